This is an optimization exercise on Yosys and OpenROAD, whose aim is small area, not a production implementation. At most, simulation tests tie the RTL to the original design; equivalence was not proved. Order is by start time. A run may have started before the one above it ended, and the first run may already hold edits. The series may have gaps, and a smaller design here may also do less where the tests do not look. Only the layout flow was run in runs 4, 5 and 7 to 10; the RTL was not checked for function there. No activity file was given, so power comes from the tool's default toggle rates.

==> design/flow/design.v <==
module ALU (alu_cntrl,opr1,opr2,result,z_flg);
	input [15:0] opr1,opr2;
	input [1:0] alu_cntrl;
	output reg [16:0] result;
	output z_flg;
	assign z_flg = ~(|result[15:0]);
	always@(*)
	begin
		case (alu_cntrl)
			2'b00		: result = 17'b00000000000000000;
			2'b01		: result = opr1+opr2;
			2'b10		: result = {1'b0,~(opr1 & opr2)};
			2'b11		: result = opr1 - opr2;
			default	: result = 17'b00000000000000000;
		endcase
	end
endmodule
module ALU_BR (opr1,opr2,result);
	input [15:0] opr1,opr2;
	output reg [15:0] result;
	always@(*)
	begin
		result = opr1+opr2;
	end
endmodule 
module ALU_PC (opr1,opr2,result);
	input [15:0] opr1,opr2;
	output reg [15:0] result;
	always@(*)
	begin
		result = opr1+opr2;
	end
endmodule
module alu_control (input [3:0] opcode, output reg [1:0] alu_cntrl);
	always@(*)
	begin
		case (opcode)
			4'b0001, 4'b0100, 4'b0000 : alu_cntrl = 2'b01;
			4'b0010 : alu_cntrl = 2'b10;
			default : alu_cntrl = 2'b00;
		endcase
	end
endmodule 
module controller (ir_id,regwrite_id,memtoreg_id,memread_id,memwrite_id,branch_id,aluop_id,alusrc_id,
						regdest_id, pc_regread_id, irlast_id, lhi_reg_id);
	input [15:0] ir_id;
	output reg regwrite_id,memtoreg_id,memread_id,memwrite_id,branch_id, regdest_id, pc_regread_id, lhi_reg_id;
	output reg [1:0] alusrc_id, irlast_id;
	output reg [3:0] aluop_id;
	always@(*)
	begin
		case (ir_id[15:12])
			4'b0000 : 
			begin
				regwrite_id=1'b1; memtoreg_id=1'b0; memread_id=1'b0; 
				memwrite_id=1'b0; branch_id=1'b0; aluop_id=ir_id[15:12]; alusrc_id=2'b00; 
				regdest_id=1'b0; pc_regread_id = 1'b1; irlast_id = ir_id[1:0]; lhi_reg_id = 1'b0;
			end
			4'b0001 : 
			begin
				regwrite_id=1'b1; memtoreg_id=1'b0; memread_id=1'b0; 
				memwrite_id=1'b0; branch_id=1'b0; aluop_id=ir_id[15:12]; alusrc_id=2'b10; 
				regdest_id=1'b1; pc_regread_id = 1'b1; irlast_id = ir_id[1:0]; lhi_reg_id = 1'b0;
			end
			4'b0010 : 
			begin
				regwrite_id=1'b1; memtoreg_id=1'b0; memread_id=1'b0; 
				memwrite_id=1'b0; branch_id=1'b0; aluop_id=ir_id[15:12]; alusrc_id=2'b00; 
				regdest_id=1'b0; pc_regread_id = 1'b1; irlast_id = ir_id[1:0]; lhi_reg_id = 1'b0;
			end
			4'b0011 : 
			begin
				regwrite_id=1'b1; memtoreg_id=1'b0; memread_id=1'b0; 
				memwrite_id=1'b0; branch_id=1'b0; aluop_id=ir_id[15:12]; alusrc_id=2'b00; 
				regdest_id=1'b0; pc_regread_id = 1'b1; irlast_id = ir_id[1:0]; lhi_reg_id = 1'b1;
			end
			4'b0100 : 
			begin
				regwrite_id=1'b1; memtoreg_id=1'b1; memread_id=1'b1; 
				memwrite_id=1'b0; branch_id=1'b0; aluop_id=ir_id[15:12]; alusrc_id=2'b10; 
				regdest_id=1'b1; pc_regread_id = 1'b1; irlast_id = ir_id[1:0]; lhi_reg_id = 1'b0;
			end
			default: 
			begin
				regwrite_id=1'b0; memtoreg_id=1'b0; memread_id=1'b0; 
				memwrite_id=1'b0; branch_id=1'b0; aluop_id=ir_id[15:12]; alusrc_id=2'b00; 
				regdest_id=1'b0; pc_regread_id = 1'b1; irlast_id = ir_id[1:0]; lhi_reg_id = 1'b0;
			end
		endcase
	end
endmodule 
module IF_ID_reg (clk, resetn, ir_if,npc_if,pc_if,ir_id,npc_id,pc_id);
	input clk, resetn;
	input [15:0] ir_if,npc_if,pc_if;
	output reg [15:0] ir_id,npc_id, pc_id;
	always@(posedge clk)
	begin
		if (!resetn)
		begin
			ir_id <= 0;
			npc_id <= 0;
			pc_id <= 0;
		end
		else
		begin
		ir_id <= ir_if;
		npc_id <= npc_if;
		pc_id <= pc_if;
		end
	end 
endmodule
module ID_RD_reg (clk, resetn, npc_id, reg1add_id, reg2add_id, reg3add_id, imm6_id, pc_id, imm9_id,
						npc_rd, reg1add_rd, reg2add_rd, reg3add_rd, imm6_rd, pc_rd, imm9_rd,
						regwrite_id,memtoreg_id,memread_id,memwrite_id,branch_id,aluop_id,alusrc_id,regdest_id,pc_regread_id, irlast_id, lhi_reg_id,
						regwrite_rd,memtoreg_rd,memread_rd,memwrite_rd,branch_rd,aluop_rd,alusrc_rd,regdest_rd,pc_regread_rd, irlast_rd, lhi_reg_rd);
	input clk, resetn;
	input [15:0] npc_id, pc_id;
	input [2:0] reg1add_id, reg2add_id, reg3add_id;
	input regwrite_id,memtoreg_id,memread_id,memwrite_id,branch_id,regdest_id,pc_regread_id, lhi_reg_id;
	input [1:0] alusrc_id, irlast_id;
	input [3:0] aluop_id;
	input [5:0] imm6_id;
	input [8:0] imm9_id;
	output reg [3:0] aluop_rd;
	output reg [15:0] npc_rd, pc_rd;
	output reg [2:0] reg1add_rd, reg2add_rd, reg3add_rd;
	output reg regwrite_rd,memtoreg_rd,memread_rd,memwrite_rd,branch_rd,regdest_rd,pc_regread_rd, lhi_reg_rd;
	output reg [1:0] alusrc_rd, irlast_rd;
	output reg [5:0] imm6_rd;
	output reg [8:0] imm9_rd;
	always@(posedge clk)
	begin
		if (!resetn)
		begin
			aluop_rd <= 0;
			npc_rd <= 0;
			pc_rd <= 0;
			reg1add_rd <= 0;
			reg2add_rd <= 0;
			reg3add_rd <= 0;
			regwrite_rd <= 0;
			memtoreg_rd <= 0;
			memread_rd <= 0;
			memwrite_rd <= 0;
			branch_rd <= 0;
			regdest_rd <= 0;
			pc_regread_rd <= 0;
			lhi_reg_rd <= 0;
			alusrc_rd <= 0;
			irlast_rd <= 0;
			imm6_rd <= 0;
			imm9_rd <= 0;
		end
		else
		begin
		npc_rd <= npc_id;
		pc_rd <= pc_id;
		reg1add_rd <= reg1add_id;
		reg2add_rd <= reg2add_id;
		reg3add_rd <= reg3add_id;
		imm6_rd <= imm6_id;
		imm9_rd <= imm9_id;
		regwrite_rd <= regwrite_id;
		memtoreg_rd <= memtoreg_id;
		memread_rd <= memread_id;
		memwrite_rd <= memwrite_id;
		branch_rd <= branch_id;
		aluop_rd <= aluop_id;
		alusrc_rd <= alusrc_id;
		regdest_rd <= regdest_id;
		pc_regread_rd <= pc_regread_id;
		irlast_rd <= irlast_id;
		lhi_reg_rd <= lhi_reg_id;
		end
	end 
endmodule
module RD_EX_reg (clk, resetn, npc_rd, reg1data_rd, reg2data_rd, imm6_rd, regdst_rd, pc_rd, imm9_rd,
						npc_ex, reg1data_ex, reg2data_ex, imm6_ex, regdst_ex, pc_ex, imm9_ex,
						regwrite_rd,memtoreg_rd,memread_rd,memwrite_rd,branch_rd,aluop_rd,alusrc_rd,pc_regread_rd, irlast_rd, lhi_reg_rd,
						regwrite_ex,memtoreg_ex,memread_ex,memwrite_ex,branch_ex,aluop_ex,alusrc_ex,pc_regread_ex, irlast_ex, lhi_reg_ex);
	input clk, resetn;
	input [15:0] npc_rd, pc_rd;
	input [15:0] reg1data_rd, reg2data_rd;
	input [15:0] imm6_rd;
	input [2:0] regdst_rd;
	input regwrite_rd,memtoreg_rd,memread_rd,memwrite_rd,branch_rd,pc_regread_rd, lhi_reg_rd;
	input [1:0] alusrc_rd, irlast_rd;
	input [3:0] aluop_rd;
	input [8:0] imm9_rd;
	output reg [15:0] npc_ex, pc_ex;
	output reg [15:0] reg1data_ex, reg2data_ex;
	output reg [15:0] imm6_ex;
	output reg [2:0] regdst_ex;
	output reg regwrite_ex,memtoreg_ex,memread_ex,memwrite_ex,branch_ex,pc_regread_ex, lhi_reg_ex;
	output reg [1:0] alusrc_ex, irlast_ex;
	output reg [3:0] aluop_ex;
	output reg [8:0] imm9_ex;
	always@(posedge clk)
	begin
		if (!resetn)
		begin
			npc_ex <= 0;
			pc_ex <= 0;
			reg1data_ex <= 0;
			reg2data_ex <= 0;
			imm6_ex <= 0;
			regdst_ex <= 0;
			regwrite_ex <= 0;
			memtoreg_ex <= 0;
			memread_ex <= 0;
			memwrite_ex <= 0;
			branch_ex <= 0;
			pc_regread_ex <= 0;
			lhi_reg_ex <= 0;
			alusrc_ex <= 0;
			irlast_ex <= 0;
			aluop_ex <= 0;
			imm9_ex <= 0;
		end
		else
		begin
		npc_ex <= npc_rd;
		pc_ex <= pc_rd;
		reg1data_ex <= reg1data_rd;
		reg2data_ex <= reg2data_rd;
		imm6_ex <= imm6_rd;
		regdst_ex <= regdst_rd;
		regwrite_ex <= regwrite_rd;
		memtoreg_ex <= memtoreg_rd;
		memread_ex <= memread_rd;
		memwrite_ex <= memwrite_rd;
		branch_ex <= branch_rd;
		aluop_ex <= aluop_rd;
		alusrc_ex <= alusrc_rd;
		pc_regread_ex <= pc_regread_rd;
		irlast_ex <= irlast_rd;
		lhi_reg_ex <= lhi_reg_rd;
		imm9_ex <= imm9_rd;
		end
	end 
endmodule
module EX_MEM_reg (clk, resetn, npc_ex, alu_result_ex, alu_z_ex, alu_c_ex, reg2data_ex, regdst_ex, pc_ex, imm9_0_pad_ex, 
						npc_mem, alu_result_mem, alu_z_mem, alu_c_mem, reg2data_mem, regdst_mem, pc_mem, imm9_0_pad_mem,
						regwrite_ex,memtoreg_ex,memread_ex,memwrite_ex,branch_ex,pc_regread_ex, aluop_ex, irlast_ex, lhi_reg_ex,
						regwrite_mem,memtoreg_mem,memread_mem,memwrite_mem,branch_mem,pc_regread_mem, aluop_mem, irlast_mem, lhi_reg_mem);
	input clk, resetn, alu_z_ex, alu_c_ex;
	input [15:0] npc_ex, alu_result_ex, reg2data_ex, pc_ex;
	input [2:0] regdst_ex;
	input regwrite_ex,memtoreg_ex,memread_ex,memwrite_ex,branch_ex,pc_regread_ex;	
	input [3:0] aluop_ex;
	input [1:0] irlast_ex;
	input lhi_reg_ex;
	input [15:0] imm9_0_pad_ex;
	output reg alu_z_mem, alu_c_mem;
	output reg [15:0] npc_mem, alu_result_mem, reg2data_mem, pc_mem;
	output reg [2:0] regdst_mem;
	output reg regwrite_mem,memtoreg_mem,memread_mem,memwrite_mem,branch_mem,pc_regread_mem;
	output reg [3:0] aluop_mem;
	output reg [1:0] irlast_mem;
	output reg lhi_reg_mem;
	output reg [15:0] imm9_0_pad_mem;
	always@(posedge clk)
	begin
		if (!resetn)
		begin
			alu_z_mem <= 0;
			alu_c_mem <= 0;
			npc_mem <= 0;
			alu_result_mem <= 0;
			reg2data_mem <= 0;
			pc_mem <= 0;
			regdst_mem <= 0;
			regwrite_mem <= 0;
			memtoreg_mem <= 0;
			memread_mem <= 0;
			memwrite_mem <= 0;
			branch_mem <= 0;
			pc_regread_mem <= 0;
			aluop_mem <= 0;
			irlast_mem <= 0;
			imm9_0_pad_mem <= 0;
			lhi_reg_mem <= 0;
		end
		else
		begin
		npc_mem <= npc_ex;
		pc_mem <= pc_ex;
		alu_result_mem <= alu_result_ex;
		alu_z_mem <= alu_z_ex;
		alu_c_mem <= alu_c_ex;
		reg2data_mem <= reg2data_ex;
		regdst_mem <= regdst_ex;
		imm9_0_pad_mem <= imm9_0_pad_ex;
		regwrite_mem <= regwrite_ex;
		memtoreg_mem <= memtoreg_ex;
		memread_mem <= memread_ex;
		memwrite_mem <= memwrite_ex;
		branch_mem <= branch_ex;
		pc_regread_mem <= pc_regread_ex;
		aluop_mem <= aluop_ex;
		irlast_mem <= irlast_ex;
		lhi_reg_mem <= lhi_reg_ex;
		end
	end 
endmodule
module MEM_WB_reg (clk, resetn,  alu_result_mem, memrd_data_mem, regdst_mem, pc_mem, imm9_0_pad_mem,
						alu_result_wb, memrd_data_wb, regdst_wb, pc_wb, imm9_0_pad_wb,
						regwrite_mem,memtoreg_mem, prev_cz_mem, cz_mem, aluop_mem, irlast_mem,
						regwrite_wb,memtoreg_wb, prev_cz_wb, cz_wb, aluop_wb, irlast_wb);
	input clk, resetn;
	input [15:0] memrd_data_mem, pc_mem;
	input [15:0] alu_result_mem;
	input [2:0] regdst_mem;
	input regwrite_mem,memtoreg_mem;	
	input [1:0] prev_cz_mem, cz_mem, irlast_mem;
	input [3:0] aluop_mem;
	input [15:0] imm9_0_pad_mem;
	output reg [15:0] memrd_data_wb, pc_wb;
	output reg [15:0] alu_result_wb;
	output reg [2:0] regdst_wb;
	output reg regwrite_wb,memtoreg_wb;
	output reg [1:0] prev_cz_wb, cz_wb, irlast_wb;
	output reg [3:0] aluop_wb;
	output reg [15:0] imm9_0_pad_wb;
	always@(posedge clk)
	begin
		if (!resetn)
		begin
			memrd_data_wb <= 0;
			pc_wb <= 0;
			alu_result_wb <= 0;
			regdst_wb <= 0;
			regwrite_wb <= 0;
			memtoreg_wb <= 0;
			prev_cz_wb <= 0;
			cz_wb <= 0;
			irlast_wb <= 0;
			aluop_wb <= 0;
			imm9_0_pad_wb <= 0;
		end
		else
		begin
		memrd_data_wb <= memrd_data_mem;
		alu_result_wb <= alu_result_mem;
		regdst_wb <= regdst_mem;
		pc_wb <= pc_mem;
		prev_cz_wb <= prev_cz_mem;
		cz_wb <= cz_mem;
		aluop_wb <= aluop_mem;
		imm9_0_pad_wb <= imm9_0_pad_mem;
		regwrite_wb <= regwrite_mem;
		memtoreg_wb <= memtoreg_mem;
		irlast_wb <= irlast_mem;
		end
	end 
endmodule
module reg_16bits (clk, resetn, Ld, Din, Dout);
	input clk, resetn;
	input Ld;
	input [15:0] Din;
	output reg [15:0] Dout;
	always@(posedge clk)
	begin
		if (!resetn) Dout <= 16'h0000;
		else if(Ld==1) Dout <= Din;
	end 
endmodule
module mux_8to1 (In0, In1, In2, In3, In4, In5, In6, In7, sel, out);
	input [15:0] In0, In1, In2, In3, In4, In5, In6, In7;
	input [2:0] sel;
	output reg [15:0] out;
	always@(*)
	begin
		case (sel)
			3'b000: out = In0;
			3'b001: out = In1;
			3'b010: out = In2;
			3'b011: out = In3;
			3'b100: out = In4;
			3'b101: out = In5;
			3'b110: out = In6;
			3'b111: out = In7;
			default: out = 16'h0000;
		endcase
	end 
endmodule 
module demux_1to8 (In, out0, out1, out2, out3, out4, out5, out6, out7, sel);
	input In;
	input [2:0] sel;
	output reg out0, out1, out2, out3, out4, out5, out6, out7;
	always@(*)
	begin
		out0 = 1'b0; out1 = 1'b0; out2 = 1'b0; out3 = 1'b0;
		out4 = 1'b0; out5 = 1'b0; out6 = 1'b0; out7 = 1'b0;
		case (sel)
			3'b000: out0 = In;
			3'b001: out1 = In;
			3'b010: out2 = In;
			3'b011: out3 = In;
			3'b100: out4 = In;
			3'b101: out5 = In;
			3'b110: out6 = In;
			3'b111: out7 = In;
			default: out7 = 1'b0;
		endcase 
	end 
endmodule
module reg_file (clk, resetn, regr_add1, regr_add2, regw_add3, pc_write, pc_read, pc_held, regwrite, wr_data, reg_out1, reg_out2,
						pc_regread_rd);
	input  clk,resetn,regwrite,pc_regread_rd;
	input [2:0] regr_add1, regr_add2, regw_add3;
	input [15:0] pc_write, wr_data;
	output [15:0] pc_read, pc_held, reg_out1, reg_out2;
	wire [15:0] Dout0,Dout1,Dout2,Dout3,Dout4,Dout5,Dout6,Dout7;
	wire [15:0] Cur0,Cur1,Cur2,Cur3,Cur4,Cur5,Cur6,Cur7;
	wire Ld0,Ld1,Ld2,Ld3,Ld4,Ld5,Ld6,Ld7w,Ld7;
	wire [15:0] LoadDin7;
	demux_1to8 DMUX (regwrite, Ld0, Ld1, Ld2, Ld3, Ld4, Ld5, Ld6, Ld7w, regw_add3);
	assign Ld7 = pc_regread_rd || regwrite;
	assign LoadDin7 = (Ld7w==1'b1) ? wr_data : pc_write; 
	assign Cur0 = Ld0 ? wr_data : Dout0;
	assign Cur1 = Ld1 ? wr_data : Dout1;
	assign Cur2 = Ld2 ? wr_data : Dout2;
	assign Cur3 = Ld3 ? wr_data : Dout3;
	assign Cur4 = Ld4 ? wr_data : Dout4;
	assign Cur5 = Ld5 ? wr_data : Dout5;
	assign Cur6 = Ld6 ? wr_data : Dout6;
	assign Cur7 = Ld7 ? LoadDin7 : Dout7;
	reg_16bits R0(clk, resetn, Ld0, wr_data, Dout0);
	reg_16bits R1(clk, resetn, Ld1, wr_data, Dout1);
	reg_16bits R2(clk, resetn, Ld2, wr_data, Dout2);
	reg_16bits R3(clk, resetn, Ld3, wr_data, Dout3);
	reg_16bits R4(clk, resetn, Ld4, wr_data, Dout4);
	reg_16bits R5(clk, resetn, Ld5, wr_data, Dout5);
	reg_16bits R6(clk, resetn, Ld6, wr_data, Dout6);
	reg_16bits R7(clk, resetn, Ld7, LoadDin7, Dout7);
	mux_8to1 MUX1 (Cur0, Cur1, Cur2, Cur3, Cur4, Cur5, Cur6, Cur7, regr_add1, reg_out1);
	mux_8to1 MUX2 (Cur0, Cur1, Cur2, Cur3, Cur4, Cur5, Cur6, Cur7, regr_add2, reg_out2);
	assign pc_read = Cur7;
	assign pc_held = Dout7;
endmodule
module regwrite_cntrl (irlast_wb, prev_cz_wb, aluop_wb, regwrite_wb, regwrite_wb_final);
	input [1:0] prev_cz_wb, irlast_wb;
	input [3:0] aluop_wb;
	input regwrite_wb;
	output reg regwrite_wb_final;
	always@(*)
	begin
		case (aluop_wb)
			4'b0010, 4'b0000 : 
				begin
					if ((irlast_wb == 2'b01) & (prev_cz_wb[0] == 1'b1))
						regwrite_wb_final = regwrite_wb;
					else if ((irlast_wb == 2'b10) & (prev_cz_wb[1] == 1'b1))
						regwrite_wb_final = regwrite_wb;
					else if ((irlast_wb == 2'b00))
						regwrite_wb_final = regwrite_wb;
					else
						regwrite_wb_final = 1'b0;
				end
			4'b0100, 4'b0001, 4'b0011 : regwrite_wb_final = regwrite_wb;
			default : regwrite_wb_final = 1'b0;
		endcase
	end
endmodule 
module datapath_proc (clk, resetn, imem_addr, imem_data, dmem_addr, dmem_re, dmem_rdata,
						wb_en, wb_addr, wb_data);
	input clk, resetn;
	output [15:0] imem_addr;
	input [15:0] imem_data;
	output [15:0] dmem_addr;
	output dmem_re;
	input [15:0] dmem_rdata;
	output wb_en;
	output [2:0] wb_addr;
	output [15:0] wb_data;
	wire [15:0] NPC_IF, NPC_ID, NPC_RD, NPC_EX, NPC_MEM, NPC_WB;
	wire [15:0] PC_IF, PC_ID, PC_RD, PC_EX, PC_MEM, PC_WB;
	wire [15:0] IR_IF, IR_ID;
	wire [2:0] REG1ADD_ID, REG2ADD_ID, REG3ADD_ID, REG1ADD_RD, REG2ADD_RD, REG3ADD_RD;
	wire REGWRITE_ID,MEMTOREG_ID,MEMREAD_ID,MEMWRITE_ID,BRANCH_ID,REGDEST_ID, 
			REGWRITE_RD,MEMTOREG_RD,MEMREAD_RD,MEMWRITE_RD,BRANCH_RD,REGDEST_RD;
	wire [1:0] ALUSRC_ID, ALUSRC_RD;
	wire [3:0] ALUOP_ID;
	wire [5:0] IMM6_ID, IMM6_RD, IMM6_EX;
	wire [15:0] REG1DATA_RD, REG2DATA_RD, REG1DATA_EX, REG2DATA_EX;
	wire [2:0] REGDST_RD, REGDST_EX;
	wire REGWRITE_EX,MEMTOREG_EX,MEMREAD_EX,MEMWRITE_EX,BRANCH_EX;
	wire [1:0] ALUSRC_EX;
	wire [3:0] ALUOP_RD, ALUOP_EX;
	wire ALU_Z_EX, ALU_Z_MEM, ALU_C_EX, ALU_C_MEM;
	wire [15:0] ALU_RESULT_EX, ALU_RESULT_MEM, REG2DATA_MEM;
	wire [2:0] REGDST_MEM;
	wire REGWRITE_MEM, MEMTOREG_MEM, MEMREAD_MEM, MEMWRITE_MEM, BRANCH_MEM;	
	wire [15:0] MEMRD_DATA_MEM, MEMRD_DATA_WB, ALU_RESULT_WB;
	wire [2:0] REGDST_WB;
	wire REGWRITE_WB, MEMTOREG_WB;	
	wire [15:0] REG3WR_WB;
	wire [1:0] ALU_CNTRL_EX;
	wire [15:0] OPR1, OPR2, OPR_BR_1, OPR_BR_2, RESULT_BR_NPC;
	wire [16:0] RESULT;
	wire [15:0] PC_READ, PC_WRITE, PC_HELD, NPC_HELD;
	wire [15:0] IMM6_RD_SIGN_EXT;
	wire [2:0] REG3ADD_FINAL_RD;
	wire PC_REGREAD_ID, PC_REGREAD_RD, PC_REGREAD_EX, PC_REGREAD_MEM, NPC_CNTRL_MEM;
	wire [3:0] ALUOP_MEM, ALUOP_WB;
	wire [1:0] CZ_MEM, CZ_WB, PREV_CZ_WB;
	wire REGWRITE_WB_FINAL;
	wire [1:0] IRLAST_ID, IRLAST_RD, IRLAST_EX, IRLAST_MEM, IRLAST_WB;
	wire [8:0] IMM9_ID, IMM9_RD, IMM9_EX;
	wire [15:0] IMM9_0_PAD_EX, IMM9_0_PAD_MEM, IMM9_0_PAD_ALURSLT_MEM, IMM9_0_PAD_WB; 
	wire LHI_REG_ID, LHI_REG_RD, LHI_REG_EX, LHI_REG_MEM;
	assign imem_addr = PC_READ;
	assign IR_IF = imem_data;
	assign PC_IF = PC_READ;
	ALU_PC alupc_dut(PC_READ,16'h0001,NPC_IF);
	IF_ID_reg ifid_reg(clk,resetn,IR_IF,NPC_IF,PC_IF,IR_ID,NPC_ID,PC_ID);
	ALU_PC alupc_wr(PC_HELD,16'h0001,NPC_HELD);
	assign PC_WRITE = (NPC_CNTRL_MEM != 1'b1) ? NPC_HELD : RESULT_BR_NPC;
	controller cntrl (IR_ID,REGWRITE_ID,MEMTOREG_ID,MEMREAD_ID,MEMWRITE_ID,BRANCH_ID,ALUOP_ID,ALUSRC_ID,REGDEST_ID, PC_REGREAD_ID, IRLAST_ID, LHI_REG_ID);
	assign REG1ADD_ID = IR_ID[11:9];
	assign REG2ADD_ID = IR_ID[8:6];
	assign IMM6_ID = IR_ID[5:0];
	assign REG3ADD_ID = IR_ID[5:3];
	assign IMM9_ID = IR_ID[8:0];
	ID_RD_reg idrd_reg (clk,resetn,NPC_ID,REG1ADD_ID, REG2ADD_ID, REG3ADD_ID, IMM6_ID, PC_ID, IMM9_ID,
									NPC_RD, REG1ADD_RD, REG2ADD_RD, REG3ADD_RD, IMM6_RD, PC_RD, IMM9_RD,
									REGWRITE_ID,MEMTOREG_ID,MEMREAD_ID,MEMWRITE_ID,BRANCH_ID,ALUOP_ID,ALUSRC_ID,REGDEST_ID,PC_REGREAD_ID, IRLAST_ID, LHI_REG_ID, 
									REGWRITE_RD,MEMTOREG_RD,MEMREAD_RD,MEMWRITE_RD,BRANCH_RD,ALUOP_RD,ALUSRC_RD,REGDEST_RD,PC_REGREAD_RD, IRLAST_RD, LHI_REG_RD);
	reg_file regfile(clk, resetn, REG1ADD_RD, REG2ADD_RD, REGDST_WB, PC_WRITE, PC_READ, PC_HELD, REGWRITE_WB_FINAL, 
								REG3WR_WB, REG1DATA_RD, REG2DATA_RD, PC_REGREAD_RD);
	assign IMM6_RD_SIGN_EXT = {10'b0000000000, IMM6_RD};
	assign REG3ADD_FINAL_RD = (LHI_REG_RD==1'b1) ? REG1ADD_RD : ((REGDEST_RD==1'b1) ? REG2ADD_RD : REG3ADD_RD);
	RD_EX_reg rdex_reg (clk,resetn,NPC_RD, REG1DATA_RD, REG2DATA_RD, IMM6_RD_SIGN_EXT, REG3ADD_FINAL_RD, PC_RD, IMM9_RD,
									NPC_EX, REG1DATA_EX, REG2DATA_EX, IMM6_EX, REGDST_EX, PC_EX, IMM9_EX,
									REGWRITE_RD,MEMTOREG_RD,MEMREAD_RD,MEMWRITE_RD,BRANCH_RD,ALUOP_RD,ALUSRC_RD,PC_REGREAD_RD, IRLAST_RD, LHI_REG_RD,
									REGWRITE_EX,MEMTOREG_EX,MEMREAD_EX,MEMWRITE_EX,BRANCH_EX,ALUOP_EX,ALUSRC_EX,PC_REGREAD_EX, IRLAST_EX, LHI_REG_EX);
	alu_control alu_cntrl_dut (ALUOP_EX,ALU_CNTRL_EX);
	assign OPR2 = ALUSRC_EX[1] ? IMM6_EX : REG2DATA_EX;
	assign OPR1 = ALUSRC_EX[0] ? REG2DATA_EX : REG1DATA_EX;
	ALU alu_dut(ALU_CNTRL_EX, OPR1, OPR2, RESULT, ALU_Z_EX);
	assign ALU_RESULT_EX = RESULT[15:0];
	assign ALU_C_EX = RESULT[16];
	assign OPR_BR_1 = IMM6_EX << 2;
	assign OPR_BR_2 = NPC_EX;
	assign IMM9_0_PAD_EX = {IMM9_EX, 7'b0000000};
	ALU_BR alu_br_dut(OPR_BR_1, OPR_BR_2, RESULT_BR_NPC);
	EX_MEM_reg exmem_reg(clk,resetn,RESULT_BR_NPC, ALU_RESULT_EX, ALU_Z_EX, ALU_C_EX, REG2DATA_EX, REGDST_EX, PC_EX, IMM9_0_PAD_EX,
						NPC_MEM, ALU_RESULT_MEM, ALU_Z_MEM, ALU_C_MEM, REG2DATA_MEM, REGDST_MEM, PC_MEM, IMM9_0_PAD_MEM,
						REGWRITE_EX,MEMTOREG_EX,MEMREAD_EX,MEMWRITE_EX,BRANCH_EX,PC_REGREAD_EX, ALUOP_EX, IRLAST_EX, LHI_REG_EX,
						REGWRITE_MEM,MEMTOREG_MEM,MEMREAD_MEM,MEMWRITE_MEM,BRANCH_MEM,PC_REGREAD_MEM, ALUOP_MEM, IRLAST_MEM, LHI_REG_MEM);
	assign dmem_addr = ALU_RESULT_MEM;
	assign dmem_re = MEMREAD_MEM;
	assign MEMRD_DATA_MEM = dmem_rdata;
	assign NPC_CNTRL_MEM = BRANCH_MEM && ALU_Z_MEM;
	assign CZ_MEM = {ALU_C_MEM, ALU_Z_MEM};
	assign IMM9_0_PAD_ALURSLT_MEM = (LHI_REG_MEM == 1'b1) ? IMM9_0_PAD_MEM : ALU_RESULT_MEM;
	MEM_WB_reg memwb_reg(.clk(clk), .resetn(resetn),
						.alu_result_mem(IMM9_0_PAD_ALURSLT_MEM), .memrd_data_mem(MEMRD_DATA_MEM), .regdst_mem(REGDST_MEM), .pc_mem(PC_MEM), .imm9_0_pad_mem(IMM9_0_PAD_MEM),
						.alu_result_wb(ALU_RESULT_WB), .memrd_data_wb(MEMRD_DATA_WB), .regdst_wb(REGDST_WB), .pc_wb(PC_WB), .imm9_0_pad_wb(IMM9_0_PAD_WB),
						.regwrite_mem(REGWRITE_MEM), .memtoreg_mem(MEMTOREG_MEM), .prev_cz_mem(CZ_WB), .cz_mem(CZ_MEM), .aluop_mem(ALUOP_MEM), .irlast_mem(IRLAST_MEM),
						.regwrite_wb(REGWRITE_WB), .memtoreg_wb(MEMTOREG_WB), .prev_cz_wb(PREV_CZ_WB), .cz_wb(CZ_WB), .aluop_wb(ALUOP_WB), .irlast_wb(IRLAST_WB));
	assign REG3WR_WB = MEMTOREG_WB ? MEMRD_DATA_WB : ALU_RESULT_WB;	
	regwrite_cntrl regwrite_cntrl_dut(IRLAST_WB, PREV_CZ_WB, ALUOP_WB, REGWRITE_WB, REGWRITE_WB_FINAL);
	assign wb_en = REGWRITE_WB_FINAL;
	assign wb_addr = REGDST_WB;
	assign wb_data = REG3WR_WB;
endmodule 
==> design/flow/run.sh <==
#!/bin/bash
# synth_recipe.tcl (not shown) runs the flow's synth.tcl, then flattens the netlist and writes it again
# the make line also repeats each setting of config.mk as NAME=value (left out here)
make -C /OpenROAD-flow-scripts/flow DESIGN_CONFIG=/design/flow/config.mk WORK_HOME=/design/flow/orfs CLKGATE_MAP_FILE= SYNTH_SCRIPT=/design/flow/synth_recipe.tcl finish
==> design/flow/config.mk <==
export PLATFORM = sky130hd
export DESIGN_NAME = datapath_proc
export DESIGN_NICKNAME = datapath_proc
export VERILOG_FILES = /design/flow/design.v
export SDC_FILE = /design/flow/constraint.sdc
export NUM_CORES = 4
export LEC_CHECK = 0
export CAP_MARGIN = 20
export CORE_MARGIN = 2
export CORE_UTILIZATION = 40
export PLACE_DENSITY = 0.6
export SLEW_MARGIN = 20
==> design/flow/constraint.sdc <==
create_clock -name core_clock -period 6.0 [get_ports {clk}]
set_input_delay 1.2000 -clock core_clock [delete_from_list [all_inputs] [get_ports {clk}]]
set_output_delay 1.2000 -clock core_clock [all_outputs]
set_load 0.01 [all_outputs]
==> results.tsv, run 1 <==
metric	value	unit
cell area after synthesis	13500	um2
total of warnings raised by yosys	15	
Post-Syn Nets	1586	
sequential area share after synthesis	0.447	
layout cells sized above 1	0.0843	
DR vias	11300	
Post-CTS Setup Bufs	0	
DR iter-0 viols	1015	
CTS max path bufs	3	
Final Cycle Share	0.798	
min cycle time layout	4.79	ns
first-pass GRT wire length	64200	um
placed cells	1991	
Pre-Repair DR Iteration Count	6	
area grow syn2layout	17.3	%
Root Driver	clkbuf_16	
final-report setup violation count	0	
Layout Cells excl Fill	2051	
Antenna Nets Post-Route	0	
Die H	188	um
ys flop type	dfxtp_1	
port bufs	86	
die area	35200	um2
CTS tree	built	
worst-path fanout max	16	
multi-input logic area	6910	um2
Final Core Density	0.474	
final worst setup slack	1.21	ns
Core Area	33400	um2
synthesized flop and latch total	301	
RePlAce Congestion	0.884	
crit path cell chain	mux2i_1 > inv_1 > mux2i_1 > o22ai_1 > clkdlybuf4s50_1	
switching share of power	0.266	
dpl ws	1.38	ns
outcome	timing/DRC/antenna clean	
filler cell count	3271	
Post-CTS Resized	0	
Req. time, crit path	4.80	ns
VDD IR-drop max	173	uV
Int Power	3.59	mW
Max-slew headroom	0.324	
RSZ-0062 raised after global routing	false	
num rows	67	
Post-CTS Hold Buffers	0	
I/O pin cnt	87	
LEAKAGE	5.97	nW
total gr overflow	0	
Power Density	309	nW/um2
Post-route DRC	0	
Starting Density	0.404	
Syn Area/Cell	8.80	um2
Top cell by count, worst path	mux2i_1	
Gate power share	0.144	
Net Switching	1.30	mW
critical path class	flop to output port	
most frequent cells in the layout	dfxtp_1 (298), nor2_1 (193), and2_1 (143), nand2_1 (134), o21ai_0 (107)	
all-layer global routing usage	0.237	
Worst Skew	0.0208	ns
crit path DAT	3.59	ns
Hold Path Class	flop to flop	
initial antenna violation count	1	
Clock Sinks	301	
max_cap viols	0	
setup TNS	0	ns
CTS Buf Count	34	
Final Hold Vio Count	0	
commonest non-fill, non-tap cell in the layout	dfxtp_1	
Critical Path End Type	output port	
fin nets	1633	
Distinct cells, synth	79	
sequential share of power	0.437	
Post-Syn Instances	1532	
CP delay by family, top	multiplexers	
Post-synth EDFFs	0	
Final HPWL DP	29500	um
H-Tree Depth	2	
vias in the first global route	10700	
fin. max-slew vios	0	
Max Freq	0.209	GHz
average wire per standard cell	20.8	um
final wirelength	42600	um
Critical Path Start Type	flop	
pin count of the biggest net entering global routing	137	
worst slew pin tran	0.986	ns
Via density	5.52	
DIE WIDTH	188	um
Clk pin slew, worst setup/hold paths	0.06	ns
register area	6030	um2
Slowest-stage cell, CP	dfxtp_1	
Worst path max stage delay	0.98	ns
Async S/R FF share, synth	0	
WP buf/inv	2	
Worst-Skew Late Latency	0.52	ns
clock power share	0.419	
final timing paths:
path	from	endpoint	slack, ns	cells past startpoint
worst max-delay path	memwb_reg.memtoreg_wb$_SDFF_PN0_	imem_addr[11]	1.21	5
worst min-delay path	ifid_reg.ir_id[10]$_SDFF_PN0_	idrd_reg.reg1add_rd[1]$_SDFF_PN0_	0.43	1
worst max register to register	rdex_reg.alusrc_ex[1]$_SDFF_PN0_	exmem_reg.alu_z_mem$_SDFF_PN0_	1.23	15
worst min register to register	ifid_reg.ir_id[10]$_SDFF_PN0_	idrd_reg.reg1add_rd[1]$_SDFF_PN0_	0.43	1
metal layers:
metal	track usage	routed length, um	vias up
li1	-	-	5432
met1	0.324	19100	5316
met2	0.364	18500	469
met3	0.0507	3570	95
met4	0.0942	1500	0
met5	0	0	-
power groups by stage:
stage	registers, mW	logic, mW	clock network [mW]
6_report	2.14	0.704	2.05
5_1_grt	2.15	0.764	2.17
4_1_cts	2.14	0.699	2.08
3_5_place_dp	2.18	0.693	0
3_3_place_gp	2.18	0.694	0
2_1_floorplan	2.17	0.426	0
synthesized netlist by cell type (8+ instances only):
| cell | number | area [um2] |
|---|---|---|
| a211oi_1 | 12 | 90.1 |
| a21o_1 | 8 | 60.1 |
| a21oi_1 | 72 | 360 |
| a221oi_1 | 10 | 87.6 |
| a31oi_1 | 12 | 75.1 |
| and2_1 | 143 | 895 |
| and3_1 | 9 | 56.3 |
| buf_1 | 10 | 37.5 |
| buf_2 | 12 | 60.1 |
| clkbuf_1 | 71 | 267 |
| dfxtp_1 | 301 | 6030 |
| ha_1 | 19 | 238 |
| inv_1 | 38 | 143 |
| mux2_2 | 19 | 214 |
| mux2i_1 | 90 | 901 |
| mux4_2 | 12 | 270 |
| nand2_1 | 134 | 503 |
| nand3_1 | 33 | 165 |
| nor2_1 | 193 | 724 |
| nor2b_1 | 14 | 87.6 |
| nor3_1 | 23 | 115 |
| o211ai_1 | 14 | 105 |
| o21ai_0 | 107 | 536 |
| o21ai_1 | 8 | 40.0 |
| o22ai_1 | 21 | 131 |
| xnor2_1 | 11 | 96.3 |
| xor2_1 | 10 | 87.6 |
area by class of cell:
type,instances,share of cell area
clock inverter,9,0.00641
inverter,39,0.00942
multi-input combinational,1095,0.437
antenna,1,0.000158
sequential,301,0.382
timing repair buffer,108,0.0656
clock buffer,50,0.0641
tap,448,0.0355
cell families (layout without fill, tap and decap cells):
kind of cell / count (synthesis) / in the layout / synth area share
XOR/XNOR: 21 / 21 / 0.0136
buffers and inverters: 136 / 206 / 0.0412
other: 0 / 1 / 0
adder cells (fa/ha/maj): 20 / 20 / 0.0191
AO/OA/AOI/OAI: 335 / 335 / 0.157
AND/OR/NAND/NOR: 598 / 598 / 0.219
multiplexers: 121 / 121 / 0.103
flip-flops: 301 / 301 / 0.447
per-stage QoR:
| step | hold slack [ns] | cell area (um2) | power (mW) |
|---|---|---|---|
| finish | 0.429 | 15800 | 4.89 |
| global route | 0.442 | 15800 | 5.08 |
| CTS | 0.430 | 15800 | 4.92 |
| detailed placement | 0.417 | 14700 | 2.88 |
| global placement | 0.414 | 14700 | 2.88 |
| floorplan | 0.412 | 13500 | 2.59 |
worst register-to-register path, stage by stage, from the launching register on:
cell	delay, ns
dfxtp_1	0.85
inv_1	0.38
o31ai_1	0.39
and2_1	0.19
nand3_1	0.14
o311ai_0	0.42
nand2_1	0.10
ha_1	0.37
a21oi_1	0.34
nand3b_1	0.12
a311oi_1	0.35
o31ai_1	0.14
xor2_1	0.17
a2111oi_0	0.41
nand4_1	0.15
nor3_1	0.16
==> run 2: changes to the inputs <==
==> design/flow/design.v (replaced) <==
module datapath_proc (clk, resetn, imem_addr, imem_data, dmem_addr, dmem_re, dmem_rdata,
                      wb_en, wb_addr, wb_data);
    input clk, resetn;
    output [15:0] imem_addr;
    input [15:0] imem_data;
    output [15:0] dmem_addr;
    output dmem_re;
    input [15:0] dmem_rdata;
    output wb_en;
    output [2:0] wb_addr;
    output [15:0] wb_data;
    reg [15:0] pc;
    reg [15:0] ir_id;
    always @(posedge clk)
        ir_id <= resetn ? imem_data : 16'h0000;
    wire [3:0] op = ir_id[15:12];
    wire [1:0] cz = ir_id[1:0];
    wire c_add = (op == 4'b0000);
    wire c_adi = (op == 4'b0001);
    wire c_nd  = (op == 4'b0010);
    wire c_lhi = (op == 4'b0011);
    wire c_lw  = (op == 4'b0100);
    wire z_rd, c_rd;             
    wire we_id = (c_add | c_nd) ? ((cz == 2'b00) | ((cz == 2'b01) & z_rd) | ((cz == 2'b10) & c_rd))
                                : (c_adi | c_lw | c_lhi);
    reg [11:0] f_rd;
    reg [1:0]  k_rd;
    reg        lw_rd, we_rd;
    always @(posedge clk) begin
        f_rd <= ir_id[11:0];
        k_rd <= (c_adi | c_lw) ? 2'd1 : c_nd ? 2'd2 : c_add ? 2'd0 : 2'd3;
        lw_rd <= resetn & c_lw;
        we_rd <= resetn & we_id;
    end
    reg [15:0] rf [0:6];
    wire [2:0] ra = f_rd[11:9];
    wire [2:0] rb = f_rd[8:6];
    wire [2:0] rc = f_rd[5:3];
    wire [15:0] a = (ra == 3'd7) ? pc : rf[ra];
    wire [15:0] b = (rb == 3'd7) ? pc : rf[rb];
    wire [15:0] opb = (k_rd == 2'd1) ? {10'b0, f_rd[5:0]} : b;
    wire [16:0] sum = a + opb;
    wire [15:0] alu = (k_rd == 2'd2) ? ~(a & b) : sum[15:0];
    wire        kconst = (k_rd == 2'd3);
    assign z_rd = kconst | (alu == 16'h0000);
    assign c_rd = (k_rd[1] == 1'b0) & sum[16];
    wire [15:0] res_rd = kconst ? {f_rd[8:0], 7'b0} : alu;
    wire [2:0]  dst_rd = kconst ? ra : (k_rd == 2'd1) ? rb : rc;
    reg [15:0] res_ex, res_mem;
    reg [2:0]  dst_ex, dst_mem;
    reg        we_ex, we_mem, lw_ex, lw_mem;
    always @(posedge clk) begin
        res_ex <= res_rd;
        dst_ex <= dst_rd;
        we_ex  <= resetn & we_rd;
        lw_ex  <= resetn & lw_rd;
        res_mem <= res_ex;
        dst_mem <= dst_ex;
        we_mem  <= resetn & we_ex;
        lw_mem  <= resetn & lw_ex;
    end
    assign dmem_addr = res_mem;
    assign dmem_re = lw_mem;
    wire [15:0] wd = lw_mem ? dmem_rdata : res_mem;
    wire [15:0] wd_g = wd & {16{resetn}};
    genvar gi;
    generate
        for (gi = 0; gi < 7; gi = gi + 1) begin : g_rf
            wire ld = (we_mem & (dst_mem == gi)) | ~resetn;
            always @(posedge clk)
                if (ld) rf[gi] <= wd_g;
        end
    endgenerate
    wire [15:0] pc_inc = pc + 16'd1;
    always @(posedge clk)
        if (!resetn) pc <= 16'h0000;
        else if (we_mem & (dst_mem == 3'd7)) pc <= wd;
        else pc <= pc_inc;
    reg [15:0] wbd;
    reg [2:0]  wba;
    reg        wbe;
    always @(posedge clk) begin
        wbd <= wd;
        wba <= dst_mem;
        wbe <= resetn & we_mem;
    end
    assign imem_addr = pc;
    assign wb_en = wbe;
    assign wb_addr = wba;
    assign wb_data = wbd;
endmodule
==> run 2 against run 1 <==
Effect of this change:
- still clean
- via count is 32% lower
- final cell count is 34% lower
- synthesized area is 24% lower
- hold slack worse by 0.11 ns
- synthesized cell count fell by 40%
- setup slack lost 0.14 ns
- sequential cell count is 79 lower
- register-to-register slack worse by 0.16 ns
- wire length down 28%
- highest routed layer unchanged
==> results.tsv, run 2 <==
metric	value	unit
Clock Sinks	222	
Post-route DRC	0	
Req. time, crit path	6.48	ns
Gate power share	0.250	
Post-CTS Hold Buffers	0	
top register by number of flip-flops	rf	
RSZ-0062 raised after global routing	false	
Critical Path End Type	flop	
CTS Buf Count	24	
Max-slew headroom	0.309	
Critical Path Start Type	flop	
average wire per standard cell	22.6	um
critical path class	flop to flop	
RePlAce Congestion	0.926	
I/O pin cnt	87	
pin count of the biggest net entering global routing	38	
synthesized flop and latch total	222	
Syn Area/Cell	11.0	um2
final hold slack	0.323	ns
Final Hold Vio Count	0	
Pre-Repair DR Iteration Count	6	
commonest non-fill, non-tap cell in the layout	edfxtp_1	
Design Power	4.91	mW
final worst setup slack	1.07	ns
die area	26800	um2
max reg flops	112	
Antenna Nets Post-Route	0	
H-Tree Depth	1	
switching share of power	0.298	
max_cap viols	0	
Worst-Skew Late Latency	0.53	ns
worst-path fanout max	33	
DR iter-0 viols	880	
CTS tree	built	
final wirelength	30600	um
Core Area	25100	um2
placed cells	1309	
outcome	timing/DRC/antenna clean	
Post-CTS Resized	0	
Yosys top cell area share	0.330	
crit path DAT	5.41	ns
dpl ws	1.21	ns
most instantiated cells after synthesis	edfxtp_1 (112), dfxtp_1 (110), nand2_1 (72)	
setup TNS	0	ns
Net Switching	1.46	mW
port bufs	86	
DIE WIDTH	164	um
total gr overflow	0	
Async S/R FF share, synth	0	
cell area after synthesis	10200	um2
Hold Path Class	flop to flop	
Distinct cells, synth	75	
first-pass GRT wire length	46300	um
Root Driver	clkbuf_16	
sequential share of power	0.431	
CTS max path bufs	3	
Clk pin slew, worst setup/hold paths	0.06	ns
all-layer global routing usage	0.232	
most common cell in the netlist	edfxtp_1	
initial antenna violation count	0	
final-report setup violation count	0	
largest cells by area after synthesis	edfxtp_1 (33%), dfxtp_1 (22%), mux2i_1 (4.2%), nand2_1 (2.7%), nor2_1 (2.6%)	
worst slew pin tran	1.03	ns
ys flop type	edfxtp_1	
clock power share	0.319	
Yosys top cell by area	edfxtp_1	
sequential area share after synthesis	0.546	
Max Freq	0.203	GHz
area grow syn2layout	19.9	%
DR vias	7694	
fin nets	1057	
most frequent cells in the layout	edfxtp_1 (112), dfxtp_1 (108), clkdlybuf4s50_1 (85), nand2_1 (72), nor2_1 (70)	
Post-synth EDFFs	112	
Int Power	3.45	mW
layout cells sized above 1	0.102	
Via density	5.69	
VDD IR-drop max	216	uV
vias in the first global route	7606	
Power Density	402	nW/um2
min cycle time layout	4.93	ns
Worst Skew	0.0210	ns
Post-Syn Instances	923	
num rows	58	
Starting Density	0.406	
fin. max-slew vios	0	
total of warnings raised by yosys	2	
LEAKAGE	4.69	nW
Diodes inserted	0	
Post-Syn Nets	975	
Final HPWL DP	21800	um
Layout Cells excl Fill	1353	
Final Cycle Share	0.821	
Die H	164	um
Post-CTS Setup Bufs	0	
==> run 2: worst paths after layout <==
path,to,from,depth (start not counted),slack [ns]
worst max register to register,we_rd$_DFF_P_,f_rd[8]$_DFF_P_,17,1.07
worst min-delay path,f_rd[11]$_DFF_P_,ir_id[11]$_SDFF_PN0_,0,0.32
worst min register to register,f_rd[11]$_DFF_P_,ir_id[11]$_SDFF_PN0_,0,0.32
worst max-delay path,we_rd$_DFF_P_,f_rd[8]$_DFF_P_,17,1.07
==> run 2: through the flow <==
stage	instance area, um2	utilization
floorplan	10200	-
global placement	11400	0.453
detailed placement	11400	0.453
CTS	12200	0.487
global route	12200	0.487
finish	12200	0.487
==> run 2: kinds of logic (layout without fill, tap and decap cells) <==
group	count (synthesis)	in the layout	synth area share
simple gates	270	270	0.131
compound gates	228	228	0.154
buf+inv	86	186	0.0403
mux	74	74	0.0853
fa+ha+maj	18	18	0.0228
flops	222	222	0.546
xor+xnor	25	25	0.0215
==> run 2: power groups by stage <==
stage,logic (mW),registers [mW],clock network (mW)
6_report,1.23,2.11,1.56
4_1_cts,1.23,2.11,1.58
3_5_place_dp,1.22,2.14,0
5_1_grt,1.33,2.15,1.66
2_1_floorplan,0.676,2.14,0
3_3_place_gp,1.23,2.14,0
==> run 2: final cells by class <==
cell class	instances	area, um2
fill	2371	12900
multi-input combinational	615	4230
sequential	222	5570
tap	330	413
timing repair buffer	109	1030
clock buffer	36	772
inverter	33	124
clock inverter	8	90.1
==> run 2: metal layers <==
layer | vias up | global-route usage | wire, um
li1 | 3578 | - | -
met1 | 3662 | 0.323 | 13100
met2 | 380 | 0.365 | 13800
met3 | 74 | 0.0361 | 2460
met4 | 0 | 0.0873 | 1170
met5 | - | 0 | 0
==> run 2: worst max-delay path, stage by stage (launching register included) <==
cell	delay [ns]
dfxtp_2	0.80
nor2b_1	0.62
a22oi_1	0.18
o2111ai_1	0.28
o221ai_2	0.15
o21ai_0	0.20
ha_1	0.21
inv_1	0.06
fa_1	0.40
nor2b_1	0.20
o31ai_2	0.11
a211oi_1	0.38
nand2_1	0.09
a41oi_1	0.32
o211a_1	0.20
nand4_1	0.14
nor4bb_1	0.36
o211a_1	0.17
==> run 3: changes to the inputs <==
==> design/flow/flow/run.sh (new file) <==
#!/bin/bash
# Own layout flow: the standard ORFS flow (standard.sh) with area-minded settings.
#  * synthesis: the standard script, but ABC maps the logic for area (flip-flops are
#    mapped by dfflibmap before ABC, so registers keep their names and cells);
#  * port buffers are buf_1;
#  * CTS uses small clock buffers and no dummy loads.
# Each tool's output goes to a log file of its own here; ORFS's logs are under orfs/logs.
set -euo pipefail
W=$(pwd)
rm -rf "$W/scripts_area"
cp -r "$FLOW_HOME/scripts" "$W/scripts_area"
cp "$W/flow/abc_area.script" "$W/scripts_area/abc_speed.script"
export SCRIPTS_DIR="$W/scripts_area"
export BUFFER_PORTS_ARGS="-buffer_cell sky130_fd_sc_hd__buf_1"
export CTS_ARGS="-sink_clustering_enable -repair_clock_nets -dont_use_dummy_load -buf_list sky130_fd_sc_hd__clkbuf_4"
bash standard.sh synth > "$W/synth.log" 2>&1
bash standard.sh > "$W/layout.log" 2>&1
==> design/flow/flow/abc_area.script (new file) <==
strash
&get -n
&st
&dch
&nf -a
&put
==> design/flow/standard.sh (new file) <==
#!/bin/bash
# synth_recipe.tcl (not shown) runs the flow's synth.tcl, then flattens the netlist and writes it again
# the make line also repeats each setting of config.mk as NAME=value (left out here)
make -C /OpenROAD-flow-scripts/flow DESIGN_CONFIG=/design/flow/config.mk WORK_HOME=/design/flow/orfs CLKGATE_MAP_FILE= SYNTH_SCRIPT=/design/flow/synth_recipe.tcl "${@:-finish}"
removed: design/flow/run.sh
==> run 3 against run 2 <==
Effect of this change:
- sequential share of layout area grew 7.1 points
- largest power group unchanged
- critical endpoint unchanged
- clock power shrank 41%
- synthesized cell count shrank 11%
- final cell count shrank 6.3%
- critical path type unchanged
- clock skew grew 0.087 ns
- global-route usage grew 0.43 points
- maximum frequency shrank 9.7%
- clock-buffer cell count grew 19
- register-to-register slack lost 0.53 ns
- critical path depth grew 1
- setup slack lost 0.53 ns
- sequential cell count is the same
==> results.tsv, run 3 <==
metric	value	unit
outcome	timing/DRC/antenna clean	
commonest non-fill, non-tap cell in the layout	edfxtp_1	
Via density	6.06	
Pre-Repair DR Iteration Count	6	
VDD IR-drop max	203	uV
RSZ-0062 raised after global routing	false	
Yosys top cell area share	0.362	
CP delay by family, top	compound AO/OA/AOI/OAI gates	
Max-slew headroom	0.381	
first-pass GRT wire length	43200	um
Int Power	2.59	mW
pin count of the biggest net entering global routing	63	
final-report setup violation count	0	
Gate power share	0.218	
area grow syn2layout	13.8	%
Post-synth EDFFs	112	
reg-to-reg startpoint	f_rd[6]$_DFF_P_	
Power Density	357	nW/um2
Post-CTS Hold Buffers	0	
total gr overflow	0	
Slowest-stage cell, CP	nor3_1	
most instantiated cells after synthesis	edfxtp_1 (112), dfxtp_1 (110), a22oi_1 (103)	
Worst Skew	0.108	ns
Starting Density	0.409	
ys flop type	edfxtp_1	
num rows	55	
Clk pin slew, worst setup/hold paths	0.06	ns
final wirelength	28700	um
CTS tree	built	
Clock Sinks	222	
initial antenna violation count	1	
fin. max-slew vios	0	
DR vias	7680	
Critical Path Start Type	flop	
R2R Setup Slk	0.54	ns
Final Cycle Share	0.909	
DIE WIDTH	156	um
switching share of power	0.314	
Final HPWL DP	19600	um
Core Area	22700	um2
Req. time, crit path	6.63	ns
Yosys top cell by area	edfxtp_1	
Syn Area/Cell	11.3	um2
crit path DAT	6.08	ns
sequential area share after synthesis	0.599	
Antenna Nets Post-Route	0	
most common cell in the netlist	edfxtp_1	
setup TNS	0	ns
Post-CTS Setup Bufs	0	
all-layer global routing usage	0.236	
GRT met3 Usage	0.0457	
sequential share of power	0.539	
H-Tree Depth	2	
total of warnings raised by yosys	2	
port bufs	86	
I/O pin cnt	87	
Distinct cells, synth	47	
Stages on worst setup path	18	
average wire per standard cell	22.6	um
filler cell count	2199	
Most Used Layer, Global Route	met2	
CTS Buf Count	55	
LEAKAGE	3.80	nW
Net Switching	1.18	mW
synthesized flop and latch total	222	
Reg2Reg Depth	18	
worst-path fanout max	12	
clock power share	0.243	
worst slew pin tran	0.928	ns
RR Endpoint	we_rd$_DFF_P_	
DR iter-0 viols	893	
Post-Syn Nets	873	
Post-route DRC	0	
hold depth	0	
cell area after synthesis	9290	um2
Final Hold Vio Count	0	
RePlAce Congestion	0.946	
fin nets	1036	
layout cells sized above 1	0.0855	
Post-CTS Resized	0	
crit path cell chain	nor3_1 > nor2_1 > and4_1 > o21ai_0 > mux2_1 > ha_1 > clkinv_1 > fa_1 > nand3b_1 > a2111oi_0 > a211oi_1 > o21ai_0 > xnor2_1 > o21ai_0 > a2111oi_0 > nand3_1 > a31oi_1 > o211a_1	
WP buf/inv	1	
vias in the first global route	7332	
max reg flops	112	
most frequent cells in the layout	edfxtp_1 (112), dfxtp_1 (110), a22oi_1 (103), buf_1 (85), nor2_1 (81)	
Top cell by count, worst path	o21ai_0	
Design Power	3.77	mW
CTS max path bufs	3	
Critical Path End Type	flop	
min cycle time layout	5.46	ns
Root Driver	clkbuf_4	
Worst-Skew Late Latency	0.69	ns
critical path class	flop to flop	
Worst path max stage delay	0.74	ns
Async S/R FF share, synth	0	
Die H	156	um
Post-Syn Instances	821	
top register by number of flip-flops	rf	
die area	24500	um2
max_cap viols	0	
largest cells by area after synthesis	edfxtp_1 (36%), dfxtp_1 (24%), a22oi_1 (8.3%), nor2_1 (3.3%), o21ai_0 (3.1%)	
Max Freq	0.183	GHz
CP Capture Point	we_rd$_DFF_P_	
met2 Usage GRT	0.349	
Hold Path Class	flop to flop	
met1 Usage GRT	0.337	
CP startpoint	f_rd[6]$_DFF_P_	
[run 3: worst min path at each step]
stage / startpoint / endpoint / slack [ns]
after CTS: res_ex[15]$_DFF_P_ / res_mem[15]$_DFF_P_ / 0.32
after global placement: res_ex[6]$_SDFF_PP0_ / res_mem[6]$_DFF_P_ / 0.31
after detailed placement: ir_id[4]$_SDFF_PN0_ / f_rd[4]$_DFF_P_ / 0.31
final: ir_id[11]$_SDFF_PN0_ / f_rd[11]$_DFF_P_ / 0.32
after floorplan: dst_ex[0]$_DFF_P_ / dst_mem[0]$_DFF_P_ / 0.31
after global routing: ir_id[11]$_SDFF_PN0_ / f_rd[11]$_DFF_P_ / 0.33
[run 3: power groups by stage]
| stage | clock network (mW) | logic [mW] | registers [mW] |
|---|---|---|---|
| final | 0.916 | 0.824 | 2.03 |
| after global routing | 1.02 | 0.897 | 2.06 |
| after CTS | 0.953 | 0.815 | 2.03 |
| after detailed placement | 0 | 0.812 | 2.05 |
| after global placement | 0 | 0.817 | 2.06 |
| after floorplan | 0 | 0.458 | 2.06 |
[run 3: per-stage QoR]
step | setup WS, ns | instance area, um2 | instances | util | hold WS (ns)
3_5_place_dp | 0.626 | 10200 | 1212 | 0.447 | 0.312
5_1_grt | 0.0619 | 10600 | 1268 | 0.466 | 0.327
6_report | 0.545 | 10600 | 1268 | 0.466 | 0.322
4_1_cts | 0.577 | 10600 | 1267 | 0.466 | 0.325
3_3_place_gp | 0.892 | 10200 | 1212 | 0.447 | 0.311
2_1_floorplan | 1.19 | 9290 | 821 | - | 0.310
[run 3: layout make-up]
cell class                      count  area [um2]  area share
Timing Repair Buffer              106         474      0.0448
Sequential cell                   222        5570       0.526
Multi-Input combinational cell    582        3700       0.350
Inverter                           17        63.8     0.00603
Antenna cell                        1        2.50    0.000237
Clock buffer                       55         413      0.0390
Tap cell                          285         357      0.0337
[run 3: kinds of logic (layout without fill, tap and decap cells)]
| kind of cell | count (synthesis) | in the layout | share of synthesized area |
|---|---|---|---|
| AO/OA/AOI/OAI | 263 | 263 | 0.186 |
| multiplexers | 18 | 18 | 0.0217 |
| adder cells (fa/ha/maj) | 18 | 18 | 0.0251 |
| XOR/XNOR | 20 | 20 | 0.0189 |
| flip-flops | 222 | 222 | 0.599 |
| buffers and inverters | 17 | 178 | 0.00687 |
| other | 0 | 1 | 0 |
| AND/OR/NAND/NOR | 263 | 263 | 0.143 |
[run 3: routing by layer]
metal  wire length [um]  up-vias
met5                  0        -
met4               1050        0
met3               2640       62
met2              12600      452
met1              12400     3663
li1                   -     3503
==> run 4: changes to the inputs <==
--- a/design/flow/design.v
+++ b/design/flow/design.v
@@ -12,6 +12,7 @@
     reg [15:0] pc;
     reg [15:0] ir_id;
+    wire [15:0] ir_keep = 16'b0000_0110_1100_0100;
     always @(posedge clk)
-        ir_id <= resetn ? imem_data : 16'h0000;
+        ir_id <= imem_data & (ir_keep | {16{resetn}});
     wire [3:0] op = ir_id[15:12];
     wire [1:0] cz = ir_id[1:0];
@@ -62,6 +63,7 @@
     assign dmem_addr = res_mem;
     assign dmem_re = lw_mem;
-    wire [15:0] wd = lw_mem ? dmem_rdata : res_mem;
-    wire [15:0] wd_g = wd & {16{resetn}};
+    wire lw_g = lw_mem & resetn;
+    wire al_g = ~lw_mem & resetn;
+    wire [15:0] wd_g = ({16{lw_g}} & dmem_rdata) | ({16{al_g}} & res_mem);
     genvar gi;
     generate
@@ -74,6 +76,5 @@
     wire [15:0] pc_inc = pc + 16'd1;
     always @(posedge clk)
-        if (!resetn) pc <= 16'h0000;
-        else if (we_mem & (dst_mem == 3'd7)) pc <= wd;
+        if ((we_mem & (dst_mem == 3'd7)) | ~resetn) pc <= wd_g;
         else pc <= pc_inc;
     reg [15:0] wbd;
@@ -81,5 +82,5 @@
     reg        wbe;
     always @(posedge clk) begin
-        wbd <= wd;
+        wbd <= wd_g;
         wba <= dst_mem;
         wbe <= resetn & we_mem;
--- a/design/flow/flow/run.sh
+++ b/design/flow/flow/run.sh
@@ -12,6 +12,7 @@
 cp "$W/flow/abc_area.script" "$W/scripts_area/abc_speed.script"
 export SCRIPTS_DIR="$W/scripts_area"
+export SYNTH_OPERATIONS_ARGS="-noshare"
 export BUFFER_PORTS_ARGS="-buffer_cell sky130_fd_sc_hd__buf_1"
-export CTS_ARGS="-sink_clustering_enable -repair_clock_nets -dont_use_dummy_load -buf_list sky130_fd_sc_hd__clkbuf_4"
+export CTS_ARGS="-sink_clustering_enable -repair_clock_nets -dont_use_dummy_load -buf_list {sky130_fd_sc_hd__clkbuf_2 sky130_fd_sc_hd__clkbuf_4 sky130_fd_sc_hd__clkbuf_8} -sink_clustering_buffer sky130_fd_sc_hd__clkbuf_8 -root_buf sky130_fd_sc_hd__clkbuf_4 -sink_clustering_size 16 -sink_clustering_max_diameter 60"
 bash standard.sh synth > "$W/synth.log" 2>&1
 bash standard.sh > "$W/layout.log" 2>&1
--- a/design/flow/config.mk
+++ b/design/flow/config.mk
@@ -6,7 +6,7 @@
 export NUM_CORES = 4
 export LEC_CHECK = 0
-export CAP_MARGIN = 20
+export CAP_MARGIN = 5
 export CORE_MARGIN = 2
-export CORE_UTILIZATION = 40
-export PLACE_DENSITY = 0.6
-export SLEW_MARGIN = 20
+export CORE_UTILIZATION = 65
+export PLACE_DENSITY = 0.75
+export SLEW_MARGIN = 5
==> run 4 against run 3 <==
Effect of this change:
- final cell count decreased by 19%
- sequential cell count unchanged
- still clean on timing, DRC and antenna
- via count decreased by 9.3%
- combinational power increased by 5.6%
- die area decreased by 40%
- highest routed layer unchanged
==> results.tsv, run 4 <==
metric	value	unit
outcome	timing/DRC/antenna clean	
die area	14700	um2
Starting Density	0.671	
fin. max-slew vios	0	
max reg flops	112	
VDD IR-drop max	268	uV
Req. time, crit path	6.55	ns
Clk pin slew, worst setup/hold paths	0.10	ns
Post-route DRC	0	
most frequent cells in the layout	edfxtp_1 (112), dfxtp_1 (110), buf_1 (86), nor2_1 (68), nand2_1 (62)	
RSZ-0062 raised after global routing	false	
Int Power	2.52	mW
layout cells sized above 1	0.0613	
Post-Syn Nets	779	
XOR/XNOR share of the synthesized area	0.0118	
Yosys top cell area share	0.377	
CTS max path bufs	3	
Die H	121	um
crit path DAT	6.10	ns
Critical Path End Type	flop	
min cycle time layout	5.55	ns
sequential share of power	0.585	
average wire per standard cell	24.2	um
worst slew pin tran	0.957	ns
Clock Sinks	222	
DR iter-0 viols	1324	
fin nets	915	
Power Density	372	nW/um2
final-report setup violation count	0	
sequential area share after synthesis	0.624	
vias in the first global route	6851	
setup TNS	0	ns
Pre-Repair DR Iteration Count	9	
final hold slack	0.320	ns
WP buf/inv	0	
CP delay by family, top	compound AO/OA/AOI/OAI gates	
RePlAce Congestion	0.936	
largest family of logic cells by synthesized area	compound AO/OA/AOI/OAI gates	
filler cell count	882	
most instantiated cells after synthesis	edfxtp_1 (112), dfxtp_1 (110), nor2_1 (68)	
ys flop type	edfxtp_1	
Diodes inserted	0	
LEAKAGE	3.68	nW
Stages on worst setup path	22	
Root Driver	clkbuf_4	
Post-Syn Instances	714	
DIE WIDTH	121	um
Reg2Reg Depth	22	
Final Cycle Share	0.925	
first-pass GRT wire length	37500	um
Final HPWL DP	16500	um
Syn Area/Cell	12.5	um2
pin count of the biggest net entering global routing	32	
Worst Skew	0.0352	ns
Async S/R FF share, synth	0	
total gr overflow	0	
DR vias	6969	
Via density	6.81	
design area	9920	um2
I/O pin cnt	87	
simple-gate area share of the yosys netlist	0.124	
critical path class	flop to flop	
crit path cell chain	and3b_1 > or4_1 > and3_1 > o31ai_1 > ha_1 > fa_1 > a21o_1 > a21oi_1 > o21ai_0 > a21o_1 > a21oi_2 > o31a_1 > o21a_1 > fa_1 > xor2_1 > nand2_1 > o31ai_1 > nand4_1 > nor3_1 > a21oi_1 > o221ai_1 > o21a_1	
Distinct cells, synth	39	
Post-CTS Hold Buffers	0	
Critical Path Start Type	flop	
Worst-Skew Late Latency	0.62	ns
Antenna Nets Post-Route	0	
Yosys top cell by area	edfxtp_1	
clock power share	0.179	
total of warnings raised by yosys	2	
all-layer global routing usage	0.341	
Post-synth EDFFs	112	
multiplexer area fraction after synthesis	0.0126	
most common cell in the netlist	edfxtp_1	
Worst path max stage delay	0.67	ns
Adder-Cell Fraction of Synth Area	0.0502	
Max-slew headroom	0.362	
switching share of power	0.318	
final wirelength	24800	um
hold depth	0	
Hold Path Class	flop to flop	
largest cells by area after synthesis	edfxtp_1 (38%), dfxtp_1 (25%), a222oi_1 (4.8%), a22oi_1 (3.5%), ha_1 (3.2%)	
CTS Buf Count	17	
max_cap viols	0	
placed instance area	9700	um2
initial antenna violation count	0	
synthesized flop and latch total	222	
H-Tree Depth	1	
top register by number of flip-flops	rf	
Slowest-stage cell, CP	or4_1	
commonest non-fill, non-tap cell in the layout	edfxtp_1	
port bufs	86	
Net Switching	1.17	mW
Max Freq	0.180	GHz
Gate power share	0.236	
worst-path fanout max	10	
Core Area	13300	um2
area grow syn2layout	11.3	%
cell area after synthesis	8910	um2
num rows	42	
Final Hold Vio Count	0	
CTS tree	built	
Synth Area in Compound Gates	0.169	
==> run 4: changes by cell type after synthesis, sizes merged, moves of 16 or more <==
cell | before | now
and2 | 40 | 18
o21ai | 57 | 36
a22o | 1 | 21
a222oi | 5 | 43
a21oi | 50 | 9
nand3 | 16 | 0
a22oi | 103 | 42
==> run 4: final cells by class <==
type                            instances  area, um2  area share
Timing Repair Buffer                  117        556      0.0560
Inverter                               20       75.1     0.00757
Clock buffer                           17        215      0.0217
Multi-Input combinational cell        472       3290       0.332
Tap cell                              176        220      0.0222
Sequential cell                       222       5570       0.561
==> run 4: worst paths after layout <==
kind                          start                  to  slack (ns)
hold / removal    res_ex[9]$_DFF_P_  res_mem[9]$_DFF_P_        0.32
hold reg to reg   res_ex[9]$_DFF_P_  res_mem[9]$_DFF_P_        0.32
setup reg to reg   f_rd[10]$_DFF_P_       we_rd$_DFF_P_        0.45
setup / recovery   f_rd[10]$_DFF_P_       we_rd$_DFF_P_        0.45
==> run 4: metrics by stage <==
stage          utilization  worst slack (ns)  cells  power (mW)
2_1_floorplan            -             0.353    714        2.67
3_3_place_gp         0.730             0.603   1007        2.99
3_5_place_dp         0.730             0.457   1007        3.04
4_1_cts              0.746             0.428   1024        3.68
5_1_grt              0.746            0.0275   1024        3.86
6_report             0.746             0.452   1024        3.69
==> run 4: layer usage <==
metal / vias to the layer above / global-route usage / wire (um)
met5: - / 0 / 0
met3: 97 / 0.0456 / 2650
met4: 0 / 0.141 / 1020
li1: 3057 / - / -
met2: 491 / 0.543 / 11500
met1: 3324 / 0.477 / 9660
==> run 4: cells by family (layout without fill, tap and decap cells) <==
family / after synthesis / count (layout)
xor+xnor: 12 / 12
buf+inv: 20 / 154
simple gates: 224 / 224
mux: 10 / 10
flops: 222 / 222
compound gates: 195 / 195
fa+ha+maj: 31 / 31
==> run 4: power groups by stage <==
| stage | registers (mW) | clock network, mW | logic (mW) |
|---|---|---|---|
| floorplan | 2.18 | 0 | 0.488 |
| global placement | 2.16 | 0 | 0.826 |
| detailed placement | 2.18 | 0 | 0.852 |
| CTS | 2.15 | 0.665 | 0.857 |
| global route | 2.19 | 0.718 | 0.953 |
| finish | 2.16 | 0.661 | 0.870 |
==> run 4: repair_timing <==
action | in CTS | in global routing
buffers inserted | 0 | 0
setup endpoints to repair | 0 | 1
gates resized for setup | 0 | 1
==> run 5: changes to the inputs <==
--- a/design/flow/flow/run.sh
+++ b/design/flow/flow/run.sh
@@ -12,5 +12,4 @@
 cp "$W/flow/abc_area.script" "$W/scripts_area/abc_speed.script"
 export SCRIPTS_DIR="$W/scripts_area"
-export SYNTH_OPERATIONS_ARGS="-noshare"
 export BUFFER_PORTS_ARGS="-buffer_cell sky130_fd_sc_hd__buf_1"
 export CTS_ARGS="-sink_clustering_enable -repair_clock_nets -dont_use_dummy_load -buf_list {sky130_fd_sc_hd__clkbuf_2 sky130_fd_sc_hd__clkbuf_4 sky130_fd_sc_hd__clkbuf_8} -sink_clustering_buffer sky130_fd_sc_hd__clkbuf_8 -root_buf sky130_fd_sc_hd__clkbuf_4 -sink_clustering_size 16 -sink_clustering_max_diameter 60"
==> run 5 against run 4 <==
Effect of this change:
- sequential cell count stayed put
- via count grew 6.8%
- utilization down 1.5 points
- sequential share of layout area fell by 1.0 points
- final cell count is 5.6% higher
- clock skew is 0.0019 ns higher
- maximum frequency increased by 7.5%
- synthesized cell count increased by 8.8%
- combinational power up 4.1%
- sequential power is 2% lower
- hold slack improved by 0.013 ns
- critical endpoint unchanged
- largest power group unchanged
==> results.tsv, run 5 <==
metric	value	unit
Core Area	13800	um2
Syn Area/Cell	11.8	um2
Post-CTS Resized	0	
CTS tree	built	
area grow syn2layout	10.6	%
design area	10100	um2
first-pass GRT wire length	39500	um
layout cells sized above 1	0.0511	
average wire per standard cell	24.8	um
VDD IR-drop max	276	uV
Pre-Repair DR Iteration Count	6	
final wirelength	26800	um
crit path DAT	5.73	ns
filler cell count	941	
max_cap viols	0	
met1 Usage GRT	0.488	
Max Freq	0.194	GHz
most common cell in the netlist	edfxtp_1	
LEAKAGE	3.73	nW
CTS max path bufs	3	
Final Core Density	0.731	
Final Hold Vio Count	0	
Power Density	368	nW/um2
Clk pin slew, worst setup/hold paths	0.10	ns
synthesized flop and latch total	222	
total gr overflow	0	
sequential share of power	0.570	
setup TNS	0	ns
Post-CTS Hold Buffers	0	
H-Tree Depth	1	
multi-input logic area	3550	um2
DIE WIDTH	123	um
critical path class	flop to flop	
Final HPWL DP	18700	um
largest cells by area after synthesis	edfxtp_1 (37%), dfxtp_1 (24%), a22oi_1 (8.2%), nand2_1 (2.9%), ha_1 (2.3%)	
clock power share	0.187	
ys flop type	edfxtp_1	
Post-CTS Setup Bufs	0	
sequential area share after synthesis	0.609	
Async S/R FF share, synth	0	
commonest non-fill, non-tap cell in the layout	edfxtp_1	
cell area after synthesis	9140	um2
Root Driver	clkbuf_4	
DR iter-0 viols	1282	
Worst-Skew Late Latency	0.63	ns
switching share of power	0.329	
vias in the first global route	6996	
outcome	timing/DRC/antenna clean	
Post-Syn Nets	829	
I/O pin cnt	87	
initial antenna violation count	0	
Net Switching	1.22	mW
Int Power	2.49	mW
most frequent cells in the layout	edfxtp_1 (112), dfxtp_1 (110), a22oi_1 (100), buf_1 (86), nand2_1 (70)	
Post-synth EDFFs	112	
Diodes inserted	0	
top register by number of flip-flops	rf	
placed instance area	9880	um2
GRT met3 Usage	0.0534	
max reg flops	112	
Max-slew headroom	0.224	
pin count of the biggest net entering global routing	28	
Die H	123	um
most instantiated cells after synthesis	edfxtp_1 (112), dfxtp_1 (110), a22oi_1 (100)	
Worst Skew	0.0371	ns
CTS Buf Count	18	
min cycle time layout	5.16	ns
Gate power share	0.244	
fin. max-slew vios	0	
Hold Path Class	flop to flop	
final-report setup violation count	0	
port bufs	86	
Most Used Layer, Global Route	met2	
Yosys top cell area share	0.368	
total of warnings raised by yosys	2	
Via density	6.89	
Req. time, crit path	6.57	ns
RSZ-0062 raised after global routing	false	
all-layer global routing usage	0.357	
worst slew pin tran	1.16	ns
RePlAce Congestion	0.968	
Distinct cells, synth	47	
Clock Sinks	222	
register area	5570	um2
fin nets	955	
num rows	43	
Post-route DRC	0	
Critical Path End Type	flop	
Antenna Nets Post-Route	0	
Yosys top cell by area	edfxtp_1	
die area	15000	um2
met2 Usage GRT	0.560	
worst-path fanout max	15	
Starting Density	0.661	
DR vias	7445	
Post-Syn Instances	777	
Final Cycle Share	0.860	
Critical Path Start Type	flop	
[run 5: critical path, stage by stage, from the launching register on]
cell and delay, ns:
dfxtp_1 0.45, and3_1 0.46, nor2_1 0.77, nand4_1 0.22
a22oi_1 0.31, a21oi_1 0.12, ha_1 0.37, a21oi_1 0.35
a2111oi_0 0.20, a211oi_1 0.48, nor2_1 0.07, o32ai_1 0.20
o2111ai_1 0.17, nor4_1 0.31, nand4_1 0.20, a31oi_1 0.26
o211a_1 0.16
[run 5: layer usage]
metal | vias to the layer above | share of wire
met5 | - | 0
met4 | 0 | 0.051
met3 | 103 | 0.11
met2 | 563 | 0.46
met1 | 3493 | 0.38
li1 | 3286 | -
[run 5: final timing paths]
| path | slack [ns] | end | startpoint | cells after the start |
|---|---|---|---|---|
| min | 0.33 | res_mem[10]$_DFF_P_ | res_ex[10]$_DFF_P_ | 0 |
| max | 0.84 | we_rd$_DFF_P_ | f_rd[8]$_DFF_P_ | 16 |
| min reg2reg | 0.33 | res_mem[10]$_DFF_P_ | res_ex[10]$_DFF_P_ | 0 |
| max reg2reg | 0.84 | we_rd$_DFF_P_ | f_rd[8]$_DFF_P_ | 16 |
[run 5: area by class of cell]
type                            instances  area share
Clock buffer                           18      0.0227
Tap cell                              180      0.0223
Multi-Input combinational cell        539       0.352
Inverter                               16     0.00594
Timing Repair Buffer                  106      0.0468
Sequential cell                       222       0.551
[run 5: per-stage QoR]
stage	setup slack, ns	total power, mW	hold WS (ns)	instances
after detailed placement	1.06	3.03	0.314	1063
after global placement	1.18	3.00	0.310	1063
after global routing	0.533	3.87	0.325	1081
final	0.837	3.72	0.333	1081
after floorplan	1.52	2.66	0.310	777
after CTS	1.03	3.69	0.335	1081
[run 5: cells by family (layout without fill, tap and decap cells)]
| kind of cell | Yosys count | in the layout | share of synthesized area |
|---|---|---|---|
| mux | 14 | 14 | 0.0172 |
| xor+xnor | 18 | 18 | 0.0172 |
| fa+ha+maj | 18 | 18 | 0.0255 |
| buf+inv | 16 | 140 | 0.00657 |
| compound gates | 256 | 256 | 0.198 |
| simple gates | 233 | 233 | 0.126 |
| flops | 222 | 222 | 0.609 |
[run 5: power by group through the flow]
stage / clock (mW) / combinational (mW) / sequential [mW]
global placement: 0 / 0.877 / 2.12
global route: 0.741 / 0.981 / 2.14
finish: 0.694 / 0.906 / 2.12
floorplan: 0 / 0.523 / 2.13
CTS: 0.697 / 0.889 / 2.11
detailed placement: 0 / 0.885 / 2.14
==> run 6: changes to the inputs <==
--- a/design/flow/design.v
+++ b/design/flow/design.v
@@ -69,7 +69,8 @@
     generate
         for (gi = 0; gi < 7; gi = gi + 1) begin : g_rf
-            wire ld = (we_mem & (dst_mem == gi)) | ~resetn;
+            wire ld = we_mem & (dst_mem == gi);
+            wire hold = resetn & ~ld;
             always @(posedge clk)
-                if (ld) rf[gi] <= wd_g;
+                rf[gi] <= ({16{ld}} & wd_g) | ({16{hold}} & rf[gi]);
         end
     endgenerate
==> run 6 against run 5 <==
Effect of this change:
- critical path depth up 4
- first-iteration DRC count down 0.70%
- non-clock buffer count up 10
- clock power up 0.6%
- synthesized cell count up 18%
- register-to-register slack worse by 0.25 ns
- hold slack worse by 0.0081 ns
- largest cell class is now multi-input combinational cells
==> results.tsv, run 6 <==
metric	value	unit
sequential area share after synthesis	0.493	
die area	14800	um2
Pre-Repair DR Iteration Count	6	
Clk pin slew, worst setup/hold paths	0.10	ns
R2R Setup Slk	0.59	ns
H-Tree Depth	1	
Post-Syn Instances	917	
Worst path max stage delay	0.56	ns
VDD IR-drop max	257	uV
LEAKAGE	3.77	nW
crit path DAT	5.97	ns
DR vias	8505	
Critical Path Start Type	flop	
Req. time, crit path	6.56	ns
Power Density	276	nW/um2
most instantiated cells after synthesis	dfxtp_1 (222), a22o_1 (132), a22oi_1 (102)	
vias in the first global route	7755	
worst-path fanout max	16	
outcome	timing/DRC/antenna clean	
most frequent cells in the layout	dfxtp_1 (222), a22o_1 (132), a22oi_1 (102), buf_1 (86), nand2_1 (81)	
ys flop type	dfxtp_1	
Post-CTS Hold Buffers	0	
RePlAce Congestion	1.05	
Reg2Reg Depth	20	
total gr overflow	0	
WP buf/inv	2	
Core Area	13700	um2
Syn Area/Cell	9.84	um2
hold depth	0	
final wirelength	29100	um
Top cell by count, worst path	o21ai_0	
DIE WIDTH	122	um
placed cells	1213	
first-pass GRT wire length	44300	um
Final HPWL DP	20600	um
Worst-Skew Late Latency	0.66	ns
RSZ-0062 raised after global routing	false	
DR iter-0 viols	1273	
worst slew pin tran	1.32	ns
Yosys top cell area share	0.493	
Post-CTS Setup Bufs	0	
Distinct cells, synth	49	
initial antenna violation count	1	
Root Driver	clkbuf_4	
commonest non-fill, non-tap cell in the layout	dfxtp_1	
Stages on worst setup path	20	
crit path cell chain	nor3b_2 > buf_4 > a22oi_1 > and4_1 > o21ai_0 > o21ai_0 > o21ai_0 > ha_1 > clkinv_1 > fa_1 > nand3b_1 > a2111oi_0 > a211oi_1 > o21ai_0 > xnor2_1 > o21ai_0 > or4b_1 > nor4_1 > o21a_1 > o211a_1	
Starting Density	0.658	
Die H	122	um
Final Core Density	0.734	
area grow syn2layout	11.6	%
Final Hold Vio Count	0	
Post-synth EDFFs	0	
Yosys top cell by area	dfxtp_1	
Slowest-stage cell, CP	dfxtp_1	
Critical Path End Type	flop	
CP delay by family, top	compound AO/OA/AOI/OAI gates	
Via density	6.90	
Max-slew headroom	0.117	
synthesized flop and latch total	222	
max reg flops	112	
Clock Sinks	222	
Final Cycle Share	0.902	
final-report setup violation count	0	
CTS Buf Count	18	
total of warnings raised by yosys	2	
Async S/R FF share, synth	0	
fin nets	1105	
layout cells sized above 1	0.0542	
average wire per standard cell	23.6	um
filler cell count	1050	
pin count of the biggest net entering global routing	32	
num rows	43	
Post-CTS Resized	0	
setup TNS	0	ns
largest cells by area after synthesis	dfxtp_1 (49%), a22o_1 (13%), a22oi_1 (8.5%), nand2_1 (3.4%), o21ai_0 (2.9%)	
min cycle time layout	5.41	ns
cell area after synthesis	9020	um2
Hold Path Class	flop to flop	
max_cap viols	0	
CTS tree	built	
all-layer global routing usage	0.389	
Antenna Nets Post-Route	0	
top register by number of flip-flops	rf	
final hold slack	0.324	ns
Max Freq	0.185	GHz
critical path class	flop to flop	
Post-Syn Nets	969	
fin. max-slew vios	0	
Worst Skew	0.0658	ns
port bufs	86	
Post-route DRC	0	
most common cell in the netlist	dfxtp_1	
I/O pin cnt	87	
CTS max path bufs	3	
Layout Cells excl Fill	1232	
run 6: cell types whose count changed in the layout (fill, tap and decap cells not counted), sizes merged, moves of 5 or more:
cell,delta
dfxtp,+112
mux2,-13
buf,+10
a21oi,-6
a22o,+114
nand2,+11
o21ai,+27
nor2,+16
o21a,-5
o22ai,-5
nor2b,+11
edfxtp,-112
run 6: layout make-up:
cell class | count | area [um2] | share of cell area
Timing Repair Buffer | 116 | 548 | 0.0544
Sequential cell | 222 | 4440 | 0.441
Inverter | 16 | 60.1 | 0.00596
Clock buffer | 18 | 229 | 0.0227
Tap cell | 180 | 225 | 0.0224
Antenna cell | 1 | 2.50 | 0.000248
Multi-Input combinational cell | 679 | 4560 | 0.453
run 6: kinds of logic after synthesis:
family | count (synthesis) | synth area share
AO/OA/AOI/OAI | 367 | 0.303
XOR/XNOR | 20 | 0.0194
adder cells (fa/ha/maj) | 18 | 0.0258
buffers and inverters | 16 | 0.00666
flip-flops | 222 | 0.493
multiplexers | 2 | 0.00236
AND/OR/NAND/NOR | 272 | 0.150
run 6: metrics by stage:
stage / cell area (um2) / power [mW] / setup WS, ns
floorplan: 9020 / 1.91 / 0.746
CTS: 10100 / 2.76 / 0.753
global placement: 9840 / 2.09 / 0.926
detailed placement: 9840 / 2.09 / 0.796
finish: 10100 / 2.78 / 0.591
global route: 10100 / 2.87 / 0.116
run 6: path summary, 6_finish.rpt:
path                          end        startpoint
setup / recovery    we_rd$_DFF_P_   f_rd[7]$_DFF_P_
hold / removal    f_rd[5]$_DFF_P_  ir_id[5]$_DFF_P_
setup reg to reg    we_rd$_DFF_P_   f_rd[7]$_DFF_P_
hold reg to reg   f_rd[5]$_DFF_P_  ir_id[5]$_DFF_P_
run 6: layer usage:
layer / global-route usage / up-vias / part of all wire / wire (um)
met2: 0.593 / 574 / 0.44 / 12700
li1: - / 3811 / - / -
met4: 0.161 / 0 / 0.041 / 1210
met5: 0 / - / 0 / 0
met3: 0.0904 / 91 / 0.11 / 3260
met1: 0.534 / 4029 / 0.41 / 11900
run 6: where the power goes:
part           internal, mW  switching, mW  total, mW
registers              1.57         0.0799       1.65
clock network         0.245          0.453      0.698
logic                 0.140          0.287      0.427
==> run 7: changes to the inputs <==
--- a/design/flow/design.v
+++ b/design/flow/design.v
@@ -12,7 +12,6 @@
     reg [15:0] pc;
     reg [15:0] ir_id;
-    wire [15:0] ir_keep = 16'b0000_0110_1100_0100;
     always @(posedge clk)
-        ir_id <= imem_data & (ir_keep | {16{resetn}});
+        ir_id <= imem_data & {16{resetn}};
     wire [3:0] op = ir_id[15:12];
     wire [1:0] cz = ir_id[1:0];
--- a/design/flow/flow/run.sh
+++ b/design/flow/flow/run.sh
@@ -12,4 +12,5 @@
 cp "$W/flow/abc_area.script" "$W/scripts_area/abc_speed.script"
 export SCRIPTS_DIR="$W/scripts_area"
+export SYNTH_OPERATIONS_ARGS="-noshare"
 export BUFFER_PORTS_ARGS="-buffer_cell sky130_fd_sc_hd__buf_1"
 export CTS_ARGS="-sink_clustering_enable -repair_clock_nets -dont_use_dummy_load -buf_list {sky130_fd_sc_hd__clkbuf_2 sky130_fd_sc_hd__clkbuf_4 sky130_fd_sc_hd__clkbuf_8} -sink_clustering_buffer sky130_fd_sc_hd__clkbuf_8 -root_buf sky130_fd_sc_hd__clkbuf_4 -sink_clustering_size 16 -sink_clustering_max_diameter 60"
--- a/design/flow/config.mk
+++ b/design/flow/config.mk
@@ -8,5 +8,5 @@
 export CAP_MARGIN = 5
 export CORE_MARGIN = 2
-export CORE_UTILIZATION = 65
-export PLACE_DENSITY = 0.75
+export CORE_UTILIZATION = 75
+export PLACE_DENSITY = 0.85
 export SLEW_MARGIN = 5
==> run 7 against run 6 <==
Effect of this change:
- register-to-register slack got worse by 0.19 ns
- largest power group unchanged
- hold slack gained 0.0064 ns
- sequential share of layout area increased by 0.83 points
- maximum frequency down 3.5%
- still clean on timing, DRC and antenna
- via count is 0.69% higher
- non-clock buffer count rose by 1
- wire length decreased by 0.72%
- global-route usage grew 6.1 points
- clock skew fell by 0.049 ns
- final cell count decreased by 8.4%
- synthesized area down 1.2%
==> results.tsv, run 7 <==
metric	value	unit
outcome	timing/DRC/antenna clean	
Top cell by count, worst path	o21ai_0	
Max Freq	0.178	GHz
I/O pin cnt	87	
Clock Sinks	222	
initial antenna violation count	0	
multi-input logic area	4390	um2
cell area after synthesis	8910	um2
ys flop type	dfxtp_1	
Critical Path Start Type	flop	
DR vias	8564	
Max-slew headroom	0.141	
design area	9880	um2
min-delay src	res_ex[1]$_SDFF_PP0_	
XOR/XNOR share of the synthesized area	0.0108	
total of warnings raised by yosys	2	
Worst path max stage delay	0.53	ns
min cycle time layout	5.60	ns
final worst setup slack	0.397	ns
Yosys top cell by area	dfxtp_1	
Post-CTS Setup Bufs	0	
die area	12800	um2
Final Hold Vio Count	0	
fin. max-slew vios	0	
largest family of logic cells by synthesized area	compound AO/OA/AOI/OAI gates	
Yosys top cell area share	0.499	
layout cells sized above 1	0.0548	
Distinct cells, synth	37	
RePlAce Congestion	1.09	
Starting Density	0.774	
commonest non-fill, non-tap cell in the layout	dfxtp_1	
most instantiated cells after synthesis	dfxtp_1 (222), a22o_1 (128), a22oi_1 (78)	
Final HPWL DP	19600	um
RSZ-0062 raised after global routing	false	
all-layer global routing usage	0.450	
CP delay by family, top	compound AO/OA/AOI/OAI gates	
R2R Setup Slk	0.40	ns
Async S/R FF share, synth	0	
CP startpoint	f_rd[8]$_DFF_P_	
setup TNS	0	ns
Req. time, crit path	6.49	ns
final wirelength	28800	um
dpl ws	0.467	ns
Post-Syn Nets	916	
Final Cycle Share	0.934	
total gr overflow	0	
port bufs	86	
CTS Buf Count	17	
max_cap viols	0	
filler cell count	610	
largest cells by area after synthesis	dfxtp_1 (50%), a22o_1 (13%), a22oi_1 (6.6%), ha_1 (3.2%), nand2_1 (2.9%)	
crit path cell chain	and3b_2 > a222oi_1 > and4_1 > a2bb2oi_1 > o21ai_0 > ha_1 > fa_1 > a21o_1 > a21oi_1 > o21ai_0 > a21o_1 > a21oi_1 > o21ai_0 > fa_1 > o21ai_0 > a21o_1 > o31ai_1 > nand4_1 > nor4_1 > o21ai_0 > a31oi_1	
Antenna Nets Post-Route	0	
Adder-Cell Fraction of Synth Area	0.0503	
most frequent cells in the layout	dfxtp_1 (222), a22o_1 (128), buf_1 (86), a22oi_1 (78), nand2_1 (69)	
crit path DAT	6.10	ns
Syn Area/Cell	10.5	um2
DIE WIDTH	113	um
area grow syn2layout	10.9	%
VDD IR-drop max	286	uV
placed instance area	9670	um2
Via density	7.59	
DR iter-0 viols	1618	
final hold slack	0.331	ns
Power Density	291	nW/um2
sequential area share after synthesis	0.499	
synthesized flop and latch total	222	
num rows	39	
WP buf/inv	0	
final-report setup violation count	0	
reg-to-reg startpoint	f_rd[8]$_DFF_P_	
Hold Path Class	flop to flop	
Diodes inserted	0	
worst-path fanout max	16	
Clk pin slew, worst setup/hold paths	0.10	ns
CTS tree	built	
Core Area	11500	um2
Pre-Repair DR Iteration Count	22	
average wire per standard cell	25.6	um
simple-gate area share of the yosys netlist	0.135	
top register by number of flip-flops	rf	
most common cell in the netlist	dfxtp_1	
Die H	113	um
Worst Skew	0.0173	ns
LEAKAGE	3.78	nW
register area	4440	um2
first-pass GRT wire length	44900	um
pin count of the biggest net entering global routing	33	
Post-synth EDFFs	0	
Worst-Skew Late Latency	0.62	ns
fin nets	1052	
worst slew pin tran	1.29	ns
H-Tree Depth	1	
vias in the first global route	8175	
Post-Syn Instances	851	
Root Driver	clkbuf_4	
multiplexer area fraction after synthesis	0.0101	
Critical Path End Type	flop	
CTS max path bufs	3	
critical path class	flop to flop	
Post-route DRC	0	
Synth Area in Compound Gates	0.284	
Slowest-stage cell, CP	dfxtp_1	
max reg flops	112	
## run 7: what timing repair did
| action | CTS | global route |
|---|---|---|
| resized for setup | 0 | 1 |
| endpoints found under the setup margin | 0 | 1 |
| hold buffers | 0 | 0 |
## run 7: where the power goes
part	switching, mW	internal, mW	total, mW
sequential	0.0885	1.59	1.68
combinational	0.348	0.179	0.527
clock	0.445	0.231	0.676
## run 7: per-layer routing
metal  up-vias  wire length (um)  GRT usage
met3       231              3980     0.0862
met1      3906              9860      0.587
met5         -                 0          0
met2       852             12600      0.701
li1       3575                 -          -
met4         0              2400      0.264
## run 7: per-stage QoR
stage	utilization	power [mW]	instances
6_report	0.858	2.88	1128
2_1_floorplan	-	1.99	851
3_3_place_gp	0.839	2.17	1111
4_1_cts	0.858	2.85	1128
5_1_grt	0.858	2.97	1128
3_5_place_dp	0.839	2.21	1111
## run 7: kinds of logic (layout without fill, tap and decap cells)
logic type | Yosys count | after routing
adder cells (fa/ha/maj) | 31 | 31
multiplexers | 8 | 8
XOR/XNOR | 11 | 11
AND/OR/NAND/NOR | 227 | 227
flip-flops | 222 | 222
buffers and inverters | 28 | 162
AO/OA/AOI/OAI | 324 | 324
## run 7: worst paths after layout
kind / to / depth (start not counted)
worst min register to register: res_mem[1]$_DFF_P_ / 0
worst max-delay path: we_rd$_DFF_P_ / 21
worst min-delay path: res_mem[1]$_DFF_P_ / 0
worst max register to register: we_rd$_DFF_P_ / 21
## run 7: layout make-up
type / instances / area share
Clock buffer: 17 / 0.0218
Inverter: 28 / 0.0106
Multi-Input combinational cell: 601 / 0.444
Sequential cell: 222 / 0.450
Tap cell: 143 / 0.0181
Timing Repair Buffer: 117 / 0.0562
==> run 8: changes to the inputs <==
--- a/design/flow/flow/run.sh
+++ b/design/flow/flow/run.sh
@@ -13,4 +13,5 @@
 export SCRIPTS_DIR="$W/scripts_area"
 export SYNTH_OPERATIONS_ARGS="-noshare"
+export DONT_USE_CELLS="sky130_fd_sc_hd__buf_4 sky130_fd_sc_hd__buf_6 sky130_fd_sc_hd__buf_8 sky130_fd_sc_hd__buf_12 sky130_fd_sc_hd__buf_16"
 export BUFFER_PORTS_ARGS="-buffer_cell sky130_fd_sc_hd__buf_1"
 export CTS_ARGS="-sink_clustering_enable -repair_clock_nets -dont_use_dummy_load -buf_list {sky130_fd_sc_hd__clkbuf_2 sky130_fd_sc_hd__clkbuf_4 sky130_fd_sc_hd__clkbuf_8} -sink_clustering_buffer sky130_fd_sc_hd__clkbuf_8 -root_buf sky130_fd_sc_hd__clkbuf_4 -sink_clustering_size 16 -sink_clustering_max_diameter 60"
--- a/design/flow/config.mk
+++ b/design/flow/config.mk
@@ -8,5 +8,5 @@
 export CAP_MARGIN = 5
 export CORE_MARGIN = 2
-export CORE_UTILIZATION = 75
-export PLACE_DENSITY = 0.85
+export CORE_UTILIZATION = 65
+export PLACE_DENSITY = 0.75
 export SLEW_MARGIN = 5
==> run 8 against run 7 <==
Effect of this change:
- synthesized cell count is the same
- first-iteration DRC count fell by 21%
- synthesized area stayed put
- wire length is 3.5% lower
- final cell count grew 3.5%
- die area rose by 15%
- combinational power decreased by 2%
- critical path depth increased by 2
- critical path type unchanged
==> results.tsv, run 8 <==
metric	value	unit
num rows	42	
RSZ-0062 raised after global routing	false	
area grow syn2layout	11.9	%
total gr overflow	0	
Yosys top cell by area	dfxtp_1	
R2R Setup Slk	0.55	ns
Yosys top cell area share	0.499	
LEAKAGE	3.81	nW
I/O pin cnt	87	
Final Cycle Share	0.908	
Max Freq	0.184	GHz
all-layer global routing usage	0.383	
commonest non-fill, non-tap cell in the layout	dfxtp_1	
RePlAce Congestion	0.987	
total of warnings raised by yosys	2	
simple-gate area share of the yosys netlist	0.135	
critical path class	flop to flop	
CTS max path bufs	3	
most frequent cells in the layout	dfxtp_1 (222), a22o_1 (128), buf_1 (86), a22oi_1 (78), nand2_1 (69)	
final-report setup violation count	0	
fin. max-slew vios	0	
Post-CTS Hold Buffers	0	
final hold slack	0.335	ns
worst slew pin tran	1.19	ns
CP Capture Point	we_rd$_DFF_P_	
Starting Density	0.670	
first-pass GRT wire length	43200	um
min cycle time layout	5.45	ns
sequential area share after synthesis	0.499	
worst-path fanout max	16	
CP startpoint	f_rd[11]$_DFF_P_	
DR vias	8134	
multiplexer area fraction after synthesis	0.0101	
Reg2Reg Depth	23	
CTS Buf Count	17	
Adder-Cell Fraction of Synth Area	0.0503	
setup TNS	0	ns
largest cells by area after synthesis	dfxtp_1 (50%), a22o_1 (13%), a22oi_1 (6.6%), ha_1 (3.2%), nand2_1 (2.9%)	
Syn Area/Cell	10.5	um2
filler cell count	946	
Post-CTS Setup Bufs	0	
Async S/R FF share, synth	0	
Post-CTS Resized	0	
Power Density	287	nW/um2
Post-Syn Instances	851	
most instantiated cells after synthesis	dfxtp_1 (222), a22o_1 (128), a22oi_1 (78)	
H-Tree Depth	1	
Req. time, crit path	6.52	ns
top register by number of flip-flops	rf	
initial antenna violation count	0	
port bufs	86	
Critical Path End Type	flop	
placed instance area	9750	um2
RR Endpoint	we_rd$_DFF_P_	
Pre-Repair DR Iteration Count	7	
CTS tree	built	
max reg flops	112	
Core Area	13300	um2
crit path DAT	5.96	ns
Final HPWL DP	19500	um
Distinct cells, synth	37	
DR iter-0 viols	1281	
most common cell in the netlist	dfxtp_1	
synthesized flop and latch total	222	
fin nets	1057	
outcome	timing/DRC/antenna clean	
XOR/XNOR share of the synthesized area	0.0108	
Hold Path Class	flop to flop	
average wire per standard cell	23.8	um
Die H	121	um
layout cells sized above 1	0.0596	
DIE WIDTH	121	um
ys flop type	dfxtp_1	
Worst-Skew Late Latency	0.65	ns
cell area after synthesis	8910	um2
Critical Path Start Type	flop	
Clk pin slew, worst setup/hold paths	0.10	ns
Post-synth EDFFs	0	
Root Driver	clkbuf_4	
Worst Skew	0.0798	ns
Max-slew headroom	0.207	
Synth Area in Compound Gates	0.284	
reg-to-reg startpoint	f_rd[11]$_DFF_P_	
design area	9970	um2
Clock Sinks	222	
max_cap viols	0	
Post-route DRC	0	
VDD IR-drop max	258	uV
Design Power	2.86	mW
vias in the first global route	7808	
Antenna Nets Post-Route	0	
Post-Syn Nets	916	
Via density	6.97	
pin count of the biggest net entering global routing	34	
Final Hold Vio Count	0	
die area	14700	um2
final wirelength	27800	um
largest family of logic cells by synthesized area	compound AO/OA/AOI/OAI gates	
## run 8: changes by cell type in the layout (fill, tap and decap cells not counted)
| cell | before | now |
|---|---|---|
| and3b_1 | 5 | 6 |
| and3b_2 | 1 | 0 |
| buf_4 | 31 | 36 |
| diode_2 | 0 | 1 |
| nor2b_1 | 8 | 9 |
| nor2b_2 | 1 | 0 |
| nor3b_1 | 4 | 2 |
| nor3b_2 | 2 | 4 |
## run 8: cells by family after synthesis
group / after synthesis
XOR/XNOR: 11
adder cells (fa/ha/maj): 31
buffers and inverters: 28
AND/OR/NAND/NOR: 227
multiplexers: 8
AO/OA/AOI/OAI: 324
flip-flops: 222
## run 8: per-stage QoR
stage,setup WS (ns),std cells,utilization
floorplan,0.856,851,-
global placement,0.901,1149,0.734
detailed placement,0.757,1149,0.734
CTS,0.618,1166,0.750
global route,0.180,1166,0.750
finish,0.553,1167,0.750
## run 8: layout make-up
| cell class | count | area [um2] | area share |
|---|---|---|---|
| antenna | 1 | 2.50 | 0.000251 |
| clock buffer | 17 | 215 | 0.0216 |
| inverter | 28 | 105 | 0.0105 |
| multi-input combinational | 601 | 4390 | 0.440 |
| sequential | 222 | 4440 | 0.446 |
| tap | 176 | 220 | 0.0221 |
| timing repair buffer | 122 | 593 | 0.0595 |
## run 8: critical path, stage by stage, from the launching register on
cell      delay [ns]
dfxtp_1         0.50
and3b_1         0.47
a22oi_1         0.28
nand4_1         0.11
a22oi_1         0.23
clkinv_1        0.10
ha_1            0.23
fa_1            0.47
a21o_1          0.18
a21oi_1         0.25
o21ai_0         0.23
a21o_1          0.22
a21oi_1         0.38
o21a_1          0.26
nor2_1          0.06
nor2_1          0.14
fa_1            0.21
xor2_1          0.15
nand2_1         0.07
o31ai_1         0.11
nand4_1         0.15
nor4_1          0.22
o21ai_0         0.10
a31oi_1         0.16
## run 8: report_power, final
group / switching (mW) / internal, mW
clock: 0.440 / 0.231
combinational: 0.338 / 0.179
sequential: 0.0826 / 1.59
## run 8: worst min path at each step
stage / from / end / slack (ns) / cells past startpoint
3_3_place_gp: res_ex[2]$_SDFF_PP0_ / res_mem[2]$_DFF_P_ / 0.31 / 0
2_1_floorplan: dst_ex[0]$_DFF_P_ / dst_mem[0]$_DFF_P_ / 0.31 / 0
5_1_grt: res_ex[7]$_DFF_P_ / res_mem[7]$_DFF_P_ / 0.34 / 0
6_report: res_ex[8]$_DFF_P_ / res_mem[8]$_DFF_P_ / 0.33 / 0
3_5_place_dp: ir_id[5]$_DFF_P_ / f_rd[5]$_DFF_P_ / 0.31 / 0
4_1_cts: ir_id[5]$_DFF_P_ / f_rd[5]$_DFF_P_ / 0.33 / 0
## run 8: layer usage
layer / track usage / vias to the layer above / wire (um)
li1: - / 3595 / -
met1: 0.525 / 3835 / 11000
met2: 0.588 / 598 / 12400
met3: 0.0573 / 106 / 2990
met4: 0.196 / 0 / 1470
met5: 0 / - / 0
==> run 9: changes to the inputs <==
--- a/design/flow/flow/run.sh
+++ b/design/flow/flow/run.sh
@@ -13,5 +13,4 @@
 export SCRIPTS_DIR="$W/scripts_area"
 export SYNTH_OPERATIONS_ARGS="-noshare"
-export DONT_USE_CELLS="sky130_fd_sc_hd__buf_4 sky130_fd_sc_hd__buf_6 sky130_fd_sc_hd__buf_8 sky130_fd_sc_hd__buf_12 sky130_fd_sc_hd__buf_16"
 export BUFFER_PORTS_ARGS="-buffer_cell sky130_fd_sc_hd__buf_1"
 export CTS_ARGS="-sink_clustering_enable -repair_clock_nets -dont_use_dummy_load -buf_list {sky130_fd_sc_hd__clkbuf_2 sky130_fd_sc_hd__clkbuf_4 sky130_fd_sc_hd__clkbuf_8} -sink_clustering_buffer sky130_fd_sc_hd__clkbuf_8 -root_buf sky130_fd_sc_hd__clkbuf_4 -sink_clustering_size 16 -sink_clustering_max_diameter 60"
==> run 9 against run 8 <==
Effect of this change:
- die area did not move
- combinational power hardly changed
- critical endpoint unchanged
- utilization is the same
- final cell count unchanged
==> results.tsv, run 9 <==
metric	value	unit
LEAKAGE	3.81	nW
Post-Syn Instances	851	
total gr overflow	0	
sequential area share after synthesis	0.499	
I/O pin cnt	87	
largest cells by area after synthesis	dfxtp_1 (50%), a22o_1 (13%), a22oi_1 (6.6%), ha_1 (3.2%), nand2_1 (2.9%)	
Yosys top cell by area	dfxtp_1	
fin. max-slew vios	0	
Final Hold Vio Count	0	
Final Cycle Share	0.908	
CTS Buf Count	17	
Distinct cells, synth	37	
Yosys top cell area share	0.499	
most common cell in the netlist	dfxtp_1	
Post-synth EDFFs	0	
Antenna Nets Post-Route	0	
port bufs	86	
Pre-Repair DR Iteration Count	7	
Worst-Skew Late Latency	0.65	ns
Clk pin slew, worst setup/hold paths	0.10	ns
Starting Density	0.670	
DR vias	8134	
Power Density	287	nW/um2
crit path cell chain	and3b_1 > a22oi_1 > nand4_1 > a22oi_1 > clkinv_1 > ha_1 > fa_1 > a21o_1 > a21oi_1 > o21ai_0 > a21o_1 > a21oi_1 > o21a_1 > nor2_1 > nor2_1 > fa_1 > xor2_1 > nand2_1 > o31ai_1 > nand4_1 > nor4_1 > o21ai_0 > a31oi_1	
Critical Path Start Type	flop	
Reg2Reg Depth	23	
Post-CTS Resized	0	
cell area after synthesis	8910	um2
vias in the first global route	7808	
crit path DAT	5.96	ns
Req. time, crit path	6.52	ns
H-Tree Depth	1	
max_cap viols	0	
first-pass GRT wire length	43200	um
fin nets	1057	
CTS max path bufs	3	
WP buf/inv	1	
die area	14700	um2
Max-slew headroom	0.207	
Hold Path Class	flop to flop	
RSZ-0062 raised after global routing	false	
outcome	timing/DRC/antenna clean	
num rows	42	
initial antenna violation count	0	
Die H	121	um
Via density	6.97	
synthesized flop and latch total	222	
total of warnings raised by yosys	2	
Slowest-stage cell, CP	dfxtp_1	
final wirelength	27800	um
worst-path fanout max	16	
Post-route DRC	0	
Critical Path End Type	flop	
Post-CTS Setup Bufs	0	
Worst path max stage delay	0.50	ns
ys flop type	dfxtp_1	
Core Area	13300	um2
Max Freq	0.184	GHz
commonest non-fill, non-tap cell in the layout	dfxtp_1	
pin count of the biggest net entering global routing	34	
min cycle time layout	5.45	ns
max reg flops	112	
clock power share	0.235	
Gate power share	0.181	
Post-Syn Nets	916	
sequential share of power	0.585	
Async S/R FF share, synth	0	
top register by number of flip-flops	rf	
RePlAce Congestion	0.987	
average wire per standard cell	23.8	um
Clock Sinks	222	
VDD IR-drop max	258	uV
all-layer global routing usage	0.383	
critical path class	flop to flop	
Stages on worst setup path	23	
final hold slack	0.335	ns
Final HPWL DP	19500	um
most frequent cells in the layout	dfxtp_1 (222), a22o_1 (128), buf_1 (86), a22oi_1 (78), nand2_1 (69)	
setup TNS	0	ns
Int Power	2.00	mW
CTS tree	built	
Root Driver	clkbuf_4	
worst slew pin tran	1.19	ns
area grow syn2layout	11.9	%
final-report setup violation count	0	
Syn Area/Cell	10.5	um2
layout cells sized above 1	0.0596	
Worst Skew	0.0798	ns
DIE WIDTH	121	um
DR iter-0 viols	1281	
Net Switching	861	uW
switching share of power	0.301	
CP delay by family, top	compound AO/OA/AOI/OAI gates	
Post-CTS Hold Buffers	0	
most instantiated cells after synthesis	dfxtp_1 (222), a22o_1 (128), a22oi_1 (78)	
hold depth	0	
run 9: power groups by stage:
| stage | clock network, mW | logic (mW) | registers, mW |
|---|---|---|---|
| finish | 0.672 | 0.517 | 1.67 |
| global route | 0.728 | 0.560 | 1.68 |
| CTS | 0.678 | 0.507 | 1.67 |
| detailed placement | 0 | 0.505 | 1.70 |
| global placement | 0 | 0.489 | 1.69 |
| floorplan | 0 | 0.274 | 1.71 |
run 9: worst paths after layout:
kind,from,to,slack [ns]
worst min register to register,res_ex[8]$_DFF_P_,res_mem[8]$_DFF_P_,0.33
worst max register to register,f_rd[11]$_DFF_P_,we_rd$_DFF_P_,0.55
worst min-delay path,res_ex[8]$_DFF_P_,res_mem[8]$_DFF_P_,0.33
worst max-delay path,f_rd[11]$_DFF_P_,we_rd$_DFF_P_,0.55
run 9: area by class of cell:
| type | instances | area (um2) |
|---|---|---|
| multi-input cells | 601 | 4390 |
| well taps | 176 | 220 |
| repair buffers | 122 | 593 |
| clock buffers | 17 | 215 |
| fillers | 946 | 3320 |
| inverters | 28 | 105 |
| flip-flops and latches | 222 | 4440 |
| diodes | 1 | 2.50 |
run 9: kinds of logic after synthesis:
family	after synthesis	share of synthesized area
flip-flops	222	0.499
AND/OR/NAND/NOR	227	0.135
AO/OA/AOI/OAI	324	0.284
multiplexers	8	0.0101
adder cells (fa/ha/maj)	31	0.0503
XOR/XNOR	11	0.0108
buffers and inverters	28	0.0118
run 9: worst register-to-register path, stage by stage (launching register included):
cell      delay, ns
dfxtp_1        0.50
and3b_1        0.47
a22oi_1        0.29
nand4_1        0.11
a22oi_1        0.23
clkinv_1       0.10
ha_1           0.23
fa_1           0.47
a21o_1         0.18
a21oi_1        0.25
o21ai_0        0.23
a21o_1         0.22
a21oi_1        0.38
o21a_1         0.26
nor2_1         0.06
nor2_1         0.14
fa_1           0.21
xor2_1         0.15
nand2_1        0.07
o31ai_1        0.11
nand4_1        0.15
nor4_1         0.22
o21ai_0        0.10
a31oi_1        0.16
run 9: per-stage QoR:
step / power [mW] / setup WS, ns / std cells / cell area [um2] / utilization
detailed placement: 2.21 / 0.757 / 1149 / 9750 / 0.734
global route: 2.97 / 0.180 / 1166 / 9970 / 0.750
CTS: 2.86 / 0.618 / 1166 / 9970 / 0.750
finish: 2.86 / 0.553 / 1167 / 9970 / 0.750
global placement: 2.18 / 0.901 / 1149 / 9750 / 0.734
floorplan: 1.99 / 0.856 / 851 / 8910 / -
run 9: metal layers:
layer	vias to the layer above	global-route usage	share of wire
met5	-	0	0
met4	0	0.196	0.053
met3	106	0.0573	0.11
met2	598	0.588	0.45
met1	3835	0.525	0.39
li1	3595	-	-
==> run 10: changes to the inputs <==
--- a/design/flow/flow/run.sh
+++ b/design/flow/flow/run.sh
@@ -13,4 +13,5 @@
 export SCRIPTS_DIR="$W/scripts_area"
 export SYNTH_OPERATIONS_ARGS="-noshare"
+export RECOVER_POWER=100
 export BUFFER_PORTS_ARGS="-buffer_cell sky130_fd_sc_hd__buf_1"
 export CTS_ARGS="-sink_clustering_enable -repair_clock_nets -dont_use_dummy_load -buf_list {sky130_fd_sc_hd__clkbuf_2 sky130_fd_sc_hd__clkbuf_4 sky130_fd_sc_hd__clkbuf_8} -sink_clustering_buffer sky130_fd_sc_hd__clkbuf_8 -root_buf sky130_fd_sc_hd__clkbuf_4 -sink_clustering_size 16 -sink_clustering_max_diameter 60"
==> run 10 against run 9 <==
Effect of this change:
- sequential share of layout area about the same
- die area unchanged
- non-clock buffer count unchanged
- synthesized area unchanged
- largest cell class unchanged
==> results.tsv, run 10 <==
metric	value	unit
Root Driver	clkbuf_4	
Layout Cells excl Fill	1167	
register area	4440	um2
DR iter-0 viols	1288	
outcome	timing/DRC/antenna clean	
Final Cycle Share	0.904	
multi-input logic area	4390	um2
Yosys top cell by area	dfxtp_1	
Yosys top cell area share	0.499	
Die H	121	um
setup TNS	0	ns
min-delay src	res_ex[8]$_DFF_P_	
DIE WIDTH	121	um
crit path DAT	5.94	ns
min cycle time layout	5.43	ns
total gr overflow	0	
design area	9960	um2
placed cells	1149	
Clk pin slew, worst setup/hold paths	0.10	ns
max_cap viols	0	
Req. time, crit path	6.51	ns
synthesized flop and latch total	222	
Critical Path End Type	flop	
port bufs	86	
fin nets	1057	
reg-to-reg startpoint	f_rd[11]$_DFF_P_	
num rows	42	
top register by number of flip-flops	rf	
Max Freq	0.184	GHz
Power Density	287	nW/um2
commonest non-fill, non-tap cell in the layout	dfxtp_1	
critical path class	flop to flop	
most common cell in the netlist	dfxtp_1	
Final Core Density	0.749	
final wirelength	27900	um
LEAKAGE	3.80	nW
R2R Setup Slk	0.57	ns
Via density	7.02	
Pre-Repair DR Iteration Count	9	
Final Hold Vio Count	0	
initial antenna violation count	0	
Core Area	13300	um2
Distinct cells, synth	37	
Post-CTS Hold Buffers	0	
Clock Sinks	222	
Post-Syn Instances	851	
VDD IR-drop max	258	uV
most frequent cells in the layout	dfxtp_1 (222), a22o_1 (128), buf_1 (86), a22oi_1 (78), nand2_1 (69)	
Critical Path Start Type	flop	
Worst-Skew Late Latency	0.65	ns
area grow syn2layout	11.8	%
DR vias	8193	
H-Tree Depth	1	
CTS tree	built	
all-layer global routing usage	0.383	
most instantiated cells after synthesis	dfxtp_1 (222), a22o_1 (128), a22oi_1 (78)	
Final HPWL DP	19500	um
filler cell count	950	
Design Power	2.86	mW
placed instance area	9750	um2
I/O pin cnt	87	
Antenna Nets Post-Route	0	
Post-Syn Nets	916	
Syn Area/Cell	10.5	um2
largest cells by area after synthesis	dfxtp_1 (50%), a22o_1 (13%), a22oi_1 (6.6%), ha_1 (3.2%), nand2_1 (2.9%)	
RSZ-0062 raised after global routing	false	
worst slew pin tran	1.15	ns
Async S/R FF share, synth	0	
Post-CTS Setup Bufs	0	
first-pass GRT wire length	43200	um
RePlAce Congestion	0.987	
Worst Skew	0.0783	ns
CTS Buf Count	17	
final-report setup violation count	0	
hold depth	0	
layout cells sized above 1	0.0576	
die area	14700	um2
cell area after synthesis	8910	um2
Reg2Reg Depth	23	
CTS max path bufs	3	
Max-slew headroom	0.229	
worst-path fanout max	16	
max reg flops	112	
Post-route DRC	0	
vias in the first global route	7808	
Hold Path Class	flop to flop	
Starting Density	0.670	
total of warnings raised by yosys	2	
pin count of the biggest net entering global routing	34	
CP startpoint	f_rd[11]$_DFF_P_	
ys flop type	dfxtp_1	
average wire per standard cell	23.9	um
Post-CTS Resized	0	
sequential area share after synthesis	0.499	
fin. max-slew vios	0	
Post-synth EDFFs	0	
run 10: path summary, 6_finish.rpt:
check	endpoint
worst min-delay path	res_mem[8]$_DFF_P_
worst max-delay path	we_rd$_DFF_P_
worst min register to register	res_mem[8]$_DFF_P_
worst max register to register	we_rd$_DFF_P_
run 10: logic make-up after synthesis:
family | share of synthesized area
mux | 0.0101
xor+xnor | 0.0108
compound gates | 0.284
buf+inv | 0.0118
fa+ha+maj | 0.0503
simple gates | 0.135
flops | 0.499
run 10: through the flow:
| stage | hold WS [ns] | setup slack [ns] |
|---|---|---|
| 2_1_floorplan | 0.310 | 0.856 |
| 3_3_place_gp | 0.310 | 0.901 |
| 3_5_place_dp | 0.312 | 0.757 |
| 4_1_cts | 0.334 | 0.618 |
| 5_1_grt | 0.343 | 0.177 |
| 6_report | 0.335 | 0.573 |
run 10: power breakdown:
group,total [mW],switching (mW),internal [mW]
combinational,0.516,0.338,0.178
sequential,1.67,0.0827,1.59
clock,0.673,0.442,0.231
total,2.86,0.863,2.00
run 10: layer usage:
layer	GRT usage	share of wire	wire (um)	up-vias
met4	0.196	0.053	1490	0
met2	0.588	0.44	12400	630
met3	0.0573	0.10	2890	120
met1	0.525	0.40	11200	3849
li1	-	-	-	3594
met5	0	0	0	-
run 10: layout make-up:
type,count,share of cell area
antenna,1,0.000251
clock buffer,17,0.0216
tap,176,0.0221
inverter,28,0.0105
sequential,222,0.446
timing repair buffer,122,0.0588
multi-input combinational,601,0.441
run 10: worst max-delay path: stages, from the launching register on:
cell      delay [ns]
dfxtp_1         0.50
and3b_1         0.46
a22oi_1         0.28
nand4_1         0.11
a22oi_1         0.23
clkinv_1        0.10
ha_1            0.22
fa_1            0.47
a21o_1          0.18
a21oi_1         0.25
o21ai_0         0.23
a21o_1          0.22
a21oi_1         0.38
o21a_1          0.26
nor2_1          0.06
nor2_1          0.14
fa_1            0.21
xor2_1          0.15
nand2_1         0.07
o31ai_1         0.11
nand4_1         0.14
nor4_1          0.22
o21ai_0         0.10
a31oi_1         0.16
==> run 11: changes to the inputs <==
--- a/design/flow/design.v
+++ b/design/flow/design.v
@@ -37,13 +37,20 @@
     wire [2:0] rb = f_rd[8:6];
     wire [2:0] rc = f_rd[5:3];
-    wire [15:0] a = (ra == 3'd7) ? pc : rf[ra];
-    wire [15:0] b = (rb == 3'd7) ? pc : rf[rb];
-    wire [15:0] opb = (k_rd == 2'd1) ? {10'b0, f_rd[5:0]} : b;
-    wire [16:0] sum = a + opb;
-    wire [15:0] alu = (k_rd == 2'd2) ? ~(a & b) : sum[15:0];
-    wire        kconst = (k_rd == 2'd3);
+    wire kconst = (k_rd == 2'd3);
+    wire kimm   = (k_rd == 2'd1);
+    wire knand  = (k_rd == 2'd2);
+    wire [7:0] sa = kconst ? 8'b0 : (8'b1 << ra);
+    wire [7:0] sb = (kconst | kimm) ? 8'b0 : (8'b1 << rb);
+    wire [15:0] a = ({16{sa[0]}} & rf[0]) | ({16{sa[1]}} & rf[1]) | ({16{sa[2]}} & rf[2]) | ({16{sa[3]}} & rf[3])
+                  | ({16{sa[4]}} & rf[4]) | ({16{sa[5]}} & rf[5]) | ({16{sa[6]}} & rf[6]) | ({16{sa[7]}} & pc);
+    wire [15:0] imx = ({16{kimm}} & {10'b0, f_rd[5:0]}) | ({16{kconst}} & {f_rd[8:0], 7'b0});
+    wire [15:0] b = ({16{sb[0]}} & rf[0]) | ({16{sb[1]}} & rf[1]) | ({16{sb[2]}} & rf[2]) | ({16{sb[3]}} & rf[3])
+                  | ({16{sb[4]}} & rf[4]) | ({16{sb[5]}} & rf[5]) | ({16{sb[6]}} & rf[6]) | ({16{sb[7]}} & pc)
+                  | imx;
+    wire [16:0] sum = a + b;
+    wire [15:0] alu = knand ? ~(a & b) : sum[15:0];
     assign z_rd = kconst | (alu == 16'h0000);
-    assign c_rd = (k_rd[1] == 1'b0) & sum[16];
-    wire [15:0] res_rd = kconst ? {f_rd[8:0], 7'b0} : alu;
+    assign c_rd = ~knand & sum[16];
+    wire [15:0] res_rd = alu;
     wire [2:0]  dst_rd = kconst ? ra : (k_rd == 2'd1) ? rb : rc;
     reg [15:0] res_ex, res_mem;
--- a/design/flow/flow/run.sh
+++ b/design/flow/flow/run.sh
@@ -13,5 +13,4 @@
 export SCRIPTS_DIR="$W/scripts_area"
 export SYNTH_OPERATIONS_ARGS="-noshare"
-export RECOVER_POWER=100
 export BUFFER_PORTS_ARGS="-buffer_cell sky130_fd_sc_hd__buf_1"
 export CTS_ARGS="-sink_clustering_enable -repair_clock_nets -dont_use_dummy_load -buf_list {sky130_fd_sc_hd__clkbuf_2 sky130_fd_sc_hd__clkbuf_4 sky130_fd_sc_hd__clkbuf_8} -sink_clustering_buffer sky130_fd_sc_hd__clkbuf_8 -root_buf sky130_fd_sc_hd__clkbuf_4 -sink_clustering_size 16 -sink_clustering_max_diameter 60"
==> run 11 against run 10 <==
Effect of this change:
- utilization grew 0.39 points
- sequential share of layout area increased by 2.0 points
- total power decreased by 11%
- wire length rose by 2.3%
- setup slack worse by 0.17 ns
- clock-buffer cell count grew 1
- critical path depth down 1
- register-to-register slack lost 0.17 ns
- hold slack got worse by 0.023 ns
- clock skew is 0.029 ns lower
- sequential cell count did not move
- final cell count fell by 9.7%
- largest cell class unchanged
- largest power group unchanged
==> results.tsv, run 11 <==
metric	value	unit
CTS max path bufs	3	
CTS Buf Count	18	
outcome	timing/DRC/antenna clean	
total of warnings raised by yosys	2	
Clock Sinks	222	
Yosys top cell by area	dfxtp_1	
DIE WIDTH	118	um
H-Tree Depth	1	
Distinct cells, synth	35	
Power Density	268	nW/um2
vias in the first global route	7631	
crit path DAT	6.12	ns
all-layer global routing usage	0.400	
Syn Area/Cell	11.3	um2
fin. max-slew vios	0	
Post-Syn Instances	748	
most instantiated cells after synthesis	dfxtp_1 (222), a22o_1 (131), nand2_1 (68)	
min cycle time layout	5.59	ns
Hold Path Class	flop to flop	
Post-CTS Setup Bufs	0	
Via density	7.35	
DR iter-0 viols	1608	
worst-path fanout max	15	
pin count of the biggest net entering global routing	34	
simple-gate area share of the yosys netlist	0.111	
synthesized flop and latch total	222	
XOR/XNOR share of the synthesized area	0.0144	
worst slew pin tran	1.33	ns
fin nets	950	
Antenna Nets Post-Route	0	
Critical Path End Type	flop	
final wirelength	28600	um
Post-synth EDFFs	0	
final hold slack	0.312	ns
LEAKAGE	3.84	nW
multiplexer area fraction after synthesis	0.0295	
ys flop type	dfxtp_1	
sequential area share after synthesis	0.524	
dpl ws	0.317	ns
Async S/R FF share, synth	0	
Worst path max stage delay	0.45	ns
total gr overflow	0	
cell area after synthesis	8490	um2
max_cap viols	0	
Worst Skew	0.0497	ns
largest family of logic cells by synthesized area	compound AO/OA/AOI/OAI gates	
RePlAce Congestion	0.977	
max reg flops	112	
port bufs	86	
Final Core Density	0.753	
critical path class	flop to flop	
Pre-Repair DR Iteration Count	9	
CTS tree	built	
Die H	118	um
Design Power	2.56	mW
Post-Syn Nets	814	
first-pass GRT wire length	43300	um
Critical Path Start Type	flop	
Final Cycle Share	0.932	
Final HPWL DP	18700	um
Synth Area in Compound Gates	0.260	
most frequent cells in the layout	dfxtp_1 (221), a22o_1 (131), buf_1 (86), nand2_1 (68), a222oi_1 (62)	
Max Freq	0.179	GHz
DR vias	7747	
die area	14000	um2
Root Driver	clkbuf_4	
VDD IR-drop max	202	uV
Adder-Cell Fraction of Synth Area	0.0542	
Yosys top cell area share	0.524	
Req. time, crit path	6.53	ns
Max-slew headroom	0.116	
commonest non-fill, non-tap cell in the layout	dfxtp_1	
I/O pin cnt	87	
Diodes inserted	0	
setup TNS	0	ns
num rows	41	
Slowest-stage cell, CP	fa_1	
RSZ-0062 raised after global routing	false	
average wire per standard cell	27.1	um
initial antenna violation count	0	
Final Hold Vio Count	0	
layout cells sized above 1	0.0737	
top register by number of flip-flops	rf	
Starting Density	0.670	
Core Area	12700	um2
final-report setup violation count	0	
Clk pin slew, worst setup/hold paths	0.09	ns
area grow syn2layout	12.5	%
crit path cell chain	and2_1 > buf_4 > nor4_2 > buf_4 > a222oi_1 > clkinv_1 > a221oi_1 > nand2_1 > fa_1 > a211o_1 > a41oi_1 > o21ai_0 > clkinv_1 > o21ai_0 > a31o_1 > fa_1 > xnor2_1 > mux2i_1 > nor4_2 > nand4_1 > a31o_1 > a31oi_1	
Worst-Skew Late Latency	0.65	ns
most common cell in the netlist	dfxtp_1	
largest cells by area after synthesis	dfxtp_1 (52%), a22o_1 (14%), a222oi_1 (7.3%), ha_1 (3.5%), nand2_1 (3.0%)	
final worst setup slack	0.407	ns
Post-route DRC	0	
run 11: changes by cell type after synthesis, sizes merged, moves of 8 or more:
cell / change
a22oi: -64
a222oi: +43
o21ai: -31
nor2: -27
nand4: -20
mux2i: +16
o31ai: -16
and4: -13
clkinv: -13
a2bb2oi: -12
and2: +11
nand3: +9
nor3: +9
a221o: +8
run 11: where the power goes:
part / internal [mW] / switching [mW] / total [mW]
Clock: 0.245 / 0.449 / 0.695
Combinational: 0.0861 / 0.180 / 0.267
Sequential: 1.54 / 0.0563 / 1.60
Total: 1.87 / 0.686 / 2.56
run 11: critical path: cells and delay by family (launching register included):
family                     cells  cell delay [ns]
adders and majority gates      2             0.88
and+or+nand+nor                5             1.01
buffers and inverters          4             0.58
muxes                          1             0.14
xor gates and xnor gates       1             0.19
AOI/OAI and AO/OA              9             2.25
DFF                            1             0.44
run 11: cells by family (layout without fill, tap and decap cells):
family                     after synthesis  count (layout)
AOI/OAI and AO/OA                      253             253
xor gates and xnor gates                14              14
adders and majority gates               32              32
buffers and inverters                   15             149
DFF                                    222             222
muxes                                   24              24
and+or+nand+nor                        188             188
run 11: stage by stage:
| step | instances | cell area (um2) |
|---|---|---|
| 6_report | 1054 | 9550 |
| 4_1_cts | 1054 | 9540 |
| 5_1_grt | 1054 | 9550 |
| 3_5_place_dp | 1036 | 9310 |
| 3_3_place_gp | 1036 | 9310 |
| 2_1_floorplan | 748 | 8490 |
run 11: path summary, 6_finish.rpt:
| check | startpoint | end | slack (ns) | cells after the start |
|---|---|---|---|---|
| min reg2reg | ir_id[6]$_DFF_P_ | f_rd[6]$_DFF_P_ | 0.31 | 0 |
| max reg2reg | k_rd[0]$_SDFF_PN1_ | we_rd$_DFF_P_ | 0.41 | 22 |
| min | ir_id[6]$_DFF_P_ | f_rd[6]$_DFF_P_ | 0.31 | 0 |
| max | k_rd[0]$_SDFF_PN1_ | we_rd$_DFF_P_ | 0.41 | 22 |
run 11: cell type report:
type / instances / area (um2)
well taps: 172 / 215
inverters: 15 / 56.3
clock buffers: 18 / 229
repair buffers: 116 / 548
flip-flops and latches: 222 / 4450
fillers: 921 / 3130
multi-input cells: 511 / 4050
run 11: per-layer routing:
layer | wire length [um] | global-route usage | up-vias | part of all wire
li1 | - | - | 3257 | -
met4 | 1770 | 0.217 | 0 | 0.062
met1 | 10300 | 0.523 | 3592 | 0.36
met5 | 0 | 0 | - | 0
met2 | 12300 | 0.604 | 725 | 0.43
met3 | 4180 | 0.108 | 173 | 0.15
run 11: timing repair:
action	4_1_cts	5_1_grt
gates resized for setup	0	3
hold buffers	0	0
endpoints found under the hold margin	0	0
setup endpoints to repair	0	1
==> run 12: changes to the inputs <==
--- a/design/flow/flow/run.sh
+++ b/design/flow/flow/run.sh
@@ -11,4 +11,8 @@
 cp -r "$FLOW_HOME/scripts" "$W/scripts_area"
 cp "$W/flow/abc_area.script" "$W/scripts_area/abc_speed.script"
+# placement and routing repairs may not use the larger buffers
+for f in cts floorplan global_place global_route repair_timing_post_place resize; do
+  sed -i 's/set_dont_use \$::env(DONT_USE_CELLS)/set_dont_use "$::env(DONT_USE_CELLS) sky130_fd_sc_hd__buf_2 sky130_fd_sc_hd__buf_4 sky130_fd_sc_hd__buf_6 sky130_fd_sc_hd__buf_8 sky130_fd_sc_hd__buf_12 sky130_fd_sc_hd__buf_16"/' "$W/scripts_area/$f.tcl"
+done
 export SCRIPTS_DIR="$W/scripts_area"
 export SYNTH_OPERATIONS_ARGS="-noshare"
--- a/design/flow/config.mk
+++ b/design/flow/config.mk
@@ -6,7 +6,7 @@
 export NUM_CORES = 4
 export LEC_CHECK = 0
-export CAP_MARGIN = 5
+export CAP_MARGIN = 0
 export CORE_MARGIN = 2
 export CORE_UTILIZATION = 65
 export PLACE_DENSITY = 0.75
-export SLEW_MARGIN = 5
+export SLEW_MARGIN = 0
==> run 12 against run 11 <==
Effect of this change:
- register-to-register slack worse by 0.15 ns
- hold slack improved by 0.017 ns
- combinational power down 3%
- die area unchanged
- via count rose by 0.50%
- cell area shrank 0.97%
- final cell count up 0.66%
- sequential share of layout area up 0.46 points
- total power fell by 1.1%
- clock-buffer cell count shrank 1
- sequential cell count did not move
- highest routed layer unchanged
- utilization shrank 0.73 points
- critical path type unchanged
- critical endpoint unchanged
==> results.tsv, run 12 <==
metric	value	unit
Post-CTS Hold Buffers	0	
min-delay src	ir_id[9]$_DFF_P_	
total gr overflow	0	
Post-CTS Setup Bufs	0	
Hold Crit Endpoint	f_rd[9]$_DFF_P_	
Clk pin slew, worst setup/hold paths	0.10	ns
cell area after synthesis	8490	um2
Power Density	268	nW/um2
WP buf/inv	2	
DIE WIDTH	118	um
Via density	7.34	
Final Cycle Share	0.958	
Die H	118	um
final-report setup violation count	0	
RSZ-0062 raised after global routing	false	
worst-path fanout max	12	
Starting Density	0.670	
fin. max-slew vios	0	
min cycle time layout	5.75	ns
final wirelength	28200	um
pin count of the biggest net entering global routing	22	
Final Hold Vio Count	0	
Worst Skew	0.0421	ns
LEAKAGE	3.72	nW
I/O pin cnt	87	
sequential area share after synthesis	0.524	
Worst-Skew Late Latency	0.64	ns
Final HPWL DP	19500	um
crit path cell chain	and2_0 > nor3_1 > a222oi_1 > clkinv_1 > a221oi_1 > nand2_1 > ha_1 > fa_1 > a211o_1 > a41oi_1 > o21ai_0 > clkinv_1 > o21ai_0 > a31o_1 > fa_1 > xnor2_1 > mux2i_1 > nor4_1 > nand4_1 > a31o_1 > a31oi_1	
Root Driver	clkbuf_4	
most instantiated cells after synthesis	dfxtp_1 (222), a22o_1 (131), nand2_1 (68)	
worst slew pin tran	1.40	ns
Max-slew headroom	0.0651	
Syn Area/Cell	11.3	um2
Post-synth EDFFs	0	
CP delay by family, top	compound AO/OA/AOI/OAI gates	
Slowest-stage cell, CP	fa_1	
all-layer global routing usage	0.399	
most frequent cells in the layout	dfxtp_1 (221), a22o_1 (131), buf_1 (123), nand2_1 (68), a222oi_1 (62)	
Clock Sinks	222	
CTS tree	built	
Async S/R FF share, synth	0	
hold depth	0	
placed cells	1043	
CTS Buf Count	17	
H-Tree Depth	1	
CTS max path bufs	3	
DR iter-0 viols	1738	
RR Endpoint	we_rd$_DFF_P_	
Layout Cells excl Fill	1061	
most common cell in the netlist	dfxtp_1	
outcome	timing/DRC/antenna clean	
port bufs	86	
Post-Syn Instances	748	
first-pass GRT wire length	43100	um
crit path DAT	6.30	ns
setup TNS	0	ns
Max Freq	0.174	GHz
Critical Path Start Type	flop	
critical path class	flop to flop	
Reg2Reg Depth	21	
DR vias	7786	
largest cells by area after synthesis	dfxtp_1 (52%), a22o_1 (14%), a222oi_1 (7.3%), ha_1 (3.5%), nand2_1 (3.0%)	
die area	14000	um2
total of warnings raised by yosys	2	
Pre-Repair DR Iteration Count	10	
max_cap viols	0	
Yosys top cell area share	0.524	
initial antenna violation count	0	
Worst path max stage delay	0.48	ns
Core Area	12700	um2
Req. time, crit path	6.55	ns
R2R Setup Slk	0.25	ns
Hold Path Class	flop to flop	
Yosys top cell by area	dfxtp_1	
reg-to-reg startpoint	k_rd[0]$_SDFF_PN1_	
top register by number of flip-flops	rf	
area grow syn2layout	11.4	%
Final Core Density	0.746	
ys flop type	dfxtp_1	
Post-Syn Nets	814	
max reg flops	112	
RePlAce Congestion	0.995	
synthesized flop and latch total	222	
fin nets	956	
VDD IR-drop max	221	uV
layout cells sized above 1	0.0394	
average wire per standard cell	26.6	um
Antenna Nets Post-Route	0	
commonest non-fill, non-tap cell in the layout	dfxtp_1	
Post-route DRC	0	
Critical Path End Type	flop	
Distinct cells, synth	35	
num rows	41	
vias in the first global route	7431	
==> run 12: worst max-delay path by stage <==
stage                  startpoint             to  slack (ns)  cells past startpoint
4_1_cts        k_rd[0]$_SDFF_PN1_  we_rd$_DFF_P_        0.32                     21
3_5_place_dp   k_rd[0]$_SDFF_PN1_  we_rd$_DFF_P_        0.35                     21
2_1_floorplan  k_rd[0]$_SDFF_PN1_  we_rd$_DFF_P_        0.57                     21
6_report       k_rd[0]$_SDFF_PN1_  we_rd$_DFF_P_        0.25                     21
5_1_grt        k_rd[0]$_SDFF_PN1_  we_rd$_DFF_P_        0.02                     21
3_3_place_gp   k_rd[0]$_SDFF_PN1_  we_rd$_DFF_P_        0.57                     21
==> run 12: timing repair <==
action / in CTS / in global routing
setup endpoints to repair: 0 / 1
endpoints found under the hold margin: 0 / 0
gates resized for setup: 0 / 1
==> run 12: cell type report <==
class	instances	area [um2]
inverter	15	56.3
sequential	222	4450
antenna	1	2.50
tap	172	215
fill	910	3220
multi-input combinational	511	4060
clock buffer	17	215
timing repair buffer	123	462
==> run 12: per-layer routing <==
layer / track usage / wire length [um] / share of wire / up-vias
li1: - / - / - / 3270
met1: 0.543 / 10400 / 0.37 / 3671
met2: 0.595 / 12100 / 0.43 / 698
met3: 0.0931 / 4120 / 0.15 / 147
met4: 0.201 / 1640 / 0.058 / 0
met5: 0 / 0 / 0 / -
==> run 12: logic make-up (layout without fill, tap and decap cells) <==
| family | Yosys count | count (layout) | synth area share |
|---|---|---|---|
| compound gates | 253 | 253 | 0.260 |
| flops | 222 | 222 | 0.524 |
| simple gates | 188 | 188 | 0.111 |
| fa+ha+maj | 32 | 32 | 0.0542 |
| mux | 24 | 24 | 0.0295 |
| buf+inv | 15 | 155 | 0.00663 |
| xor+xnor | 14 | 14 | 0.0144 |
| other cells | 0 | 1 | 0 |
==> run 12: power by group <==
part,leakage [nW],internal [mW],switching [mW]
registers,1.81,1.54,0.0602
clock network,0.114,0.231,0.440
logic,1.79,0.0800,0.178
total,3.72,1.85,0.677
==> run 12: per-stage QoR <==
| step | cell area (um2) | hold WS (ns) | total power, mW | setup WS, ns |
|---|---|---|---|---|
| finish | 9450 | 0.329 | 2.53 | 0.253 |
| detailed placement | 9230 | 0.313 | 1.88 | 0.351 |
| global route | 9450 | 0.333 | 2.60 | 0.0248 |
| global placement | 9230 | 0.310 | 1.87 | 0.568 |
| CTS | 9450 | 0.332 | 2.52 | 0.320 |
| floorplan | 8490 | 0.310 | 1.75 | 0.569 |
==> run 12: worst reg2reg max path: stages, from the launching register on <==
cell	delay, ns
dfxtp_2	0.44
and2_0	0.31
nor3_1	0.15
a222oi_1	0.39
clkinv_1	0.11
a221oi_1	0.28
nand2_1	0.10
ha_1	0.23
fa_1	0.48
a211o_1	0.34
a41oi_1	0.38
o21ai_0	0.25
clkinv_1	0.07
o21ai_0	0.15
a31o_1	0.28
fa_1	0.43
xnor2_1	0.16
mux2i_1	0.11
nor4_1	0.38
nand4_1	0.22
a31o_1	0.29
a31oi_1	0.11
==> run 13: changes to the inputs <==
--- a/design/flow/design.v
+++ b/design/flow/design.v
@@ -12,6 +12,9 @@
     reg [15:0] pc;
     reg [15:0] ir_id;
-    always @(posedge clk)
-        ir_id <= imem_data & {16{resetn}};
+    reg rs_id;
+    always @(posedge clk) begin
+        ir_id <= imem_data;
+        rs_id <= ~resetn;
+    end
     wire [3:0] op = ir_id[15:12];
     wire [1:0] cz = ir_id[1:0];
@@ -22,13 +25,14 @@
     wire c_lw  = (op == 4'b0100);
     wire z_rd, c_rd;             
-    wire we_id = (c_add | c_nd) ? ((cz == 2'b00) | ((cz == 2'b01) & z_rd) | ((cz == 2'b10) & c_rd))
-                                : (c_adi | c_lw | c_lhi);
+    wire we_id = rs_id | ((c_add | c_nd) ? ((cz == 2'b00) | ((cz == 2'b01) & z_rd) | ((cz == 2'b10) & c_rd))
+                                         : (c_adi | c_lw | c_lhi));
     reg [11:0] f_rd;
     reg [1:0]  k_rd;
-    reg        lw_rd, we_rd;
+    reg        z0_rd, lw_rd, we_rd;
     always @(posedge clk) begin
         f_rd <= ir_id[11:0];
-        k_rd <= (c_adi | c_lw) ? 2'd1 : c_nd ? 2'd2 : c_add ? 2'd0 : 2'd3;
-        lw_rd <= resetn & c_lw;
+        k_rd <= rs_id ? 2'd3 : (c_adi | c_lw) ? 2'd1 : c_nd ? 2'd2 : c_add ? 2'd0 : 2'd3;
+        z0_rd <= rs_id;
+        lw_rd <= resetn & ~rs_id & c_lw;
         we_rd <= resetn & we_id;
     end
@@ -44,5 +48,5 @@
     wire [15:0] a = ({16{sa[0]}} & rf[0]) | ({16{sa[1]}} & rf[1]) | ({16{sa[2]}} & rf[2]) | ({16{sa[3]}} & rf[3])
                   | ({16{sa[4]}} & rf[4]) | ({16{sa[5]}} & rf[5]) | ({16{sa[6]}} & rf[6]) | ({16{sa[7]}} & pc);
-    wire [15:0] imx = ({16{kimm}} & {10'b0, f_rd[5:0]}) | ({16{kconst}} & {f_rd[8:0], 7'b0});
+    wire [15:0] imx = ({16{kimm}} & {10'b0, f_rd[5:0]}) | ({16{kconst & ~z0_rd}} & {f_rd[8:0], 7'b0});
     wire [15:0] b = ({16{sb[0]}} & rf[0]) | ({16{sb[1]}} & rf[1]) | ({16{sb[2]}} & rf[2]) | ({16{sb[3]}} & rf[3])
                   | ({16{sb[4]}} & rf[4]) | ({16{sb[5]}} & rf[5]) | ({16{sb[6]}} & rf[6]) | ({16{sb[7]}} & pc)
@@ -53,5 +57,5 @@
     assign c_rd = ~knand & sum[16];
     wire [15:0] res_rd = alu;
-    wire [2:0]  dst_rd = kconst ? ra : (k_rd == 2'd1) ? rb : rc;
+    wire [2:0]  dst_rd = z0_rd ? 3'd0 : kconst ? ra : (k_rd == 2'd1) ? rb : rc;
     reg [15:0] res_ex, res_mem;
     reg [2:0]  dst_ex, dst_mem;
==> run 13 against run 12 <==
Effect of this change:
- still clean on timing, DRC and antenna
- die area decreased by 0.62%
- via count decreased by 1.4%
- non-clock buffer count stayed put
- register-to-register slack gained 0.30 ns
- wire length rose by 0.53%
- final cell count down 0.19%
- total power fell by 3.8%
- sequential share of layout area is 0.62 points higher
- combinational power shrank 35%
- synthesized cell count is 0.27% lower
- critical path type unchanged
- largest cell class unchanged
==> results.tsv, run 13 <==
metric	value	unit
Yosys top cell by area	dfxtp_1	
Int Power	1.83	mW
min cycle time layout	5.44	ns
most frequent cells in the layout	dfxtp_1 (223), a22o_1 (134), buf_1 (123), nand2_1 (76), a222oi_1 (59)	
design area	9410	um2
Via density	7.25	
RSZ-0062 raised after global routing	false	
CTS tree	built	
Final Cycle Share	0.907	
DR vias	7680	
max_cap viols	0	
setup TNS	0	ns
num rows	41	
most instantiated cells after synthesis	dfxtp_1 (224), a22o_1 (134), nand2_1 (76)	
Post-synth EDFFs	0	
Power Density	259	nW/um2
initial antenna violation count	0	
Yosys top cell area share	0.532	
Critical Path End Type	flop	
Reg2Reg Depth	21	
layout cells sized above 1	0.0417	
max reg flops	112	
final-report setup violation count	0	
Clock Sinks	224	
R2R Setup Slk	0.56	ns
Max Freq	0.184	GHz
Distinct cells, synth	37	
top register by number of flip-flops	rf	
H-Tree Depth	1	
DR iter-0 viols	1539	
Antenna Nets Post-Route	0	
Worst path max stage delay	0.55	ns
critical path class	flop to flop	
CTS max path bufs	3	
filler cell count	902	
area grow syn2layout	11.6	%
RR Endpoint	we_rd$_DFF_P_	
I/O pin cnt	87	
Clk pin slew, worst setup/hold paths	0.11	ns
VDD IR-drop max	273	uV
Critical Path Start Type	flop	
largest cells by area after synthesis	dfxtp_1 (53%), a22o_1 (14%), a222oi_1 (7.0%), ha_1 (3.6%), nand2_1 (3.4%)	
Slowest-stage cell, CP	buf_1	
worst slew pin tran	1.27	ns
total gr overflow	0	
Post-route DRC	0	
Req. time, crit path	6.56	ns
Diodes inserted	0	
final wirelength	28400	um
Post-CTS Hold Buffers	0	
Core Area	12600	um2
commonest non-fill, non-tap cell in the layout	dfxtp_1	
crit path DAT	6.00	ns
pin count of the biggest net entering global routing	18	
crit path cell chain	and2_1 > nor3_1 > buf_1 > a22o_1 > or3_1 > ha_1 > a211o_1 > o21ai_0 > o21a_1 > o21ai_0 > a21bo_1 > nand3_1 > nand2_1 > fa_1 > xnor2_1 > mux2i_1 > nor4_1 > nand4_1 > a31oi_1 > a41oi_1 > a31oi_1	
all-layer global routing usage	0.404	
Root Driver	clkbuf_4	
total of warnings raised by yosys	2	
Starting Density	0.668	
first-pass GRT wire length	43700	um
Post-Syn Instances	746	
sequential share of power	0.647	
Die H	118	um
placed instance area	9180	um2
RePlAce Congestion	1.04	
ys flop type	dfxtp_1	
register area	4490	um2
Async S/R FF share, synth	0	
cell area after synthesis	8430	um2
fin nets	955	
Worst-Skew Late Latency	0.62	ns
vias in the first global route	7563	
worst-path fanout max	12	
Worst Skew	0.0564	ns
outcome	timing/DRC/antenna clean	
Final Hold Vio Count	0	
reg-to-reg startpoint	k_rd[0]$_SDFF_PP1_	
switching share of power	0.248	
average wire per standard cell	26.8	um
fin. max-slew vios	0	
hold depth	0	
multi-input logic area	3960	um2
Hold Path Class	flop to flop	
final hold slack	0.333	ns
Max-slew headroom	0.151	
port bufs	86	
DIE WIDTH	118	um
most common cell in the netlist	dfxtp_1	
Hold Crit Endpoint	dst_mem[1]$_DFF_P_	
die area	13900	um2
Post-Syn Nets	812	
min-delay src	dst_ex[1]$_SDFF_PP0_	
sequential area share after synthesis	0.532	
LEAKAGE	3.69	nW
Syn Area/Cell	11.3	um2
Net Switching	605	uW
Pre-Repair DR Iteration Count	10	
Gate power share	0.069	
Design Power	2.44	mW
CTS Buf Count	18	
synthesized flop and latch total	224	
clock power share	0.284	
Final HPWL DP	19500	um
==> run 13: routing by layer <==
| metal | GRT usage | share of wire |
|---|---|---|
| met4 | 0.186 | 0.048 |
| met3 | 0.107 | 0.14 |
| met5 | 0 | 0 |
| met1 | 0.550 | 0.38 |
| met2 | 0.602 | 0.43 |
==> run 13: what timing repair did <==
| item | in CTS | in global routing |
|---|---|---|
| setup buffers | 0 | 0 |
| setup endpoints to repair | 0 | 1 |
| resized for setup | 0 | 2 |
| hold endpoints to repair | 0 | 0 |
==> run 13: worst max path at each step <==
stage / to / cells past startpoint / slack, ns / start
5_1_grt: we_rd$_DFF_P_ / 23 / 0.07 / k_rd[0]$_SDFF_PP1_
3_5_place_dp: we_rd$_DFF_P_ / 21 / 0.44 / k_rd[0]$_SDFF_PP1_
3_3_place_gp: we_rd$_DFF_P_ / 23 / 0.72 / k_rd[0]$_SDFF_PP1_
6_report: we_rd$_DFF_P_ / 21 / 0.56 / k_rd[0]$_SDFF_PP1_
4_1_cts: we_rd$_DFF_P_ / 21 / 0.41 / k_rd[0]$_SDFF_PP1_
2_1_floorplan: we_rd$_DFF_P_ / 21 / 0.88 / k_rd[0]$_SDFF_PP1_
==> run 13: cell type report <==
| class | instances | share of cell area |
|---|---|---|
| inverter | 18 | 0.00718 |
| clock buffer | 18 | 0.0243 |
| timing repair buffer | 123 | 0.0490 |
| sequential | 224 | 0.476 |
| multi-input combinational | 504 | 0.420 |
| tap | 172 | 0.0229 |
==> run 13: cell families (layout without fill, tap and decap cells) <==
| kind of cell | Yosys count | after routing | synth area share |
|---|---|---|---|
| AO/OA/AOI/OAI | 250 | 250 | 0.259 |
| flip-flops | 224 | 224 | 0.532 |
| AND/OR/NAND/NOR | 184 | 184 | 0.102 |
| adder cells (fa/ha/maj) | 32 | 32 | 0.0546 |
| multiplexers | 24 | 24 | 0.0297 |
| buffers and inverters | 18 | 159 | 0.00801 |
| XOR/XNOR | 14 | 14 | 0.0145 |
==> run 13: power groups by stage <==
stage	registers, mW	logic [mW]	clock network [mW]
5_1_grt	1.58	0.178	0.739
3_3_place_gp	1.61	0.158	0
3_5_place_dp	1.61	0.162	0
2_1_floorplan	1.60	0.0800	0
6_report	1.58	0.168	0.692
4_1_cts	1.57	0.163	0.683
==> run 13: metrics by stage <==
step / setup WS (ns) / instances / utilization
after CTS: 0.415 / 1059 / 0.746
after detailed placement: 0.439 / 1041 / 0.728
after floorplan: 0.879 / 746 / -
final: 0.556 / 1059 / 0.746
after global placement: 0.719 / 1041 / 0.728
after global routing: 0.0683 / 1059 / 0.746
==> run 13: worst max-delay path: cells and delay by family, from the launching register on <==
family / cells / cell delay (ns)
AOI/OAI and AO/OA: 9 / 1.91
and+or+nand+nor: 7 / 1.57
adders and majority gates: 2 / 0.68
buffers and inverters: 1 / 0.55
DFF: 1 / 0.39
xor gates and xnor gates: 1 / 0.17
muxes: 1 / 0.11
==> run 14: changes to the inputs <==
--- a/design/flow/config.mk
+++ b/design/flow/config.mk
@@ -8,5 +8,5 @@
 export CAP_MARGIN = 0
 export CORE_MARGIN = 2
-export CORE_UTILIZATION = 65
-export PLACE_DENSITY = 0.75
+export CORE_UTILIZATION = 70
+export PLACE_DENSITY = 0.8
 export SLEW_MARGIN = 0
==> run 14 against run 13 <==
Effect of this change:
- sequential power barely moved
- largest power group unchanged
- hold slack got worse by 0.012 ns
- cell area fell by 0.27%
- total power rose by 0.48%
- final cell count fell by 1.5%
- critical endpoint unchanged
- largest cell class unchanged
- synthesized cell count did not move
- clock power rose by 2%
- critical path depth rose by 2
- still clean on timing, DRC and antenna
- register-to-register slack got worse by 0.16 ns
- highest routed layer unchanged
- setup slack got worse by 0.16 ns
- first-iteration DRC count fell by 8.2%
- sequential cell count did not move
==> results.tsv, run 14 <==
metric	value	unit
outcome	timing/DRC/antenna clean	
I/O pin cnt	87	
largest cells by area after synthesis	dfxtp_1 (53%), a22o_1 (14%), a222oi_1 (7.0%), ha_1 (3.6%), nand2_1 (3.4%)	
Slowest-stage cell, CP	dfxtp_1	
final hold slack	0.322	ns
RePlAce Congestion	1.07	
fin. max-slew vios	0	
commonest non-fill, non-tap cell in the layout	dfxtp_1	
Critical Path Start Type	flop	
Final Cycle Share	0.934	
Root Driver	clkbuf_4	
Post-CTS Resized	0	
final wirelength	28000	um
CP startpoint	k_rd[0]$_SDFF_PP1_	
min cycle time layout	5.60	ns
DIE WIDTH	114	um
Clock Sinks	224	
Net Switching	617	uW
Antenna Nets Post-Route	0	
crit path DAT	6.20	ns
Critical Path End Type	flop	
DR iter-0 viols	1413	
max reg flops	112	
Distinct cells, synth	37	
max_cap viols	0	
Top cell by count, worst path	nand2_1	
RSZ-0062 raised after global routing	false	
LEAKAGE	3.70	nW
area grow syn2layout	11.3	%
worst-path fanout max	12	
Max-slew headroom	0.0884	
clock power share	0.288	
Via density	7.51	
Post-route DRC	0	
dpl ws	0.463	ns
DR vias	7838	
Int Power	1.83	mW
setup TNS	0	ns
Layout Cells excl Fill	1043	
Post-CTS Hold Buffers	0	
most instantiated cells after synthesis	dfxtp_1 (224), a22o_1 (134), nand2_1 (76)	
Core Area	11900	um2
Yosys top cell area share	0.532	
crit path cell chain	nand2_1 > nand2_1 > nor2_1 > a22o_1 > a221oi_1 > nand3_1 > ha_1 > fa_1 > a211o_1 > o21ai_0 > o21a_1 > o21ai_0 > a21bo_1 > nand3_1 > nand2_1 > fa_1 > xnor2_1 > mux2i_1 > nor4_1 > nand4_1 > a31oi_1 > a41oi_1 > a31oi_1	
layout cells sized above 1	0.0346	
worst slew pin tran	1.37	ns
Syn Area/Cell	11.3	um2
H-Tree Depth	1	
first-pass GRT wire length	42400	um
Power Density	261	nW/um2
min-delay src	dst_mem[2]$_DFF_P_	
Post-synth EDFFs	0	
Final HPWL DP	19500	um
total of warnings raised by yosys	2	
Pre-Repair DR Iteration Count	13	
CTS tree	built	
most frequent cells in the layout	dfxtp_1 (224), a22o_1 (134), buf_1 (131), nand2_1 (76), a222oi_1 (59)	
cell area after synthesis	8430	um2
Post-Syn Instances	746	
top register by number of flip-flops	rf	
WP buf/inv	0	
all-layer global routing usage	0.428	
critical path class	flop to flop	
Async S/R FF share, synth	0	
fin nets	963	
pin count of the biggest net entering global routing	18	
final-report setup violation count	0	
total gr overflow	0	
initial antenna violation count	1	
Worst Skew	0.0606	ns
die area	12900	um2
Hold Path Class	flop to flop	
Req. time, crit path	6.60	ns
Gate power share	0.068	
Post-Syn Nets	812	
Clk pin slew, worst setup/hold paths	0.11	ns
ys flop type	dfxtp_1	
sequential share of power	0.643	
Final Core Density	0.792	
Starting Density	0.711	
Die H	114	um
most common cell in the netlist	dfxtp_1	
average wire per standard cell	26.8	um
Final Hold Vio Count	0	
CTS Buf Count	18	
VDD IR-drop max	261	uV
port bufs	86	
reg-to-reg startpoint	k_rd[0]$_SDFF_PP1_	
Max Freq	0.178	GHz
Post-CTS Setup Bufs	0	
final worst setup slack	0.395	ns
placed cells	1024	
switching share of power	0.252	
Yosys top cell by area	dfxtp_1	
vias in the first global route	7560	
CP delay by family, top	compound AO/OA/AOI/OAI gates	
synthesized flop and latch total	224	
num rows	40	
CTS max path bufs	3	
Worst path max stage delay	0.55	ns
sequential area share after synthesis	0.532	
Worst-Skew Late Latency	0.66	ns
run 14: logic make-up after synthesis:
group / Yosys count / share of synthesized area
adder cells (fa/ha/maj): 32 / 0.0546
AND/OR/NAND/NOR: 184 / 0.102
XOR/XNOR: 14 / 0.0145
buffers and inverters: 18 / 0.00801
multiplexers: 24 / 0.0297
AO/OA/AOI/OAI: 250 / 0.259
flip-flops: 224 / 0.532
run 14: final cells by class:
type,instances,area [um2]
Timing Repair Buffer,131,492
Antenna cell,1,2.50
Tap cell,147,184
Multi-Input combinational cell,504,3930
Fill cell,784,2470
Inverter,18,67.6
Clock buffer,18,229
Sequential cell,224,4480
run 14: worst paths after layout:
path	endpoint	slack, ns	cells after the start
hold reg to reg	wba[2]$_DFF_P_	0.32	0
setup reg to reg	we_rd$_DFF_P_	0.40	23
hold / removal	wba[2]$_DFF_P_	0.32	0
setup / recovery	we_rd$_DFF_P_	0.40	23
run 14: worst reg2reg max path: cells and delay by family, from the launching register on:
family	cells	cell delay [ns]
AND/OR/NAND/NOR	8	1.35
AO/OA/AOI/OAI	10	2.21
adder cells (fa/ha/maj)	3	1.16
XOR/XNOR	1	0.18
multiplexers	1	0.13
flip-flops	1	0.55
run 14: power by group through the flow:
| stage | combinational [mW] | sequential, mW | clock, mW |
|---|---|---|---|
| floorplan | 0.0800 | 1.60 | 0 |
| finish | 0.167 | 1.57 | 0.705 |
| CTS | 0.162 | 1.57 | 0.699 |
| global route | 0.177 | 1.58 | 0.752 |
| global placement | 0.157 | 1.60 | 0 |
| detailed placement | 0.161 | 1.61 | 0 |
run 14: metal layers:
metal,part of all wire,up-vias,global-route usage
met5,0,-,0
met4,0.060,0,0.239
met3,0.14,197,0.0866
met2,0.44,774,0.660
met1,0.36,3604,0.568
li1,-,3263,-
run 14: metrics by stage:
| step | cell area [um2] | power, mW |
|---|---|---|
| after floorplan | 8430 | 1.68 |
| after global placement | 9160 | 1.76 |
| after detailed placement | 9160 | 1.77 |
| after CTS | 9390 | 2.43 |
| after global routing | 9390 | 2.51 |
| final | 9390 | 2.45 |
==> run 15: changes to the inputs <==
==> design/flow/flow/abc_area.script (replaced) <==
strash
dch
&get -n
&st
&dch -f
&nf -a -R 1000
&put
--- a/design/flow/config.mk
+++ b/design/flow/config.mk
@@ -8,5 +8,5 @@
 export CAP_MARGIN = 0
 export CORE_MARGIN = 2
-export CORE_UTILIZATION = 70
-export PLACE_DENSITY = 0.8
+export CORE_UTILIZATION = 65
+export PLACE_DENSITY = 0.75
 export SLEW_MARGIN = 0
==> run 15 against run 14 <==
Effect of this change:
- sequential share of layout area grew 0.97 points
- largest cell class unchanged
- largest power group unchanged
- synthesized cell count decreased by 3.2%
- cell area is 2.0% lower
- clock-buffer cell count down 1
- global-route usage decreased by 2.7 points
- total power shrank 1.4%
- maximum frequency increased by 3.3%
==> results.tsv, run 15 <==
metric	value	unit
Post-Syn Instances	722	
Post-CTS Setup Bufs	0	
Top cell by count, worst path	nand3_1	
Post-CTS Hold Buffers	0	
max_cap viols	0	
Async S/R FF share, synth	0	
Req. time, crit path	6.53	ns
layout cells sized above 1	0.0410	
Max Freq	0.184	GHz
fin nets	922	
multi-input logic area	3800	um2
Final HPWL DP	18800	um
Root Driver	clkbuf_4	
average wire per standard cell	26.8	um
num rows	41	
most common cell in the netlist	dfxtp_1	
max reg flops	112	
VDD IR-drop max	258	uV
Yosys top cell by area	dfxtp_1	
min cycle time layout	5.43	ns
most frequent cells in the layout	dfxtp_1 (224), a22o_1 (136), buf_1 (114), a222oi_1 (63)	
outcome	timing/DRC/antenna clean	
Critical Path End Type	flop	
total gr overflow	0	
Syn Area/Cell	11.5	um2
CTS tree	built	
Antenna Nets Post-Route	0	
vias in the first global route	7140	
final hold slack	0.322	ns
Post-route DRC	0	
LEAKAGE	3.50	nW
Critical Path Start Type	flop	
R2R Setup Slk	0.57	ns
top register by number of flip-flops	rf	
pin count of the biggest net entering global routing	18	
Post-CTS Resized	0	
initial antenna violation count	1	
DR vias	7539	
final wirelength	27600	um
RSZ-0062 raised after global routing	false	
most instantiated cells after synthesis	dfxtp_1 (224), a22o_1 (136), a222oi_1 (63)	
I/O pin cnt	87	
Starting Density	0.661	
final-report setup violation count	0	
all-layer global routing usage	0.401	
Final Cycle Share	0.905	
Distinct cells, synth	30	
sequential area share after synthesis	0.542	
crit path cell chain	nand2_1 > nor2_1 > a222oi_1 > nand3_1 > ha_1 > fa_1 > a211o_1 > o21ai_0 > o21ai_0 > nand3_1 > nand2_1 > nand3_1 > and2_0 > fa_1 > mux2i_1 > or4_1 > nor4_1 > nand4_1 > nand3_1 > a21oi_1 > nor3_1	
Post-Syn Nets	788	
Worst path max stage delay	0.68	ns
Final Hold Vio Count	0	
Clk pin slew, worst setup/hold paths	0.11	ns
CTS max path bufs	3	
synthesized flop and latch total	224	
Die H	117	um
worst slew pin tran	1.21	ns
cell area after synthesis	8280	um2
DIE WIDTH	117	um
ys flop type	dfxtp_1	
Hold Path Class	flop to flop	
Via density	7.34	
Post-synth EDFFs	0	
CP delay by family, top	simple AND/OR/NAND/NOR gates	
Clock Sinks	224	
DR iter-0 viols	1884	
die area	13700	um2
crit path DAT	5.96	ns
fin. max-slew vios	0	
worst-path fanout max	9	
port bufs	86	
first-pass GRT wire length	41100	um
setup TNS	0	ns
Design Power	2.41	mW
RePlAce Congestion	1.00	
Core Area	12500	um2
Power Density	262	nW/um2
largest cells by area after synthesis	dfxtp_1 (54%), a22o_1 (14%), a222oi_1 (7.6%), ha_1 (3.6%), a22oi_1 (2.5%)	
filler cell count	951	
Pre-Repair DR Iteration Count	12	
Worst Skew	0.0528	ns
Yosys top cell area share	0.542	
Worst-Skew Late Latency	0.64	ns
H-Tree Depth	1	
area grow syn2layout	11.2	%
critical path class	flop to flop	
WP buf/inv	0	
CTS Buf Count	17	
commonest non-fill, non-tap cell in the layout	dfxtp_1	
register area	4480	um2
total of warnings raised by yosys	2	
Slowest-stage cell, CP	nor2_1	
Max-slew headroom	0.191	
run 15: through the flow:
stage	area [um2]	instances	setup WS, ns	util
floorplan	8280	722	0.937	-
global placement	8980	1009	1.05	0.718
detailed placement	8980	1009	0.822	0.718
CTS	9200	1026	0.755	0.735
global route	9200	1026	0.282	0.735
finish	9200	1027	0.572	0.735
run 15: path summary, 6_finish.rpt:
kind                      startpoint                   to  cells after the start
setup / recovery     f_rd[8]$_DFF_P_        we_rd$_DFF_P_                     21
hold / removal    res_ex[10]$_DFF_P_  res_mem[10]$_DFF_P_                      0
setup reg to reg     f_rd[8]$_DFF_P_        we_rd$_DFF_P_                     21
hold reg to reg   res_ex[10]$_DFF_P_  res_mem[10]$_DFF_P_                      0
run 15: area by class of cell:
| cell class | count | area share |
|---|---|---|
| timing repair buffer | 115 | 0.0476 |
| sequential | 224 | 0.487 |
| inverter | 13 | 0.00530 |
| antenna | 1 | 0.000272 |
| tap | 172 | 0.0234 |
| multi-input combinational | 485 | 0.413 |
| clock buffer | 17 | 0.0234 |
run 15: cells by family (layout without fill, tap and decap cells):
| kind of cell | after synthesis | after routing | share of synthesized area |
|---|---|---|---|
| compound gates | 268 | 268 | 0.274 |
| xor+xnor | 14 | 14 | 0.0148 |
| fa+ha+maj | 32 | 32 | 0.0556 |
| buf+inv | 13 | 145 | 0.00589 |
| flops | 224 | 224 | 0.542 |
| mux | 12 | 12 | 0.0157 |
| other cells | 0 | 1 | 0 |
| simple gates | 159 | 159 | 0.0919 |
run 15: worst reg2reg max path: stages, from the launching register on:
cell	delay (ns)
dfxtp_1	0.49
nand2_1	0.17
nor2_1	0.68
a222oi_1	0.27
nand3_1	0.16
ha_1	0.22
fa_1	0.23
a211o_1	0.13
o21ai_0	0.15
o21ai_0	0.29
nand3_1	0.11
nand2_1	0.17
nand3_1	0.10
and2_0	0.19
fa_1	0.54
mux2i_1	0.08
or4_1	0.54
nor4_1	0.22
nand4_1	0.19
nand3_1	0.13
a21oi_1	0.07
nor3_1	0.21
run 15: power breakdown:
group	switching (mW)	total, mW	internal, mW
registers	0.0393	1.57	1.53
logic	0.113	0.162	0.0496
clock network	0.447	0.679	0.232
total	0.599	2.41	1.81
run 15: routing by layer:
layer  vias to the layer above  wire length [um]  GRT usage
li1                       3184                 -          -
met1                      3500             10100      0.528
met2                       699             11900      0.604
met3                       156              4140      0.125
met4                         0              1440      0.190
met5                         -                 0          0

[port drivers added, routing unchanged]
Ports are ideal in the flow. The routed layouts listed here were re-timed in OpenROAD. Step 1 sets driving cells, clkbuf_16 on the clock port and buf_2 on the other inputs (assumed; they add their load-dependent delay and slew). Step 2, shift: input delay + t, output delay - t, t = (earliest + latest rising clock arrival at the registers) / 2. This alone moves slack from input paths to output paths. Three values: ideal, step 1, step 2; two values: the first two.
run	shift t [ns]	slack for setup (ns)	pins driven straight from the clock port
run 1	0.567	1.213 / 1.161 / 1.230	1
run 2	0.569	1.072 / 1.072 / 1.072	1
run 3	0.671	0.545 / 0.545 / 0.545	1
run 4	0.639	0.452 / 0.452 / 0.452	1
run 5	0.647	0.837 / 0.837 / 0.837	1
run 6	0.663	0.591 / 0.591 / 0.591	1
run 7	0.650	0.397 / 0.397 / 0.397	1
run 8	0.650	0.553 / 0.553 / 0.553	1
run 9	0.650	0.553 / 0.553 / 0.553	1
run 10	0.649	0.573 / 0.573 / 0.573	1
run 11	0.657	0.407 / 0.407 / 0.407	1
run 12	0.650	0.253 / 0.253 / 0.253	1
run 13	0.633	0.556 / 0.556 / 0.556	1
run 14	0.667	0.395 / 0.395 / 0.395	1
run 15	0.645	0.572 / 0.572 / 0.572	1
After both steps setup and hold are still met in every run listed.
